Background: an optimization exercise with open tools, aiming at small area. Do not read the settings as production practice.
Only simulation tests tie the RTL to the original design; equivalence was not proved.
The runs stand in the order in which they began. Some may have run side by side, so a run need not build on the results above it, and the first need not be the original design.
Some runs may be left out. An edit can pass the tests and still lose a function that they never use.
In runs 10 to 16 and 18 to 26 the design's own scripts or RTL, not TritonCTS, make the clock network.
The flow treats the clock pin as an ideal source. Dropping or thinning the clock tree relies on that and would not hold on a real chip.

### flow/run.sh
#!/bin/bash
# synth_recipe.tcl (not shown) runs the flow's synth.tcl, then flattens the netlist and writes it again
# the make line also repeats each setting of config.mk as NAME=value (left out here)
make -C /OpenROAD-flow-scripts/flow DESIGN_CONFIG=/design/flow/config.mk WORK_HOME=/design/flow/orfs CLKGATE_MAP_FILE= SYNTH_SCRIPT=/design/flow/synth_recipe.tcl finish
### flow/config.mk
export PLATFORM = sky130hd
export DESIGN_NAME = bemicro_top
export DESIGN_NICKNAME = bemicro_top
export VERILOG_FILES = /design/flow/design.v
export SDC_FILE = /design/flow/constraint.sdc
export NUM_CORES = 4
export LEC_CHECK = 0
export CAP_MARGIN = 20
export CORE_MARGIN = 2
export CORE_UTILIZATION = 40
export SLEW_MARGIN = 20
### flow/constraint.sdc
create_clock -name core_clock -period 5.0 [get_ports {CLK_FPGA_50M}]
set_input_delay 1.0000 -clock core_clock [delete_from_list [all_inputs] [get_ports {CLK_FPGA_50M}]]
set_output_delay 1.0000 -clock core_clock [all_outputs]
set_load 0.01 [all_outputs]
### flow/design.v
module counter_sat(clk, clear, ready);
   parameter WIDTH = 12;
   parameter [WIDTH-1:0] START = 0;
   parameter [WIDTH-1:0] TAPS = 0;
   input  clk;
   input  clear;
   output ready;
   reg [WIDTH-1:0] s;
   wire low_zero = ~|s[WIDTH-2:0];
   wire fb = (^(s & TAPS)) & ~low_zero;
   always @(posedge clk)
     if (clear)
       s <= START;
     else
       s <= {s[WIDTH-2:0], fb};
   assign ready = low_zero & ~s[WIDTH-1];
endmodule
module binary_counter(v, down, clr, u);
   input  [7:0] v;
   input        down;
   input        clr;
   output [7:0] u;
   wire [7:0] w = v ^ {8{down}};
   wire [7:0] t;
   assign t[0] = 1'b1;
   genvar i;
   generate
      for (i = 1; i < 8; i = i + 1) begin : g
         assign t[i] = t[i-1] & w[i-1];
      end
   endgenerate
   assign u = (v ^ t) & {8{~clr}};
endmodule
module gray_counter(clk, load, d, q);
   input            clk;
   input            load;
   input      [7:0] d;
   output reg [7:0] q;
   always @(posedge clk)
     if (load)
       q <= d;
endmodule
module life_1d(clk, rs, count_en, rst_n, event0, event1, d, q, timer);
   parameter RULE150 = 0;
   input            clk;
   input            rs;         
   input            count_en;
   input            rst_n;
   input            event0;
   input            event1;
   input      [7:0] d;          
   output reg [7:0] q;
   output reg [11:0] timer;
   reg run;
   wire low_zero = ~|timer[10:0];
   wire fb = timer[11] ^ timer[7] ^ timer[1] ^ timer[0] ^ low_zero;
   wire gen = run & low_zero & ~timer[11];
   always @(posedge clk)
     if (rst_n & (run | count_en))
       timer <= {timer[10:0], fb};
     else
       timer <= 12'h001;
   always @(posedge clk)
     if (rs)
       run <= 1'b0;
     else if (event1)
       run <= ~run;
   wire [7:0] nxt;
   genvar i;
   generate
      for (i = 0; i < 8; i = i + 1) begin : g
         wire l = q[(i + 1) % 8];
         wire c = q[i];
         wire r = q[(i + 7) % 8];
         if (RULE150)
           assign nxt[i] = l ^ c ^ r;
         else
           assign nxt[i] = l ^ (c | r);
      end
   endgenerate
   always @(posedge clk)
     if (rs | (~run & event0))
       q <= d;
     else if (gen)
       q <= nxt;
endmodule
module bemicro_top(
   input  wire CLK_FPGA_50M,
   input  wire RST_N,
   input  wire CPU_RST_N,
   input  wire PBSW_N,
   output wire F_LED0,
   output wire F_LED1,
   output wire F_LED2,
   output wire F_LED3,
   output wire F_LED4,
   output wire F_LED5,
   output wire F_LED6,
   output wire F_LED7
   );
   wire clk = CLK_FPGA_50M;
   reg         rst_done;            
   wire [11:0] t2;                  
   wire        rs = ~(RST_N & rst_done);
   wire        t2_is31;
   always @(posedge clk)
     rst_done <= RST_N & (rst_done | t2_is31);
   reg [1:0] pb_s0, pb_s1, pb_in;
   always @(posedge clk) begin
      pb_s0 <= {PBSW_N, CPU_RST_N};
      pb_s1 <= pb_s0;
      pb_in <= pb_s1;
   end
   wire p0 = ~pb_in[0];
   wire p1 = ~pb_in[1];
   wire r0, r1;
   counter_sat #(.WIDTH(12), .START(12'hd41), .TAPS(12'h883)) PB0_CNTR
     (.clk(clk), .clear(p0 | rs), .ready(r0));
   counter_sat #(.WIDTH(10), .START(10'h177), .TAPS(10'h204)) PB1_CNTR
     (.clk(clk), .clear(p1 | rs), .ready(r1));
   wire e0 = p0 & ~p1 & r0;
   wire e1 = p1 & ~p0 & r1;
   wire em = p0 & p1 & (r0 | r1);
   reg [1:0] mode;
   always @(posedge clk)
     if (rs)
       mode <= 2'd0;
     else if (em)
       mode <= mode + 2'd1;
   wire sel0 = (mode == 2'd0);
   wire sel1 = (mode == 2'd1);
   wire sel2 = (mode == 2'd2);
   wire sel3 = (mode == 2'd3);
   wire [7:0] c0, c1, l2, l3;
   reg  [7:0] v;
   always @*
     case (mode)
       2'd0: v = c0;
       2'd1: v = c1;
       2'd2: v = l2;
       default: v = l3;
     endcase
   wire [7:0] u;
   binary_counter step_unit(.v(v), .down(~e0), .clr(rs), .u(u));
   wire run2, run3;
   gray_counter counter0(.clk(clk), .load(rs | (sel0 & (e0 | e1))), .d(u), .q(c0));
   gray_counter counter1(.clk(clk), .load(rs | (sel1 & (e0 | e1))), .d(u), .q(c1));
   life_1d #(.RULE150(0)) life_1d_0
     (.clk(clk), .rs(rs), .count_en(~rst_done), .rst_n(RST_N),
      .event0(sel2 & e0), .event1(sel2 & e1), .d(u), .q(l2), .timer(t2));
   life_1d #(.RULE150(1)) life_1d_1
     (.clk(clk), .rs(rs), .count_en(1'b0), .rst_n(1'b1),
      .event0(sel3 & e0), .event1(sel3 & e1), .d(u), .q(l3), .timer());
   assign t2_is31 = t2[11] & ~t2[8] & ~t2[2];
   wire [7:0] led = v ^ ({1'b0, v[7:1]} & {8{sel1}});
   assign {F_LED0,F_LED1,F_LED2,F_LED3,F_LED4,F_LED5,F_LED6,F_LED7} = ~led;
endmodule
==> results.cfg, run 1 <==
[clock_network]
cts_tree = done
ctsLongestPathBuffers = 2
cts_root_buffer = clkbuf_8
clkLatencyLatePin_ps = 350
cts_hold_buf = 0
clkTransAtPathRegs_ps = 90
post_cts_resized = 0
post_cts_buffers = 0
clock-sinks = 89
cts-buffers-inserted = 9
cts-htree-levels = 3

[die]
dieArea_um2 = 10500
dieWidth_um = 102
num_rows = 35
fp.dieH_um = 102
ios = 12
start_util_pct = 41.6
core-area_um2 = 9330

[grt]
gr-total-overflow = 0
globalRouteTotalUtil_pct = 15.5
grt_pass1_wl_um = 12300
grt_pass1_vias = 2398
grt_max_degree = 22
grt_antenna_before_repair = 0

[sta]
setup_violations = 0
timing.fmax_mhz = 257
slew_violations = 0
min_period_ps = 3890
grt_setup_unrepaired = false
post-route-period-util_pct = 77.7
tns_ps = 0
hold_viol = 0
relSlewSlack_pct = 33.3
worst_pin_slew_ps = 990
skew_ps = 12.3

[finish]
n_fill_cell = 885
fin_nets = 385
antennaDiodeCount = 0
final_layout_size_suffix_gt1_share_pct = 10.8
ff_latch_area_um2 = 2100
multiInputGateArea_um2 = 1650
syn_to_final_growth_pct = 9.97

[yosys]
synthFlopType = dfxtp_1
synth_nets = 372
ys_seq_elements = 89
synth_common_cells = 57 x dfxtp_1, 34 x nor2_1, 32 x edfxtp_1
synth_edf_count = 32
synth_most_common_cell = dfxtp_1
synth.area.top_cells = dfxtp_1 29%, edfxtp_1 25%, xnor2_1 6.1%
async_reset_ff_share_pct = 0
synth_cell_types = 50
avgSynthCellArea_um2 = 10.7
synthesis.instances = 363
ys_warn_count = 6
ys_seq_area_share_pct = 54.2
netlist.area_leader.share_pct = 29.4
syn_area_um2 = 3880
synth_top_cell_by_area = dfxtp_1

[job]
drv_cap = 0

[setup_path]
crit_path_end_kind = output port
r2r-start = mode[1]$_SDFFE_PN0P_
rrSetupSlack_ps = 1670
r2r_end = life_1d_1.q[7]$_DFFE_PP_
crit_path_end = F_LED6
cp.arrival_ps = 2890
worst_ep_required_time_ps = 4000
critPathKind = reg -> out
crit_start = mode[1]$_SDFFE_PN0P_
worstSetupStartpointType = register
crit_fanout = 16
reg2regPathDepth = 9

[route]
ant_nets = 0
vias_per_cell = 5.06
post-route-drc-count = 0
vias = 2576
wl_per_cell_um = 14.9
dr.pass1.iters = 4
drt-total-wl_um = 7600
drt_iter0_markers = 157

[placement]
io_buffers = 11
place_hpwl_um = 5460
place_congestion = 0.813

[status]
status = timing/DRC/antenna clean

[worst_hold_path]
min_path_type = reg -> reg
-- worst max-delay path, stage by stage, from the launching register on --
cell	delay (ps)
dfxtp_1	350
inv_1	90
ha_1	530
a222oi_1	180
a21oi_1	490
nand2_1	130
xor2_1	210
clkdlybuf4s50_1	570
-- through the flow --
step	area, um^2	std cells	hold WS (ps)	util [%]	setup slack, ps
floorplan	3880	363	310	-	2090
global placement	4080	494	310	43.7	1580
detailed placement	4080	494	314	43.7	1530
CTS	4260	509	336	45.7	1120
global route	4260	509	342	45.7	956
finish	4260	509	333	45.7	1110
-- sequential cells by signal (all words and copies together), names as in the netlist, 2 cells and up --
signal / cells
PB0_CNTR.s: 12
pb_s1: 2
life_1d_0.q: 8
mode: 2
PB1_CNTR.s: 10
counter1.q: 8
life_1d_1.timer: 12
counter0.q: 8
life_1d_1.q: 8
life_1d_0.timer: 12
pb_s0: 2
pb_in: 2
-- worst min-delay path by stage --
| stage | from | cells past startpoint | slack [ps] | endpoint |
|---|---|---|---|---|
| floorplan | pb_s1[0]$_DFF_P_ | 0 | 310 | pb_in[0]$_DFF_P_ |
| global route | pb_s0[1]$_DFF_P_ | 0 | 340 | pb_s1[1]$_DFF_P_ |
| detailed placement | pb_s1[1]$_DFF_P_ | 0 | 310 | pb_in[1]$_DFF_P_ |
| finish | pb_s1[1]$_DFF_P_ | 0 | 330 | pb_in[1]$_DFF_P_ |
| global placement | pb_s0[0]$_DFF_P_ | 0 | 310 | pb_s1[0]$_DFF_P_ |
| CTS | pb_s1[1]$_DFF_P_ | 0 | 340 | pb_in[1]$_DFF_P_ |
-- routing by layer --
metal  global-route usage [%]  up-vias  part of all wire [%]
met5                        0        -                     0
li1                         -     1295                     -
met4                     5.03        0                  0.68
met3                     3.97        4                   4.6
met1                     22.2     1232                    48
met2                     22.7       45                    47
-- layout by cell type (no fill, tap or decap), drive strengths merged, types with 8 or more instances in the layout --
cell type / instances
dfxtp: 57
xor2: 19
clkbuf: 10
clkdlybuf4s50: 11
nand2: 31
o22ai: 8
and3: 8
xnor2: 27
a222oi: 8
edfxtp: 32
or2: 11
a21oi: 8
and2: 24
nor2: 34
nor4: 9
inv: 13
o21ai: 11
-- kinds of logic (layout without fill, tap and decap cells) --
| logic type | Yosys count | after routing | share of synthesized area [%] |
|---|---|---|---|
| adder cells (fa/ha/maj) | 5 | 5 | 1.61 |
| XOR/XNOR | 46 | 46 | 10.4 |
| flip-flops | 89 | 89 | 54.2 |
| AO/OA/AOI/OAI | 45 | 45 | 8.68 |
| multiplexers | 3 | 3 | 0.807 |
| AND/OR/NAND/NOR | 154 | 154 | 21.1 |
| buffers and inverters | 21 | 38 | 3.23 |
-- area by class of cell --
cell class	instances	share of cell area [%]
Sequential cell	89	49.3
Multi-Input combinational cell	253	38.7
Tap cell	129	3.79
Clock buffer	10	3.49
Timing Repair Buffer	14	3.11
Clock inverter	5	0.822
Inverter	9	0.792
Power of run 1 is not shown: the default activity estimate is doubtful for this run.
==> run 2, diff against run 1 <==
--- a/flow/config.mk
+++ b/flow/config.mk
@@ -5,7 +5,8 @@
 export SDC_FILE = /design/flow/constraint.sdc
 export NUM_CORES = 4
 export LEC_CHECK = 0
+export ABC_AREA = 1
 export CAP_MARGIN = 20
 export CORE_MARGIN = 2
-export CORE_UTILIZATION = 40
+export CORE_UTILIZATION = 70
 export SLEW_MARGIN = 20
==> results.cfg, run 2 <==
[clock_network]
cts_hold_buf = 0
cts-buffers-inserted = 9
post_cts_buffers = 0
clkTransAtPathRegs_ps = 80
clock-sinks = 89
ctsLongestPathBuffers = 2
clkLatencyLatePin_ps = 360
cts_root_buffer = clkbuf_8
post_cts_resized = 0
cts-htree-levels = 3
cts_tree = done

[sta]
min_period_ps = 3620
finalWorstSetupSlack_ps = 1380
slew_violations = 0
hold_viol = 0
worst_pin_slew_ps = 1060
tns_ps = 0
setup_violations = 0
timing.fmax_mhz = 276
skew_ps = 12.4
grt_setup_unrepaired = false
relSlewSlack_pct = 28.9
post-route-period-util_pct = 72.4

[status]
status = timing/DRC/antenna clean

[yosys]
synth_most_common_cell = nand2_1
synth_common_cells = 111 x nand2_1, 64 x inv_1, 57 x dfxtp_1
synth_edf_count = 32
async_reset_ff_share_pct = 0
avgSynthCellArea_um2 = 8.60
synth_cell_types = 36
ys_seq_elements = 89
syn_area_um2 = 4030
ys_seq_area_share_pct = 52.1
synthesis.instances = 469
synth.area.top_cells = dfxtp_1 28%, edfxtp_1 24%, nand2_1 10%
netlist.area_leader.share_pct = 28.3
synth_top_cell_by_area = dfxtp_1
ys_warn_count = 6
synthFlopType = dfxtp_1
synth_nets = 478

[job]
drv_cap = 0

[finish]
utilization_pct = 79.6
antennaDiodeCount = 0
final_layout_size_suffix_gt1_share_pct = 10.0
syn_to_final_growth_pct = 9.40
reg.largest.list = PB0_CNTR.s: 12 flops, life_1d_0.timer: 12 flops, life_1d_1.timer: 12 flops
layout_commonest_cell = nand2_1
fin_nets = 492
post-route-cell-area_um2 = 4410
n_fill_cell = 378
final_cell_mix = 111 x nand2_1, 64 x inv_1, 57 x dfxtp_1, 55 x nor2_1, 32 x edfxtp_1

[setup_path]
crit_start = mode[1]$_SDFFE_PN0P_
worstPathCellList = inv_1 -> ha_1 -> nand2_1 -> nand2_1 -> inv_1 -> a21oi_2 -> nand2_1 -> xnor2_1 -> clkdlybuf4s50_1
crit_path_end = F_LED4
r2r-start = PB0_CNTR.s[1]$_SDFF_PP0_
critPathMaxStageDelay_ps = 550
r2r_end = life_1d_1.q[2]$_DFFE_PP_
cp.arrival_ps = 2620
crit_slowest_cell = clkdlybuf4s50_1
worstSetupStartpointType = register
critPathKind = reg -> out
cpMostUsedCell = nand2_1
crit_fanout = 13
reg2regPathDepth = 10
worst_ep_required_time_ps = 4000
rrSetupSlack_ps = 2420
crit_path_end_kind = output port

[route]
ant_nets = 0
vias_per_cell = 5.34
wl_per_cell_um = 14.1
vias = 2989
drt-total-wl_um = 7900
dr.pass1.iters = 5
post-route-drc-count = 0
drt_iter0_markers = 196

[die]
fp.dieH_um = 79.9
dieArea_um2 = 6380
dieWidth_um = 79.9
num_rows = 27
start_util_pct = 72.8
ios = 12
core-area_um2 = 5540

[grt]
grt_pass1_vias = 2891
gr-total-overflow = 0
grt_antenna_before_repair = 0
grt_pass1_wl_um = 13100
globalRouteTotalUtil_pct = 27.2
grt_max_degree = 19

[placement]
dpl_cell_area_um2 = 4190
place_congestion = 0.955
dp_slack_ps = 1510
io_buffers = 11
place_hpwl_um = 5720

[worst_hold_path]
min_path_type = reg -> reg
[run 2: critical path: cells and delay by family (launching register included)]
| family | cells | cell delay [ps] |
|---|---|---|
| fa+ha+maj | 1 | 470 |
| flops | 1 | 330 |
| compound gates | 1 | 330 |
| buf+inv | 3 | 690 |
| simple gates | 3 | 300 |
| xor+xnor | 1 | 140 |
[run 2: per-stage QoR]
stage / hold WS (ps) / instances
after floorplan: 310 / 469
after global placement: 311 / 544
after detailed placement: 312 / 544
after CTS: 335 / 560
after global routing: 338 / 560
final: 331 / 560
[run 2: logic make-up after synthesis]
group                    share of synthesized area [%]
AO/OA/AOI/OAI                                     7.23
XOR/XNOR                                          7.82
adder cells (fa/ha/maj)                           1.55
buffers and inverters                             7.82
flip-flops                                        52.1
AND/OR/NAND/NOR                                   23.5
[run 2: worst min-delay path by stage]
stage,start,to,slack [ps],cells past startpoint
CTS,pb_s1[0]$_DFF_P_,pb_in[0]$_DFF_P_,330,0
detailed placement,pb_s0[0]$_DFF_P_,pb_s1[0]$_DFF_P_,310,0
global placement,pb_s0[0]$_DFF_P_,pb_s1[0]$_DFF_P_,310,0
global route,pb_s1[0]$_DFF_P_,pb_in[0]$_DFF_P_,340,0
finish,pb_s1[0]$_DFF_P_,pb_in[0]$_DFF_P_,330,0
floorplan,pb_s1[0]$_DFF_P_,pb_in[0]$_DFF_P_,310,0
[run 2: metal layers]
metal / vias to the layer above / global-route usage [%] / wire [um]
met5: - / 0 / 0
met4: 0 / 10.7 / 197
met3: 20 / 7.81 / 479
met2: 108 / 44.7 / 3680
met1: 1357 / 33.7 / 3540
li1: 1504 / - / -
[run 2: layout make-up]
type,count,area [um^2],share of cell area [%]
well taps,72,90.1,2.04
clock buffers,12,176,4.00
flip-flops and latches,89,2100,47.6
repair buffers,11,110,2.50
inverters,72,270,6.13
multi-input cells,300,1620,36.6
clock inverters,4,47.5,1.08
Power of run 2 is not shown: the default activity estimate is doubtful for this run.
==> run 3, diff against run 2 <==
--- a/flow/config.mk
+++ b/flow/config.mk
@@ -5,7 +5,6 @@
 export SDC_FILE = /design/flow/constraint.sdc
 export NUM_CORES = 4
 export LEC_CHECK = 0
-export ABC_AREA = 1
 export CAP_MARGIN = 20
 export CORE_MARGIN = 2
 export CORE_UTILIZATION = 70
==> results.cfg, run 3 <==
[grt]
grt_max_degree = 24
gr-total-overflow = 0
grt_pass1_vias = 2558
globalRouteTotalUtil_pct = 27.2
grt_antenna_before_repair = 0
grt_pass1_wl_um = 12500

[sta]
tns_ps = 0
setup_violations = 0
skew_ps = 10.6
min_period_ps = 3930
finalWorstSetupSlack_ps = 1070
relSlewSlack_pct = 55.4
timing.fmax_mhz = 255
worst_pin_slew_ps = 664
hold_viol = 0
post-route-period-util_pct = 78.5
grt_setup_unrepaired = false
hold_ws_ps = 332
slew_violations = 0

[setup_path]
rrSetupSlack_ps = 1700
cpLargestDelayFamily = compound AO/OA/AOI/OAI gates
critPathKind = reg -> out
crit_path_end_kind = output port
cp.arrival_ps = 2930
worstPathCellList = inv_1 -> ha_1 -> a222oi_1 -> a21oi_1 -> nand2_1 -> xor2_1 -> clkdlybuf4s50_1
r2r-start = mode[1]$_SDFFE_PN0P_
r2r_end = life_1d_1.q[7]$_DFFE_PP_
worstSetupStartpointType = register
worst_ep_required_time_ps = 4000
crit_slowest_cell = clkdlybuf4s50_1
path_buf_inv = 2
critPathMaxStageDelay_ps = 560
crit_fanout = 16
reg2regPathDepth = 9

[yosys]
synth_edf_count = 32
synth.area.top_cells = dfxtp_1 29%, edfxtp_1 25%, xnor2_1 6.1%
syn_area_um2 = 3880
avgSynthCellArea_um2 = 10.7
netlist.area_leader.share_pct = 29.4
synth_top_cell_by_area = dfxtp_1
ys_seq_area_share_pct = 54.2
synth_common_cells = 57 x dfxtp_1, 34 x nor2_1, 32 x edfxtp_1
synth_nets = 372
synthesis.instances = 363
ys_warn_count = 6
synth_cell_types = 50
synth_most_common_cell = dfxtp_1
async_reset_ff_share_pct = 0
synthFlopType = dfxtp_1
ys_seq_elements = 89

[route]
drt_iter0_markers = 256
drt-total-wl_um = 7750
dr.pass1.iters = 5
post-route-drc-count = 0
vias_per_cell = 5.85
vias = 2643
wl_per_cell_um = 17.1
ant_nets = 0

[die]
dieArea_um2 = 6150
core-area_um2 = 5440
fp.dieH_um = 78.4
ios = 12
num_rows = 27
start_util_pct = 71.3
dieWidth_um = 78.4

[clock_network]
post_cts_buffers = 0
cts_hold_buf = 0
cts-htree-levels = 3
post_cts_resized = 0
clock-sinks = 89
cts-buffers-inserted = 9
ctsLongestPathBuffers = 2
clkLatencyLatePin_ps = 360
cts_root_buffer = clkbuf_8
clkTransAtPathRegs_ps = 90
cts_tree = done

[worst_hold_path]
min_path_type = reg -> reg
hold_depth = 0
hp-start = pb_s1[0]$_DFF_P_
hold_end = pb_in[0]$_DFF_P_

[finish]
fin_nets = 384
layout_commonest_cell = dfxtp_1
antennaDiodeCount = 0
n_fill_cell = 381
finalNonFillerCells = 452
syn_to_final_growth_pct = 7.74
final_cell_mix = 57 x dfxtp_1, 34 x nor2_1, 32 x edfxtp_1, 31 x nand2_1, 27 x xnor2_1
reg.largest.list = PB0_CNTR.s: 12 flops, life_1d_0.timer: 12 flops, life_1d_1.timer: 12 flops
final_layout_size_suffix_gt1_share_pct = 10.3

[placement]
dp_slack_ps = 1570
place_congestion = 0.942
io_buffers = 11
dp_cells = 436
place_hpwl_um = 5470

[status]
status = timing/DRC/antenna clean

[job]
drv_cap = 0
run 3: cell count changes in the layout (fill, tap and decap cells not counted), moves of 7 or more:
cell and change:
nand3_1 -9, inv_2 -7, inv_1 -55, and2_1 +23, a222oi_1 +8, nand2_1 -80
nor2_1 -21, and3_1 +7
run 3: layout make-up:
type / instances / area (um^2) / area share [%]
flip-flops and latches: 89 / 2100 / 50.3
multi-input cells: 253 / 1650 / 39.5
clock buffers: 10 / 128 / 3.05
repair buffers: 13 / 125 / 2.99
well taps: 72 / 90.1 / 2.16
clock inverters: 6 / 48.8 / 1.17
inverters: 9 / 33.8 / 0.809
run 3: routing by layer:
layer  vias up  routed length (um)  global-route usage [%]
li1       1299                   -                       -
met1      1230                3540                    37.0
met2       103                3610                    42.2
met3        11                 491                    6.09
met4         0                 105                    11.6
met5         -                   0                       0
run 3: worst max path at each step:
| stage | startpoint | endpoint | slack (ps) | depth (start not counted) |
|---|---|---|---|---|
| floorplan | mode[0]$_SDFFE_PN0P_ | life_1d_0.q[7]$_DFFE_PP_ | 2090 | 10 |
| global placement | mode[1]$_SDFFE_PN0P_ | F_LED6 | 1640 | 7 |
| detailed placement | mode[1]$_SDFFE_PN0P_ | F_LED6 | 1570 | 7 |
| CTS | mode[1]$_SDFFE_PN0P_ | F_LED6 | 1100 | 7 |
| global route | mode[1]$_SDFFE_PN0P_ | F_LED6 | 830 | 7 |
| finish | mode[1]$_SDFFE_PN0P_ | F_LED6 | 1070 | 7 |
run 3: cell families (layout without fill, tap and decap cells):
group           Yosys count  in the layout  share of synthesized area [%]
compound gates           45             45                           8.68
fa+ha+maj                 5              5                           1.61
mux                       3              3                          0.807
buf+inv                  21             38                           3.23
xor+xnor                 46             46                           10.4
flops                    89             89                           54.2
simple gates            154            154                           21.1
run 3: metrics by stage:
stage	util, %	area [um^2]
final	76.8	4180
after global routing	76.8	4180
after CTS	76.8	4180
after detailed placement	73.6	4000
after global placement	73.6	4000
after floorplan	-	3880
Power of run 3 is not shown: the default activity estimate is doubtful for this run.
==> run 4, diff against run 3 <==
--- a/flow/config.mk
+++ b/flow/config.mk
@@ -7,5 +7,5 @@
 export LEC_CHECK = 0
 export CAP_MARGIN = 20
 export CORE_MARGIN = 2
-export CORE_UTILIZATION = 70
+export CORE_UTILIZATION = 85
 export SLEW_MARGIN = 20
==> results.cfg, run 4 <==
[placement]
place_hpwl_um = 6000
dp_cells = 415
place_congestion = 0.904
io_buffers = 11

[die]
num_rows = 24
core-area_um2 = 4380
start_util_pct = 88.4
dieArea_um2 = 5120
dieWidth_um = 71.5
fp.dieH_um = 71.5
ios = 12

[route]
vias_per_cell = 7.58
drt_iter0_markers = 702
drt-total-wl_um = 11500
post-route-drc-count = 0
dr.pass1.iters = 13
vias = 3268
ant_nets = 0
wl_per_cell_um = 26.8

[grt]
globalRouteTotalUtil_pct = 47.8
grt_max_degree = 24
gr-total-overflow = 0
grt_antenna_before_repair = 0
grt_pass1_vias = 3228
grt_pass1_wl_um = 17800

[yosys]
synth_edf_count = 32
synthesis.instances = 363
synth_common_cells = 57 x dfxtp_1, 34 x nor2_1, 32 x edfxtp_1
syn_area_um2 = 3880
async_reset_ff_share_pct = 0
ys_warn_count = 6
netlist.area_leader.share_pct = 29.4
synth_cell_types = 50
synthFlopType = dfxtp_1
synth.area.top_cells = dfxtp_1 29%, edfxtp_1 25%, xnor2_1 6.1%
synth_most_common_cell = dfxtp_1
avgSynthCellArea_um2 = 10.7
synth_nets = 372
synth_top_cell_by_area = dfxtp_1
ys_seq_area_share_pct = 54.2
ys_seq_elements = 89

[finish]
final_cell_mix = 57 x dfxtp_1, 34 x nor2_1, 32 x edfxtp_1, 31 x nand2_1, 27 x xnor2_1
fin_nets = 383
syn_to_final_growth_pct = 8.42
antennaDiodeCount = 0
final_layout_size_suffix_gt1_share_pct = 10.6
reg.largest.list = PB0_CNTR.s: 12 flops, life_1d_0.timer: 12 flops, life_1d_1.timer: 12 flops
finalNonFillerCells = 431
layout_commonest_cell = dfxtp_1
n_fill_cell = 102

[sta]
grt_setup_unrepaired = false
worst_pin_slew_ps = 1180
setup_violations = 0
tns_ps = 0
skew_ps = 16.3
timing.fmax_mhz = 242
slew_violations = 0
relSlewSlack_pct = 20.6
hold_viol = 0
min_period_ps = 4130
post-route-period-util_pct = 82.5

[setup_path]
worstSetupStartpointType = register
crit_path_end_kind = output port
cp.arrival_ps = 3130
r2r-start = mode[1]$_SDFFE_PN0P_
crit_fanout = 16
crit_start = mode[1]$_SDFFE_PN0P_
critPathMaxStageDelay_ps = 570
crit_slowest_cell = ha_1
worstPathCellList = inv_1 -> ha_1 -> a222oi_1 -> a21oi_1 -> nand2_1 -> xor2_1 -> clkdlybuf4s50_1
critPathKind = reg -> out
worst_ep_required_time_ps = 4000

[worst_hold_path]
min_path_type = reg -> reg
hp-start = pb_s0[1]$_DFF_P_

[clock_network]
post_cts_resized = 0
cts_tree = done
cts_root_buffer = clkbuf_8
ctsLongestPathBuffers = 2
clkTransAtPathRegs_ps = 100
clock-sinks = 89
cts_hold_buf = 0
clkLatencyLatePin_ps = 380
cts-htree-levels = 3
cts-buffers-inserted = 9
post_cts_buffers = 0

[status]
status = timing/DRC/antenna clean

[job]
drv_cap = 0
-- run 4: final timing paths --
check | cells after the start | endpoint | slack [ps]
max | 7 | F_LED6 | 870
min | 0 | pb_s1[1]$_DFF_P_ | 340
max reg2reg | 9 | life_1d_1.q[7]$_DFFE_PP_ | 1420
min reg2reg | 0 | pb_s1[1]$_DFF_P_ | 340
-- run 4: area by class of cell --
class	instances	area [um^2]	share of cell area, %
clock inverters	4	36.3	0.863
flip-flops and latches	89	2100	50.0
multi-input cells	253	1650	39.3
well taps	52	65.1	1.55
repair buffers	12	118	2.80
inverters	9	33.8	0.804
clock buffers	12	199	4.73
-- run 4: critical path, delay by kind of cell (launching register included) --
kind                       cells  cell delay [ps]
xor gates and xnor gates       1              210
adders and majority gates      1              570
DFF                            1              370
and+or+nand+nor                1              160
AOI/OAI and AO/OA              2              780
buffers and inverters          2              660
-- run 4: layer usage --
metal  GRT usage, %  share of wire [%]  vias to the layer above
li1               -                  -                     1287
met1           57.6                 33                     1465
met2           77.0                 45                      387
met3           15.3                 14                      129
met4           25.6                8.1                        0
met5              0                  0                        -
-- run 4: through the flow --
| stage | cell area, um^2 | hold slack, ps | utilization [%] | worst slack, ps |
|---|---|---|---|---|
| 6_report | 4200 | 336 | 95.9 | 873 |
| 5_1_grt | 4200 | 348 | 95.9 | 766 |
| 4_1_cts | 4200 | 335 | 95.9 | 1040 |
| 3_5_place_dp | 3970 | 312 | 90.5 | 1550 |
| 3_3_place_gp | 3970 | 310 | 90.5 | 1660 |
| 2_1_floorplan | 3880 | 310 | - | 2090 |
-- run 4: kinds of logic (layout without fill, tap and decap cells) --
family / count (synthesis) / in the layout / synth area share (%)
AND/OR/NAND/NOR: 154 / 154 / 21.1
flip-flops: 89 / 89 / 54.2
XOR/XNOR: 46 / 46 / 10.4
AO/OA/AOI/OAI: 45 / 45 / 8.68
buffers and inverters: 21 / 37 / 3.23
adder cells (fa/ha/maj): 5 / 5 / 1.61
multiplexers: 3 / 3 / 0.807
Power of run 4 is not shown: the default activity estimate is doubtful for this run.
==> run 5, diff against run 4 <==
--- a/flow/design.v
+++ b/flow/design.v
@@ -15,21 +15,21 @@
        s <= {s[WIDTH-2:0], fb};
    assign ready = low_zero & ~s[WIDTH-1];
 endmodule
-module binary_counter(v, down, clr, u);
+module binary_counter(v, down, inc, u);
    input  [7:0] v;
    input        down;
-   input        clr;
+   input        inc;
    output [7:0] u;
    wire [7:0] w = v ^ {8{down}};
    wire [7:0] t;
-   assign t[0] = 1'b1;
+   assign t[0] = inc;
    genvar i;
    generate
       for (i = 1; i < 8; i = i + 1) begin : g
          assign t[i] = t[i-1] & w[i-1];
       end
    endgenerate
-   assign u = (v ^ t) & {8{~clr}};
+   assign u = v ^ t;
 endmodule
 module gray_counter(clk, load, d, q);
    input            clk;
@@ -115,9 +115,9 @@
    wire p1 = ~pb_in[1];
    wire r0, r1;
    counter_sat #(.WIDTH(12), .START(12'hd41), .TAPS(12'h883)) PB0_CNTR
-     (.clk(clk), .clear(p0 | rs), .ready(r0));
+     (.clk(clk), .clear(p0 | ~rst_done), .ready(r0));
    counter_sat #(.WIDTH(10), .START(10'h177), .TAPS(10'h204)) PB1_CNTR
-     (.clk(clk), .clear(p1 | rs), .ready(r1));
+     (.clk(clk), .clear(p1 | ~rst_done), .ready(r1));
    wire e0 = p0 & ~p1 & r0;
    wire e1 = p1 & ~p0 & r1;
    wire em = p0 & p1 & (r0 | r1);
@@ -127,29 +127,23 @@
        mode <= 2'd0;
      else if (em)
        mode <= mode + 2'd1;
-   wire sel0 = (mode == 2'd0);
+   wire sel0 = (mode == 2'd0) & rst_done;   
    wire sel1 = (mode == 2'd1);
    wire sel2 = (mode == 2'd2);
    wire sel3 = (mode == 2'd3);
    wire [7:0] c0, c1, l2, l3;
-   reg  [7:0] v;
-   always @*
-     case (mode)
-       2'd0: v = c0;
-       2'd1: v = c1;
-       2'd2: v = l2;
-       default: v = l3;
-     endcase
+   wire [7:0] v = ({8{sel0}} & c0) | ({8{sel1}} & c1) |
+                  ({8{sel2}} & l2) | ({8{sel3}} & l3);
    wire [7:0] u;
-   binary_counter step_unit(.v(v), .down(~e0), .clr(rs), .u(u));
+   binary_counter step_unit(.v(v), .down(~e0), .inc(rst_done), .u(u));
    wire run2, run3;
-   gray_counter counter0(.clk(clk), .load(rs | (sel0 & (e0 | e1))), .d(u), .q(c0));
-   gray_counter counter1(.clk(clk), .load(rs | (sel1 & (e0 | e1))), .d(u), .q(c1));
+   gray_counter counter0(.clk(clk), .load(~rst_done | (sel0 & (e0 | e1))), .d(u), .q(c0));
+   gray_counter counter1(.clk(clk), .load(~rst_done | (sel1 & (e0 | e1))), .d(u), .q(c1));
    life_1d #(.RULE150(0)) life_1d_0
-     (.clk(clk), .rs(rs), .count_en(~rst_done), .rst_n(RST_N),
+     (.clk(clk), .rs(~rst_done), .count_en(~rst_done), .rst_n(RST_N),
       .event0(sel2 & e0), .event1(sel2 & e1), .d(u), .q(l2), .timer(t2));
    life_1d #(.RULE150(1)) life_1d_1
-     (.clk(clk), .rs(rs), .count_en(1'b0), .rst_n(1'b1),
+     (.clk(clk), .rs(~rst_done), .count_en(1'b0), .rst_n(1'b1),
       .event0(sel3 & e0), .event1(sel3 & e1), .d(u), .q(l3), .timer());
    assign t2_is31 = t2[11] & ~t2[8] & ~t2[2];
    wire [7:0] led = v ^ ({1'b0, v[7:1]} & {8{sel1}});
--- a/flow/config.mk
+++ b/flow/config.mk
@@ -7,5 +7,5 @@
 export LEC_CHECK = 0
 export CAP_MARGIN = 20
 export CORE_MARGIN = 2
-export CORE_UTILIZATION = 85
+export CORE_UTILIZATION = 40
 export SLEW_MARGIN = 20
==> results.cfg, run 5 <==
[placement]
place_congestion = 0.772
place_hpwl_um = 5000
io_buffers = 11

[yosys]
synth_common_cells = 57 x dfxtp_1, 40 x nand2_1, 32 x edfxtp_1
ys_seq_area_share_pct = 56.0
avgSynthCellArea_um2 = 10.8
synth_nets = 357
netlist.area_leader.share_pct = 30.4
ys_warn_count = 6
synth_most_common_cell = dfxtp_1
synth_top_cell_by_area = dfxtp_1
async_reset_ff_share_pct = 0
synthFlopType = dfxtp_1
synth_edf_count = 32
synthesis.instances = 348
syn_area_um2 = 3750
synth.area.top_cells = dfxtp_1 30%, edfxtp_1 26%, xnor2_1 6.1%
synth_cell_types = 41
ys_seq_elements = 89

[route]
vias = 2461
vias_per_cell = 5.14
post-route-drc-count = 0
drt-total-wl_um = 7300
ant_nets = 0
wl_per_cell_um = 15.2
drt_iter0_markers = 188
dr.pass1.iters = 4

[setup_path]
cp.arrival_ps = 2740
cpLargestDelayFamily = buffers and inverters
crit_slowest_cell = clkdlybuf4s50_1
crit_fanout = 16
critPathKind = reg -> out
worst_ep_required_time_ps = 4000
cp.depth = 7
worstPathCellList = inv_1 -> ha_1 -> a222oi_1 -> nand2_1 -> nand2_1 -> xor2_1 -> clkdlybuf4s50_1
reg2regPathDepth = 8
cpMostUsedCell = nand2_1
critPathMaxStageDelay_ps = 560
r2r-start = mode[1]$_SDFFE_PN0P_
rrSetupSlack_ps = 2010
worstSetupStartpointType = register
r2r_end = life_1d_0.q[6]$_DFFE_PP_
path_buf_inv = 2
crit_path_end_kind = output port

[finish]
final_layout_size_suffix_gt1_share_pct = 11.4
antennaDiodeCount = 0
layout_commonest_cell = dfxtp_1
syn_to_final_growth_pct = 12.3
fin_nets = 372
n_fill_cell = 862
reg.largest.list = PB0_CNTR.s: 12 flops, life_1d_0.timer: 12 flops, life_1d_1.timer: 12 flops
final_cell_mix = 57 x dfxtp_1, 40 x nand2_1, 32 x edfxtp_1, 26 x xnor2_1, 23 x and2_1

[sta]
tns_ps = 0
relSlewSlack_pct = 41.8
timing.fmax_mhz = 268
skew_ps = 12.4
slew_violations = 0
min_period_ps = 3740
post-route-period-util_pct = 74.8
hold_viol = 0
worst_pin_slew_ps = 868
grt_setup_unrepaired = false
setup_violations = 0

[grt]
use_met1_pct = 21.2
globalRouteTotalUtil_pct = 15.5
gr-total-overflow = 0
grt_pass1_vias = 2458
grt_pass1_wl_um = 12200
grt_antenna_before_repair = 0
met3_usage_pct = 2.77
grt_max_degree = 25
top_usage_layer = met2
grt.met2_usage_pct = 23.9

[clock_network]
cts_tree = done
post_cts_resized = 0
ctsLongestPathBuffers = 2
cts-htree-levels = 3
cts_hold_buf = 0
cts-buffers-inserted = 9
clock-sinks = 89
cts_root_buffer = clkbuf_8
clkTransAtPathRegs_ps = 80
clkLatencyLatePin_ps = 350
post_cts_buffers = 0

[die]
dieWidth_um = 101
ios = 12
num_rows = 35
fp.dieH_um = 101
dieArea_um2 = 10200
start_util_pct = 41.0
core-area_um2 = 9150

[worst_hold_path]
hp-start = pb_s1[0]$_DFF_P_
hold_depth = 0
hold_end = pb_in[0]$_DFF_P_
min_path_type = reg -> reg

[status]
status = timing/DRC/antenna clean

[job]
drv_cap = 0
[run 5: final cells by class]
type	instances	area, um^2	area share, %
multi-input cells	236	1560	36.9
flip-flops and latches	89	2100	49.9
clock inverters	4	53.8	1.28
clock buffers	12	176	4.19
well taps	111	139	3.30
repair buffers	16	145	3.44
inverters	11	41.3	0.980
[run 5: worst max-delay path by stage]
stage,to,from
finish,F_LED4,mode[1]$_SDFFE_PN0P_
CTS,F_LED7,mode[1]$_SDFFE_PN0P_
detailed placement,F_LED4,mode[1]$_SDFFE_PN0P_
floorplan,F_LED2,mode[1]$_SDFFE_PN0P_
global route,F_LED7,mode[1]$_SDFFE_PN0P_
global placement,F_LED3,mode[1]$_SDFFE_PN0P_
[run 5: metal layers]
metal / wire length (um) / vias to the layer above
met3: 360 / 10
met5: 0 / -
met4: 122 / 0
li1: - / 1236
met2: 3280 / 47
met1: 3530 / 1168
[run 5: worst register-to-register path: stages, from the launching register on]
cell and delay, ps:
dfxtp_1 380, inv_1 80, ha_1 380, a222oi_1 460, nand2_2 180, or4_4 590, o22ai_4 310, and3_1 290
o31ai_1 80
[run 5: cell families (layout without fill, tap and decap cells)]
family,count (synthesis),count (layout),synth area share [%]
AOI/OAI and AO/OA,37,37,7.80
xor gates and xnor gates,47,47,11.0
adders and majority gates,5,5,1.67
buffers and inverters,23,43,2.53
DFF,89,89,56.0
muxes,6,6,1.73
and+or+nand+nor,141,141,19.3
[run 5: per-stage QoR]
| stage | worst slack (ps) | util [%] | hold slack [ps] | area, um^2 | cells |
|---|---|---|---|---|---|
| after floorplan | 2300 | - | 310 | 3750 | 348 |
| after global placement | 1680 | 43.5 | 312 | 3980 | 462 |
| after detailed placement | 1630 | 43.5 | 313 | 3980 | 462 |
| after CTS | 1240 | 46.0 | 332 | 4210 | 478 |
| after global routing | 1040 | 46.0 | 340 | 4210 | 479 |
| final | 1260 | 46.0 | 332 | 4210 | 479 |
Power of run 5 is not shown: the default activity estimate is doubtful for this run.
==> run 6, diff against run 5 <==
==> flow/flow/run.sh (new file) <==
#!/bin/bash
# Standard ORFS layout, with buf_1 cells as the port buffers.
set -e
export BUFFER_PORTS_ARGS="-buffer_cell sky130_fd_sc_hd__buf_1"
bash standard.sh > standard.log 2>&1
==> flow/standard.sh (new file) <==
#!/bin/bash
# synth_recipe.tcl (not shown) runs the flow's synth.tcl, then flattens the netlist and writes it again
# the make line also repeats each setting of config.mk as NAME=value (left out here)
make -C /OpenROAD-flow-scripts/flow DESIGN_CONFIG=/design/flow/config.mk WORK_HOME=/design/flow/orfs CLKGATE_MAP_FILE= SYNTH_SCRIPT=/design/flow/synth_recipe.tcl "${@:-finish}"
removed: flow/run.sh
==> results.cfg, run 6 <==
[yosys]
synth.area.top_cells = dfxtp_1 30%, edfxtp_1 26%, xnor2_1 6.1%
synth_xor_area_share_pct = 11.0
avgSynthCellArea_um2 = 10.8
synth_top_cell_by_area = dfxtp_1
syn_area_um2 = 3750
synthFlopType = dfxtp_1
synthAdderAreaFrac_pct = 1.67
synth_nets = 357
synth-simple-area-share_pct = 19.3
synth.mux.area_fraction_pct = 1.73
synth_cell_types = 41
ys_warn_count = 6
ys_seq_elements = 89
synth_edf_count = 32
synth_top_family_by_area = simple AND/OR/NAND/NOR gates
synth_common_cells = 57 x dfxtp_1, 40 x nand2_1, 32 x edfxtp_1
synthesis.instances = 348
synth_most_common_cell = dfxtp_1
async_reset_ff_share_pct = 0
ys_seq_area_share_pct = 56.0
netlist.area_leader.share_pct = 30.4
synth-compound-area-share_pct = 7.80

[sta]
tns_ps = 0
grt_setup_unrepaired = false
setup_violations = 0
worst_pin_slew_ps = 973
min_period_ps = 3420
slew_violations = 0
post-route-period-util_pct = 68.4
skew_ps = 8.07
timing.fmax_mhz = 293
hold_viol = 0
relSlewSlack_pct = 34.7

[finish]
syn_to_final_growth_pct = 9.87
n_fill_cell = 863
layout_commonest_cell = dfxtp_1
fin_nets = 369
final_cell_mix = 57 x dfxtp_1, 40 x nand2_1, 32 x edfxtp_1, 26 x xnor2_1, 23 x and2_1
reg.largest.list = PB0_CNTR.s: 12 flops, life_1d_0.timer: 12 flops, life_1d_1.timer: 12 flops
antennaDiodeCount = 0
final_layout_size_suffix_gt1_share_pct = 11.0
finalNonFillerCells = 476

[route]
dr.pass1.iters = 4
wl_per_cell_um = 15.4
vias = 2474
vias_per_cell = 5.20
ant_nets = 0
post-route-drc-count = 0
drt_iter0_markers = 233
drt-total-wl_um = 7330

[clock_network]
cts_root_buffer = clkbuf_8
clock-sinks = 89
post_cts_resized = 0
ctsLongestPathBuffers = 2
post_cts_buffers = 0
clkTransAtPathRegs_ps = 80
cts-htree-levels = 3
cts_tree = done
cts-buffers-inserted = 9
clkLatencyLatePin_ps = 360
cts_hold_buf = 0

[die]
start_util_pct = 41.0
dieArea_um2 = 10200
ios = 12
fp.dieH_um = 101
num_rows = 35
core-area_um2 = 9150
dieWidth_um = 101

[placement]
io_buffers = 11
place_hpwl_um = 5100
dp_cells = 460
place_congestion = 0.781

[setup_path]
rrSetupSlack_ps = 1960
reg2regPathDepth = 8
cp.arrival_ps = 2420
r2r-start = mode[1]$_SDFFE_PN0P_
worst_ep_required_time_ps = 4000
crit_path_end_kind = output port
crit_fanout = 16
worstSetupStartpointType = register
critPathKind = reg -> out
r2r_end = life_1d_0.q[5]$_DFFE_PP_

[worst_hold_path]
hold_end = pb_in[1]$_DFF_P_
min_path_type = reg -> reg
hold_depth = 0
hp-start = pb_s1[1]$_DFF_P_

[grt]
grt_max_degree = 30
grt_pass1_wl_um = 12300
grt_antenna_before_repair = 0
gr-total-overflow = 0
grt_pass1_vias = 2440
globalRouteTotalUtil_pct = 16.0

[job]
drv_cap = 0

[status]
status = timing/DRC/antenna clean
## run 6: how the worst max path moves through the flow
| stage | from | endpoint | slack (ps) | cells past startpoint |
|---|---|---|---|---|
| finish | mode[1]$_SDFFE_PN0P_ | F_LED4 | 1580 | 7 |
| global route | mode[1]$_SDFFE_PN0P_ | F_LED6 | 1320 | 7 |
| CTS | mode[1]$_SDFFE_PN0P_ | F_LED4 | 1560 | 7 |
| detailed placement | mode[1]$_SDFFE_PN0P_ | life_1d_0.q[5]$_DFFE_PP_ | 1950 | 8 |
| global placement | mode[1]$_SDFFE_PN0P_ | life_1d_0.q[5]$_DFFE_PP_ | 2000 | 8 |
| floorplan | mode[1]$_SDFFE_PN0P_ | F_LED2 | 2300 | 7 |
## run 6: worst max-delay path, stage by stage, from the launching register on
cell and delay [ps]:
dfxtp_1 380, inv_1 80, ha_1 400, a222oi_1 410, nand2_1 290, nand2_1 170, xor2_1 170, buf_1 170
## run 6: kinds of logic after synthesis
group / Yosys count
xor+xnor: 47
buf+inv: 23
fa+ha+maj: 5
mux: 6
compound gates: 37
simple gates: 141
flops: 89
## run 6: final cells by class
| cell class | instances | area [um^2] | area share, % |
|---|---|---|---|
| sequential | 89 | 2100 | 51.0 |
| multi-input combinational | 236 | 1570 | 38.0 |
| clock buffer | 13 | 191 | 4.64 |
| tap | 111 | 139 | 3.37 |
| timing repair buffer | 13 | 56.3 | 1.37 |
| inverter | 11 | 41.3 | 1.00 |
| clock inverter | 3 | 26.3 | 0.637 |
## run 6: layer usage
metal	wire (um)	global-route usage, %	part of all wire (%)	up-vias
met5	0	0	0	-
li1	-	-	-	1230
met1	3500	22.3	48	1169
met4	150	7.69	2.0	0
met3	386	4.65	5.3	15
met2	3300	22.8	45	60
## run 6: through the flow
stage	hold WS, ps	area [um^2]	utilization (%)	worst slack [ps]
2_1_floorplan	310	3750	-	2300
3_3_place_gp	310	3910	42.7	2000
3_5_place_dp	312	3910	42.7	1950
4_1_cts	333	4120	45.1	1560
5_1_grt	344	4120	45.1	1320
6_report	333	4120	45.1	1580
Power of run 6 is not shown: the default activity estimate is doubtful for this run.
==> run 7, diff against run 6 <==
==> flow/flow/run.sh (replaced) <==
#!/bin/bash
# Standard ORFS layout with buf_1 port buffers and a clock tree without
# dummy loads, clustered into few large sinks groups.
set -e
export BUFFER_PORTS_ARGS="-buffer_cell sky130_fd_sc_hd__buf_1"
export CTS_ARGS="-sink_clustering_enable -repair_clock_nets -dont_use_dummy_load -buf_list sky130_fd_sc_hd__clkbuf_16 -sink_clustering_size 100 -sink_clustering_max_diameter 500"
bash standard.sh > standard.log 2>&1
==> results.cfg, run 7 <==
[die]
dieWidth_um = 101
ios = 12
fp.dieH_um = 101
dieArea_um2 = 10200
start_util_pct = 41.0
num_rows = 35
core-area_um2 = 9150

[sta]
hold_viol = 0
worst_pin_slew_ps = 963
relSlewSlack_pct = 35.4
min_period_ps = 3400
grt_setup_unrepaired = false
tns_ps = 0
post-route-period-util_pct = 68.1
timing.fmax_mhz = 294
slew_violations = 0
skew_ps = 14.5
setup_violations = 0

[yosys]
syn_area_um2 = 3750
ys_warn_count = 6
synthesis.instances = 348
synthFlopType = dfxtp_1
synth_nets = 357
synth.area.top_cells = dfxtp_1 30%, edfxtp_1 26%, xnor2_1 6.1%
avgSynthCellArea_um2 = 10.8
ys_seq_elements = 89
synth_most_common_cell = dfxtp_1
synth_cell_types = 41
ys_seq_area_share_pct = 56.0
synth_top_cell_by_area = dfxtp_1
synth_edf_count = 32
async_reset_ff_share_pct = 0
synth_common_cells = 57 x dfxtp_1, 40 x nand2_1, 32 x edfxtp_1
netlist.area_leader.share_pct = 30.4

[finish]
finalNonFillerCells = 469
fin_nets = 369
syn_to_final_growth_pct = 10.1
antennaDiodeCount = 0
reg.largest.list = PB0_CNTR.s: 12 flops, life_1d_0.timer: 12 flops, life_1d_1.timer: 12 flops
n_fill_cell = 852
final_cell_mix = 57 x dfxtp_1, 40 x nand2_1, 32 x edfxtp_1, 26 x xnor2_1, 23 x and2_1
final_layout_size_suffix_gt1_share_pct = 9.50
layout_commonest_cell = dfxtp_1

[clock_network]
clkTransAtPathRegs_ps = 60
clock-sinks = 89
cts_hold_buf = 0
post_cts_resized = 0
clkLatencyLatePin_ps = 330
cts-htree-levels = 3
ctsLongestPathBuffers = 2
cts-buffers-inserted = 9
post_cts_buffers = 0
cts_tree = done
cts_root_buffer = clkbuf_16

[worst_hold_path]
min_path_type = reg -> reg
hp-start = pb_s1[1]$_DFF_P_

[route]
ant_nets = 0
dr.pass1.iters = 7
post-route-drc-count = 0
drt_iter0_markers = 203
wl_per_cell_um = 15.7
vias = 2463
vias_per_cell = 5.25
drt-total-wl_um = 7340

[setup_path]
critPathKind = reg -> out
worst_ep_required_time_ps = 4000
worstSetupStartpointType = register
crit_start = mode[1]$_SDFFE_PN0P_
r2r-start = mode[1]$_SDFFE_PN0P_
cp.arrival_ps = 2400
crit_fanout = 16
crit_path_end_kind = output port

[grt]
gr-total-overflow = 0
grt_antenna_before_repair = 0
globalRouteTotalUtil_pct = 15.8
grt_pass1_vias = 2461
grt_pass1_wl_um = 12300
grt_max_degree = 30

[placement]
dp_cells = 460
io_buffers = 11
place_congestion = 0.781
place_hpwl_um = 5100

[status]
status = timing/DRC/antenna clean

[job]
drv_cap = 0
run 7: cell counts after synthesis:
Identical to the previous run, type by type.
run 7: final timing paths:
check / to / slack [ps] / depth (start not counted)
setup / recovery: F_LED4 / 1600 / 7
hold reg to reg: pb_in[1]$_DFF_P_ / 330 / 0
setup reg to reg: life_1d_0.q[5]$_DFFE_PP_ / 1920 / 8
hold / removal: pb_in[1]$_DFF_P_ / 330 / 0
run 7: logic make-up after synthesis:
kind of cell	count (synthesis)	share of synthesized area, %
XOR/XNOR	47	11.0
flip-flops	89	56.0
multiplexers	6	1.73
buffers and inverters	23	2.53
AO/OA/AOI/OAI	37	7.80
AND/OR/NAND/NOR	141	19.3
adder cells (fa/ha/maj)	5	1.67
run 7: per-stage QoR:
step / utilization, % / hold WS (ps) / area, um^2 / worst slack, ps
after detailed placement: 42.7 / 312 / 3910 / 1950
after floorplan: - / 310 / 3750 / 2300
after global routing: 45.1 / 335 / 4130 / 1380
after global placement: 42.7 / 310 / 3910 / 2000
final: 45.1 / 327 / 4130 / 1600
after CTS: 45.1 / 327 / 4130 / 1600
run 7: area by class of cell:
cell class                 instances  area [um^2]  area share, %
clock buffer                       9          225           5.45
inverter                          11         41.3          0.999
multi-input combinational        236         1570           37.9
sequential                        89         2100           50.9
tap                              111          139           3.36
timing repair buffer              13         56.3           1.36
run 7: per-layer routing:
| layer | part of all wire, % | global-route usage [%] | vias up |
|---|---|---|---|
| met3 | 4.3 | 3.26 | 16 |
| li1 | - | - | 1223 |
| met2 | 45 | 23.0 | 56 |
| met5 | 0 | 0 | - |
| met1 | 48 | 21.9 | 1168 |
| met4 | 2.5 | 8.54 | 0 |
run 7: critical path: stages (launching register included):
cell and delay (ps):
dfxtp_1 370, inv_1 80, ha_1 400, a222oi_1 410, nand2_1 290, nand2_1 170, xor2_1 170, buf_1 170
Power of run 7 is not shown: the default activity estimate is doubtful for this run.
==> run 8, diff against run 7 <==
==> flow/run.sh (new file) <==
#!/bin/bash
# synth_recipe.tcl (not shown) runs the flow's synth.tcl, then flattens the netlist and writes it again
# the make line also repeats each setting of config.mk as NAME=value (left out here)
make -C /OpenROAD-flow-scripts/flow DESIGN_CONFIG=/design/flow/config.mk WORK_HOME=/design/flow/orfs CLKGATE_MAP_FILE= SYNTH_SCRIPT=/design/flow/synth_recipe.tcl finish
--- a/flow/config.mk
+++ b/flow/config.mk
@@ -8,4 +8,7 @@
 export CAP_MARGIN = 20
 export CORE_MARGIN = 2
 export CORE_UTILIZATION = 40
+export CTS_BUF_LIST = sky130_fd_sc_hd__clkbuf_16
+export CTS_CLUSTER_DIAMETER = 500
+export CTS_CLUSTER_SIZE = 100
 export SLEW_MARGIN = 20
removed: flow/flow/run.sh
removed: flow/standard.sh
==> results.cfg, run 8 <==
[status]
status = timing/DRC/antenna clean

[sta]
skew_ps = 5.61
hold_viol = 0
slew_violations = 0
tns_ps = 0
relSlewSlack_pct = 40.4
min_period_ps = 3700
timing.fmax_mhz = 270
post-route-period-util_pct = 74.1
worst_pin_slew_ps = 887
setup_violations = 0
grt_setup_unrepaired = false

[clock_network]
cts_tree = done
clkTransAtPathRegs_ps = 60
cts-buffers-inserted = 9
post_cts_buffers = 0
cts_hold_buf = 0
cts_root_buffer = clkbuf_16
ctsLongestPathBuffers = 2
clkLatencyLatePin_ps = 340
cts-htree-levels = 3
post_cts_resized = 0
clock-sinks = 89

[yosys]
synth_nets = 357
ys_seq_elements = 89
ys_seq_area_share_pct = 56.0
syn_area_um2 = 3750
synth_cell_types = 41
synth.area.top_cells = dfxtp_1 30%, edfxtp_1 26%, xnor2_1 6.1%
netlist.area_leader.share_pct = 30.4
synth_edf_count = 32
synthesis.instances = 348
async_reset_ff_share_pct = 0
avgSynthCellArea_um2 = 10.8
synthFlopType = dfxtp_1
ys_warn_count = 6
synth_most_common_cell = dfxtp_1
synth_common_cells = 57 x dfxtp_1, 40 x nand2_1, 32 x edfxtp_1
synth_top_cell_by_area = dfxtp_1

[finish]
fin_nets = 372
final_cell_mix = 57 x dfxtp_1, 40 x nand2_1, 32 x edfxtp_1, 26 x xnor2_1, 23 x and2_1
antennaDiodeCount = 0
final_layout_size_suffix_gt1_share_pct = 11.1
syn_to_final_growth_pct = 14.4
layout_commonest_cell = dfxtp_1
reg.largest.list = PB0_CNTR.s: 12 flops, life_1d_0.timer: 12 flops, life_1d_1.timer: 12 flops

[setup_path]
crit_slowest_cell = clkdlybuf4s50_1
worst_ep_required_time_ps = 4000
cpLargestDelayFamily = buffers and inverters
crit_path_end_kind = output port
path_buf_inv = 2
cp.arrival_ps = 2700
cpMostUsedCell = nand2_1
crit_fanout = 16
worstSetupStartpointType = register
critPathMaxStageDelay_ps = 560
critPathKind = reg -> out
worstPathCellList = inv_1 -> ha_1 -> a222oi_1 -> nand2_1 -> nand2_1 -> xor2_1 -> clkdlybuf4s50_1

[worst_hold_path]
min_path_type = reg -> reg

[route]
vias_per_cell = 5.15
post-route-drc-count = 0
drt-total-wl_um = 7370
wl_per_cell_um = 15.4
dr.pass1.iters = 4
ant_nets = 0
vias = 2465
drt_iter0_markers = 192

[die]
dieWidth_um = 101
start_util_pct = 41.0
dieArea_um2 = 10200
core-area_um2 = 9150
num_rows = 35
ios = 12
fp.dieH_um = 101

[grt]
grt_pass1_wl_um = 12400
grt_max_degree = 25
grt_antenna_before_repair = 0
gr-total-overflow = 0
globalRouteTotalUtil_pct = 15.9
grt_pass1_vias = 2464

[job]
drv_cap = 0

[placement]
io_buffers = 11
place_hpwl_um = 5000
place_congestion = 0.772
==> run 8: cell counts after synthesis <==
No cell type changed its count.
==> run 8: final cells by class <==
type | instances | area, um^2
inverters | 11 | 41.3
well taps | 111 | 139
multi-input cells | 236 | 1560
repair buffers | 16 | 145
fillers | 850 | 4860
clock buffers | 10 | 250
clock inverters | 6 | 61.3
flip-flops and latches | 89 | 2100
==> run 8: cell families after synthesis <==
group / synth area share, %
adder cells (fa/ha/maj): 1.67
flip-flops: 56.0
multiplexers: 1.73
XOR/XNOR: 11.0
AND/OR/NAND/NOR: 19.3
buffers and inverters: 2.53
AO/OA/AOI/OAI: 7.80
==> run 8: layer usage <==
metal	vias to the layer above	routed length, um	track usage (%)
li1	1243	-	-
met1	1168	3500	21.5
met2	47	3350	24.2
met3	7	426	4.44
met4	0	92	6.01
met5	-	0	0
==> run 8: path summary, 6_finish.rpt <==
path	slack (ps)	start	end	cells after the start
worst min register to register	330	pb_s0[0]$_DFF_P_	pb_s1[0]$_DFF_P_	0
worst max register to register	2020	mode[1]$_SDFFE_PN0P_	counter1.q[6]$_DFFE_PP_	8
worst min-delay path	330	pb_s0[0]$_DFF_P_	pb_s1[0]$_DFF_P_	0
worst max-delay path	1300	mode[1]$_SDFFE_PN0P_	F_LED4	7
==> run 8: worst reg2reg max path, cell delays in order (launching register included) <==
cell	delay (ps)
dfxtp_1	380
inv_1	80
ha_1	380
a222oi_1	450
nand2_2	180
or4_4	600
o22ai_4	300
and3_1	290
nor2_1	80
==> run 8: stage by stage <==
| step | worst slack, ps | cells | hold WS, ps | cell area (um^2) | util (%) |
|---|---|---|---|---|---|
| 3_3_place_gp | 1680 | 462 | 312 | 3980 | 43.5 |
| 3_5_place_dp | 1630 | 462 | 313 | 3980 | 43.5 |
| 6_report | 1300 | 479 | 327 | 4300 | 46.9 |
| 4_1_cts | 1260 | 478 | 327 | 4290 | 46.9 |
| 5_1_grt | 1070 | 479 | 334 | 4300 | 46.9 |
| 2_1_floorplan | 2300 | 348 | 310 | 3750 | - |
Power of run 8 is not shown: the default activity estimate is doubtful for this run.
==> run 9, diff against run 8 <==
--- a/flow/config.mk
+++ b/flow/config.mk
@@ -8,7 +8,7 @@
 export CAP_MARGIN = 20
 export CORE_MARGIN = 2
 export CORE_UTILIZATION = 40
-export CTS_BUF_LIST = sky130_fd_sc_hd__clkbuf_16
-export CTS_CLUSTER_DIAMETER = 500
-export CTS_CLUSTER_SIZE = 100
+export CTS_BUF_LIST = sky130_fd_sc_hd__clkbuf_8
+export CTS_CLUSTER_DIAMETER = 200
+export CTS_CLUSTER_SIZE = 50
 export SLEW_MARGIN = 20
==> results.cfg, run 9 <==
[yosys]
synthFlopType = dfxtp_1
synth_cell_types = 41
synth_edf_count = 32
async_reset_ff_share_pct = 0
synth.area.top_cells = dfxtp_1 30%, edfxtp_1 26%, xnor2_1 6.1%
ys_seq_area_share_pct = 56.0
syn_area_um2 = 3750
ys_warn_count = 6
synthesis.instances = 348
netlist.area_leader.share_pct = 30.4
synth_common_cells = 57 x dfxtp_1, 40 x nand2_1, 32 x edfxtp_1
synth_top_cell_by_area = dfxtp_1
synth_nets = 357
ys_seq_elements = 89
synth_most_common_cell = dfxtp_1
avgSynthCellArea_um2 = 10.8

[setup_path]
worstPathCellList = inv_1 -> ha_1 -> a222oi_1 -> nand2_1 -> nand2_1 -> xor2_1 -> clkdlybuf4s50_1
cp.arrival_ps = 2740
reg2regPathDepth = 8
crit_fanout = 16
cp.depth = 7
critPathMaxStageDelay_ps = 560
cpLargestDelayFamily = buffers and inverters
crit_path_end_kind = output port
worst_ep_required_time_ps = 4000
path_buf_inv = 2
critPathKind = reg -> out
worstSetupStartpointType = register
crit_slowest_cell = clkdlybuf4s50_1
cpMostUsedCell = nand2_1

[clock_network]
clkLatencyLatePin_ps = 350
cts-buffers-inserted = 9
ctsLongestPathBuffers = 2
clkTransAtPathRegs_ps = 80
cts_root_buffer = clkbuf_8
cts-htree-levels = 3
cts_hold_buf = 0
post_cts_resized = 0
post_cts_buffers = 0
clock-sinks = 89
cts_tree = done

[sta]
hold_viol = 0
relSlewSlack_pct = 41.9
grt_setup_unrepaired = false
skew_ps = 12.3
min_period_ps = 3740
setup_violations = 0
timing.fmax_mhz = 268
slew_violations = 0
hold_ws_ps = 332
worst_pin_slew_ps = 865
post-route-period-util_pct = 74.7
tns_ps = 0

[status]
status = timing/DRC/antenna clean

[placement]
place_congestion = 0.772
io_buffers = 11
dpl_cell_area_um2 = 3980
place_hpwl_um = 5000

[finish]
syn_to_final_growth_pct = 12.4
antennaDiodeCount = 0
utilization_pct = 46.1
final_layout_size_suffix_gt1_share_pct = 11.4
layout_commonest_cell = dfxtp_1
post-route-cell-area_um2 = 4220
final_cell_mix = 57 x dfxtp_1, 40 x nand2_1, 32 x edfxtp_1, 26 x xnor2_1, 23 x and2_1
fin_nets = 372
reg.largest.list = PB0_CNTR.s: 12 flops, life_1d_0.timer: 12 flops, life_1d_1.timer: 12 flops

[route]
post-route-drc-count = 0
vias_per_cell = 5.13
drt_iter0_markers = 173
wl_per_cell_um = 15.2
drt-total-wl_um = 7270
ant_nets = 0
dr.pass1.iters = 5
vias = 2459

[grt]
grt_max_degree = 25
globalRouteTotalUtil_pct = 15.5
grt_pass1_wl_um = 12200
gr-total-overflow = 0
grt_pass1_vias = 2457
grt_antenna_before_repair = 0

[die]
num_rows = 35
dieWidth_um = 101
dieArea_um2 = 10200
core-area_um2 = 9150
fp.dieH_um = 101
ios = 12
start_util_pct = 41.0

[job]
drv_cap = 0

[worst_hold_path]
min_path_type = reg -> reg
hold_depth = 0
[run 9: worst reg2reg max path, stage by stage (launching register included)]
cell and delay [ps]:
dfxtp_1 380, inv_1 80, ha_1 380, a222oi_1 460, nand2_2 180, or4_4 600
o22ai_4 310, and3_1 290, nor2_1 80
[run 9: layout make-up]
class,instances,area (um^2)
Tap cell,111,139
Timing Repair Buffer,16,145
Multi-Input combinational cell,236,1560
Clock buffer,11,151
Clock inverter,5,83.8
Sequential cell,89,2100
Inverter,11,41.3
Fill cell,861,4930
[run 9: cells by family (layout without fill, tap and decap cells)]
group	after synthesis	in the layout	synth area share (%)
xor+xnor	47	47	11.0
buf+inv	23	43	2.53
simple gates	141	141	19.3
mux	6	6	1.73
compound gates	37	37	7.80
flops	89	89	56.0
fa+ha+maj	5	5	1.67
[run 9: worst paths after layout]
| kind | start | endpoint | slack [ps] |
|---|---|---|---|
| hold / removal | pb_s1[0]$_DFF_P_ | pb_in[0]$_DFF_P_ | 330 |
| setup / recovery | mode[1]$_SDFFE_PN0P_ | F_LED4 | 1260 |
| hold reg to reg | pb_s1[0]$_DFF_P_ | pb_in[0]$_DFF_P_ | 330 |
| setup reg to reg | mode[1]$_SDFFE_PN0P_ | counter1.q[6]$_DFFE_PP_ | 2000 |
[run 9: through the flow]
stage	cells	worst slack (ps)
6_report	479	1260
5_1_grt	479	1040
4_1_cts	478	1240
3_5_place_dp	462	1630
3_3_place_gp	462	1680
2_1_floorplan	348	2300
[run 9: per-layer routing]
metal  global-route usage [%]  wire length, um  vias up
li1                         -                -     1237
met1                     21.2             3530     1170
met2                     23.9             3290       42
met3                     2.77              329       10
met4                     6.95              122        0
met5                        0                0        -
Power of run 9 is not shown: the default activity estimate is doubtful for this run.
==> run 10, diff against run 9 <==
==> flow/flow/run.sh (new file) <==
#!/bin/bash
# Layout flow: the standard ORFS flow (standard.sh), with two changes:
#  - the port buffers are sky130_fd_sc_hd__buf_1 cells;
#  - after CTS, the clock tree is rebuilt as CK_K buffers (CK_BUF) driven by
#    the clock port, each at the centre of its group of flip-flops
#    (flow/clock_tree.tcl); routing and finishing then run as standard.
# Each tool's output goes to its own log in this folder.
set -euo pipefail
export BUFFER_PORTS_ARGS="-buffer_cell sky130_fd_sc_hd__buf_1"
export CTS_ARGS="-sink_clustering_enable -repair_clock_nets -dont_use_dummy_load"
bash standard.sh cts > standard_to_cts.log 2>&1
RES=$PWD/orfs/results/$FLOW_PLATFORM/bemicro_top/base
PLATFORM_DIR=$FLOW_HOME/platforms/$FLOW_PLATFORM \
CK_K=${CK_K:-4} CK_BUF=${CK_BUF:-sky130_fd_sc_hd__clkbuf_16} \
IN_DB=$RES/4_cts.odb IN_SDC=$RES/4_cts.sdc OUT_DB=$RES/4_cts.odb \
  openroad -no_init -exit flow/clock_tree.tcl > clock_tree.log 2>&1
bash standard.sh > standard_finish.log 2>&1
==> flow/flow/clock_tree.tcl (new file) <==
# Rebuild the clock network after CTS: the clock port drives K buffers
# (BUF), each placed at the centre of its group of clock sinks (k-means on
# sink locations); the tree CTS built is removed.
set P $::env(PLATFORM_DIR)
set K $::env(CK_K)
set BUF $::env(CK_BUF)
read_liberty $P/lib/sky130_fd_sc_hd__tt_025C_1v80.lib
read_db $::env(IN_DB)
read_sdc $::env(IN_SDC)
source $P/setRC.tcl
set db [ord::get_db]
set block [ord::get_db_block]
set pnet [$block findNet CLK_FPGA_50M]

# collect sinks: flip-flop clock pins reached through clock buffers
set sinks {}
set bufs {}
set todo [list $pnet]
while {[llength $todo]} {
  set net [lindex $todo 0]; set todo [lrange $todo 1 end]
  foreach it [$net getITerms] {
    if {[$it isOutputSignal]} continue
    set inst [$it getInst]
    set m [[$inst getMaster] getName]
    if {[string match sky130_fd_sc_hd__clkbuf_* $m] || [string match sky130_fd_sc_hd__clkinv_* $m]} {
      if {[string match *clkinv* $m]} { error "inverter in clock tree" }
      lappend bufs $inst
      lappend todo [[$inst findITerm X] getNet]
    } else {
      lappend sinks $it
    }
  }
}
puts "sinks [llength $sinks], old buffers [llength $bufs]"
# detach sinks, destroy old tree
foreach it $sinks { $it disconnect }
foreach inst $bufs {
  set onet [[$inst findITerm X] getNet]
  odb::dbInst_destroy $inst
  odb::dbNet_destroy $onet
}
# sink locations
set xs {}; set ys {}
foreach it $sinks {
  set b [[$it getInst] getBBox]
  lappend xs [expr {([$b xMin] + [$b xMax]) / 2.0}]
  lappend ys [expr {([$b yMin] + [$b yMax]) / 2.0}]
}
set n [llength $sinks]
# k-means, seeded by spreading along the longer die side
set dbox [$block getDieArea]
for {set k 0} {$k < $K} {incr k} {
  set cx($k) [expr {[$dbox xMin] + ([$dbox dx]) * (2*$k+1) / (2.0*$K)}]
  set cy($k) [expr {[$dbox yMin] + ([$dbox dy]) / 2.0}]
}
for {set iter 0} {$iter < 50} {incr iter} {
  for {set k 0} {$k < $K} {incr k} { set sx($k) 0; set sy($k) 0; set cnt($k) 0 }
  for {set i 0} {$i < $n} {incr i} {
    set best 0; set bd 1e30
    for {set k 0} {$k < $K} {incr k} {
      set d [expr {abs([lindex $xs $i]-$cx($k)) + abs([lindex $ys $i]-$cy($k))}]
      if {$d < $bd} { set bd $d; set best $k }
    }
    set grp($i) $best
    set sx($best) [expr {$sx($best) + [lindex $xs $i]}]
    set sy($best) [expr {$sy($best) + [lindex $ys $i]}]
    incr cnt($best)
  }
  for {set k 0} {$k < $K} {incr k} {
    if {$cnt($k)} { set cx($k) [expr {$sx($k)/$cnt($k)}]; set cy($k) [expr {$sy($k)/$cnt($k)}] }
  }
}
set master [$db findMaster $BUF]
for {set k 0} {$k < $K} {incr k} {
  if {!$cnt($k)} continue
  set inst [odb::dbInst_create $block $master "clkbuf_leaf_$k"]
  set onet [odb::dbNet_create $block "clknet_leaf_$k"]
  $onet setSigType CLOCK
  [$inst findITerm A] connect $pnet
  [$inst findITerm X] connect $onet
  set vdd [$inst findITerm VPWR]
  $inst setLocation [expr {int($cx($k))}] [expr {int($cy($k))}]
  $inst setPlacementStatus PLACED
  set leafnet($k) $onet
  puts "leaf $k: $cnt($k) sinks at [expr {int($cx($k))}] [expr {int($cy($k))}]"
}
for {set i 0} {$i < $n} {incr i} { [lindex $sinks $i] connect $leafnet($grp($i)) }
detailed_placement
check_placement
set_propagated_clock [all_clocks]
estimate_parasitics -placement
set worst 0
foreach p [get_pins -hierarchical */CLK] {
  foreach rf {rise fall} { set v [get_property $p slew_max_$rf]; if {$v > $worst} {set worst $v} }
}
puts "worst CLK slew $worst"
report_clock_skew
report_worst_slack -max
report_worst_slack -min
write_db $::env(OUT_DB)
==> flow/standard.sh (new file) <==
#!/bin/bash
# synth_recipe.tcl (not shown) runs the flow's synth.tcl, then flattens the netlist and writes it again
# the make line also repeats each setting of config.mk as NAME=value (left out here)
make -C /OpenROAD-flow-scripts/flow DESIGN_CONFIG=/design/flow/config.mk WORK_HOME=/design/flow/orfs CLKGATE_MAP_FILE= SYNTH_SCRIPT=/design/flow/synth_recipe.tcl "${@:-finish}"
--- a/flow/config.mk
+++ b/flow/config.mk
@@ -8,7 +8,4 @@
 export CAP_MARGIN = 20
 export CORE_MARGIN = 2
 export CORE_UTILIZATION = 40
-export CTS_BUF_LIST = sky130_fd_sc_hd__clkbuf_8
-export CTS_CLUSTER_DIAMETER = 200
-export CTS_CLUSTER_SIZE = 50
 export SLEW_MARGIN = 20
removed: flow/run.sh
==> results.cfg, run 10 <==
[route]
vias_per_cell = 5.23
dr.pass1.iters = 7
vias = 2428
ant_nets = 0
post-route-drc-count = 0
wl_per_cell_um = 15.6
drt-total-wl_um = 7230
drt_iter0_markers = 189

[setup_path]
path_buf_inv = 2
crit_fanout = 16
r2r-start = mode[1]$_SDFFE_PN0P_
crit_slowest_cell = a222oi_1
cpLargestDelayFamily = simple AND/OR/NAND/NOR gates
critPathMaxStageDelay_ps = 410
rrSetupSlack_ps = 1910
cp.arrival_ps = 2230
critPathKind = reg -> out
crit_path_end_kind = output port
worst_ep_required_time_ps = 4000
reg2regPathDepth = 8
cpMostUsedCell = nand2_1
r2r_end = life_1d_0.q[5]$_DFFE_PP_
worstPathCellList = inv_1 -> ha_1 -> a222oi_1 -> nand2_1 -> nand2_1 -> xor2_1 -> buf_1
worstSetupStartpointType = register

[grt]
globalRouteTotalUtil_pct = 15.2
grt_pass1_wl_um = 12000
grt_pass1_vias = 2389
grt_antenna_before_repair = 0
grt_max_degree = 31
gr-total-overflow = 0

[finish]
layout_commonest_cell = dfxtp_1
antennaDiodeCount = 0
final_cell_mix = 57 x dfxtp_1, 40 x nand2_1, 32 x edfxtp_1, 26 x xnor2_1, 23 x and2_1
post-route-cell-area_um2 = 4010
ff_latch_area_um2 = 2100
syn_to_final_growth_pct = 6.73
final_layout_size_suffix_gt1_share_pct = 8.22
multiInputGateArea_um2 = 1570
reg.largest.list = PB0_CNTR.s: 12 flops, life_1d_0.timer: 12 flops, life_1d_1.timer: 12 flops
fin_nets = 364
n_fill_cell = 866

[yosys]
avgSynthCellArea_um2 = 10.8
ys_warn_count = 6
synth_top_family_by_area = simple AND/OR/NAND/NOR gates
synth_common_cells = 57 x dfxtp_1, 40 x nand2_1, 32 x edfxtp_1
synth_cell_types = 41
synthAdderAreaFrac_pct = 1.67
synth_edf_count = 32
synth-simple-area-share_pct = 19.3
ys_seq_area_share_pct = 56.0
ys_seq_elements = 89
synth-compound-area-share_pct = 7.80
synthFlopType = dfxtp_1
synth_nets = 357
synth.mux.area_fraction_pct = 1.73
syn_area_um2 = 3750
synth_top_cell_by_area = dfxtp_1
synthesis.instances = 348
synth.area.top_cells = dfxtp_1 30%, edfxtp_1 26%, xnor2_1 6.1%
synth_xor_area_share_pct = 11.0
netlist.area_leader.share_pct = 30.4
async_reset_ff_share_pct = 0
synth_most_common_cell = dfxtp_1

[sta]
timing.fmax_mhz = 309
slew_violations = 0
finalWorstSetupSlack_ps = 1770
min_period_ps = 3230
worst_pin_slew_ps = 942
post-route-period-util_pct = 64.7
setup_violations = 0
hold_viol = 0
relSlewSlack_pct = 36.8
skew_ps = 31.3
grt_setup_unrepaired = false
tns_ps = 0

[die]
dieWidth_um = 101
num_rows = 35
dieArea_um2 = 10200
fp.dieH_um = 101
start_util_pct = 41.0
ios = 12
core-area_um2 = 9150

[status]
status = timing/DRC/antenna clean

[placement]
io_buffers = 11
place_congestion = 0.781
dp_slack_ps = 1950
place_hpwl_um = 5100
dpl_cell_area_um2 = 3910

[clock_network]
post_cts_resized = 0
clock-sinks = 89
clkLatencyLatePin_ps = 170
cts_hold_buf = 0
clkTransAtPathRegs_ps = 100
post_cts_buffers = 0

[worst_hold_path]
hold_depth = 0
hp-start = pb_s0[1]$_DFF_P_
min_path_type = reg -> reg
hold_end = pb_s1[1]$_DFF_P_

[job]
drv_cap = 0
[run 10: cell counts after synthesis]
Identical to the previous run, type by type.
[run 10: worst register-to-register path: stages (launching register included)]
cell and delay (ps):
dfxtp_1 390, inv_1 80, ha_1 400, a222oi_1 480, nand2_2 180, or4_4 590, o22ai_4 310, and3_1 270
o31ai_1 90
[run 10: how the worst max path moves through the flow]
stage                                           to                  from  depth (start not counted)
after floorplan                             F_LED2  mode[1]$_SDFFE_PN0P_                          7
after global placement    life_1d_0.q[5]$_DFFE_PP_  mode[1]$_SDFFE_PN0P_                          8
after detailed placement  life_1d_0.q[5]$_DFFE_PP_  mode[1]$_SDFFE_PN0P_                          8
after CTS                                   F_LED4  mode[1]$_SDFFE_PN0P_                          7
after global routing                        F_LED6  mode[1]$_SDFFE_PN0P_                          7
final                                       F_LED4  mode[1]$_SDFFE_PN0P_                          7
[run 10: logic make-up after synthesis]
group                    count (synthesis)
multiplexers                             6
XOR/XNOR                                47
AO/OA/AOI/OAI                           37
buffers and inverters                   23
flip-flops                              89
AND/OR/NAND/NOR                        141
adder cells (fa/ha/maj)                  5
[run 10: through the flow]
| stage | util, % | hold WS [ps] | instances |
|---|---|---|---|
| 4_1_cts | 44.0 | 333 | 469 |
| 5_1_grt | 43.8 | 332 | 464 |
| 6_report | 43.8 | 328 | 464 |
| 3_3_place_gp | 42.7 | 310 | 460 |
| 3_5_place_dp | 42.7 | 312 | 460 |
| 2_1_floorplan | - | 310 | 348 |
[run 10: metal layers]
layer  GRT usage, %  vias to the layer above  part of all wire (%)
li1               -                     1215                     -
met3           4.65                        8                   5.6
met2           22.7                       63                    45
met4           4.43                        0                   1.4
met1           21.4                     1142                    48
met5              0                        -                     0
[run 10: cell type report]
type	count	share of cell area (%)
plain buffers	4	2.50
inverters	11	1.03
multi-input cells	236	39.1
flip-flops and latches	89	52.5
well taps	111	3.47
repair buffers	13	1.41
Power of run 10 is not shown: the default activity estimate is doubtful for this run.
==> run 11, diff against run 10 <==
--- a/flow/design.v
+++ b/flow/design.v
@@ -1,19 +1,25 @@
-module counter_sat(clk, clear, ready);
+module counter_sat(clk, rclear, clear, ready, q);
    parameter WIDTH = 12;
    parameter [WIDTH-1:0] START = 0;
+   parameter [WIDTH-1:0] RSTART = 0;
    parameter [WIDTH-1:0] TAPS = 0;
-   input  clk;
-   input  clear;
-   output ready;
+   input              clk;
+   input              rclear;
+   input              clear;
+   output             ready;
+   output [WIDTH-1:0] q;
    reg [WIDTH-1:0] s;
    wire low_zero = ~|s[WIDTH-2:0];
    wire fb = (^(s & TAPS)) & ~low_zero;
    always @(posedge clk)
-     if (clear)
+     if (rclear)
+       s <= RSTART;
+     else if (clear)
        s <= START;
      else
        s <= {s[WIDTH-2:0], fb};
    assign ready = low_zero & ~s[WIDTH-1];
+   assign q = s;
 endmodule
 module binary_counter(v, down, inc, u);
    input  [7:0] v;
@@ -40,26 +46,21 @@
      if (load)
        q <= d;
 endmodule
-module life_1d(clk, rs, count_en, rst_n, event0, event1, d, q, timer);
+module life_1d(clk, rs, event0, event1, d, q);
    parameter RULE150 = 0;
    input            clk;
    input            rs;         
-   input            count_en;
-   input            rst_n;
    input            event0;
    input            event1;
    input      [7:0] d;          
    output reg [7:0] q;
-   output reg [11:0] timer;
-   reg run;
+   reg        run;
+   reg [11:0] timer;
    wire low_zero = ~|timer[10:0];
    wire fb = timer[11] ^ timer[7] ^ timer[1] ^ timer[0] ^ low_zero;
-   wire gen = run & low_zero & ~timer[11];
+   wire gen = run & low_zero & timer[11];
    always @(posedge clk)
-     if (rst_n & (run | count_en))
-       timer <= {timer[10:0], fb};
-     else
-       timer <= 12'h001;
+     timer <= {timer[10:0], run & fb};
    always @(posedge clk)
      if (rs)
        run <= 1'b0;
@@ -100,11 +101,11 @@
    );
    wire clk = CLK_FPGA_50M;
    reg         rst_done;            
-   wire [11:0] t2;                  
    wire        rs = ~(RST_N & rst_done);
-   wire        t2_is31;
+   wire [11:0] f0;
+   wire        f0_is_r31 = ~f0[11] & ~f0[6] & ~f0[1];  
    always @(posedge clk)
-     rst_done <= RST_N & (rst_done | t2_is31);
+     rst_done <= RST_N & (rst_done | f0_is_r31);
    reg [1:0] pb_s0, pb_s1, pb_in;
    always @(posedge clk) begin
       pb_s0 <= {PBSW_N, CPU_RST_N};
@@ -114,10 +115,10 @@
    wire p0 = ~pb_in[0];
    wire p1 = ~pb_in[1];
    wire r0, r1;
-   counter_sat #(.WIDTH(12), .START(12'hd41), .TAPS(12'h883)) PB0_CNTR
-     (.clk(clk), .clear(p0 | ~rst_done), .ready(r0));
+   counter_sat #(.WIDTH(12), .START(12'hd41), .RSTART(12'h570), .TAPS(12'h883)) PB0_CNTR
+     (.clk(clk), .rclear(~RST_N), .clear(p0 & rst_done), .ready(r0), .q(f0));
    counter_sat #(.WIDTH(10), .START(10'h177), .TAPS(10'h204)) PB1_CNTR
-     (.clk(clk), .clear(p1 | ~rst_done), .ready(r1));
+     (.clk(clk), .rclear(1'b0), .clear(p1 | ~rst_done), .ready(r1), .q());
    wire e0 = p0 & ~p1 & r0;
    wire e1 = p1 & ~p0 & r1;
    wire em = p0 & p1 & (r0 | r1);
@@ -136,16 +137,12 @@
                   ({8{sel2}} & l2) | ({8{sel3}} & l3);
    wire [7:0] u;
    binary_counter step_unit(.v(v), .down(~e0), .inc(rst_done), .u(u));
-   wire run2, run3;
    gray_counter counter0(.clk(clk), .load(~rst_done | (sel0 & (e0 | e1))), .d(u), .q(c0));
    gray_counter counter1(.clk(clk), .load(~rst_done | (sel1 & (e0 | e1))), .d(u), .q(c1));
    life_1d #(.RULE150(0)) life_1d_0
-     (.clk(clk), .rs(~rst_done), .count_en(~rst_done), .rst_n(RST_N),
-      .event0(sel2 & e0), .event1(sel2 & e1), .d(u), .q(l2), .timer(t2));
+     (.clk(clk), .rs(~rst_done), .event0(sel2 & e0), .event1(sel2 & e1), .d(u), .q(l2));
    life_1d #(.RULE150(1)) life_1d_1
-     (.clk(clk), .rs(~rst_done), .count_en(1'b0), .rst_n(1'b1),
-      .event0(sel3 & e0), .event1(sel3 & e1), .d(u), .q(l3), .timer());
-   assign t2_is31 = t2[11] & ~t2[8] & ~t2[2];
+     (.clk(clk), .rs(~rst_done), .event0(sel3 & e0), .event1(sel3 & e1), .d(u), .q(l3));
    wire [7:0] led = v ^ ({1'b0, v[7:1]} & {8{sel1}});
    assign {F_LED0,F_LED1,F_LED2,F_LED3,F_LED4,F_LED5,F_LED6,F_LED7} = ~led;
 endmodule
==> results.cfg, run 11 <==
[clock_network]
post_cts_resized = 0
cts_hold_buf = 0
post_cts_buffers = 0
clkLatencyLatePin_ps = 160
clkTransAtPathRegs_ps = 90
clock-sinks = 89

[route]
wl_per_cell_um = 16.0
post-route-drc-count = 0
vias = 2445
dr.pass1.iters = 5
drt_iter0_markers = 114
vias_per_cell = 5.30
ant_nets = 0
drt-total-wl_um = 7400

[yosys]
synthFlopType = dfxtp_1
synth_nets = 355
synth_edf_count = 32
ys_warn_count = 6
synth.area.top_cells = dfxtp_1 30%, edfxtp_1 25%, xnor2_1 6.7%
avgSynthCellArea_um2 = 10.9
async_reset_ff_share_pct = 0
synthesis.instances = 346
synth_cell_types = 48
netlist.area_leader.share_pct = 30.3
syn_area_um2 = 3770
ys_seq_elements = 89
synth_common_cells = 57 x dfxtp_1, 38 x nand2_1, 32 x edfxtp_1
synth_most_common_cell = dfxtp_1
synth_top_cell_by_area = dfxtp_1
ys_seq_area_share_pct = 55.8

[finish]
antennaDiodeCount = 0
reg.largest.list = PB0_CNTR.s: 12 flops, life_1d_0.timer: 12 flops, life_1d_1.timer: 12 flops
layout_commonest_cell = dfxtp_1
fin_nets = 361
post-route-cell-area_um2 = 4000
finalNonFillerCells = 461
final_cell_mix = 57 x dfxtp_1, 38 x nand2_1, 32 x edfxtp_1, 29 x xnor2_1
syn_to_final_growth_pct = 6.08
final_layout_size_suffix_gt1_share_pct = 6.00

[status]
status = timing/DRC/antenna clean

[worst_hold_path]
hold_depth = 0
min_path_type = reg -> reg

[die]
ios = 12
fp.dieH_um = 101
core-area_um2 = 9200
dieWidth_um = 101
dieArea_um2 = 10200
num_rows = 35
start_util_pct = 41.0

[setup_path]
worst_ep_required_time_ps = 4000
reg2regPathDepth = 8
crit_path_end_kind = output port
cp.arrival_ps = 2300
critPathKind = reg -> out
crit_fanout = 16
worstSetupStartpointType = register

[sta]
hold_viol = 0
grt_setup_unrepaired = false
relSlewSlack_pct = 39.1
skew_ps = 20.6
slew_violations = 0
post-route-period-util_pct = 65.9
hold_ws_ps = 335
worst_pin_slew_ps = 912
setup_violations = 0
tns_ps = 0
min_period_ps = 3300
timing.fmax_mhz = 303

[job]
drv_cap = 0

[grt]
grt_pass1_wl_um = 12300
grt_pass1_vias = 2441
grt_antenna_before_repair = 0
gr-total-overflow = 0
globalRouteTotalUtil_pct = 15.5
grt_max_degree = 28

[placement]
dpl_cell_area_um2 = 3900
place_congestion = 0.824
place_hpwl_um = 5230
io_buffers = 11
dp_cells = 457
-- run 11: cell types whose count changed after synthesis, sizes merged, moves of 4 or more --
| cell | before | now |
|---|---|---|
| or2 | 10 | 6 |
| nand4 | 2 | 6 |
| and2 | 23 | 5 |
| nor4b | 1 | 5 |
-- run 11: worst max-delay path, stage by stage, from the launching register on --
cell	delay, ps
dfxtp_1	390
inv_1	80
ha_1	390
a222oi_1	380
nor2b_1	430
nor2b_1	120
xnor2_1	190
buf_1	170
-- run 11: kinds of logic (layout without fill, tap and decap cells) --
family	after synthesis	in the layout	synth area share, %
simple gates	137	137	19.1
fa+ha+maj	5	5	1.66
buf+inv	22	26	2.66
mux	5	5	1.36
xor+xnor	49	49	11.4
flops	89	89	55.8
compound gates	39	39	8.10
-- run 11: per-stage QoR --
stage | utilization (%) | setup slack [ps]
after floorplan | - | 2280
after global placement | 42.4 | 1880
after detailed placement | 42.4 | 1770
after CTS | 43.7 | 1490
after global routing | 43.5 | 1500
final | 43.5 | 1700
-- run 11: layout make-up --
cell class / instances / area (um^2)
Sequential cell: 89 / 2100
Inverter: 9 / 33.8
Fill cell: 865 / 5200
Multi-Input combinational cell: 235 / 1570
Tap cell: 111 / 139
Timing Repair Buffer: 13 / 56.3
Buffer: 4 / 100
-- run 11: final timing paths --
| kind | end | start | slack, ps |
|---|---|---|---|
| worst min register to register | pb_s1[1]$_DFF_P_ | pb_s0[1]$_DFF_P_ | 330 |
| worst max register to register | life_1d_0.q[7]$_DFFE_PP_ | mode[1]$_SDFFE_PN0P_ | 1700 |
| worst max-delay path | F_LED2 | mode[1]$_SDFFE_PN0P_ | 1700 |
| worst min-delay path | pb_s1[1]$_DFF_P_ | pb_s0[1]$_DFF_P_ | 330 |
-- run 11: routing by layer --
| metal | global-route usage, % | wire (um) | up-vias |
|---|---|---|---|
| met5 | 0 | 0 | - |
| met4 | 4.37 | 109 | 0 |
| met3 | 3.33 | 284 | 7 |
| met2 | 24.7 | 3360 | 37 |
| met1 | 21.5 | 3650 | 1170 |
| li1 | - | - | 1231 |
Power of run 11 is not shown: the default activity estimate is doubtful for this run.
==> run 12, diff against run 11 <==
==> flow/flow/run.sh (replaced) <==
#!/bin/bash
# Layout flow: the standard ORFS flow (standard.sh), with three changes:
#  - synthesis maps the logic with an area-oriented ABC script
#    (flow/synth_abc.tcl, flow/abc_area.script); the rest of the synthesis,
#    flip-flop mapping, flattening and renaming are the standard flow's own;
#  - the port buffers are sky130_fd_sc_hd__buf_1 cells;
#  - after CTS, the clock tree is rebuilt as CK_K buffers (CK_BUF) driven by
#    the clock port, each at the centre of its group of flip-flops
#    (flow/clock_tree.tcl); routing and finishing then run as standard.
# Each tool's output goes to its own log in this folder.
set -euo pipefail
W=$PWD
export FLOW_ABC_SCRIPT=$W/flow/abc_area.script
export FLOW_SYNTH_TCL=$W/synth_recipe.tcl
sed "s#SYNTH_SCRIPT=[^ ]*#SYNTH_SCRIPT=$W/flow/synth_abc.tcl#" standard.sh > flow_make.sh
grep -q "SYNTH_SCRIPT=$W/flow/synth_abc.tcl" flow_make.sh
export BUFFER_PORTS_ARGS="-buffer_cell sky130_fd_sc_hd__buf_1"
export CTS_ARGS="-sink_clustering_enable -repair_clock_nets -dont_use_dummy_load"
bash flow_make.sh cts > flow_to_cts.log 2>&1
RES=$W/orfs/results/$FLOW_PLATFORM/bemicro_top/base
PLATFORM_DIR=$FLOW_HOME/platforms/$FLOW_PLATFORM \
CK_K=${CK_K:-4} CK_BUF=${CK_BUF:-sky130_fd_sc_hd__clkbuf_16} \
IN_DB=$RES/4_cts.odb IN_SDC=$RES/4_cts.sdc OUT_DB=$RES/4_cts.odb \
  openroad -no_init -exit flow/clock_tree.tcl > clock_tree.log 2>&1
bash flow_make.sh > flow_finish.log 2>&1
==> flow/flow/abc_area.script (new file) <==
&get -n
&st
&dch -x
&nf -a -R 1000
&put
==> flow/flow/synth_abc.tcl (new file) <==
# The standard flow's synthesis (synth_recipe.tcl, which runs ORFS's synth.tcl) with one
# change: ABC maps the logic with flow/abc_area.script, an area-oriented
# script, instead of ORFS's speed script.  Flip-flops are mapped before ABC
# runs, so the registers are those of the standard synthesis.
proc abc {args} {
  set i [lsearch -exact $args -script]
  if {$i >= 0} { lset args [expr {$i + 1}] $::env(FLOW_ABC_SCRIPT) }
  yosys abc {*}$args
}
source $::env(FLOW_SYNTH_TCL)
==> results.cfg, run 12 <==
[clock_network]
clock-sinks = 89
post_cts_resized = 0
cts_hold_buf = 0
clkTransAtPathRegs_ps = 90
post_cts_buffers = 0
clkLatencyLatePin_ps = 160

[yosys]
synth_common_cells = 57 x dfxtp_1, 57 x nand2_1, 32 x edfxtp_1, 32 x xor2_1, 23 x o21ai_0
ys_seq_area_share_pct = 61.1
syn_area_um2 = 3440
synthesis.instances = 311
synth_cell_types = 25
synth_edf_count = 32
synth.area.top_cells = dfxtp_1 33%, edfxtp_1 28%, xor2_1 8.1%
ys_seq_elements = 89
async_reset_ff_share_pct = 0
synthFlopType = dfxtp_1
synth_nets = 320
ys_warn_count = 6
avgSynthCellArea_um2 = 11.1
synth_top_cell_by_area = dfxtp_1
netlist.area_leader.share_pct = 33.2

[die]
ios = 12
dieArea_um2 = 9360
start_util_pct = 41.5
core-area_um2 = 8300
num_rows = 33
dieWidth_um = 96.8
fp.dieH_um = 96.8

[grt]
grt_pass1_wl_um = 10100
grt_antenna_before_repair = 0
globalRouteTotalUtil_pct = 13.1
grt_pass1_vias = 2091
gr-total-overflow = 0
grt_max_degree = 27

[setup_path]
worstSetupStartpointType = register
crit_path_end_kind = register
crit_fanout = 8
worst_ep_required_time_ps = 4910
critPathKind = reg -> reg
cp.arrival_ps = 3090

[finish]
fin_nets = 341
final_cell_mix = 57 x dfxtp_1, 57 x nand2_1, 32 x xor2_1, 32 x edfxtp_1, 23 x o21ai_0
syn_to_final_growth_pct = 8.98
reg.largest.list = PB0_CNTR.s: 12 flops, life_1d_0.timer: 12 flops, life_1d_1.timer: 12 flops
final_layout_size_suffix_gt1_share_pct = 2.73
antennaDiodeCount = 0

[status]
status = timing/DRC/antenna clean

[route]
ant_nets = 0
dr.pass1.iters = 5
drt_iter0_markers = 117
vias_per_cell = 4.91
drt-total-wl_um = 5910
vias = 2138
wl_per_cell_um = 13.6
post-route-drc-count = 0

[sta]
setup_violations = 0
relSlewSlack_pct = 45.7
min_period_ps = 3180
skew_ps = 14.0
timing.fmax_mhz = 314
finalWorstSetupSlack_ps = 1820
hold_viol = 0
post-route-period-util_pct = 63.7
worst_pin_slew_ps = 812
grt_setup_unrepaired = false
slew_violations = 0
tns_ps = 0

[job]
drv_cap = 0

[worst_hold_path]
min_path_type = reg -> reg

[placement]
place_congestion = 0.818
io_buffers = 11
place_hpwl_um = 4320
dp_slack_ps = 1850
-- run 12: cell count changes after synthesis, moves of 8 or more --
cell / delta
clkbuf_1: -8
inv_1: -9
xnor2_1: -9
xor2_1: +12
o21ai_0: +15
nand2_1: +19
nand3_1: -8
-- run 12: layout make-up --
| cell class | count | area [um^2] |
|---|---|---|
| timing repair buffer | 15 | 71.3 |
| sequential | 89 | 2100 |
| tap | 105 | 131 |
| buffer | 4 | 100 |
| fill | 765 | 4550 |
| inverter | 6 | 22.5 |
| multi-input combinational | 216 | 1320 |
-- run 12: final timing paths --
path / from / to / slack [ps] / depth (start not counted)
worst max-delay path: mode[0]$_SDFFE_PN0P_ / life_1d_0.q[7]$_DFFE_PP_ / 1820 / 13
worst min-delay path: pb_s0[0]$_DFF_P_ / pb_s1[0]$_DFF_P_ / 330 / 0
worst max register to register: mode[0]$_SDFFE_PN0P_ / life_1d_0.q[7]$_DFFE_PP_ / 1820 / 13
worst min register to register: pb_s0[0]$_DFF_P_ / pb_s1[0]$_DFF_P_ / 330 / 0
-- run 12: per-stage QoR --
stage          util (%)  instances  hold slack (ps)  cell area (um^2)
2_1_floorplan         -        311              310              3440
3_3_place_gp       44.0        431              311              3650
3_5_place_dp       44.0        431              312              3650
4_1_cts            45.5        440              329              3770
5_1_grt            45.2        435              354              3750
6_report           45.2        435              333              3750
-- run 12: worst max-delay path, stage by stage (launching register included) --
cell and delay, ps:
dfxtp_1 370, clkinv_1 130, ha_1 220, and2_0 300, a222oi_1 310, nand2_1 180
xnor2_1 160, nand2_1 120, nor3_1 370, nand3_1 200, nor3_1 260, xnor2_1 150
nand2_1 90, o21ai_0 70
-- run 12: routing by layer --
| metal | wire length [um] | share of wire, % | global-route usage [%] | vias up |
|---|---|---|---|---|
| met5 | 0 | 0 | 0 | - |
| met4 | 103 | 1.7 | 4.98 | 0 |
| met3 | 166 | 2.8 | 2.17 | 9 |
| met2 | 2830 | 48 | 21.3 | 31 |
| met1 | 2810 | 48 | 17.8 | 981 |
| li1 | - | - | - | 1117 |
-- run 12: cell families after synthesis --
family | share of synthesized area (%)
AO/OA/AOI/OAI | 7.78
XOR/XNOR | 13.2
adder cells (fa/ha/maj) | 1.82
buffers and inverters | 0.654
flip-flops | 61.1
AND/OR/NAND/NOR | 15.4
Power of run 12 is not shown: the default activity estimate is doubtful for this run.
==> run 13, diff against run 12 <==
--- a/flow/config.mk
+++ b/flow/config.mk
@@ -8,4 +8,5 @@
 export CAP_MARGIN = 20
 export CORE_MARGIN = 2
 export CORE_UTILIZATION = 40
+export GPL_TIMING_DRIVEN = 0
 export SLEW_MARGIN = 20
==> results.cfg, run 13 <==
[grt]
grt_pass1_vias = 2135
grt_max_degree = 30
grt_pass1_wl_um = 10500
grt_antenna_before_repair = 0
gr-total-overflow = 0
globalRouteTotalUtil_pct = 13.8

[job]
drv_cap = 0

[sta]
finalWorstSetupSlack_ps = 1310
skew_ps = 24.9
worst_pin_slew_ps = 917
slew_violations = 0
post-route-period-util_pct = 73.8
min_period_ps = 3690
setup_violations = 0
grt_setup_unrepaired = false
timing.fmax_mhz = 271
relSlewSlack_pct = 38.5
hold_viol = 0

[clock_network]
post_cts_resized = 0
cts_hold_buf = 0
post_cts_buffers = 0
clkLatencyLatePin_ps = 160
clock-sinks = 89
clkTransAtPathRegs_ps = 100

[yosys]
synth_nets = 320
synthesis.instances = 311
synth_top_cell_by_area = dfxtp_1
synthFlopType = dfxtp_1
async_reset_ff_share_pct = 0
synth_cell_types = 25
syn_area_um2 = 3440
avgSynthCellArea_um2 = 11.1
synth.area.top_cells = dfxtp_1 33%, edfxtp_1 28%, xor2_1 8.1%
ys_seq_elements = 89
ys_seq_area_share_pct = 61.1
synth_edf_count = 32
ys_warn_count = 6
netlist.area_leader.share_pct = 33.2
synth_common_cells = 57 x dfxtp_1, 57 x nand2_1, 32 x edfxtp_1, 32 x xor2_1, 23 x o21ai_0

[finish]
utilization_pct = 45.0
n_fill_cell = 805
fin_nets = 339
antennaDiodeCount = 0
finalNonFillerCells = 433
final_cell_mix = 57 x dfxtp_1, 57 x nand2_1, 32 x xor2_1, 32 x edfxtp_1, 21 x o21ai_0
syn_to_final_growth_pct = 8.47
reg.largest.list = PB0_CNTR.s: 12 flops, life_1d_0.timer: 12 flops, life_1d_1.timer: 12 flops
final_layout_size_suffix_gt1_share_pct = 2.13
post-route-cell-area_um2 = 3730

[setup_path]
r2r-start = PB0_CNTR.s[6]$_SDFF_PP1_
worstPathCellList = nor4_1 -> nand4b_1 -> nor4b_2 -> buf_2 -> xnor2_1 -> nand2_1 -> nor3_1 -> nand3_1 -> nor3_1 -> xnor2_1 -> nand2_1 -> o21ai_0
worstSetupStartpointType = register
r2r_end = life_1d_0.q[7]$_DFFE_PP_
crit_fanout = 7
cp.arrival_ps = 3570
critPathMaxStageDelay_ps = 690
reg2regPathDepth = 12
crit_slowest_cell = nor4b_2
worst_ep_required_time_ps = 4880
rrSetupSlack_ps = 1310
critPathKind = reg -> reg
crit_path_end_kind = register

[worst_hold_path]
min_path_type = reg -> reg
hp-start = life_1d_1.timer[4]$_DFF_P_
hold_end = life_1d_1.timer[5]$_DFF_P_
hold_depth = 0

[die]
start_util_pct = 41.5
dieWidth_um = 96.8
fp.dieH_um = 96.8
num_rows = 33
dieArea_um2 = 9360
ios = 12
core-area_um2 = 8300

[route]
drt_iter0_markers = 212
vias = 2177
vias_per_cell = 5.03
wl_per_cell_um = 13.9
post-route-drc-count = 0
drt-total-wl_um = 6020
dr.pass1.iters = 5
ant_nets = 0

[placement]
io_buffers = 11
dpl_cell_area_um2 = 3630
dp_cells = 429
dp_slack_ps = 1280
place_congestion = 0.745
place_hpwl_um = 4260

[status]
status = timing/DRC/antenna clean
run 13: layout make-up:
cell class	count	area [um^2]	share of cell area (%)
well taps	105	131	3.52
flip-flops and latches	89	2100	56.3
multi-input cells	216	1320	35.5
repair buffers	13	53.8	1.44
inverters	6	22.5	0.603
plain buffers	4	100	2.68
run 13: cell families (layout without fill, tap and decap cells):
logic type / after synthesis / in the layout / synth area share, %
buf+inv: 6 / 23 / 0.654
compound gates: 42 / 42 / 7.78
simple gates: 117 / 117 / 15.4
fa+ha+maj: 5 / 5 / 1.82
xor+xnor: 52 / 52 / 13.2
flops: 89 / 89 / 61.1
run 13: critical path, delay by kind of cell (launching register included):
family / cells / cell delay, ps
AOI/OAI and AO/OA: 1 / 80
and+or+nand+nor: 8 / 2370
buffers and inverters: 1 / 330
DFF: 1 / 330
xor gates and xnor gates: 2 / 320
run 13: how the worst max path moves through the flow:
stage          slack (ps)                       end                     start  cells after the start
2_1_floorplan        1200  life_1d_1.q[0]$_DFFE_PP_  PB0_CNTR.s[6]$_SDFF_PP1_                      6
3_3_place_gp         -240  life_1d_1.q[4]$_DFFE_PP_  PB0_CNTR.s[6]$_SDFF_PP1_                      6
3_5_place_dp         1280  life_1d_0.q[7]$_DFFE_PP_  PB0_CNTR.s[6]$_SDFF_PP1_                     12
4_1_cts              1260  life_1d_0.q[7]$_DFFE_PP_  PB0_CNTR.s[6]$_SDFF_PP1_                     12
5_1_grt               840  life_1d_0.q[7]$_DFFE_PP_  PB0_CNTR.s[2]$_SDFF_PP0_                     12
6_report             1310  life_1d_0.q[7]$_DFFE_PP_  PB0_CNTR.s[6]$_SDFF_PP1_                     12
run 13: through the flow:
step	hold slack (ps)	setup TNS [ps]
floorplan	310	0
global placement	311	-3040
detailed placement	314	0
CTS	331	0
global route	318	0
finish	325	0
run 13: metal layers:
metal  GRT usage, %  wire (um)  vias to the layer above
li1               -          -                     1116
met1           19.1       2860                     1031
met2           22.3       2880                       27
met3           3.25        243                        3
met4           2.71         39                        0
met5              0          0                        -
Power of run 13 is not shown: the default activity estimate is doubtful for this run.
==> run 14, diff against run 13 <==
--- a/flow/config.mk
+++ b/flow/config.mk
@@ -7,6 +7,6 @@
 export LEC_CHECK = 0
 export CAP_MARGIN = 20
 export CORE_MARGIN = 2
-export CORE_UTILIZATION = 40
+export CORE_UTILIZATION = 70
 export GPL_TIMING_DRIVEN = 0
 export SLEW_MARGIN = 20
==> results.cfg, run 14 <==
[sta]
post-route-period-util_pct = 71.4
min_period_ps = 3570
finalWorstSetupSlack_ps = 1430
grt_setup_unrepaired = false
skew_ps = 11.6
worst_pin_slew_ps = 995
tns_ps = 0
timing.fmax_mhz = 280
setup_violations = 0
slew_violations = 0
relSlewSlack_pct = 33.2
hold_viol = 0

[yosys]
synth.area.top_cells = dfxtp_1 33%, edfxtp_1 28%, xor2_1 8.1%
synth_xor_area_share_pct = 13.2
synth_nets = 320
synth-simple-area-share_pct = 15.4
synth_edf_count = 32
ys_seq_elements = 89
synthesis.instances = 311
synth.mux.area_fraction_pct = 0
avgSynthCellArea_um2 = 11.1
syn_area_um2 = 3440
async_reset_ff_share_pct = 0
synth_top_cell_by_area = dfxtp_1
netlist.area_leader.share_pct = 33.2
synth_common_cells = 57 x dfxtp_1, 57 x nand2_1, 32 x edfxtp_1, 32 x xor2_1, 23 x o21ai_0
synth-compound-area-share_pct = 7.78
synthFlopType = dfxtp_1
ys_warn_count = 6
ys_seq_area_share_pct = 61.1
synthAdderAreaFrac_pct = 1.82
synth_cell_types = 25
synth_top_family_by_area = simple AND/OR/NAND/NOR gates

[setup_path]
crit_path_end_kind = register
worstSetupStartpointType = register
r2r-start = mode[0]$_SDFFE_PN0P_
cp.depth = 13
path_buf_inv = 1
critPathKind = reg -> reg
crit_start = mode[0]$_SDFFE_PN0P_
cp.arrival_ps = 3420
worst_ep_required_time_ps = 4850
cpLargestDelayFamily = simple AND/OR/NAND/NOR gates
cpMostUsedCell = nand2_1
crit_slowest_cell = nor3_1
critPathMaxStageDelay_ps = 420
rrSetupSlack_ps = 1430
worstPathCellList = clkinv_1 -> ha_1 -> and2_0 -> a222oi_1 -> nand2_1 -> xnor2_1 -> nand2_1 -> nor3_1 -> nand3_1 -> nor3_1 -> xnor2_1 -> nand2_1 -> o21ai_0
reg2regPathDepth = 13
crit_fanout = 8

[die]
dieArea_um2 = 5490
ios = 12
dieWidth_um = 74.1
start_util_pct = 72.9
num_rows = 25
fp.dieH_um = 74.1
core-area_um2 = 4720

[route]
vias_per_cell = 5.67
drt-total-wl_um = 6130
ant_nets = 0
post-route-drc-count = 0
drt_iter0_markers = 138
wl_per_cell_um = 15.6
vias = 2233
dr.pass1.iters = 6

[clock_network]
post_cts_resized = 0
post_cts_buffers = 0
cts_hold_buf = 0
clkTransAtPathRegs_ps = 90
clock-sinks = 89
clkLatencyLatePin_ps = 150

[grt]
grt_max_degree = 26
gr-total-overflow = 0
grt_antenna_before_repair = 0
globalRouteTotalUtil_pct = 24.6
grt_pass1_wl_um = 10200
grt_pass1_vias = 2243

[job]
drv_cap = 0

[finish]
reg.largest.list = PB0_CNTR.s: 12 flops, life_1d_0.timer: 12 flops, life_1d_1.timer: 12 flops
antennaDiodeCount = 0
final_layout_size_suffix_gt1_share_pct = 1.83
finalNonFillerCells = 394
syn_to_final_growth_pct = 6.87
final_cell_mix = 57 x dfxtp_1, 57 x nand2_1, 32 x xor2_1, 32 x edfxtp_1, 21 x o21ai_0
utilization_pct = 77.9
fin_nets = 338

[placement]
place_congestion = 0.825
dp_cells = 390
dp_slack_ps = 1480
place_hpwl_um = 4380
io_buffers = 11

[worst_hold_path]
hold_depth = 0
hp-start = pb_s1[1]$_DFF_P_
min_path_type = reg -> reg

[status]
status = timing/DRC/antenna clean
run 14: cell counts after synthesis:
Identical to the previous run, type by type.
run 14: cells by family (layout without fill, tap and decap cells):
group	after synthesis	after routing
adder cells (fa/ha/maj)	5	5
AO/OA/AOI/OAI	42	42
XOR/XNOR	52	52
AND/OR/NAND/NOR	117	117
flip-flops	89	89
buffers and inverters	6	22
run 14: layout make-up:
class | count | area (um^2)
plain buffers | 4 | 100
fillers | 318 | 1040
inverters | 6 | 22.5
multi-input cells | 216 | 1320
flip-flops and latches | 89 | 2100
well taps | 67 | 83.8
repair buffers | 12 | 46.3
run 14: path summary, 6_finish.rpt:
path / end
worst max-delay path: life_1d_0.q[7]$_DFFE_PP_
worst min-delay path: pb_in[1]$_DFF_P_
worst max register to register: life_1d_0.q[7]$_DFFE_PP_
worst min register to register: pb_in[1]$_DFF_P_
run 14: routing by layer:
layer  GRT usage (%)  wire length, um
met5               0                0
met3            5.15              252
met2            42.1             2930
met4            6.87              137
met1            31.9             2810
run 14: stage by stage:
stage / instance area [um^2] / hold slack [ps]
after floorplan: 3440 / 310
after global placement: 3570 / 311
after detailed placement: 3580 / 312
after CTS: 3700 / 331
after global routing: 3680 / 351
final: 3680 / 334
Power of run 14 is not shown: the default activity estimate is doubtful for this run.
==> run 15, diff against run 14 <==
--- a/flow/flow/run.sh
+++ b/flow/flow/run.sh
@@ -19,7 +19,7 @@
 bash flow_make.sh cts > flow_to_cts.log 2>&1
 RES=$W/orfs/results/$FLOW_PLATFORM/bemicro_top/base
 PLATFORM_DIR=$FLOW_HOME/platforms/$FLOW_PLATFORM \
-CK_K=${CK_K:-4} CK_BUF=${CK_BUF:-sky130_fd_sc_hd__clkbuf_16} \
+CK_K=${CK_K:-3} CK_BUF=${CK_BUF:-sky130_fd_sc_hd__clkbuf_16} \
 IN_DB=$RES/4_cts.odb IN_SDC=$RES/4_cts.sdc OUT_DB=$RES/4_cts.odb \
   openroad -no_init -exit flow/clock_tree.tcl > clock_tree.log 2>&1
 bash flow_make.sh > flow_finish.log 2>&1
==> results.cfg, run 15 <==
[setup_path]
crit_fanout = 7
critPathKind = reg -> reg
worst_ep_required_time_ps = 4890
worstSetupStartpointType = register
cp.arrival_ps = 3440
crit_path_end_kind = register

[route]
ant_nets = 0
wl_per_cell_um = 15.4
post-route-drc-count = 0
vias = 2220
drt-total-wl_um = 6050
dr.pass1.iters = 5
vias_per_cell = 5.65
drt_iter0_markers = 166

[die]
ios = 12
num_rows = 25
dieArea_um2 = 5490
fp.dieH_um = 74.1
dieWidth_um = 74.1
start_util_pct = 72.9
core-area_um2 = 4720

[clock_network]
clkLatencyLatePin_ps = 170
clkTransAtPathRegs_ps = 110
post_cts_resized = 0
clock-sinks = 89
cts_hold_buf = 0
post_cts_buffers = 0

[placement]
dpl_cell_area_um2 = 3580
io_buffers = 11
place_hpwl_um = 4380
place_congestion = 0.825
dp_slack_ps = 1480
dp_cells = 390

[grt]
met3_usage_pct = 3.52
grt_pass1_wl_um = 10000
top_usage_layer = met2
grt.met2_usage_pct = 41.9
use_met1_pct = 31.5
grt_antenna_before_repair = 0
globalRouteTotalUtil_pct = 23.9
gr-total-overflow = 0
grt_pass1_vias = 2209
grt_max_degree = 36

[yosys]
ys_warn_count = 6
synth_cell_types = 25
synthFlopType = dfxtp_1
netlist.area_leader.share_pct = 33.2
syn_area_um2 = 3440
synthesis.instances = 311
synth_nets = 320
ys_seq_elements = 89
ys_seq_area_share_pct = 61.1
avgSynthCellArea_um2 = 11.1
synth_common_cells = 57 x dfxtp_1, 57 x nand2_1, 32 x edfxtp_1, 32 x xor2_1, 23 x o21ai_0
synth_top_cell_by_area = dfxtp_1
synth.area.top_cells = dfxtp_1 33%, edfxtp_1 28%, xor2_1 8.1%
synth_edf_count = 32
async_reset_ff_share_pct = 0

[sta]
hold_viol = 0
timing.fmax_mhz = 281
tns_ps = 0
relSlewSlack_pct = 32.2
post-route-period-util_pct = 71.1
finalWorstSetupSlack_ps = 1440
min_period_ps = 3560
skew_ps = 11.6
setup_violations = 0
worst_pin_slew_ps = 1010
grt_setup_unrepaired = false
slew_violations = 0

[finish]
antennaDiodeCount = 0
finalNonFillerCells = 393
reg.largest.list = PB0_CNTR.s: 12 flops, life_1d_0.timer: 12 flops, life_1d_1.timer: 12 flops
final_cell_mix = 57 x dfxtp_1, 57 x nand2_1, 32 x xor2_1, 32 x edfxtp_1, 21 x o21ai_0
post-route-cell-area_um2 = 3650
final_layout_size_suffix_gt1_share_pct = 1.53
n_fill_cell = 322
fin_nets = 337
syn_to_final_growth_pct = 6.14

[job]
drv_cap = 0

[status]
status = timing/DRC/antenna clean

[worst_hold_path]
min_path_type = reg -> reg
-- run 15: cell counts after synthesis --
No cell type changed its count.
-- run 15: routing by layer --
layer / vias up / share of wire, %
li1: 1108 / -
met1: 1041 / 44
met2: 59 / 50
met3: 12 / 4.4
met4: 0 / 2.0
met5: - / 0
-- run 15: final timing paths --
| kind | startpoint | end | slack, ps | cells past startpoint |
|---|---|---|---|---|
| min reg2reg | pb_s1[1]$_DFF_P_ | pb_in[1]$_DFF_P_ | 340 | 0 |
| max | PB0_CNTR.s[6]$_SDFF_PP1_ | life_1d_0.q[7]$_DFFE_PP_ | 1440 | 11 |
| max reg2reg | PB0_CNTR.s[6]$_SDFF_PP1_ | life_1d_0.q[7]$_DFFE_PP_ | 1440 | 11 |
| min | pb_s1[1]$_DFF_P_ | pb_in[1]$_DFF_P_ | 340 | 0 |
-- run 15: worst max-delay path, cell delays in order, from the launching register on --
cell	delay (ps)
dfxtp_1	340
nor4_1	340
nand4b_1	240
nor4b_2	680
buf_2	330
xor2_1	90
nor3_1	340
nand3_1	250
nor3_1	310
xnor2_1	170
nand2_1	90
o21ai_0	100
-- run 15: area by class of cell --
| cell class | instances | area (um^2) | share of cell area, % |
|---|---|---|---|
| plain buffers | 3 | 75.1 | 2.05 |
| multi-input cells | 216 | 1320 | 36.2 |
| well taps | 67 | 83.8 | 2.29 |
| inverters | 6 | 22.5 | 0.616 |
| repair buffers | 12 | 46.3 | 1.27 |
| flip-flops and latches | 89 | 2100 | 57.5 |
-- run 15: stage by stage --
| step | hold WS, ps | util (%) |
|---|---|---|
| after floorplan | 310 | - |
| after global placement | 311 | 75.5 |
| after detailed placement | 312 | 75.8 |
| after CTS | 331 | 78.4 |
| after global routing | 355 | 77.4 |
| final | 335 | 77.4 |
-- run 15: kinds of logic after synthesis --
logic type	after synthesis	synth area share (%)
XOR/XNOR	52	13.2
buffers and inverters	6	0.654
AND/OR/NAND/NOR	117	15.4
adder cells (fa/ha/maj)	5	1.82
flip-flops	89	61.1
AO/OA/AOI/OAI	42	7.78
Power of run 15 is not shown: the default activity estimate is doubtful for this run.
==> run 16, diff against run 15 <==
==> flow/flow/run.sh (replaced) <==
#!/bin/bash
# Layout flow: the standard ORFS flow (standard.sh), with these changes:
#  - synthesis maps the logic with several area-oriented ABC scripts
#    (flow/abc/*.script) and keeps the smallest result (flow/synth_abc.tcl);
#    ORFS's separate half/full-adder mapping step is left out (ABC maps that
#    logic too); the rest of the synthesis, flip-flop mapping, flattening
#    and renaming are the standard flow's own (synth_recipe.tcl);
#  - the port buffers are sky130_fd_sc_hd__buf_1 cells;
set -euo pipefail
W=$PWD
export FLOW_ABC_DIR=$W/flow/abc
export FLOW_SYNTH_TCL=$W/synth_recipe.tcl
sed "s#SYNTH_SCRIPT=[^ ]*#SYNTH_SCRIPT=$W/flow/synth_abc.tcl ADDER_MAP_FILE=#" standard.sh > flow_make.sh
grep -q "SYNTH_SCRIPT=$W/flow/synth_abc.tcl ADDER_MAP_FILE=" flow_make.sh
export BUFFER_PORTS_ARGS="-buffer_cell sky130_fd_sc_hd__buf_1"
export CTS_ARGS="-sink_clustering_enable -repair_clock_nets -dont_use_dummy_load"
bash flow_make.sh cts > flow_to_cts.log 2>&1
RES=$W/orfs/results/$FLOW_PLATFORM/bemicro_top/base
PLATFORM_DIR=$FLOW_HOME/platforms/$FLOW_PLATFORM \
CK_MAX_SLEW=${CK_MAX_SLEW:-0.110} \
IN_DB=$RES/4_cts.odb IN_SDC=$RES/4_cts.sdc OUT_DB=$RES/4_cts.odb \
  openroad -no_init -exit flow/clock_tree.tcl > clock_tree.log 2>&1
bash flow_make.sh > flow_finish.log 2>&1
==> flow/flow/abc/s10.script (new file) <==
&get -n
&st
&dc2
&dch
&nf -p -R 1000
&put
==> flow/flow/abc/s11.script (new file) <==
strash
dc2
dch -f
amap -m
==> flow/flow/abc/s12.script (new file) <==
&get -n
&st
&dch -x
&nf -a -R 1000
&st
&dch -x
&nf -a -R 1000
&put
==> flow/flow/abc/s13.script (new file) <==
&get -n
&st
&dch -x
&nf -a -R 1000 -C 32
&put
==> flow/flow/abc/s14.script (new file) <==
&get -n
&st
&syn2
&dch -x
&nf -a -R 1000
&put
==> flow/flow/abc/s2.script (new file) <==
&get -n
&st
&dch
&nf -R 1000
&put
==> flow/flow/abc/s5.script (new file) <==
strash
ifraig
scorr
dc2
dretime
strash
&get -n
&dch -f
&nf -R 1000
&put
==> flow/flow/abc/s6.script (new file) <==
&get -n
&st
&dch
&nf -R 1000
&st
&dch
&nf -R 1000
&put
==> flow/flow/abc/s8.script (new file) <==
&get -n
&st
&dch -x
&nf -a -R 1000
&put
==> flow/flow/abc/s9.script (new file) <==
&get -n
&st
&syn2
&dch
&nf -R 1000
&put
==> flow/flow/clock_tree.tcl (replaced) <==
set P $::env(PLATFORM_DIR)
set target $::env(CK_MAX_SLEW)
read_liberty $P/lib/sky130_fd_sc_hd__tt_025C_1v80.lib
read_db $::env(IN_DB)
read_sdc $::env(IN_SDC)
source $P/setRC.tcl
set_propagated_clock [all_clocks]
set db [ord::get_db]
set block [ord::get_db_block]
set pnet [$block findNet CLK_FPGA_50M]
set sizes {sky130_fd_sc_hd__clkbuf_2 sky130_fd_sc_hd__clkbuf_4 sky130_fd_sc_hd__clkbuf_8 sky130_fd_sc_hd__clkbuf_16}

# collect the sinks (flip-flop clock pins), through CTS's buffers
set sinks {}
set bufs {}
set todo [list $pnet]
while {[llength $todo]} {
  set net [lindex $todo 0]; set todo [lrange $todo 1 end]
  foreach it [$net getITerms] {
    if {[$it isOutputSignal]} continue
    set inst [$it getInst]
    set m [[$inst getMaster] getName]
    if {[string match sky130_fd_sc_hd__clkbuf_* $m]} {
      lappend bufs $inst
      lappend todo [[$inst findITerm X] getNet]
    } elseif {[string match sky130_fd_sc_hd__df* $m] || [string match sky130_fd_sc_hd__edf* $m]} {
      lappend sinks $it
    } else {
      error "unexpected clock load $m"
    }
  }
}
puts "sinks [llength $sinks], CTS buffers [llength $bufs]"
foreach it $sinks { $it disconnect }
foreach inst $bufs {
  set onet [[$inst findITerm X] getNet]
  odb::dbInst_destroy $inst
  odb::dbNet_destroy $onet
}
set n [llength $sinks]
set xs {}; set ys {}
foreach it $sinks {
  set b [[$it getInst] getBBox]
  lappend xs [expr {([$b xMin] + [$b xMax]) / 2.0}]
  lappend ys [expr {([$b yMin] + [$b yMax]) / 2.0}]
}
set dbox [$block getDieArea]

proc kmeans {K} {
  upvar n n xs xs ys ys dbox dbox
  for {set k 0} {$k < $K} {incr k} {
    set cx($k) [expr {[$dbox xMin] + [$dbox dx] * (2*$k+1) / (2.0*$K)}]
    set cy($k) [expr {[$dbox yMin] + [$dbox dy] / 2.0}]
  }
  for {set iter 0} {$iter < 100} {incr iter} {
    for {set k 0} {$k < $K} {incr k} { set sx($k) 0; set sy($k) 0; set cnt($k) 0 }
    set grp {}
    for {set i 0} {$i < $n} {incr i} {
      set best 0; set bd 1e30
      for {set k 0} {$k < $K} {incr k} {
        set d [expr {abs([lindex $xs $i]-$cx($k)) + abs([lindex $ys $i]-$cy($k))}]
        if {$d < $bd} { set bd $d; set best $k }
      }
      lappend grp $best
      set sx($best) [expr {$sx($best) + [lindex $xs $i]}]
      set sy($best) [expr {$sy($best) + [lindex $ys $i]}]
      incr cnt($best)
    }
    for {set k 0} {$k < $K} {incr k} {
      if {$cnt($k)} { set cx($k) [expr {$sx($k)/$cnt($k)}]; set cy($k) [expr {$sy($k)/$cnt($k)}] }
    }
  }
  set cents {}
  for {set k 0} {$k < $K} {incr k} { lappend cents [list [expr {int($cx($k))}] [expr {int($cy($k))}] $cnt($k)] }
  return [list $grp $cents]
}

set leaves {}
proc build {grp cents masters} {
  upvar db db block block pnet pnet sinks sinks leaves leaves
  foreach it $sinks { if {[$it getNet] ne "NULL"} { $it disconnect } }
  foreach inst $leaves {
    set onet [[$inst findITerm X] getNet]
    odb::dbInst_destroy $inst
    odb::dbNet_destroy $onet
  }
  set leaves {}
  set k 0
  foreach c $cents m $masters {
    set inst [odb::dbInst_create $block [$db findMaster $m] "clkbuf_leaf_$k"]
    set onet [odb::dbNet_create $block "clknet_leaf_$k"]
    $onet setSigType CLOCK
    [$inst findITerm A] connect $pnet
    [$inst findITerm X] connect $onet
    $inst setLocation [lindex $c 0] [lindex $c 1]
    $inst setPlacementStatus PLACED
    lappend leaves $inst
    incr k
  }
  set i 0
  foreach it $sinks {
    $it connect [[[lindex $leaves [lindex $grp $i]] findITerm X] getNet]
    incr i
  }
}
proc leaf_slews {} {
  upvar leaves leaves
  estimate_parasitics -placement
  set res {}
  foreach inst $leaves {
    set w 0
    foreach it [[[$inst findITerm X] getNet] getITerms] {
      if {[$it getInst] == $inst} continue
      set p [get_pins "[[$it getInst] getName]/[[$it getMTerm] getName]"]
      foreach rf {rise fall} { set v [get_property $p slew_max_$rf]; if {$v > $w} {set w $v} }
    }
    lappend res $w
  }
  return $res
}
proc masters_area {ms} {
  upvar db db
  set a 0
  foreach m $ms { set mm [$db findMaster $m]; set a [expr {$a + [$mm getWidth] * [$mm getHeight]}] }
  return $a
}

set best_area 1e30
set best {}
for {set K 1} {$K <= 4} {incr K} {
  lassign [kmeans $K] grp cents
  set ms {}
  foreach c $cents { lappend ms [lindex $sizes end] }
  build $grp $cents $ms
  set sl [leaf_slews]
  set ok 1
  foreach s $sl { if {$s > $target} { set ok 0 } }
  puts "K=$K all clkbuf_16: slews $sl"
  if {!$ok} continue
  # downsize each leaf to the smallest size that keeps its slew
  for {set k 0} {$k < $K} {incr k} {
    foreach m $sizes {
      lset ms $k $m
      [lindex $leaves $k] swapMaster [$db findMaster $m]
      set s [lindex [leaf_slews] $k]
      if {$s <= $target} break
    }
  }
  set sl [leaf_slews]
  set area [masters_area $ms]
  puts "K=$K masters $ms slews $sl area $area"
  set ok 1
  foreach s $sl { if {$s > $target} { set ok 0 } }
  if {$ok && $area < $best_area} { set best_area $area; set best [list $grp $cents $ms] }
}
if {$best eq ""} { error "no clock network meets the slew target" }
lassign $best grp cents ms
build $grp $cents $ms
puts "chosen: $ms"
detailed_placement
check_placement
estimate_parasitics -placement
puts "leaf slews: [leaf_slews]"
report_clock_skew
report_worst_slack -max
report_worst_slack -min
write_db $::env(OUT_DB)
==> flow/flow/synth_abc.tcl (replaced) <==
# The standard flow's synthesis (synth_recipe.tcl, which runs ORFS's synth.tcl) with one
# change: ABC maps the logic with each area-oriented script in flow/abc/ in
# turn, and the smallest result is kept.  Flip-flops are mapped before ABC
# runs, so the registers are those of the standard synthesis.
proc abc {args} {
  set i [lsearch -exact $args -script]
  set libargs {}
  foreach {k v} $args { if {$k eq "-liberty"} { lappend libargs -liberty $v } }
  set scripts [lsort [glob $::env(FLOW_ABC_DIR)/*.script]]
  design -save pre_abc
  set best ""
  set best_area 1e30
  foreach s $scripts {
    design -load pre_abc
    set a $args
    lset a [expr {$i + 1}] $s
    yosys abc {*}$a
    opt_clean
    set rep [tee -q -s result.string stat {*}$libargs]
    if {![regexp {Chip area for module[^:]*:\s*([0-9.]+)} $rep -> area]} { error "no area for $s" }
    puts "ABC script [file tail $s]: area $area"
    if {$area < $best_area} { set best_area $area; set best $s }
  }
  puts "ABC script chosen: [file tail $best] ($best_area)"
  design -load pre_abc
  set a $args
  lset a [expr {$i + 1}] $best
  yosys abc {*}$a
}
source $::env(FLOW_SYNTH_TCL)
removed: flow/flow/abc_area.script
==> results.cfg, run 16 <==
[sta]
grt_setup_unrepaired = false
slew_violations = 0
timing.fmax_mhz = 288
skew_ps = 9.38
post-route-period-util_pct = 69.5
relSlewSlack_pct = 38.4
min_period_ps = 3470
setup_violations = 0
hold_viol = 0
worst_pin_slew_ps = 917
tns_ps = 0

[route]
drt_iter0_markers = 170
vias = 2111
vias_per_cell = 5.64
dr.pass1.iters = 4
ant_nets = 0
drt-total-wl_um = 5410
post-route-drc-count = 0
wl_per_cell_um = 14.5

[setup_path]
worstSetupStartpointType = register
worstPathCellList = nor3b_1 -> a222oi_1 -> nand2_1 -> xor2_1 -> buf_1
cp.depth = 5
crit_slowest_cell = nor3b_1
worst_ep_required_time_ps = 4000
reg2regPathDepth = 10
cpLargestDelayFamily = simple AND/OR/NAND/NOR gates
critPathKind = reg -> out
critPathMaxStageDelay_ps = 800
cp.arrival_ps = 2470
crit_fanout = 17
path_buf_inv = 1
crit_path_end_kind = output port

[yosys]
synthFlopType = dfxtp_1
ys_seq_area_share_pct = 62.1
synth_common_cells = 57 x dfxtp_1, 51 x nand2_1, 32 x edfxtp_1
synth_nets = 308
synth.area.top_cells = dfxtp_1 34%, edfxtp_1 28%, xor2_1 7.8%
avgSynthCellArea_um2 = 11.1
synth_top_cell_by_area = dfxtp_1
synth_most_common_cell = dfxtp_1
syn_area_um2 = 3390
synth_cell_types = 29
synthesis.instances = 304
async_reset_ff_share_pct = 0
netlist.area_leader.share_pct = 33.7
ys_warn_count = 6
ys_seq_elements = 89
synth_edf_count = 32

[die]
fp.dieH_um = 73.5
start_util_pct = 72.2
num_rows = 25
core-area_um2 = 4690
ios = 12
dieArea_um2 = 5410
dieWidth_um = 73.5

[status]
status = timing/DRC/antenna clean

[finish]
syn_to_final_growth_pct = 6.32
fin_nets = 326
antennaDiodeCount = 0
final_layout_size_suffix_gt1_share_pct = 2.19
final_cell_mix = 57 x dfxtp_1, 51 x nand2_1, 32 x edfxtp_1, 30 x xor2_1, 23 x o21ai_0
n_fill_cell = 322
layout_commonest_cell = dfxtp_1
reg.largest.list = PB0_CNTR.s: 12 flops, life_1d_0.timer: 12 flops, life_1d_1.timer: 12 flops

[grt]
grt_pass1_vias = 1913
grt_antenna_before_repair = 0
gr-total-overflow = 0
grt_max_degree = 29
globalRouteTotalUtil_pct = 21.8
grt_pass1_wl_um = 9030

[clock_network]
post_cts_buffers = 0
clkLatencyLatePin_ps = 150
cts_hold_buf = 0
post_cts_resized = 0
clkTransAtPathRegs_ps = 80
clock-sinks = 89

[worst_hold_path]
min_path_type = reg -> reg
hold_depth = 0

[placement]
io_buffers = 11
place_congestion = 0.879
place_hpwl_um = 4010

[job]
drv_cap = 0
run 16: path summary, 6_finish.rpt:
| kind | from | end | slack (ps) |
|---|---|---|---|
| setup / recovery | rst_done$_DFF_P_ | F_LED2 | 1530 |
| hold / removal | pb_s1[1]$_DFF_P_ | pb_in[1]$_DFF_P_ | 330 |
| setup reg to reg | rst_done$_DFF_P_ | life_1d_0.q[6]$_DFFE_PP_ | 1550 |
| hold reg to reg | pb_s1[1]$_DFF_P_ | pb_in[1]$_DFF_P_ | 330 |
run 16: cell type report:
type / count / area (um^2) / share of cell area, %
flip-flops and latches: 89 / 2100 / 58.4
multi-input cells: 214 / 1290 / 35.9
plain buffers: 4 / 88.8 / 2.47
well taps: 54 / 67.6 / 1.88
repair buffers: 12 / 46.3 / 1.29
inverters: 1 / 3.75 / 0.104
run 16: layer usage:
metal	wire [um]	track usage (%)	share of wire [%]	vias to the layer above
li1	-	-	-	1107
met1	2800	33.0	52	967
met2	2370	32.6	44	31
met3	178	3.57	3.3	6
met4	64	6.46	1.2	0
met5	0	0	0	-
run 16: logic make-up after synthesis:
kind of cell	Yosys count	synth area share, %
simple gates	118	16.5
flops	89	62.1
xor+xnor	50	12.9
compound gates	46	8.35
buf+inv	1	0.111
run 16: metrics by stage:
stage	hold slack, ps	area (um^2)	util, %	instances	worst slack [ps]
finish	332	3600	76.7	374	1530
global route	343	3600	76.7	374	1200
CTS	330	3630	77.5	379	1300
detailed placement	312	3510	74.8	370	1570
global placement	312	3490	74.5	369	1120
floorplan	310	3390	-	304	1870
Power of run 16 is not shown: the default activity estimate is doubtful for this run.
==> run 17, diff against run 16 <==
--- a/flow/config.mk
+++ b/flow/config.mk
@@ -7,6 +7,6 @@
 export LEC_CHECK = 0
 export CAP_MARGIN = 20
 export CORE_MARGIN = 2
-export CORE_UTILIZATION = 70
+export CORE_UTILIZATION = 85
 export GPL_TIMING_DRIVEN = 0
 export SLEW_MARGIN = 20
==> results.cfg, run 17 <==
[yosys]
ys_seq_area_share_pct = 62.1
synth.area.top_cells = dfxtp_1 34%, edfxtp_1 28%, xor2_1 7.8%
synthFlopType = dfxtp_1
netlist.area_leader.share_pct = 33.7
synth_top_cell_by_area = dfxtp_1
synthesis.instances = 304
syn_area_um2 = 3390
synth_edf_count = 32
avgSynthCellArea_um2 = 11.1
synth_common_cells = 57 x dfxtp_1, 51 x nand2_1, 32 x edfxtp_1
async_reset_ff_share_pct = 0
ys_seq_elements = 89
ys_warn_count = 6
synth_nets = 308
synth_most_common_cell = dfxtp_1
synth_cell_types = 29

[status]
stop_stage = clock tree synthesis (4_1_cts)
status = aborted with a tool error
error = [ERROR DPL-0033] detailed placement checks failed during check placement.

[clock_network]
cts_root_buffer = clkbuf_8
cts-htree-levels = 3
cts-buffers-inserted = 9
post_cts_buffers = 0
cts_hold_buf = 0
ctsLongestPathBuffers = 2
clock-sinks = 89
post_cts_resized = 0

[placement]
dp_cells = 365
io_buffers = 11
place_hpwl_um = 6170
place_congestion = 0.789
dp_slack_ps = 1400

[die]
dieWidth_um = 67.1
fp.dieH_um = 67.1
num_rows = 22
ios = 12
start_util_pct = 90.4
[run 17: cell counts after synthesis]
No cell type changed its count.
[run 17: cells by family after synthesis]
logic type,share of synthesized area (%)
compound gates,8.35
xor+xnor,12.9
simple gates,16.5
flops,62.1
buf+inv,0.111
[run 17: through the flow]
stage / hold WS [ps] / instance area (um^2)
after floorplan: 310 / 3390
after global placement: 312 / 3490
after detailed placement: 312 / 3510
[run 17: worst max path at each step]
stage                               endpoint  slack [ps]  cells after the start
detailed placement  life_1d_0.q[6]$_DFFE_PP_        1400                     10
global placement    life_1d_0.q[6]$_DFFE_PP_        1200                     10
floorplan           life_1d_0.q[7]$_DFFE_PP_        1870                     10
==> run 18, diff against run 17 <==
--- a/flow/config.mk
+++ b/flow/config.mk
@@ -7,6 +7,7 @@
 export LEC_CHECK = 0
 export CAP_MARGIN = 20
 export CORE_MARGIN = 2
-export CORE_UTILIZATION = 85
+export CORE_UTILIZATION = 70
 export GPL_TIMING_DRIVEN = 0
+export PLACE_DENSITY = 0.9
 export SLEW_MARGIN = 20
==> results.cfg, run 18 <==
[sta]
worst_pin_slew_ps = 927
timing.fmax_mhz = 286
tns_ps = 0
slew_violations = 0
hold_ws_ps = 335
hold_viol = 0
relSlewSlack_pct = 37.8
post-route-period-util_pct = 70.0
skew_ps = 19.9
grt_setup_unrepaired = false
setup_violations = 0
min_period_ps = 3500

[route]
vias = 2177
wl_per_cell_um = 15.4
post-route-drc-count = 0
drt_iter0_markers = 202
dr.pass1.iters = 4
vias_per_cell = 5.82
ant_nets = 0
drt-total-wl_um = 5760

[clock_network]
clkTransAtPathRegs_ps = 110
post_cts_resized = 0
clock-sinks = 89
post_cts_buffers = 0
clkLatencyLatePin_ps = 160
cts_hold_buf = 0

[finish]
post-route-cell-area_um2 = 3590
multiInputGateArea_um2 = 1290
reg.largest.list = PB0_CNTR.s: 12 flops, life_1d_0.timer: 12 flops, life_1d_1.timer: 12 flops
antennaDiodeCount = 0
fin_nets = 326
syn_to_final_growth_pct = 5.99
layout_commonest_cell = dfxtp_1
final_cell_mix = 57 x dfxtp_1, 51 x nand2_1, 32 x edfxtp_1, 30 x xor2_1, 23 x o21ai_0
final_layout_size_suffix_gt1_share_pct = 2.19
n_fill_cell = 310
utilization_pct = 76.5
ff_latch_area_um2 = 2100

[grt]
grt_pass1_vias = 2117
grt_max_degree = 29
grt_antenna_before_repair = 0
globalRouteTotalUtil_pct = 23.8
grt_pass1_wl_um = 9850
gr-total-overflow = 0

[yosys]
synth_nets = 308
synth_top_cell_by_area = dfxtp_1
synth_edf_count = 32
synthFlopType = dfxtp_1
synth_common_cells = 57 x dfxtp_1, 51 x nand2_1, 32 x edfxtp_1
ys_seq_elements = 89
netlist.area_leader.share_pct = 33.7
synthesis.instances = 304
synth.area.top_cells = dfxtp_1 34%, edfxtp_1 28%, xor2_1 7.8%
async_reset_ff_share_pct = 0
syn_area_um2 = 3390
synth_cell_types = 29
ys_seq_area_share_pct = 62.1
avgSynthCellArea_um2 = 11.1
ys_warn_count = 6
synth_most_common_cell = dfxtp_1

[worst_hold_path]
hold_depth = 0
hp-start = pb_s1[0]$_DFF_P_
hold_end = pb_in[0]$_DFF_P_
min_path_type = reg -> reg

[setup_path]
rrSetupSlack_ps = 1560
crit_path_end_kind = output port
crit_fanout = 17
worstSetupStartpointType = register
worst_ep_required_time_ps = 4000
r2r-start = rst_done$_DFF_P_
cp.arrival_ps = 2500
critPathKind = reg -> out
r2r_end = life_1d_0.q[6]$_DFFE_PP_
reg2regPathDepth = 10

[die]
ios = 12
core-area_um2 = 4690
fp.dieH_um = 73.5
num_rows = 25
dieWidth_um = 73.5
dieArea_um2 = 5410
start_util_pct = 72.2

[placement]
io_buffers = 11
place_hpwl_um = 4230
place_congestion = 0.810
dpl_cell_area_um2 = 3510

[status]
status = timing/DRC/antenna clean

[job]
drv_cap = 0
[run 18: cell counts after synthesis]
Identical to the previous run, type by type.
[run 18: critical path, cell delays in order, from the launching register on]
cell      delay (ps)
dfxtp_1          690
nor3b_1          790
a222oi_1         280
nand2_1          250
xor2_1           160
buf_1            160
[run 18: cell type report]
| cell class | instances | area share, % |
|---|---|---|
| multi-input combinational | 214 | 36.0 |
| buffer | 4 | 2.16 |
| inverter | 1 | 0.105 |
| sequential | 89 | 58.6 |
| tap | 54 | 1.88 |
| timing repair buffer | 12 | 1.29 |
[run 18: logic make-up after synthesis]
logic type / after synthesis / share of synthesized area, %
XOR/XNOR: 50 / 12.9
buffers and inverters: 1 / 0.111
AND/OR/NAND/NOR: 118 / 16.5
flip-flops: 89 / 62.1
AO/OA/AOI/OAI: 46 / 8.35
[run 18: worst max-delay path by stage]
stage / startpoint / to / slack, ps
CTS: rst_done$_DFF_P_ / F_LED2 / 1330
floorplan: PB0_CNTR.s[1]$_SDFF_PP0_ / life_1d_0.q[7]$_DFFE_PP_ / 1870
finish: rst_done$_DFF_P_ / F_LED2 / 1500
global placement: PB0_CNTR.s[1]$_SDFF_PP0_ / life_1d_0.q[6]$_DFFE_PP_ / 1240
global route: rst_done$_DFF_P_ / life_1d_0.q[6]$_DFFE_PP_ / 1150
detailed placement: rst_done$_DFF_P_ / life_1d_0.q[6]$_DFFE_PP_ / 1590
[run 18: stage by stage]
step,setup WS (ps),cells
2_1_floorplan,1870,304
3_3_place_gp,1240,369
3_5_place_dp,1590,370
4_1_cts,1330,379
5_1_grt,1150,374
6_report,1500,374
[run 18: metal layers]
layer	up-vias	track usage (%)	wire [um]
met2	59	37.5	2790
met3	5	5.35	255
met4	0	7.27	40
li1	1107	-	-
met1	1006	33.2	2680
met5	-	0	0
Power of run 18 is not shown: the default activity estimate is doubtful for this run.
==> run 19, diff against run 18 <==
--- a/flow/design.v
+++ b/flow/design.v
@@ -3,21 +3,23 @@
    parameter [WIDTH-1:0] START = 0;
    parameter [WIDTH-1:0] RSTART = 0;
    parameter [WIDTH-1:0] TAPS = 0;
+   localparam [WIDTH-1:0] INV = {(WIDTH+1)/2{2'b01}};
    input              clk;
    input              rclear;
    input              clear;
    output             ready;
    output [WIDTH-1:0] q;
-   reg [WIDTH-1:0] s;
+   reg  [WIDTH-1:0] r;
+   wire [WIDTH-1:0] s = r ^ INV;
    wire low_zero = ~|s[WIDTH-2:0];
    wire fb = (^(s & TAPS)) & ~low_zero;
    always @(posedge clk)
      if (rclear)
-       s <= RSTART;
+       r <= RSTART ^ INV;
      else if (clear)
-       s <= START;
+       r <= START ^ INV;
      else
-       s <= {s[WIDTH-2:0], fb};
+       r <= {s[WIDTH-2:0], fb} ^ INV;
    assign ready = low_zero & ~s[WIDTH-1];
    assign q = s;
 endmodule
@@ -41,10 +43,12 @@
    input            clk;
    input            load;
    input      [7:0] d;
-   output reg [7:0] q;
+   output     [7:0] q;
+   reg [7:0] qn;     
    always @(posedge clk)
      if (load)
-       q <= d;
+       qn <= ~d;
+   assign q = ~qn;
 endmodule
 module life_1d(clk, rs, event0, event1, d, q);
    parameter RULE150 = 0;
@@ -53,7 +57,7 @@
    input            event0;
    input            event1;
    input      [7:0] d;          
-   output reg [7:0] q;
+   output     [7:0] q;
    reg        run;
    reg [11:0] timer;
    wire low_zero = ~|timer[10:0];
@@ -79,11 +83,13 @@
            assign nxt[i] = l ^ (c | r);
       end
    endgenerate
+   reg [7:0] qn;     
    always @(posedge clk)
      if (rs | (~run & event0))
-       q <= d;
+       qn <= ~d;
      else if (gen)
-       q <= nxt;
+       qn <= ~nxt;
+   assign q = ~qn;
 endmodule
 module bemicro_top(
    input  wire CLK_FPGA_50M,
--- a/flow/config.mk
+++ b/flow/config.mk
@@ -9,5 +9,4 @@
 export CORE_MARGIN = 2
 export CORE_UTILIZATION = 70
 export GPL_TIMING_DRIVEN = 0
-export PLACE_DENSITY = 0.9
 export SLEW_MARGIN = 20
==> results.cfg, run 19 <==
[route]
drt_iter0_markers = 147
wl_per_cell_um = 14.9
vias_per_cell = 5.76
dr.pass1.iters = 4
vias = 2165
drt-total-wl_um = 5610
ant_nets = 0
post-route-drc-count = 0

[clock_network]
clkTransAtPathRegs_ps = 80
cts_hold_buf = 0
post_cts_buffers = 0
clock-sinks = 89
clkLatencyLatePin_ps = 160
post_cts_resized = 0

[die]
dieArea_um2 = 5330
num_rows = 25
ios = 12
fp.dieH_um = 73.0
dieWidth_um = 73.0
start_util_pct = 71.5
core-area_um2 = 4660

[setup_path]
worst_ep_required_time_ps = 4990
r2r_end = life_1d_0.qn[7]$_DFFE_PP_
r2r-start = PB0_CNTR.r[0]$_SDFF_PN1_
crit_slowest_cell = nand3b_1
crit_path_end = life_1d_0.qn[7]$_DFFE_PP_
worstPathCellList = nand4_1 -> nor4_1 -> nand4_1 -> nor2_1 -> nand3b_1 -> clkinv_1 -> o21ai_0 -> a21oi_1 -> nand4_1 -> nor2_1 -> o21ai_0 -> xnor2_1 -> nand2_1 -> o21ai_0
cpLargestDelayFamily = simple AND/OR/NAND/NOR gates
path_buf_inv = 1
critPathKind = reg -> reg
crit_path_end_kind = register
crit_start = PB0_CNTR.r[0]$_SDFF_PN1_
worstSetupStartpointType = register
cp.depth = 14
cp.arrival_ps = 3360
crit_fanout = 11
reg2regPathDepth = 14
critPathMaxStageDelay_ps = 470
rrSetupSlack_ps = 1630

[finish]
final_cell_mix = 57 x dfxtp_1, 39 x nor2_1, 36 x nand2_1, 32 x edfxtp_1, 29 x xnor2_1
syn_to_final_growth_pct = 6.68
antennaDiodeCount = 0
reg.largest.list = PB0_CNTR.r: 12 flops, life_1d_0.timer: 12 flops, life_1d_1.timer: 12 flops
n_fill_cell = 321
final_layout_size_suffix_gt1_share_pct = 2.48
layout_commonest_cell = dfxtp_1
fin_nets = 328

[sta]
tns_ps = 0
grt_setup_unrepaired = false
skew_ps = 20.9
setup_violations = 0
worst_pin_slew_ps = 797
slew_violations = 0
hold_viol = 0
min_period_ps = 3370
post-route-period-util_pct = 67.4
relSlewSlack_pct = 46.5
timing.fmax_mhz = 297

[yosys]
ys_seq_area_share_pct = 63.1
synth_cell_types = 22
synth_top_cell_by_area = dfxtp_1
synthFlopType = dfxtp_1
synth_nets = 309
avgSynthCellArea_um2 = 10.9
synth_common_cells = 57 x dfxtp_1, 39 x nor2_1, 36 x nand2_1
synthesis.instances = 305
async_reset_ff_share_pct = 0
ys_seq_elements = 89
synth_most_common_cell = dfxtp_1
ys_warn_count = 6
netlist.area_leader.share_pct = 34.2
syn_area_um2 = 3330
synth.area.top_cells = dfxtp_1 34%, edfxtp_1 29%, xnor2_1 7.6%
synth_edf_count = 32

[grt]
globalRouteTotalUtil_pct = 23.2
grt_antenna_before_repair = 0
grt_pass1_wl_um = 9440
grt_pass1_vias = 1987
gr-total-overflow = 0
grt_max_degree = 26

[placement]
place_congestion = 0.809
place_hpwl_um = 4010
io_buffers = 11

[job]
drv_cap = 0

[status]
status = timing/DRC/antenna clean

[worst_hold_path]
min_path_type = reg -> reg
hold_depth = 0
hp-start = pb_s0[1]$_DFF_P_
run 19: worst min path at each step:
stage	slack (ps)	endpoint
floorplan	310	pb_in[0]$_DFF_P_
finish	330	pb_s1[1]$_DFF_P_
global route	340	pb_s1[1]$_DFF_P_
detailed placement	310	pb_s1[1]$_DFF_P_
CTS	320	pb_s1[1]$_DFF_P_
global placement	310	pb_in[1]$_DFF_P_
run 19: per-stage QoR:
| stage | utilization (%) | cell area, um^2 | worst slack, ps | instances | hold slack [ps] |
|---|---|---|---|---|---|
| CTS | 77.0 | 3590 | 1690 | 381 | 316 |
| global placement | 73.9 | 3440 | 1130 | 370 | 311 |
| detailed placement | 74.4 | 3470 | 1720 | 372 | 314 |
| global route | 76.3 | 3560 | 1140 | 376 | 340 |
| floorplan | - | 3330 | 2080 | 305 | 310 |
| finish | 76.3 | 3560 | 1630 | 376 | 331 |
run 19: cell families after synthesis:
logic type / Yosys count / share of synthesized area (%)
and+or+nand+nor: 113 / 14.9
DFF: 89 / 63.1
buffers and inverters: 3 / 0.338
xor gates and xnor gates: 52 / 13.7
AOI/OAI and AO/OA: 48 / 8.07
run 19: layer usage:
metal  GRT usage, %  share of wire [%]  up-vias
met1           33.3                 48     1025
met2           36.1                 48       42
met5              0                  0        -
li1               -                  -     1094
met4           5.97               0.37        0
met3           5.25                3.8        4
run 19: final cells by class:
cell class | count | area [um^2] | share of cell area (%)
Sequential cell | 89 | 2100 | 59.1
Timing Repair Buffer | 13 | 56.3 | 1.58
Inverter | 3 | 11.3 | 0.317
Tap cell | 54 | 67.6 | 1.90
Buffer | 4 | 88.8 | 2.50
Multi-Input combinational cell | 213 | 1230 | 34.6
Power of run 19 is not shown: the default activity estimate is doubtful for this run.
==> run 20, diff against run 19 <==
--- a/flow/flow/clock_tree.tcl
+++ b/flow/flow/clock_tree.tcl
@@ -46,30 +46,45 @@
 }
 set dbox [$block getDieArea]
 
-proc kmeans {K} {
+proc kmeans {K balanced} {
   upvar n n xs xs ys ys dbox dbox
+  # k-means, optionally with a cap on the group size (balanced groups):
+  # sinks are assigned in order of their distance to the nearest centre,
+  # each to the nearest centre whose group is not yet full
+  set cap [expr {$balanced ? int(ceil(double($n) / $K)) : $n}]
   for {set k 0} {$k < $K} {incr k} {
     set cx($k) [expr {[$dbox xMin] + [$dbox dx] * (2*$k+1) / (2.0*$K)}]
     set cy($k) [expr {[$dbox yMin] + [$dbox dy] / 2.0}]
   }
   for {set iter 0} {$iter < 100} {incr iter} {
+    set order {}
+    for {set i 0} {$i < $n} {incr i} {
+      set ds {}
+      for {set k 0} {$k < $K} {incr k} {
+        lappend ds [list $k [expr {abs([lindex $xs $i]-$cx($k)) + abs([lindex $ys $i]-$cy($k))}]]
+      }
+      set ds [lsort -real -index 1 $ds]
+      lappend order [list $i [lindex $ds 0 1] $ds]
+    }
+    set order [lsort -real -decreasing -index 1 $order]
     for {set k 0} {$k < $K} {incr k} { set sx($k) 0; set sy($k) 0; set cnt($k) 0 }
-    set grp {}
-    for {set i 0} {$i < $n} {incr i} {
-      set best 0; set bd 1e30
-      for {set k 0} {$k < $K} {incr k} {
-        set d [expr {abs([lindex $xs $i]-$cx($k)) + abs([lindex $ys $i]-$cy($k))}]
-        if {$d < $bd} { set bd $d; set best $k }
+    foreach o $order {
+      lassign $o i d0 ds
+      foreach kd $ds {
+        set k [lindex $kd 0]
+        if {$cnt($k) < $cap} break
       }
-      lappend grp $best
-      set sx($best) [expr {$sx($best) + [lindex $xs $i]}]
-      set sy($best) [expr {$sy($best) + [lindex $ys $i]}]
-      incr cnt($best)
+      set g($i) $k
+      set sx($k) [expr {$sx($k) + [lindex $xs $i]}]
+      set sy($k) [expr {$sy($k) + [lindex $ys $i]}]
+      incr cnt($k)
     }
     for {set k 0} {$k < $K} {incr k} {
       if {$cnt($k)} { set cx($k) [expr {$sx($k)/$cnt($k)}]; set cy($k) [expr {$sy($k)/$cnt($k)}] }
     }
   }
+  set grp {}
+  for {set i 0} {$i < $n} {incr i} { lappend grp $g($i) }
   set cents {}
   for {set k 0} {$k < $K} {incr k} { lappend cents [list [expr {int($cx($k))}] [expr {int($cy($k))}] $cnt($k)] }
   return [list $grp $cents]
@@ -127,15 +142,15 @@
 
 set best_area 1e30
 set best {}
-for {set K 1} {$K <= 4} {incr K} {
-  lassign [kmeans $K] grp cents
+foreach {K balanced} {1 0 2 0 2 1 3 0 3 1 4 0 4 1} {
+  lassign [kmeans $K $balanced] grp cents
   set ms {}
   foreach c $cents { lappend ms [lindex $sizes end] }
   build $grp $cents $ms
   set sl [leaf_slews]
   set ok 1
   foreach s $sl { if {$s > $target} { set ok 0 } }
-  puts "K=$K all clkbuf_16: slews $sl"
+  puts "K=$K balanced=$balanced all clkbuf_16: slews $sl"
   if {!$ok} continue
   # downsize each leaf to the smallest size that keeps its slew
   for {set k 0} {$k < $K} {incr k} {
@@ -148,7 +163,7 @@
   }
   set sl [leaf_slews]
   set area [masters_area $ms]
-  puts "K=$K masters $ms slews $sl area $area"
+  puts "K=$K balanced=$balanced masters $ms slews $sl area $area"
   set ok 1
   foreach s $sl { if {$s > $target} { set ok 0 } }
   if {$ok && $area < $best_area} { set best_area $area; set best [list $grp $cents $ms] }
--- a/flow/config.mk
+++ b/flow/config.mk
@@ -5,8 +5,8 @@
 export SDC_FILE = /design/flow/constraint.sdc
 export NUM_CORES = 4
 export LEC_CHECK = 0
-export CAP_MARGIN = 20
+export CAP_MARGIN = 5
 export CORE_MARGIN = 2
 export CORE_UTILIZATION = 70
 export GPL_TIMING_DRIVEN = 0
-export SLEW_MARGIN = 20
+export SLEW_MARGIN = 5
==> results.cfg, run 20 <==
[grt]
grt_max_degree = 31
gr-total-overflow = 0
grt_pass1_vias = 2001
globalRouteTotalUtil_pct = 22.9
grt_antenna_before_repair = 0
grt_pass1_wl_um = 9420

[die]
num_rows = 25
ios = 12
fp.dieH_um = 73.0
start_util_pct = 71.5
dieWidth_um = 73.0
dieArea_um2 = 5330
core-area_um2 = 4660

[yosys]
async_reset_ff_share_pct = 0
ys_seq_area_share_pct = 63.1
syn_area_um2 = 3330
ys_seq_elements = 89
synth_edf_count = 32
synth.area.top_cells = dfxtp_1 34%, edfxtp_1 29%, xnor2_1 7.6%
synth_common_cells = 57 x dfxtp_1, 39 x nor2_1, 36 x nand2_1
synth_nets = 309
synthFlopType = dfxtp_1
synth_top_cell_by_area = dfxtp_1
netlist.area_leader.share_pct = 34.2
ys_warn_count = 6
synth_most_common_cell = dfxtp_1
synthesis.instances = 305
avgSynthCellArea_um2 = 10.9
synth_cell_types = 22

[route]
vias_per_cell = 5.76
vias = 2167
dr_wl_met3_um = 184
maxUsedRoutingLayer = met4
post-route-drc-count = 0
wl_per_cell_um = 14.9
dr.pass1.iters = 5
drt_iter0_markers = 97
drt-total-wl_um = 5620
drt-met1-wl_um = 2680
ant_nets = 0
met2_length_um = 2700

[setup_path]
cpLargestDelayFamily = simple AND/OR/NAND/NOR gates
rrSetupSlack_ps = 1710
crit_slowest_cell = nand3b_1
crit_fanout = 11
critPathMaxStageDelay_ps = 460
path_buf_inv = 1
worstPathCellList = nand4_1 -> nor4_1 -> nand4_1 -> nor2_1 -> nand3b_1 -> clkinv_1 -> o21ai_0 -> a21oi_1 -> nand4_1 -> nor2_1 -> o21ai_0 -> xnor2_1 -> nand2_1 -> o21ai_0
worstSetupStartpointType = register
worst_ep_required_time_ps = 5020
cp.arrival_ps = 3310
critPathKind = reg -> reg
crit_path_end_kind = register

[sta]
post-route-period-util_pct = 65.9
tns_ps = 0
worst_pin_slew_ps = 1190
skew_ps = 10.6
min_period_ps = 3290
hold_viol = 0
grt_setup_unrepaired = false
timing.fmax_mhz = 304
relSlewSlack_pct = 20.1
slew_violations = 0
setup_violations = 0

[finish]
antennaDiodeCount = 0
layout_commonest_cell = dfxtp_1
final_cell_mix = 57 x dfxtp_1, 39 x nor2_1, 36 x nand2_1, 32 x edfxtp_1, 29 x xnor2_1
final_layout_size_suffix_gt1_share_pct = 2.48
syn_to_final_growth_pct = 6.42
fin_nets = 328
reg.largest.list = PB0_CNTR.r: 12 flops, life_1d_0.timer: 12 flops, life_1d_1.timer: 12 flops

[clock_network]
clkTransAtPathRegs_ps = 110
clkLatencyLatePin_ps = 170
post_cts_buffers = 0
clock-sinks = 89
post_cts_resized = 0
cts_hold_buf = 0

[placement]
place_congestion = 0.809
io_buffers = 11
place_hpwl_um = 3990

[status]
status = timing/DRC/antenna clean

[worst_hold_path]
min_path_type = reg -> reg

[job]
drv_cap = 0
==> run 20: path summary, 6_finish.rpt <==
check / from / endpoint / depth (start not counted)
worst max-delay path: PB0_CNTR.r[0]$_SDFF_PN1_ / life_1d_1.qn[7]$_DFFE_PP_ / 14
worst min-delay path: pb_s1[1]$_DFF_P_ / pb_in[1]$_DFF_P_ / 0
worst max register to register: PB0_CNTR.r[0]$_SDFF_PN1_ / life_1d_1.qn[7]$_DFFE_PP_ / 14
worst min register to register: pb_s1[1]$_DFF_P_ / pb_in[1]$_DFF_P_ / 0
==> run 20: logic make-up after synthesis <==
family	after synthesis	synth area share (%)
AND/OR/NAND/NOR	113	14.9
XOR/XNOR	52	13.7
flip-flops	89	63.1
AO/OA/AOI/OAI	48	8.07
buffers and inverters	3	0.338
==> run 20: layout make-up <==
| class | count | area, um^2 |
|---|---|---|
| fillers | 312 | 1110 |
| multi-input cells | 213 | 1230 |
| flip-flops and latches | 89 | 2100 |
| well taps | 54 | 67.6 |
| plain buffers | 3 | 75.1 |
| repair buffers | 14 | 61.3 |
| inverters | 3 | 11.3 |
==> run 20: stage by stage <==
stage / setup slack, ps / instances / hold WS (ps) / cell area (um^2) / util, %
after detailed placement: 1730 / 372 / 314 / 3470 / 74.4
after CTS: 1700 / 381 / 322 / 3590 / 77.0
after global routing: 1140 / 376 / 344 / 3550 / 76.1
final: 1710 / 376 / 331 / 3550 / 76.1
after floorplan: 2080 / 305 / 310 / 3330 / -
after global placement: 1130 / 370 / 311 / 3440 / 73.9
==> run 20: per-layer routing <==
metal  track usage, %  up-vias
li1                 -     1096
met1             32.1     1028
met2             37.7       39
met3             3.59        4
met4             5.76        0
met5                0        -
Power of run 20 is not shown: the default activity estimate is doubtful for this run.
==> run 21, diff against run 20 <==
--- a/flow/config.mk
+++ b/flow/config.mk
@@ -5,8 +5,8 @@
 export SDC_FILE = /design/flow/constraint.sdc
 export NUM_CORES = 4
 export LEC_CHECK = 0
-export CAP_MARGIN = 5
+export CAP_MARGIN = 20
 export CORE_MARGIN = 2
 export CORE_UTILIZATION = 70
 export GPL_TIMING_DRIVEN = 0
-export SLEW_MARGIN = 5
+export SLEW_MARGIN = 20
==> results.cfg, run 21 <==
[setup_path]
rrSetupSlack_ps = 1680
worst_ep_required_time_ps = 5010
cp.arrival_ps = 3330
worstPathCellList = nand4_1 -> nor4_1 -> nand4_1 -> nor2_1 -> nand3b_1 -> clkinv_1 -> o21ai_0 -> a21oi_1 -> nand4_1 -> nor2_1 -> o21ai_0 -> xnor2_1 -> nand2_1 -> o21ai_0
crit_slowest_cell = nand3b_1
critPathKind = reg -> reg
worstSetupStartpointType = register
cpLargestDelayFamily = simple AND/OR/NAND/NOR gates
crit_path_end_kind = register
critPathMaxStageDelay_ps = 460
path_buf_inv = 1
crit_fanout = 11

[clock_network]
cts_hold_buf = 0
clock-sinks = 89
post_cts_buffers = 0
clkTransAtPathRegs_ps = 110
post_cts_resized = 0
clkLatencyLatePin_ps = 170

[finish]
finalNonFillerCells = 375
layout_commonest_cell = dfxtp_1
final_cell_mix = 57 x dfxtp_1, 39 x nor2_1, 36 x nand2_1, 32 x edfxtp_1, 29 x xnor2_1
syn_to_final_growth_pct = 6.27
reg.largest.list = PB0_CNTR.r: 12 flops, life_1d_0.timer: 12 flops, life_1d_1.timer: 12 flops
antennaDiodeCount = 0
utilization_pct = 76.0
final_layout_size_suffix_gt1_share_pct = 2.18
fin_nets = 327

[sta]
timing.fmax_mhz = 301
min_period_ps = 3320
relSlewSlack_pct = 44.1
grt_setup_unrepaired = false
hold_ws_ps = 331
tns_ps = 0
setup_violations = 0
post-route-period-util_pct = 66.4
worst_pin_slew_ps = 837
skew_ps = 10.5
slew_violations = 0
hold_viol = 0

[placement]
io_buffers = 11
place_hpwl_um = 4010
dp_cells = 372
place_congestion = 0.809

[die]
fp.dieH_um = 73.0
start_util_pct = 71.5
ios = 12
num_rows = 25
dieArea_um2 = 5330
core-area_um2 = 4660
dieWidth_um = 73.0

[status]
status = timing/DRC/antenna clean

[yosys]
synth_edf_count = 32
synthAdderAreaFrac_pct = 0
synth_most_common_cell = dfxtp_1
synth-compound-area-share_pct = 8.07
synth.area.top_cells = dfxtp_1 34%, edfxtp_1 29%, xnor2_1 7.6%
syn_area_um2 = 3330
ys_warn_count = 6
avgSynthCellArea_um2 = 10.9
synth.mux.area_fraction_pct = 0
synth_common_cells = 57 x dfxtp_1, 39 x nor2_1, 36 x nand2_1
synthesis.instances = 305
async_reset_ff_share_pct = 0
synth-simple-area-share_pct = 14.9
netlist.area_leader.share_pct = 34.2
synth_top_cell_by_area = dfxtp_1
synth_xor_area_share_pct = 13.7
synth_top_family_by_area = simple AND/OR/NAND/NOR gates
synth_cell_types = 22
ys_seq_area_share_pct = 63.1
synthFlopType = dfxtp_1
synth_nets = 309
ys_seq_elements = 89

[grt]
gr-total-overflow = 0
grt_pass1_wl_um = 9480
globalRouteTotalUtil_pct = 22.9
grt_max_degree = 31
grt_pass1_vias = 1992
grt_antenna_before_repair = 0

[route]
met2_length_um = 2730
drt_iter0_markers = 147
wl_per_cell_um = 15.0
dr.pass1.iters = 5
drt-total-wl_um = 5640
drt-met1-wl_um = 2610
ant_nets = 0
vias_per_cell = 5.71
post-route-drc-count = 0
dr_wl_met3_um = 264
maxUsedRoutingLayer = met4
vias = 2142

[worst_hold_path]
min_path_type = reg -> reg

[job]
drv_cap = 0
[run 21: logic make-up (layout without fill, tap and decap cells)]
family                    after synthesis  after routing
buffers and inverters                   3             19
DFF                                    89             89
AOI/OAI and AO/OA                      48             48
xor gates and xnor gates               52             52
and+or+nand+nor                       113            113
[run 21: final cells by class]
type,count,area [um^2]
Timing Repair Buffer,13,56.3
Multi-Input combinational cell,213,1230
Buffer,3,75.1
Fill cell,325,1120
Tap cell,54,67.6
Sequential cell,89,2100
Inverter,3,11.3
[run 21: path summary, 6_finish.rpt]
check / startpoint / end / cells past startpoint
hold / removal: pb_s1[1]$_DFF_P_ / pb_in[1]$_DFF_P_ / 0
setup reg to reg: PB0_CNTR.r[0]$_SDFF_PN1_ / life_1d_0.qn[7]$_DFFE_PP_ / 14
hold reg to reg: pb_s1[1]$_DFF_P_ / pb_in[1]$_DFF_P_ / 0
setup / recovery: PB0_CNTR.r[0]$_SDFF_PN1_ / life_1d_0.qn[7]$_DFFE_PP_ / 14
[run 21: worst reg2reg max path: cells and delay by family, from the launching register on]
| family | cells | cell delay [ps] |
|---|---|---|
| and+or+nand+nor | 8 | 1600 |
| AOI/OAI and AO/OA | 4 | 650 |
| DFF | 1 | 390 |
| xor gates and xnor gates | 1 | 360 |
| buffers and inverters | 1 | 170 |
[run 21: per-layer routing]
metal  track usage [%]  vias up
met3              3.87        4
met5                 0        -
met4              4.73        0
met1              32.3      994
met2              37.5       49
li1                  -     1095
[run 21: stage by stage]
stage,instance area (um^2),setup slack (ps)
2_1_floorplan,3330,2080
3_3_place_gp,3440,1130
3_5_place_dp,3470,1720
4_1_cts,3590,1690
5_1_grt,3540,1160
6_report,3540,1680
Power of run 21 is not shown: the default activity estimate is doubtful for this run.
==> run 22, diff against run 21 <==
--- a/flow/flow/clock_tree.tcl
+++ b/flow/flow/clock_tree.tcl
@@ -8,7 +8,8 @@
 set db [ord::get_db]
 set block [ord::get_db_block]
 set pnet [$block findNet CLK_FPGA_50M]
-set sizes {sky130_fd_sc_hd__clkbuf_2 sky130_fd_sc_hd__clkbuf_4 sky130_fd_sc_hd__clkbuf_8 sky130_fd_sc_hd__clkbuf_16}
+# buffer sizes, smallest first (the last one is used to test whether K works)
+set sizes {sky130_fd_sc_hd__clkbuf_2 sky130_fd_sc_hd__clkbuf_4 sky130_fd_sc_hd__buf_6 sky130_fd_sc_hd__clkbuf_8 sky130_fd_sc_hd__buf_8 sky130_fd_sc_hd__buf_12 sky130_fd_sc_hd__clkbuf_16}
 
 # collect the sinks (flip-flop clock pins), through CTS's buffers
 set sinks {}
--- a/flow/config.mk
+++ b/flow/config.mk
@@ -7,6 +7,6 @@
 export LEC_CHECK = 0
 export CAP_MARGIN = 20
 export CORE_MARGIN = 2
-export CORE_UTILIZATION = 70
+export CORE_UTILIZATION = 80
 export GPL_TIMING_DRIVEN = 0
 export SLEW_MARGIN = 20
==> results.cfg, run 22 <==
[route]
wl_per_cell_um = 19.7
vias = 2398
drt_iter0_markers = 383
vias_per_cell = 6.46
drt-total-wl_um = 7320
dr.pass1.iters = 5
post-route-drc-count = 0
ant_nets = 0

[setup_path]
crit_slowest_cell = nand3b_1
cpLargestDelayFamily = simple AND/OR/NAND/NOR gates
critPathKind = reg -> reg
rrSetupSlack_ps = 1300
crit_path_end_kind = register
worst_ep_required_time_ps = 5030
worstPathCellList = nand4_1 -> nor4_1 -> nand4_1 -> nor2_1 -> nand3b_1 -> clkinv_1 -> o21ai_0 -> a21oi_1 -> nand4_1 -> nor2_1 -> o21ai_0 -> xnor2_1 -> nand2_1 -> o21ai_0
r2r-start = PB0_CNTR.r[6]$_SDFF_PP0_
path_buf_inv = 1
r2r_end = life_1d_0.qn[7]$_DFFE_PP_
cp.arrival_ps = 3730
crit_fanout = 11
reg2regPathDepth = 14
worstSetupStartpointType = register
critPathMaxStageDelay_ps = 540

[yosys]
synth_common_cells = 57 x dfxtp_1, 39 x nor2_1, 36 x nand2_1
synth_most_common_cell = dfxtp_1
async_reset_ff_share_pct = 0
ys_warn_count = 6
netlist.area_leader.share_pct = 34.2
synth_nets = 309
syn_area_um2 = 3330
synth_cell_types = 22
synth_edf_count = 32
synthesis.instances = 305
ys_seq_area_share_pct = 63.1
synthFlopType = dfxtp_1
synth.area.top_cells = dfxtp_1 34%, edfxtp_1 29%, xnor2_1 7.6%
avgSynthCellArea_um2 = 10.9
synth_top_cell_by_area = dfxtp_1
ys_seq_elements = 89

[status]
status = timing/DRC/antenna clean

[die]
ios = 12
dieWidth_um = 68.6
dieArea_um2 = 4700
start_util_pct = 83.3
num_rows = 23
fp.dieH_um = 68.6
core-area_um2 = 4000

[sta]
timing.fmax_mhz = 270
slew_violations = 0
tns_ps = 0
hold_viol = 0
skew_ps = 39.5
grt_setup_unrepaired = false
post-route-period-util_pct = 74.0
worst_pin_slew_ps = 887
setup_violations = 0
relSlewSlack_pct = 40.8
min_period_ps = 3700

[worst_hold_path]
hold_end = pb_in[1]$_DFF_P_
hp-start = pb_s1[1]$_DFF_P_
hold_depth = 0
min_path_type = reg -> reg

[placement]
place_hpwl_um = 4780
io_buffers = 11
place_congestion = 0.822

[grt]
grt_antenna_before_repair = 0
grt_pass1_wl_um = 11500
globalRouteTotalUtil_pct = 34.5
gr-total-overflow = 0
grt_max_degree = 34
grt_pass1_vias = 2291

[finish]
final_layout_size_suffix_gt1_share_pct = 2.18
n_fill_cell = 183
final_cell_mix = 57 x dfxtp_1, 39 x nor2_1, 36 x nand2_1, 32 x edfxtp_1, 29 x xnor2_1
utilization_pct = 88.2
antennaDiodeCount = 0
layout_commonest_cell = dfxtp_1
reg.largest.list = PB0_CNTR.r: 12 flops, life_1d_0.timer: 12 flops, life_1d_1.timer: 12 flops
multiInputGateArea_um2 = 1230
syn_to_final_growth_pct = 5.82
ff_latch_area_um2 = 2100
fin_nets = 327

[clock_network]
post_cts_resized = 0
clock-sinks = 89
clkTransAtPathRegs_ps = 110
clkLatencyLatePin_ps = 170
post_cts_buffers = 0
cts_hold_buf = 0

[job]
drv_cap = 0
## run 22: cell types whose count changed in the layout (fill, tap and decap cells not counted)
cell | previous run | this run
clkbuf_16 | 3 | 1
buf_12 | 0 | 2
## run 22: layout make-up
type                            count  area share [%]
Buffer                              3            1.84
Tap cell                           50            1.77
Inverter                            3           0.319
Timing Repair Buffer               13            1.60
Sequential cell                    89            59.6
Multi-Input combinational cell    213            34.9
## run 22: how the worst max path moves through the flow
stage | end | cells past startpoint | from
floorplan | life_1d_0.qn[0]$_DFFE_PP_ | 7 | PB0_CNTR.r[0]$_SDFF_PN1_
global placement | life_1d_0.qn[1]$_DFFE_PP_ | 7 | PB0_CNTR.r[0]$_SDFF_PN1_
detailed placement | life_1d_1.qn[7]$_DFFE_PP_ | 14 | PB0_CNTR.r[6]$_SDFF_PP0_
CTS | life_1d_0.qn[7]$_DFFE_PP_ | 14 | PB0_CNTR.r[6]$_SDFF_PP0_
global route | life_1d_1.qn[7]$_DFFE_PP_ | 14 | PB0_CNTR.r[6]$_SDFF_PP0_
finish | life_1d_0.qn[7]$_DFFE_PP_ | 14 | PB0_CNTR.r[6]$_SDFF_PP0_
## run 22: cell families (layout without fill, tap and decap cells)
logic type / count (synthesis) / count (layout) / share of synthesized area (%)
AO/OA/AOI/OAI: 48 / 48 / 8.07
XOR/XNOR: 52 / 52 / 13.7
buffers and inverters: 3 / 19 / 0.338
flip-flops: 89 / 89 / 63.1
AND/OR/NAND/NOR: 113 / 113 / 14.9
## run 22: worst reg2reg max path, cell delays in order (launching register included)
cell and delay (ps):
dfxtp_1 400, nand4_1 120, nor4_1 210, nand4_1 150
nor2_1 250, nand3b_1 540, clkinv_1 180, o21ai_0 90
a21oi_1 370, nand4_1 220, nor2_1 270, o21ai_0 190
xnor2_1 370, nand2_1 120, o21ai_0 100
## run 22: per-layer routing
layer / global-route usage (%) / up-vias / share of wire [%] / wire, um
li1: - / 1095 / - / -
met1: 41.9 / 1122 / 39 / 2880
met2: 61.4 / 161 / 51 / 3730
met3: 6.66 / 20 / 7.4 / 542
met4: 11.5 / 0 / 2.3 / 171
met5: 0 / - / 0 / 0
## run 22: through the flow
| step | setup slack [ps] | cell area (um^2) | instances | hold WS [ps] |
|---|---|---|---|---|
| after CTS | 1310 | 3590 | 377 | 333 |
| after global placement | 1240 | 3440 | 366 | 312 |
| after global routing | 930 | 3530 | 371 | 346 |
| final | 1300 | 3530 | 371 | 337 |
| after detailed placement | 1470 | 3460 | 368 | 315 |
| after floorplan | 2080 | 3330 | 305 | 310 |
Power of run 22 is not shown: the default activity estimate is doubtful for this run.
==> run 23, diff against run 22 <==
--- a/flow/config.mk
+++ b/flow/config.mk
@@ -7,6 +7,6 @@
 export LEC_CHECK = 0
 export CAP_MARGIN = 20
 export CORE_MARGIN = 2
-export CORE_UTILIZATION = 80
+export CORE_UTILIZATION = 70
 export GPL_TIMING_DRIVEN = 0
 export SLEW_MARGIN = 20
==> results.cfg, run 23 <==
[finish]
layout_commonest_cell = dfxtp_1
reg.largest.list = PB0_CNTR.r: 12 flops, life_1d_0.timer: 12 flops, life_1d_1.timer: 12 flops
utilization_pct = 75.8
final_layout_size_suffix_gt1_share_pct = 2.18
final_cell_mix = 57 x dfxtp_1, 39 x nor2_1, 36 x nand2_1, 32 x edfxtp_1, 29 x xnor2_1
post-route-cell-area_um2 = 3530
syn_to_final_growth_pct = 5.97
fin_nets = 327
antennaDiodeCount = 0

[placement]
dpl_cell_area_um2 = 3470
io_buffers = 11
place_hpwl_um = 4010
place_congestion = 0.809

[sta]
setup_violations = 0
post-route-period-util_pct = 67.1
grt_setup_unrepaired = false
worst_pin_slew_ps = 829
timing.fmax_mhz = 298
hold_viol = 0
relSlewSlack_pct = 44.6
skew_ps = 36.5
min_period_ps = 3360
slew_violations = 0
tns_ps = 0

[grt]
grt_pass1_wl_um = 9460
grt_pass1_vias = 1995
top_usage_layer = met2
grt.met2_usage_pct = 37.1
grt_antenna_before_repair = 0
grt_max_degree = 31
globalRouteTotalUtil_pct = 22.8
met3_usage_pct = 3.87
gr-total-overflow = 0
use_met1_pct = 32.6

[die]
core-area_um2 = 4660
start_util_pct = 71.5
dieArea_um2 = 5330
ios = 12
num_rows = 25
dieWidth_um = 73.0
fp.dieH_um = 73.0

[worst_hold_path]
hold_depth = 0
hp-start = pb_s1[1]$_DFF_P_
hold_end = pb_in[1]$_DFF_P_
min_path_type = reg -> reg

[setup_path]
r2r_end = life_1d_0.qn[7]$_DFFE_PP_
cpLargestDelayFamily = simple AND/OR/NAND/NOR gates
worstSetupStartpointType = register
crit_slowest_cell = nand3b_1
critPathMaxStageDelay_ps = 470
r2r-start = PB0_CNTR.r[0]$_SDFF_PN1_
worst_ep_required_time_ps = 4990
rrSetupSlack_ps = 1640
critPathKind = reg -> reg
crit_path_end_kind = register
reg2regPathDepth = 14
worstPathCellList = nand4_1 -> nor4_1 -> nand4_1 -> nor2_1 -> nand3b_1 -> clkinv_1 -> o21ai_0 -> a21oi_1 -> nand4_1 -> nor2_1 -> o21ai_0 -> xnor2_1 -> nand2_1 -> o21ai_0
crit_fanout = 11
path_buf_inv = 1
cp.arrival_ps = 3340

[clock_network]
post_cts_resized = 0
clkLatencyLatePin_ps = 170
clock-sinks = 89
cts_hold_buf = 0
post_cts_buffers = 0
clkTransAtPathRegs_ps = 110

[yosys]
synth_most_common_cell = dfxtp_1
synth.area.top_cells = dfxtp_1 34%, edfxtp_1 29%, xnor2_1 7.6%
synth_common_cells = 57 x dfxtp_1, 39 x nor2_1, 36 x nand2_1
ys_seq_elements = 89
avgSynthCellArea_um2 = 10.9
synth_edf_count = 32
netlist.area_leader.share_pct = 34.2
synth_cell_types = 22
synth_top_cell_by_area = dfxtp_1
syn_area_um2 = 3330
synthFlopType = dfxtp_1
synthesis.instances = 305
ys_seq_area_share_pct = 63.1
ys_warn_count = 6
async_reset_ff_share_pct = 0
synth_nets = 309

[route]
post-route-drc-count = 0
wl_per_cell_um = 15.0
drt-total-wl_um = 5640
vias_per_cell = 5.71
vias = 2143
drt_iter0_markers = 130
dr.pass1.iters = 4
ant_nets = 0

[job]
drv_cap = 0

[status]
status = timing/DRC/antenna clean
==> run 23: worst max-delay path by stage <==
stage               depth (start not counted)  slack [ps]                startpoint                         to
floorplan                                   7        2080  PB0_CNTR.r[0]$_SDFF_PN1_  life_1d_0.qn[0]$_DFFE_PP_
global placement                            7        1130  PB0_CNTR.r[0]$_SDFF_PN1_  life_1d_0.qn[3]$_DFFE_PP_
detailed placement                         14        1720  PB0_CNTR.r[0]$_SDFF_PN1_  life_1d_1.qn[7]$_DFFE_PP_
CTS                                         5        1690      mode[0]$_SDFFE_PN0P_                     F_LED2
global route                               14        1130  PB0_CNTR.r[0]$_SDFF_PN1_  life_1d_0.qn[7]$_DFFE_PP_
finish                                     14        1640  PB0_CNTR.r[0]$_SDFF_PN1_  life_1d_0.qn[7]$_DFFE_PP_
==> run 23: through the flow <==
stage	std cells	hold slack [ps]	setup WS, ps
global route	375	340	1130
detailed placement	372	314	1720
floorplan	305	310	2080
finish	375	331	1640
CTS	381	316	1690
global placement	370	311	1130
==> run 23: final cells by class <==
class	count	area, um^2
inverter	3	11.3
multi-input combinational	213	1230
buffer	3	65.1
fill	327	1130
timing repair buffer	13	56.3
tap	54	67.6
sequential	89	2100
==> run 23: metal layers <==
metal / share of wire [%] / wire length [um]
met5: 0 / 0
met4: 0.66 / 37
met3: 4.3 / 240
met2: 49 / 2750
met1: 46 / 2610
==> run 23: cells by family after synthesis <==
| group | share of synthesized area [%] |
|---|---|
| simple gates | 14.9 |
| buf+inv | 0.338 |
| xor+xnor | 13.7 |
| compound gates | 8.07 |
| flops | 63.1 |
Power of run 23 is not shown: the default activity estimate is doubtful for this run.
==> run 24, diff against run 23 <==
--- a/flow/design.v
+++ b/flow/design.v
@@ -22,6 +22,32 @@
        r <= {s[WIDTH-2:0], fb} ^ INV;
    assign ready = low_zero & ~s[WIDTH-1];
    assign q = s;
+endmodule
+module counter_sat_flag(clk, rclear, clear, fclear, ready, is_zero);
+   parameter [10:0] RSTART = 0;
+   localparam [10:0] INV = 11'b01010101010;
+   input  clk;
+   input  rclear;
+   input  clear;
+   input  fclear;      
+   output ready;
+   output is_zero;
+   reg  [10:0] r;
+   reg         flag;
+   wire [10:0] s = r ^ INV;
+   wire low_zero = ~|s[9:0];
+   wire fb = s[10] ^ s[1] ^ low_zero;
+   assign is_zero = low_zero & ~s[10];
+   always @(posedge clk)
+     if (rclear)
+       r <= RSTART ^ INV;
+     else if (clear)
+       r <= 11'h001 ^ INV;
+     else
+       r <= {s[9:0], fb} ^ INV;
+   always @(posedge clk)
+     flag <= ~(rclear | clear | fclear) & (flag | is_zero);
+   assign ready = flag;
 endmodule
 module binary_counter(v, down, inc, u);
    input  [7:0] v;
@@ -108,8 +134,7 @@
    wire clk = CLK_FPGA_50M;
    reg         rst_done;            
    wire        rs = ~(RST_N & rst_done);
-   wire [11:0] f0;
-   wire        f0_is_r31 = ~f0[11] & ~f0[6] & ~f0[1];  
+   wire        f0_is_r31;           
    always @(posedge clk)
      rst_done <= RST_N & (rst_done | f0_is_r31);
    reg [1:0] pb_s0, pb_s1, pb_in;
@@ -121,8 +146,9 @@
    wire p0 = ~pb_in[0];
    wire p1 = ~pb_in[1];
    wire r0, r1;
-   counter_sat #(.WIDTH(12), .START(12'hd41), .RSTART(12'h570), .TAPS(12'h883)) PB0_CNTR
-     (.clk(clk), .rclear(~RST_N), .clear(p0 & rst_done), .ready(r0), .q(f0));
+   counter_sat_flag #(.RSTART(11'h284)) PB0_CNTR
+     (.clk(clk), .rclear(~RST_N), .clear(p0 & rst_done), .fclear(~rst_done),
+      .ready(r0), .is_zero(f0_is_r31));
    counter_sat #(.WIDTH(10), .START(10'h177), .TAPS(10'h204)) PB1_CNTR
      (.clk(clk), .rclear(1'b0), .clear(p1 | ~rst_done), .ready(r1), .q());
    wire e0 = p0 & ~p1 & r0;
==> results.cfg, run 24 <==
[status]
status = timing/DRC/antenna clean

[job]
drv_cap = 0

[setup_path]
crit_slowest_cell = dfxtp_1
cpLargestDelayFamily = compound AO/OA/AOI/OAI gates
critPathKind = reg -> reg
critPathMaxStageDelay_ps = 700
worst_ep_required_time_ps = 5020
crit_fanout = 15
cp.arrival_ps = 3470
crit_path_end_kind = register
worstPathCellList = nand2_1 -> o21ai_0 -> o21ai_0 -> a21oi_1 -> o2111ai_1 -> a21oi_1 -> nand2_1 -> xnor2_1 -> nand2_1 -> o21ai_0
worstSetupStartpointType = register
path_buf_inv = 0

[sta]
tns_ps = 0
relSlewSlack_pct = 33.0
timing.fmax_mhz = 289
hold_ws_ps = 309
setup_violations = 0
slew_violations = 0
worst_pin_slew_ps = 995
hold_viol = 0
min_period_ps = 3450
grt_setup_unrepaired = false
post-route-period-util_pct = 69.1
skew_ps = 31.9

[yosys]
synth_common_cells = 57 x dfxtp_1, 42 x nor2_1, 33 x nand2_1
syn_area_um2 = 3330
synth.area.top_cells = dfxtp_1 34%, edfxtp_1 29%, xnor2_1 7.1%
async_reset_ff_share_pct = 0
synth_nets = 306
synthFlopType = dfxtp_1
netlist.area_leader.share_pct = 34.3
synth_top_cell_by_area = dfxtp_1
synthesis.instances = 302
avgSynthCellArea_um2 = 11.0
ys_seq_elements = 89
ys_warn_count = 6
ys_seq_area_share_pct = 63.1
synth_most_common_cell = dfxtp_1
synth_edf_count = 32
synth_cell_types = 29

[clock_network]
clock-sinks = 89
clkLatencyLatePin_ps = 170
cts_hold_buf = 0
post_cts_buffers = 0
clkTransAtPathRegs_ps = 110
post_cts_resized = 0

[grt]
gr-total-overflow = 0
grt_pass1_wl_um = 9400
grt_max_degree = 31
globalRouteTotalUtil_pct = 22.8
grt_pass1_vias = 1973
grt_antenna_before_repair = 0

[finish]
final_layout_size_suffix_gt1_share_pct = 1.89
fin_nets = 323
utilization_pct = 75.5
layout_commonest_cell = dfxtp_1
n_fill_cell = 340
syn_to_final_growth_pct = 5.75
final_cell_mix = 57 x dfxtp_1, 42 x nor2_1, 33 x nand2_1, 32 x edfxtp_1, 27 x xnor2_1
reg.largest.list = life_1d_0.timer: 12 flops, life_1d_1.timer: 12 flops, PB0_CNTR.r: 11 flops
antennaDiodeCount = 0

[worst_hold_path]
min_path_type = reg -> reg

[route]
drt-total-wl_um = 5610
vias_per_cell = 5.74
drt_iter0_markers = 127
dr.pass1.iters = 4
ant_nets = 0
wl_per_cell_um = 15.1
vias = 2131
post-route-drc-count = 0

[die]
ios = 12
fp.dieH_um = 73.0
core-area_um2 = 4660
start_util_pct = 71.4
dieWidth_um = 73.0
dieArea_um2 = 5320
num_rows = 25

[placement]
place_hpwl_um = 4110
place_congestion = 0.839
io_buffers = 11
## run 24: cell types whose count changed after synthesis, moves of 2 or more
cell / change
nand2_1: -3
xor2_1: -3
mux2_1: +2
xnor2_1: -2
nand4_1: -2
o22ai_1: -3
o21ai_0: -2
nor2_1: +3
and3_1: -2
nor3_1: -2
## run 24: kinds of logic (layout without fill, tap and decap cells)
family | after synthesis | count (layout) | share of synthesized area [%]
buffers and inverters | 3 | 18 | 0.338
AO/OA/AOI/OAI | 48 | 48 | 8.38
XOR/XNOR | 47 | 47 | 12.4
AND/OR/NAND/NOR | 112 | 112 | 14.8
multiplexers | 3 | 3 | 0.977
flip-flops | 89 | 89 | 63.1
## run 24: stage by stage
| stage | cells | cell area [um^2] | setup WS, ps |
|---|---|---|---|
| finish | 371 | 3520 | 1550 |
| global route | 371 | 3520 | 1210 |
| CTS | 377 | 3580 | 1530 |
| detailed placement | 368 | 3460 | 1680 |
| global placement | 367 | 3440 | 1800 |
| floorplan | 302 | 3330 | 2270 |
## run 24: cell type report
type                    instances  area [um^2]  area share [%]
flip-flops and latches         89         2100            59.7
inverters                       3         11.3           0.320
plain buffers                   3         65.1            1.85
well taps                      54         67.6            1.92
multi-input cells             210         1230            34.8
repair buffers                 12         48.8            1.39
## run 24: worst reg2reg max path: cells and delay by family (launching register included)
kind             cells  cell delay, ps
AO/OA/AOI/OAI        6            1710
flip-flops           1             700
AND/OR/NAND/NOR      3             560
XOR/XNOR             1             330
## run 24: final timing paths
path                                       start                        end  slack [ps]  cells past startpoint
worst max register to register  rst_done$_DFF_P_  life_1d_1.qn[7]$_DFFE_PP_        1550                     10
worst max-delay path            rst_done$_DFF_P_  life_1d_1.qn[7]$_DFFE_PP_        1550                     10
worst min-delay path            pb_s1[0]$_DFF_P_           pb_in[0]$_DFF_P_         310                      0
worst min register to register  pb_s1[0]$_DFF_P_           pb_in[0]$_DFF_P_         310                      0
## run 24: layer usage
| layer | vias up | share of wire [%] | GRT usage, % |
|---|---|---|---|
| li1 | 1084 | - | - |
| met1 | 990 | 48 | 32.1 |
| met2 | 53 | 47 | 36.9 |
| met3 | 4 | 4.4 | 4.01 |
| met4 | 0 | 0.57 | 5.97 |
| met5 | - | 0 | 0 |
Power of run 24 is not shown: the default activity estimate is doubtful for this run.
==> run 25, diff against run 24 <==
--- a/flow/config.mk
+++ b/flow/config.mk
@@ -9,4 +9,5 @@
 export CORE_MARGIN = 2
 export CORE_UTILIZATION = 70
 export GPL_TIMING_DRIVEN = 0
+export PLACE_DENSITY = 0.95
 export SLEW_MARGIN = 20
==> results.cfg, run 25 <==
[placement]
place_hpwl_um = 4230
io_buffers = 11
dp_slack_ps = 1740
place_congestion = 0.879

[route]
ant_nets = 0
post-route-drc-count = 0
dr.pass1.iters = 4
drt-total-wl_um = 6120
vias_per_cell = 5.99
vias = 2222
drt_iter0_markers = 268
wl_per_cell_um = 16.5

[clock_network]
post_cts_resized = 0
clock-sinks = 89
post_cts_buffers = 0
clkTransAtPathRegs_ps = 110
clkLatencyLatePin_ps = 140
cts_hold_buf = 0

[yosys]
synthFlopType = dfxtp_1
synth_edf_count = 32
netlist.area_leader.share_pct = 34.3
avgSynthCellArea_um2 = 11.0
synth_most_common_cell = dfxtp_1
synth_nets = 306
synthesis.instances = 302
ys_warn_count = 6
ys_seq_area_share_pct = 63.1
synth_cell_types = 29
async_reset_ff_share_pct = 0
synth.area.top_cells = dfxtp_1 34%, edfxtp_1 29%, xnor2_1 7.1%
syn_area_um2 = 3330
synth_common_cells = 57 x dfxtp_1, 42 x nor2_1, 33 x nand2_1
synth_top_cell_by_area = dfxtp_1
ys_seq_elements = 89

[setup_path]
crit_slowest_cell = nor4_1
critPathKind = reg -> reg
rrSetupSlack_ps = 1560
worstPathCellList = nand2_1 -> nor2_1 -> nor4_1 -> mux2i_1 -> o2111ai_1 -> a21oi_1 -> nand2_1 -> xnor2_1 -> nand2_1 -> o21ai_0
r2r-start = rst_done$_DFF_P_
cpMostUsedCell = nand2_1
critPathMaxStageDelay_ps = 890
r2r_end = life_1d_0.qn[7]$_DFFE_PP_
cpLargestDelayFamily = simple AND/OR/NAND/NOR gates
path_buf_inv = 0
worstSetupStartpointType = register
crit_fanout = 15
worst_ep_required_time_ps = 4980
crit_path_end_kind = register
reg2regPathDepth = 10
cp.arrival_ps = 3430

[grt]
globalRouteTotalUtil_pct = 24.6
grt_pass1_vias = 2098
grt_antenna_before_repair = 0
gr-total-overflow = 0
grt_max_degree = 31
grt_pass1_wl_um = 9900

[die]
start_util_pct = 71.4
dieArea_um2 = 5320
dieWidth_um = 73.0
core-area_um2 = 4660
fp.dieH_um = 73.0
ios = 12
num_rows = 25

[sta]
skew_ps = 6.84
grt_setup_unrepaired = false
setup_violations = 0
post-route-period-util_pct = 68.9
hold_viol = 0
relSlewSlack_pct = 30.7
timing.fmax_mhz = 290
slew_violations = 0
worst_pin_slew_ps = 1030
finalWorstSetupSlack_ps = 1560
min_period_ps = 3440
tns_ps = 0

[finish]
final_layout_size_suffix_gt1_share_pct = 1.89
fin_nets = 323
final_cell_mix = 57 x dfxtp_1, 42 x nor2_1, 33 x nand2_1, 32 x edfxtp_1, 27 x xnor2_1
syn_to_final_growth_pct = 5.60
n_fill_cell = 297
multiInputGateArea_um2 = 1230
reg.largest.list = life_1d_0.timer: 12 flops, life_1d_1.timer: 12 flops, PB0_CNTR.r: 11 flops
ff_latch_area_um2 = 2100
antennaDiodeCount = 0
layout_commonest_cell = dfxtp_1

[worst_hold_path]
min_path_type = reg -> reg
hp-start = pb_s0[0]$_DFF_P_
hold_depth = 0
hold_end = pb_s1[0]$_DFF_P_

[job]
drv_cap = 0

[status]
status = timing/DRC/antenna clean
==> run 25: cell counts after synthesis <==
Identical to the previous run, type by type.
==> run 25: worst max path at each step <==
stage                                     from                        end  cells past startpoint  slack [ps]
after floorplan           mode[0]$_SDFFE_PN0P_  life_1d_0.qn[7]$_DFFE_PP_                     10        2270
after global placement    mode[0]$_SDFFE_PN0P_  life_1d_0.qn[7]$_DFFE_PP_                     10        1840
after detailed placement      rst_done$_DFF_P_  life_1d_1.qn[6]$_DFFE_PP_                      8        1740
after CTS                     rst_done$_DFF_P_                     F_LED5                      5        1540
after global routing          rst_done$_DFF_P_  life_1d_0.qn[7]$_DFFE_PP_                     10        1340
final                         rst_done$_DFF_P_  life_1d_0.qn[7]$_DFFE_PP_                     10        1560
==> run 25: cell families after synthesis <==
logic type | share of synthesized area, %
simple gates | 14.8
flops | 63.1
compound gates | 8.38
xor+xnor | 12.4
mux | 0.977
buf+inv | 0.338
==> run 25: cell type report <==
cell class                 count  area share [%]
sequential                    89            59.8
multi-input combinational    210            34.9
tap                           54            1.92
buffer                         3            1.71
timing repair buffer          12            1.39
inverter                       3           0.320
==> run 25: stage by stage <==
stage	hold WS [ps]	std cells	util, %	cell area, um^2
after floorplan	310	302	-	3330
after global placement	311	367	73.8	3440
after detailed placement	318	368	74.1	3460
after CTS	319	377	76.8	3580
after global routing	353	371	75.4	3520
final	341	371	75.4	3520
==> run 25: per-layer routing <==
metal | wire, um | share of wire, % | global-route usage [%] | vias to the layer above
met1 | 2630 | 43 | 33.0 | 1049
li1 | - | - | - | 1083
met3 | 307 | 5.0 | 4.14 | 10
met4 | 76 | 1.2 | 6.58 | 0
met5 | 0 | 0 | 0 | -
met2 | 3110 | 51 | 41.8 | 80
Power of run 25 is not shown: the default activity estimate is doubtful for this run.
==> run 26, diff against run 25 <==
--- a/flow/design.v
+++ b/flow/design.v
@@ -83,7 +83,7 @@
    input            event0;
    input            event1;
    input      [7:0] d;          
-   output     [7:0] q;
+   output reg [7:0] q;
    reg        run;
    reg [11:0] timer;
    wire low_zero = ~|timer[10:0];
@@ -109,13 +109,11 @@
            assign nxt[i] = l ^ (c | r);
       end
    endgenerate
-   reg [7:0] qn;     
    always @(posedge clk)
      if (rs | (~run & event0))
-       qn <= ~d;
+       q <= d;
      else if (gen)
-       qn <= ~nxt;
-   assign q = ~qn;
+       q <= nxt;
 endmodule
 module bemicro_top(
    input  wire CLK_FPGA_50M,
--- a/flow/config.mk
+++ b/flow/config.mk
@@ -9,5 +9,4 @@
 export CORE_MARGIN = 2
 export CORE_UTILIZATION = 70
 export GPL_TIMING_DRIVEN = 0
-export PLACE_DENSITY = 0.95
 export SLEW_MARGIN = 20
==> results.cfg, run 26 <==
[finish]
syn_to_final_growth_pct = 5.54
utilization_pct = 75.2
layout_commonest_cell = nor2_1
final_cell_mix = 61 x nor2_1, 57 x dfxtp_1, 46 x clkinv_1, 32 x o22ai_1, 32 x edfxtp_1
n_fill_cell = 325
ff_latch_area_um2 = 2100
post-route-cell-area_um2 = 3500
fin_nets = 358
antennaDiodeCount = 0
reg.largest.list = life_1d_0.timer: 12 flops, life_1d_1.timer: 12 flops, PB0_CNTR.r: 11 flops
final_layout_size_suffix_gt1_share_pct = 1.42
multiInputGateArea_um2 = 1050

[yosys]
synth_xor_area_share_pct = 0
synth_top_cell_by_area = dfxtp_1
synth_cell_types = 19
synth_edf_count = 32
ys_seq_elements = 89
avgSynthCellArea_um2 = 9.82
synth-simple-area-share_pct = 12.8
synthesis.instances = 338
syn_area_um2 = 3320
ys_seq_area_share_pct = 63.3
async_reset_ff_share_pct = 0
ys_warn_count = 6
synth_nets = 342
synth_common_cells = 61 x nor2_1, 57 x dfxtp_1, 46 x clkinv_1
synth.area.top_cells = dfxtp_1 34%, edfxtp_1 29%, nor2_1 6.9%
synth-compound-area-share_pct = 18.7
synth_top_family_by_area = compound AO/OA/AOI/OAI gates
netlist.area_leader.share_pct = 34.4
synth.mux.area_fraction_pct = 0
synthAdderAreaFrac_pct = 0
synthFlopType = dfxtp_1
synth_most_common_cell = nor2_1

[sta]
timing.fmax_mhz = 249
hold_viol = 0
grt_setup_unrepaired = false
min_period_ps = 4020
setup_violations = 0
skew_ps = 30.0
slew_violations = 0
worst_pin_slew_ps = 967
post-route-period-util_pct = 80.4
tns_ps = 0
relSlewSlack_pct = 35.2

[route]
wl_per_cell_um = 15.7
vias = 2496
ant_nets = 0
dr.pass1.iters = 4
drt-total-wl_um = 6370
post-route-drc-count = 0
vias_per_cell = 6.15
drt_iter0_markers = 151

[setup_path]
critPathKind = reg -> reg
rrSetupSlack_ps = 980
worstSetupStartpointType = register
r2r_end = life_1d_0.q[6]$_DFFE_PP_
r2r-start = mode[0]$_SDFFE_PN0P_
cp.arrival_ps = 3890
reg2regPathDepth = 17
crit_path_end_kind = register
crit_start = mode[0]$_SDFFE_PN0P_
worst_ep_required_time_ps = 4870
crit_fanout = 6

[clock_network]
clkTransAtPathRegs_ps = 110
post_cts_resized = 0
post_cts_buffers = 0
clock-sinks = 89
cts_hold_buf = 0
clkLatencyLatePin_ps = 170

[worst_hold_path]
hp-start = pb_s1[1]$_DFF_P_
hold_end = pb_in[1]$_DFF_P_
min_path_type = reg -> reg
hold_depth = 0

[die]
dieArea_um2 = 5310
core-area_um2 = 4660
ios = 12
fp.dieH_um = 72.9
dieWidth_um = 72.9
start_util_pct = 71.2
num_rows = 25

[placement]
dpl_cell_area_um2 = 3430
place_hpwl_um = 4670
io_buffers = 11
place_congestion = 0.888

[job]
drv_cap = 0

[grt]
grt_pass1_wl_um = 10300
globalRouteTotalUtil_pct = 25.0
grt_antenna_before_repair = 0
grt_max_degree = 31
gr-total-overflow = 0
grt_pass1_vias = 2347

[status]
status = timing/DRC/antenna clean
## run 26: stage by stage
step | setup slack (ps) | cells | hold slack (ps)
3_5_place_dp | 1150 | 403 | 319
3_3_place_gp | 1350 | 403 | 311
5_1_grt | 535 | 406 | 357
4_1_cts | 1030 | 412 | 331
2_1_floorplan | 1840 | 338 | 310
6_report | 979 | 406 | 339
## run 26: per-layer routing
metal,GRT usage (%),routed length (um),vias up
met5,0,0,-
met4,8.44,132,0
met3,4.14,291,12
met2,43.0,3160,77
met1,32.1,2790,1157
li1,-,-,1250
## run 26: cell type report
type | instances | area share (%)
flip-flops and latches | 89 | 60.0
multi-input cells | 203 | 30.1
inverters | 46 | 4.93
well taps | 54 | 1.93
plain buffers | 3 | 1.86
repair buffers | 11 | 1.18
## run 26: kinds of logic after synthesis
kind of cell | after synthesis
compound gates | 100
flops | 89
buf+inv | 46
simple gates | 103
## run 26: how the worst max path moves through the flow
stage                          endpoint  slack (ps)  cells past startpoint
4_1_cts        life_1d_1.q[6]$_DFFE_PP_        1030                     17
3_5_place_dp   life_1d_1.q[6]$_DFFE_PP_        1150                     17
2_1_floorplan  life_1d_1.q[6]$_DFFE_PP_        1840                     19
5_1_grt        life_1d_0.q[6]$_DFFE_PP_         540                     17
3_3_place_gp   life_1d_1.q[6]$_DFFE_PP_        1350                     17
6_report       life_1d_0.q[6]$_DFFE_PP_         980                     17
## run 26: worst max-delay path, cell delays in order (launching register included)
cell and delay [ps]:
dfxtp_1 430, clkinv_1 110, nor2_1 420, clkinv_1 340
o221ai_1 510, clkinv_1 230, o221ai_1 260, clkinv_1 130
o221ai_1 120, clkinv_1 130, o221ai_1 110, clkinv_1 130
o221ai_1 130, clkinv_1 130, o21ai_0 110, nand2_1 60
o21ai_0 250, o22ai_1 140
Power of run 26 is not shown: the default activity estimate is doubtful for this run.

-- re-timing with driven ports --
The flow's constraints put no driver on any port. The routed layouts listed below were extracted and timed again, unchanged, in two steps.
Step 1 sets driving cells, clkbuf_16 on the clock port and buf_2 on the other inputs (assumed; they add their load-dependent delay and slew).
Step 2 times the ports against the registers' clock, not the clock port: input delays grow and output delays shrink by t, the midpoint of the rising clock arrivals with the driver on.
Three values: no drivers, after step 1, after step 2; two values: the first two.
run | t (ns) | setup slack, ns | worst setup path at the end | clock arrival spread, ns | worst slew at a driven data input, ns
run 1 | 0.378 | 1.115 / 1.085 / 1.463 | register to output | 0.012 / 0.012 | 0.03
run 2 | 0.384 | 1.381 / 1.352 / 1.418 | input to register | 0.012 / 0.013 | 0.03
run 3 | 0.388 | 1.074 / 1.044 / 1.432 | register to output | 0.010 / 0.010 | 0.03
run 4 | 0.404 | 0.873 / 0.841 / 1.245 | register to output | 0.016 / 0.016 | 0.06
run 5 | 0.377 | 1.262 / 1.231 / 1.608 | register to output | 0.012 / 0.012 | 0.03
run 6 | 0.386 | 1.582 / 1.552 / 1.938 | register to output | 0.008 / 0.008 | 0.03
run 7 | 0.360 | 1.597 / 1.561 / 1.916 | register to register | 0.015 / 0.014 | 0.03
run 8 | 0.369 | 1.297 / 1.262 / 1.631 | register to output | 0.006 / 0.006 | 0.03
run 9 | 0.378 | 1.263 / 1.232 / 1.609 | register to output | 0.012 / 0.013 | 0.03
run 10 | 0.228 | 1.767 / 1.690 / 1.908 | register to register | 0.031 / 0.031 | 0.03
run 11 | 0.231 | 1.703 / 1.619 / 1.703 | register to register | 0.020 / 0.020 | 0.03
run 12 | 0.225 | 1.815 / 1.754 / 1.815 | register to register | 0.014 / 0.014 | 0.03
run 13 | 0.221 | 1.310 / 1.310 / 1.310 | register to register | 0.026 / 0.025 | 0.03
run 14 | 0.219 | 1.430 / 1.430 / 1.430 | register to register | 0.012 / 0.012 | 0.03
run 15 | 0.216 | 1.444 / 1.444 / 1.444 | register to register | 0.011 / 0.012 | 0.03
run 16 | 0.216 | 1.526 / 1.458 / 1.548 | register to register | 0.010 / 0.010 | 0.03
run 18 | 0.217 | 1.502 / 1.438 / 1.561 | register to register | 0.020 / 0.020 | 0.03
run 19 | 0.222 | 1.632 / 1.632 / 1.632 | register to register | 0.021 / 0.021 | 0.03
run 20 | 0.218 | 1.705 / 1.705 / 1.705 | register to register | 0.011 / 0.010 | 0.03
run 21 | 0.216 | 1.681 / 1.681 / 1.681 | register to register | 0.010 / 0.011 | 0.03
run 22 | 0.214 | 1.300 / 1.301 / 1.301 | register to register | 0.039 / 0.040 | 0.03
run 23 | 0.207 | 1.643 / 1.643 / 1.643 | register to register | 0.037 / 0.037 | 0.03
run 24 | 0.213 | 1.545 / 1.545 / 1.545 | register to register | 0.032 / 0.032 | 0.03
run 25 | 0.204 | 1.557 / 1.557 / 1.557 | register to register | 0.007 / 0.007 | 0.04
run 26 | 0.214 | 0.979 / 0.979 / 0.979 | register to register | 0.031 / 0.031 | 0.03
After both steps every run listed still meets setup and hold.
